Context: an optimization exercise on an open-source flow, tuned for small area, a short achievable clock period and few clock cycles per item. The choices shown serve that exercise and are no tape-out recipe. The RTL was checked by simulation tests, not by an equivalence proof against the original design. Order is by start time. A run may have started before the one above it ended, and the first run may already hold edits. Some runs may be left out. An edit can pass the tests and still lose a function that they never use.

==> config.mk <==
export PLATFORM = sky130hd
export DESIGN_NAME = spiral
export DESIGN_NICKNAME = spiral
export VERILOG_FILES = /design/flow/design.v
export SDC_FILE = /design/flow/constraint.sdc
export NUM_CORES = 4
export LEC_CHECK = 0
export CAP_MARGIN = 20
export CORE_MARGIN = 2
export CORE_UTILIZATION = 50
export SETUP_SLACK_MARGIN = 0.8
export SLEW_MARGIN = 20
==> constraint.sdc <==
create_clock -name core_clock -period 7.0 [get_ports {clk}]
set_input_delay 1.4000 -clock core_clock [delete_from_list [all_inputs] [get_ports {clk}]]
set_output_delay 1.4000 -clock core_clock [all_outputs]
set_load 0.01 [all_outputs]
==> design.v <==
module spiral #(
  parameter DATA_WIDTH = 8,
  parameter R_WIDTH  = 3,
  parameter C_WIDTH  = 3
)
(
  input  logic                  clk,
  input  logic                  rstn,
  input  logic [R_WIDTH-1:0]    row,  
  input  logic [C_WIDTH-1:0]    col,  
  input  logic [DATA_WIDTH-1:0] data_in,
  input  logic                  data_in_valid,
  output logic                  data_in_rdy,
  output logic [DATA_WIDTH-1:0] data_out,
  output logic                  data_out_valid,
  input  logic                  data_out_rdy
);
  parameter MAX_R   = (1 << R_WIDTH);
  parameter MAX_C   = (1 << C_WIDTH);
  logic [R_WIDTH + C_WIDTH-1 :0] total_count, total_count_nxt;
  typedef enum {IDLE, WR_ROW, WR_COL, L2R, U2D, R2L, D2U} st_type;
  st_type state, next_state;
  logic [DATA_WIDTH-1:0] matrix_data[0:MAX_R-1][0:MAX_C-1];
  logic [DATA_WIDTH-1:0] matrix_data_nxt[0:MAX_R-1][0:MAX_C-1];
  logic [R_WIDTH-1:0] wr_addr_r, rd_addr_r, wr_addr_r_nxt, rd_addr_r_nxt;
  logic [C_WIDTH-1:0] wr_addr_c, rd_addr_c, wr_addr_c_nxt, rd_addr_c_nxt; 
  logic [R_WIDTH-1:0] row_reg, row_reg_nxt;
  logic [C_WIDTH-1:0] col_reg, col_reg_nxt;
  logic [R_WIDTH-1:0] row_reg_st, row_reg_st_nxt;
  logic [C_WIDTH-1:0] col_reg_st, col_reg_st_nxt;
  logic data_out_valid_nxt;
  always_ff @(posedge clk or negedge rstn)
  begin
    if (!rstn) begin
      data_in_rdy       <= '0;
      data_out_valid    <= '0;
      total_count       <= '0;
      for (int i =0; i < MAX_R; i++) begin
        for(int j =0; j < MAX_C; j++) begin
          matrix_data[i][j] <= '0;
        end
      end
      state             <= IDLE;
      wr_addr_r         <= '0;
      wr_addr_c         <= '0;
      rd_addr_r         <= '0;
      rd_addr_c         <= '0;
      row_reg           <= '0;
      col_reg           <= '0;
      row_reg_st        <= '0;
      col_reg_st        <= '0;
    end
    else  begin
      data_in_rdy       <= (next_state == IDLE || next_state == WR_ROW || next_state == WR_COL);
      data_out_valid    <= data_out_valid_nxt;
      total_count       <= total_count_nxt;
      for (int i =0; i < MAX_R; i++) begin
        for(int j =0; j < MAX_C; j++) begin
          matrix_data[i][j] <= matrix_data_nxt[i][j];
        end
      end
      state             <= next_state;
      wr_addr_r         <= wr_addr_r_nxt;
      wr_addr_c         <= wr_addr_c_nxt;
      rd_addr_r         <= rd_addr_r_nxt;
      rd_addr_c         <= rd_addr_c_nxt;
      row_reg           <= row_reg_nxt;
      col_reg           <= col_reg_nxt;
      row_reg_st        <= row_reg_st_nxt;
      col_reg_st        <= col_reg_st_nxt;
    end
  end
  assign data_out = matrix_data[rd_addr_r][rd_addr_c];
  always_comb begin
    for (int i =0; i < MAX_R; i++) begin
      for(int j =0; j < MAX_C; j++) begin
        matrix_data_nxt[i][j] = matrix_data[i][j];
      end
    end
    if (data_in_valid && data_in_rdy) begin
      matrix_data_nxt[wr_addr_r][wr_addr_c] = data_in;
    end
    next_state          =  state;
    wr_addr_r_nxt       =  wr_addr_r;
    wr_addr_c_nxt       =  wr_addr_c;
    rd_addr_r_nxt       =  rd_addr_r;
    rd_addr_c_nxt       =  rd_addr_c;
    total_count_nxt     =  total_count;
    row_reg_nxt         =  row_reg;
    col_reg_nxt         =  col_reg;
    row_reg_st_nxt      =  row_reg_st;
    col_reg_st_nxt      =  col_reg_st;
    data_out_valid_nxt  =  data_out_valid;
    case (state)
      IDLE: begin 
        if (data_in_valid && data_in_rdy) begin
          next_state                            =  WR_COL;
          wr_addr_c_nxt                         = wr_addr_c + 1'b1; 
          total_count_nxt                       = total_count + 1'b1;
          row_reg_nxt                           = row;
          col_reg_nxt                           = col;
        end
        if (data_in_valid && data_in_rdy && (wr_addr_c + 1'b1) == col) begin
          next_state                            = WR_ROW;
          wr_addr_c_nxt                         = '0;
          wr_addr_r_nxt                         = wr_addr_r + 1'b1;
        end
        if (data_in_valid && data_in_rdy && ((wr_addr_r + 1'b1) == row) && ((wr_addr_c + 1'b1) == col)) begin
          next_state                            = L2R;
          total_count_nxt                       = total_count;
          row_reg_st_nxt                        = row_reg_st + 1'b1;
          data_out_valid_nxt                    = '1;
          wr_addr_c_nxt                         = '0;
          wr_addr_r_nxt                         = '0;
        end
      end
      WR_COL: begin
        if(data_in_valid && data_in_rdy && ((wr_addr_c + 1'b1) == col) && ((wr_addr_r+ 1'b1) == row)) begin
          next_state                            = L2R;
          row_reg_st_nxt                        = row_reg_st + 1'b1;
          data_out_valid_nxt                    = '1;
          wr_addr_c_nxt                         = '0;
          wr_addr_r_nxt                         = '0;
        end
        else if(data_in_valid && data_in_rdy && ((wr_addr_c + 1'b1) == col)) begin
          next_state                            = WR_ROW;
          wr_addr_c_nxt                         = '0;
          wr_addr_r_nxt                         = wr_addr_r + 1'b1;
          total_count_nxt                       = total_count + 1'b1;
        end
        else if (data_in_valid && data_in_rdy) begin
          next_state                            = WR_COL;
          wr_addr_c_nxt                         = wr_addr_c + 1'b1;
          total_count_nxt                       = total_count + 1'b1;
        end
      end
      WR_ROW: begin
        if(data_in_valid && data_in_rdy && ((wr_addr_r + 1'b1) == row) && (wr_addr_c + 1'b1) == col) begin
          next_state                            = L2R;
          data_out_valid_nxt                    = '1;
          row_reg_st_nxt                        = row_reg_st + 1'b1;
          wr_addr_c_nxt                         = '0;
          wr_addr_r_nxt                         = '0;
        end
        else if (data_in_valid && data_in_rdy && (wr_addr_c + 1'b1) == col) begin
          next_state                            = WR_ROW;
          wr_addr_c_nxt                         = '0;
          wr_addr_r_nxt                         = wr_addr_r + 1'b1;
          total_count_nxt                       = total_count + 1'b1;
        end
        else if (data_in_valid && data_in_rdy) begin
          next_state                            = WR_COL;
          wr_addr_c_nxt                         = wr_addr_c + 1'b1;
          total_count_nxt                       = total_count + 1'b1;
        end
      end    
      L2R: begin
        if (data_out_valid && data_out_rdy && ((rd_addr_c + 1'b1) == col_reg)) begin
          next_state                            = U2D;
          col_reg_nxt                           = col_reg - 1'b1;
          rd_addr_r_nxt                         = rd_addr_r + 1'b1;
          total_count_nxt                       = total_count - 1'b1;
        end
        else if (data_out_valid && data_out_rdy) begin
          rd_addr_c_nxt                         = rd_addr_c + 1'b1;
          total_count_nxt                       = total_count - 1'b1;
        end
        if ( total_count == '0 && data_out_rdy) begin
          next_state                            = IDLE;
          rd_addr_r_nxt                         = '0;
          rd_addr_c_nxt                         = '0;
          data_out_valid_nxt                    = '0;
          col_reg_st_nxt                        = '0;
          row_reg_st_nxt                        = '0;
          total_count_nxt                       = '0;
        end
      end
      U2D: begin
        if (data_out_valid && data_out_rdy && ((rd_addr_r + 1'b1) == row_reg)) begin
          next_state                            = R2L;
          row_reg_nxt                           = row_reg - 1'b1;
          rd_addr_c_nxt                         = rd_addr_c - 1'b1;
          total_count_nxt                       = total_count - 1'b1;
        end
        else if (data_out_valid && data_out_rdy) begin
          rd_addr_r_nxt                         = rd_addr_r + 1'b1;
          total_count_nxt                       = total_count - 1'b1;
        end
        if ( total_count == '0 && data_out_rdy) begin
          next_state      = IDLE;
          rd_addr_r_nxt                         = '0;
          rd_addr_c_nxt                         = '0;
          data_out_valid_nxt                    = '0;
          col_reg_st_nxt                        = '0;
          row_reg_st_nxt                        = '0;
          total_count_nxt                       = '0;
        end
      end
      R2L: begin
        if (data_out_valid && data_out_rdy && ((rd_addr_c) == col_reg_st)) begin
          next_state                            = D2U;
          col_reg_st_nxt                        = col_reg_st + 1'b1;
          rd_addr_r_nxt                         = rd_addr_r - 1'b1;
          total_count_nxt                       = total_count - 1'b1;
        end
        else if (data_out_valid && data_out_rdy) begin
          rd_addr_c_nxt                         = rd_addr_c - 1'b1;
          total_count_nxt                       = total_count - 1'b1;
        end
        if ( total_count == '0 && data_out_rdy) begin
          next_state      = IDLE;
          rd_addr_r_nxt                         = '0;
          rd_addr_c_nxt                         = '0;
          data_out_valid_nxt                    = '0;
          col_reg_st_nxt                        = '0;
          row_reg_st_nxt                        = '0;
          total_count_nxt                       = '0;
        end
      end
      D2U: begin
        if (data_out_valid && data_out_rdy && ((rd_addr_r) == row_reg_st)) begin
          next_state                            = L2R;
          row_reg_st_nxt                        = row_reg_st + 1'b1;
          rd_addr_c_nxt                         = rd_addr_c + 1'b1;
          total_count_nxt                       = total_count - 1'b1;
        end
        else if (data_out_valid && data_out_rdy) begin
          rd_addr_r_nxt                         = rd_addr_r - 1'b1;
          total_count_nxt                       = total_count - 1'b1;
        end
        if ( total_count == '0 && data_out_rdy) begin
          next_state      = IDLE;
          rd_addr_r_nxt                         = '0;
          rd_addr_c_nxt                         = '0;
          data_out_valid_nxt                    = '0;
          col_reg_st_nxt                        = '0;
          row_reg_st_nxt                        = '0;
          total_count_nxt                       = '0;
        end
      end
    endcase
  end
endmodule
==> run.sh <==
#!/bin/bash
# synth_recipe.tcl (not shown) runs the flow's synth.tcl, then flattens the netlist and writes it again
# the make line also repeats each setting of config.mk as NAME=value (left out here)
make -C /OpenROAD-flow-scripts/flow DESIGN_CONFIG=/design/flow/config.mk WORK_HOME=/design/flow/orfs CLKGATE_MAP_FILE= SYNTH_SCRIPT=/design/flow/synth_recipe.tcl finish
==> out/metrics.cfg, run 1 <==
[outcome]
status = timing/DRC/antenna clean

[placed_design]
placed_area_mm2 = 0.0289
hpwl_um = 75900
place_congestion = 1.01
port_buffers = 27

[global_route]
grt_pass1_wl_um = 156000
grt_use_total_pct = 38.6
grt-ovfl-total = 0
met2_usage_pct = 55.8
grt_use_met3_pct = 9.85
grt_pass1_vias = 20700
gr-max-usage-layer = met2
grt_max_degree = 163
gr-usage-met1_pct = 55.3
antenna_found_initial = 4

[synthesis]
synthFlopType = dfrtp_1
synth_nets = 2384
ys_async_sr_fraction_pct = 100
synthCells = 2347
avgSynthCellArea_um2 = 11.8
synth-edff-count = 0
ys_seq_area_share_pct = 51.9
ys_top_cells_by_area = dfrtp_1, mux2_2, a22oi_1
yosys_warnings = 3
yosysUniqueCellTypes = 84
synth.largest_area_cell = dfrtp_1
synth_top_area_share_pct = 51.9
syn-cell-area_mm2 = 0.0278
synth-seq-cells = 576

[cts]
cts_tree = built
postCtsHoldBufs = 0
numCtsBuffers = 60
clockBufferDepth = 3
cts_sinks = 576
clock_insertion_delay_worst_skew_ns = 0.65
ctsHtreeMaxLevel = 2
path_clk_slew_ns = 0.06
cts_root_buffer = clkbuf_16

[sta]
relSlewSlack_pct = 16.8
skew_ns = 0.0358
tightest_slew_ns = 1.24
tns_ns = 0
min_period_over_period_pct = 87.7
whs_ns = 0.376
grt_setup_unrepaired = yes
min_period_ns = 6.14
final-setup-viol-count = 0
hold_violations = 0
clock.fmax_mhz = 163
drv_slew = 0

[die]
die_y_um = 240
start_util_pct = 50.5
die_area_mm2 = 0.0574
core-area_mm2 = 0.0550
fp-row-count = 86
io_pins = 28
dieWidth_um = 240

[critical_path]
required_ns = 5.60
crit_type = flop to primary output
cp-start-kind = flop
critPathMaxFanout = 16
crit_arrival_ns = 4.74
end_kind = primary output

[routing]
wirelength_um = 109000
wl_per_cell_um = 34.9
via_per_inst = 6.78
num_vias = 21200
ant_nets = 0
first_iter_violations = 2839
drc_errors = 0
firstDrtPassIters = 5

[cells_and_area]
final_common_cell = dfrtp_1
regMostFlops = matrix_data
final_area_mm2 = 0.0310
largest_register_ffs = 512
syn_to_final_growth_pct = 11.8
final_cell_mix = dfrtp_1, mux2_2, a22oi_1, nor2_1, nand2_1
layout.nets = 2372
antenna_cells = 0
drive_above_1_share_pct = 32.0
reg.largest.list = matrix_data x512, state x32, total_count x5
finish.utilization_pct = 56.4

[hold_path]
hold_class = flop to flop

[run]
maxCapViolations = 0

## layer usage
metal / routed length [um] / vias up / share of wire [%]
met2: 46400 / 1135 / 42
li1: - / 8701 / -
met5: 46 / - / 0.042
met4: 5040 / 6 / 4.6
met3: 11500 / 254 / 11
met1: 46200 / 11100 / 42
## worst max-delay path, cell delays in order, from the launching register on
cell             delay (ns)
dfrtp_1                0.71
nand2b_1               0.43
buf_4                  0.26
nor2_1                 0.21
a2111oi_0              0.84
nand3_1                0.34
nor4_1                 0.35
nand4_1                0.17
mux2_2                 0.29
clkdlybuf4s50_1        0.48
## Yosys cell counts, types with 5 or more instances
library cell and number:
a211oi_1 7, a21o_1 7, a21oi_1 52, a221oi_1 5
a22o_1 5, a22oi_1 229, a31oi_1 7, and2_1 8
and3_1 25, buf_1 22, buf_2 13, clkbuf_1 141
dfrtp_1 576, ha_1 19, inv_1 34, mux2_2 521
mux2i_1 13, nand2_1 110, nand2b_1 15, nand3_1 43
nand3b_1 9, nand4_1 52, nor2_1 129, nor2_2 8
nor2b_1 10, nor3_1 35, nor4_1 23, o211ai_1 13
o21a_1 8, o21ai_0 57, o21ai_1 7, o22ai_1 12
o31ai_1 7, or2_2 7, or3_1 6, or4_1 6
xor2_1 14
## metrics by stage
stage                     std cells  setup WS [ns]
final                          3133          0.863
after global placement         3018           1.44
after global routing           3133          0.764
after detailed placement       3018           1.37
after CTS                      3130          0.861
after floorplan                2347           2.78
## kinds of logic (layout without fill, tap and decap cells)
kind of cell,after synthesis,count (layout),synth area share [%]
flip-flops,576,576,51.9
AO/OA/AOI/OAI,472,472,12.1
adder cells (fa/ha/maj),19,19,0.857
XOR/XNOR,22,22,0.902
multiplexers,535,535,21.7
AND/OR/NAND/NOR,513,513,9.58
buffers and inverters,210,248,2.90
## final cells by class
cell class,count,area (um2)
Sequential cell,576,14400
Clock buffer,87,1720
Inverter,34,128
Tap cell,748,936
Timing Repair Buffer,102,827
Clock inverter,25,343
Fill cell,4658,24000
Multi-Input combinational cell,1561,12700
## final timing paths
path                              start                  to  slack (ns)  cells past startpoint
max                        rd_addr_r[2]         data_out[1]        0.86                      9
max in group asynchronous          rstn  matrix_data[17][3]        4.81                      2
min reg2reg                    state[3]            state[3]        0.38                      0
max reg2reg                wr_addr_c[0]  matrix_data[21][3]        1.81                      9
min                            state[3]            state[3]        0.38                      0
min in group asynchronous          rstn  matrix_data[16][6]        0.80                      1
## timing repair
| item | in CTS | in global routing |
|---|---|---|
| endpoints found under the setup margin | 1 | 2 |
| setup buffers | 0 | 2 |
| pin swaps | 0 | 1 |
| gates resized for setup | 2 | 2 |
Testbench counts, summed over its fixed seeds: cycles 16,276, items 8,134.
Power of run 1 is not shown: the default activity estimate is doubtful for this run.
==> run 2: changes to the inputs <==
==> design.v (replaced) <==
module spiral #(
  parameter DATA_WIDTH = 8,
  parameter R_WIDTH  = 3,
  parameter C_WIDTH  = 3
)
(
  input  logic                  clk,
  input  logic                  rstn,
  input  logic [R_WIDTH-1:0]    row,  
  input  logic [C_WIDTH-1:0]    col,  
  input  logic [DATA_WIDTH-1:0] data_in,
  input  logic                  data_in_valid,
  output logic                  data_in_rdy,
  output logic [DATA_WIDTH-1:0] data_out,
  output logic                  data_out_valid,
  input  logic                  data_out_rdy
);
  localparam int N = 7;
  logic [DATA_WIDTH-1:0] mem [0:N-1][0:N-1];
  logic [N-1:0]          full [0:N-1];
  logic [2:0] wi, wj;
  logic       wo;
  logic [2:0] wpi, wpj;           
  logic       wfire;
  logic       w_eor, w_eom;       
  logic [2:0] wi_n, wj_n;         
  logic       wo_n;
  logic [2:0] npi, npj;           
  logic       first_w;
  assign wpi   = wo ? 3'(6 - wi) : wi;
  assign wpj   = wo ? 3'(6 - wj) : wj;
  assign wfire = data_in_valid && data_in_rdy;
  assign w_eor = (wj == 3'(col - 3'd1));
  assign w_eom = w_eor && (wi == 3'(row - 3'd1));
  assign first_w = (wi == 3'd0) && (wj == 3'd0);
  always_comb begin
    wi_n = wi; wj_n = wj + 3'd1; wo_n = wo;
    if (w_eor) begin
      wj_n = 3'd0;
      wi_n = wi + 3'd1;
      if (w_eom) begin
        wi_n = 3'd0;
        wo_n = ~wo;
      end
    end
  end
  assign npi = wo_n ? 3'(6 - wi_n) : wi_n;
  assign npj = wo_n ? 3'(6 - wj_n) : wj_n;
  logic [1:0] qn;
  logic [5:0] q0, q1;
  localparam logic [1:0] D_R = 2'd0, D_D = 2'd1, D_L = 2'd2, D_U = 2'd3;
  logic       ract, ro;
  logic [2:0] ri, rj, rt, rb, rl, rr;
  logic [1:0] rdir;
  logic [2:0] rpi, rpj;
  logic       rfire, rdone, can_rd;
  assign can_rd = ract && full[rpi][rpj];
  assign rfire  = can_rd && (!data_out_valid || data_out_rdy);
  logic [2:0] ri_n, rj_n, rt_n, rb_n, rl_n, rr_n;
  logic [1:0] rdir_n;
  always_comb begin
    ri_n = ri; rj_n = rj; rt_n = rt; rb_n = rb; rl_n = rl; rr_n = rr;
    rdir_n = rdir; rdone = 1'b0;
    case (rdir)
      D_R: if (rj != rr) rj_n = rj + 3'd1;
           else begin
             rt_n = rt + 3'd1; rdone = (rt == rb); rdir_n = D_D; ri_n = ri + 3'd1;
           end
      D_D: if (ri != rb) ri_n = ri + 3'd1;
           else begin
             rr_n = rr - 3'd1; rdone = (rl == rr); rdir_n = D_L; rj_n = rj - 3'd1;
           end
      D_L: if (rj != rl) rj_n = rj - 3'd1;
           else begin
             rb_n = rb - 3'd1; rdone = (rb == rt); rdir_n = D_U; ri_n = ri - 3'd1;
           end
      default: if (ri != rt) ri_n = ri - 3'd1;
           else begin
             rl_n = rl + 3'd1; rdone = (rl == rr); rdir_n = D_R; rj_n = rj + 3'd1;
           end
    endcase
  end
  logic       rstart;
  logic [5:0] rshape;
  logic       qpop;
  always_comb begin
    rstart = 1'b0; rshape = q0; qpop = 1'b0;
    if (!ract || (rfire && rdone)) begin
      if (qn != 2'd0) begin
        rstart = 1'b1; qpop = 1'b1;
      end else if (wfire && first_w) begin
        rstart = 1'b1; rshape = {row, col};
      end
    end
  end
  always_ff @(posedge clk or negedge rstn) begin
    if (!rstn) begin
      wi <= '0; wj <= '0; wo <= 1'b0;
      data_in_rdy <= 1'b1;
      qn <= '0; q0 <= '0; q1 <= '0;
      ract <= 1'b0; ro <= 1'b0;
      ri <= '0; rj <= '0; rt <= '0; rb <= '0; rl <= '0; rr <= '0; rdir <= D_R;
      rpi <= '0; rpj <= '0;
      data_out_valid <= 1'b0;
      for (int i = 0; i < N; i++) full[i] <= '0;
    end else begin
      if (wfire) begin
        wi <= wi_n; wj <= wj_n; wo <= wo_n;
        data_in_rdy <= !full[npi][npj] && !((npi == wpi) && (npj == wpj));
      end else begin
        data_in_rdy <= !full[wpi][wpj];
      end
      begin
        logic push;
        push = wfire && first_w && !(rstart && qn == 2'd0);
        case ({push, qpop})
          2'b10: begin
            if (qn == 2'd0) q0 <= {row, col}; else q1 <= {row, col};
            qn <= qn + 2'd1;
          end
          2'b01: begin q0 <= q1; qn <= qn - 2'd1; end
          2'b11: begin
            if (qn == 2'd1) q0 <= {row, col};
            else begin q0 <= q1; q1 <= {row, col}; end
          end
          default: ;
        endcase
      end
      if (rstart) begin
        ract <= 1'b1;
        ro   <= ract ? ~ro : ro;
        ri <= '0; rj <= '0; rt <= '0; rl <= '0; rdir <= D_R;
        rb <= rshape[5:3] - 3'd1;
        rr <= rshape[2:0] - 3'd1;
        rpi <= (ract ? ~ro : ro) ? 3'd6 : 3'd0;
        rpj <= (ract ? ~ro : ro) ? 3'd6 : 3'd0;
      end else if (rfire) begin
        if (rdone) begin
          ract <= 1'b0;
          ro   <= ~ro;
        end
        ri <= ri_n; rj <= rj_n; rt <= rt_n; rb <= rb_n; rl <= rl_n; rr <= rr_n;
        rdir <= rdir_n;
        rpi <= ro ? 3'(6 - ri_n) : ri_n;
        rpj <= ro ? 3'(6 - rj_n) : rj_n;
      end
      if (rfire) data_out_valid <= 1'b1;
      else if (data_out_rdy) data_out_valid <= 1'b0;
      for (int i = 0; i < N; i++)
        for (int j = 0; j < N; j++) begin
          if (wfire && wpi == 3'(i) && wpj == 3'(j)) full[i][j] <= 1'b1;
          else if (rfire && rpi == 3'(i) && rpj == 3'(j)) full[i][j] <= 1'b0;
        end
    end
  end
  always_ff @(posedge clk) begin
    for (int i = 0; i < N; i++)
      for (int j = 0; j < N; j++)
        if (wfire && wpi == 3'(i) && wpj == 3'(j)) mem[i][j] <= data_in;
    if (rfire) data_out <= mem[rpi][rpj];
  end
endmodule
==> run 2 against run 1 <==
  * Still clean on timing, DRC and antenna
  * Flip-flop and latch count is 78 lower
  * Synthesized cell count decreased by 29%
  * Worst setup slack gained 0.61 ns
  * Cell count shrank 25%
  * Clock skew is 0.012 ns lower
  * Largest cell class unchanged
==> out/metrics.cfg, run 2 <==
[critical_path]
crit_arrival_ns = 5.86
cp_top_family = simple AND/OR/NAND/NOR gates
critPathBufInv = 2
max_stage_delay_ns = 0.60
path_cells = inv_1 -> ha_1 -> ha_1 -> ha_1 -> fa_1 -> a21o_1 -> a21oi_1 -> xnor2_1 -> nand2_1 -> nor2_1 -> buf_4 -> a221oi_1 -> nand4_1 -> or4_1
cp_common_cell = ha_1
cp-start-kind = flop
slowest_stage = dfrtp_1
required_ns = 7.33
crit_type = flop to flop
end_kind = flop
critPathMaxFanout = 16

[cells_and_area]
regMostFlops = mem
syn_to_final_growth_pct = 11.8
reg.largest.list = mem x392, full x49, data_out x8
final_common_cell = edfxtp_1
antenna_cells = 0
fillers = 3598
layout.nets = 1809
final_cell_mix = edfxtp_1, nor2_1, a22oi_1, o21ai_0, nand2_1
largest_register_ffs = 392
drive_above_1_share_pct = 9.83

[die]
die_area_mm2 = 0.0458
fp-row-count = 76
io_pins = 28
core-area_mm2 = 0.0433
dieWidth_um = 214
start_util_pct = 51.0
die_y_um = 214

[sta]
hold_violations = 0
clock.fmax_mhz = 181
skew_ns = 0.0234
relSlewSlack_pct = 17.7
tns_ns = 0
drv_slew = 0
min_period_ns = 5.53
final-setup-viol-count = 0
tightest_slew_ns = 1.23
grt_setup_unrepaired = no
min_period_over_period_pct = 79.0

[outcome]
status = timing/DRC/antenna clean

[synthesis]
synth_top_area_share_pct = 54.5
synth-seq-cells = 498
synth_nets = 1741
syn-cell-area_mm2 = 0.0220
yosysMostFrequentCell = edfxtp_1
synth-edff-count = 400
ys_seq_area_share_pct = 65.6
yosys-top-cells-count = edfxtp_1, nor2_1, a22oi_1
ys_top_cells_by_area = edfxtp_1, dfrtp_1, a22oi_1
ys_async_sr_fraction_pct = 19.7
avgSynthCellArea_um2 = 13.2
yosys_warnings = 3
synthCells = 1674
yosysUniqueCellTypes = 86
synth.largest_area_cell = edfxtp_1
synthFlopType = edfxtp_1

[global_route]
grt-ovfl-total = 0
grt_pass1_vias = 15000
grt_use_total_pct = 32.8
antenna_found_initial = 1
grt_max_degree = 68
grt_pass1_wl_um = 108000

[routing]
first_iter_violations = 2674
wirelength_um = 75200
firstDrtPassIters = 6
num_vias = 16000
drc_errors = 0
wl_per_cell_um = 31.8
ant_nets = 0
via_per_inst = 6.75

[cts]
cts_sinks = 498
cts_root_buffer = clkbuf_16
postCtsHoldBufs = 0
cts_tree = built
ctsHtreeMaxLevel = 2
cts-resized-gates = 0
numCtsBuffers = 50
clock_insertion_delay_worst_skew_ns = 0.60
clockBufferDepth = 3
path_clk_slew_ns = 0.06
cts_setup_buffers = 0

[placed_design]
place_congestion = 0.991
hpwl_um = 50900
port_buffers = 27

[run]
maxCapViolations = 0

[hold_path]
hold_class = flop to flop

## run 2: worst paths after layout
| kind | startpoint | endpoint | slack [ns] | cells after the start |
|---|---|---|---|---|
| worst max-delay path | rpi[0] | data_out[2] | 1.47 | 14 |
| worst min-delay path | q1[3] | q1[3] | 0.48 | 2 |
| worst max register to register | rpi[0] | data_out[2] | 1.47 | 14 |
| worst min register to register | q1[3] | q1[3] | 0.48 | 2 |
| max in group asynchronous | rstn | rt[0] | 4.95 | 2 |
| min in group asynchronous | rstn | full[2][6] | 0.75 | 1 |
## run 2: cells by family after synthesis
family                   synth area share, %
flip-flops                              65.6
XOR/XNOR                                2.23
buffers and inverters                   1.76
adder cells (fa/ha/maj)                 2.92
multiplexers                            2.54
AND/OR/NAND/NOR                         8.99
AO/OA/AOI/OAI                           16.0
## run 2: worst min-delay path, stage by stage (launching register included)
cell	delay, ns
dfrtp_1	0.34
nand2_1	0.05
o21ai_0	0.06
## run 2: final cells by class
| class | count | area [um2] | share of cell area [%] |
|---|---|---|---|
| Timing Repair Buffer | 72 | 566 | 2.29 |
| Clock buffer | 66 | 1380 | 5.58 |
| Multi-Input combinational cell | 1079 | 7230 | 29.3 |
| Inverter | 41 | 154 | 0.624 |
| Tap cell | 585 | 732 | 2.97 |
| Clock inverter | 24 | 124 | 0.503 |
| Sequential cell | 498 | 14500 | 58.7 |
## run 2: metal layers
metal  vias to the layer above  global-route usage [%]  wire (um)
met5                         -                       0         15
met4                         2                    9.42       1980
met3                       130                    9.36      10000
met2                      1035                    45.5      31300
met1                      8090                    50.0      31900
li1                       6715                       -          -
## run 2: stage by stage
stage / area, um2 / worst slack, ns / std cells / hold WS, ns / util (%)
after floorplan: 22000 / 2.35 / 1674 / 0.450 / -
after detailed placement: 23100 / 1.31 / 2273 / 0.471 / 53.4
after CTS: 24600 / 1.60 / 2363 / 0.486 / 56.9
final: 24600 / 1.47 / 2365 / 0.482 / 57.0
after global placement: 23100 / 1.41 / 2271 / 0.470 / 53.4
after global routing: 24600 / 1.33 / 2365 / 0.534 / 57.0
Testbench counts for the RTL of run 2, summed over its fixed seeds: cycles 9,614, items 8,134.
Power of run 2 is not shown: the default activity estimate is doubtful for this run.
==> run 3: changes to the inputs <==
==> design.v (replaced) <==
module spiral #(
  parameter DATA_WIDTH = 8,
  parameter R_WIDTH  = 3,
  parameter C_WIDTH  = 3
)
(
  input  logic                  clk,
  input  logic                  rstn,
  input  logic [R_WIDTH-1:0]    row,  
  input  logic [C_WIDTH-1:0]    col,  
  input  logic [DATA_WIDTH-1:0] data_in,
  input  logic                  data_in_valid,
  output logic                  data_in_rdy,
  output logic [DATA_WIDTH-1:0] data_out,
  output logic                  data_out_valid,
  input  logic                  data_out_rdy
);
  localparam int N = 7;
  function automatic logic [N-1:0] dec(input logic [2:0] x);
    dec = '0;
    for (int k = 0; k < N; k++) if (x == 3'(k)) dec[k] = 1'b1;
  endfunction
  function automatic logic [N-1:0] rev(input logic [N-1:0] x);
    for (int k = 0; k < N; k++) rev[k] = x[N-1-k];
  endfunction
  function automatic logic [N-1:0] phys(input logic [2:0] x, input logic o);
    phys = o ? rev(dec(x)) : dec(x);
  endfunction
  logic [DATA_WIDTH-1:0] mem  [0:N-1][0:N-1];
  logic [N*N-1:0]        full;             
  logic [N-1:0] col0, col6;
  always_comb
    for (int i = 0; i < N; i++) begin
      col0[i] = full[i*N];
      col6[i] = full[i*N + N-1];
    end
  function automatic logic full_at(input logic [N-1:0] r, input logic [N-1:0] c,
                                   input logic [N*N-1:0] f);
    logic [N-1:0] hit;
    for (int i = 0; i < N; i++) hit[i] = r[i] && |(f[i*N +: N] & c);
    full_at = |hit;
  endfunction
  function automatic logic same(input logic [N-1:0] r0, input logic [N-1:0] c0,
                                input logic [N-1:0] r1, input logic [N-1:0] c1);
    same = |(r0 & r1) && |(c0 & c1);
  endfunction
  logic [2:0]   wi, wj;         
  logic         wo;             
  logic [N-1:0] wrow, wcol;     
  logic         wfire, w_eor, w_eom, first_w;
  assign wfire   = data_in_valid && data_in_rdy;
  assign w_eor   = (wj == 3'(col - 3'd1));
  assign w_eom   = w_eor && (wi == 3'(row - 3'd1));
  assign first_w = (wi == 3'd0) && (wj == 3'd0);
  logic [N-1:0] a_col, b_row, b_col, c_rc;
  assign a_col = wo ? (wcol >> 1) : (wcol << 1);
  assign b_row = wo ? (wrow >> 1) : (wrow << 1);
  assign b_col = wo ? 7'b1000000 : 7'b0000001;
  assign c_rc  = wo ? 7'b0000001 : 7'b1000000;
  localparam logic [1:0] D_R = 2'd0, D_D = 2'd1, D_L = 2'd2, D_U = 2'd3;
  logic         ract, ro, rok;
  logic [2:0]   ri, rj, rt, rb, rl, rr;
  logic [1:0]   rdir;
  logic [N-1:0] rrow, rcol;
  logic         rfire, rdone;
  assign rfire = rok && (!data_out_valid || data_out_rdy);
  logic [2:0] ri_n, rj_n, rt_n, rb_n, rl_n, rr_n;
  logic [1:0] rdir_n;
  always_comb begin
    ri_n = ri; rj_n = rj; rt_n = rt; rb_n = rb; rl_n = rl; rr_n = rr;
    rdir_n = rdir; rdone = 1'b0;
    case (rdir)
      D_R: if (rj != rr) rj_n = rj + 3'd1;
           else begin
             rt_n = rt + 3'd1; rdone = (rt == rb); rdir_n = D_D; ri_n = ri + 3'd1;
           end
      D_D: if (ri != rb) ri_n = ri + 3'd1;
           else begin
             rr_n = rr - 3'd1; rdone = (rl == rr); rdir_n = D_L; rj_n = rj - 3'd1;
           end
      D_L: if (rj != rl) rj_n = rj - 3'd1;
           else begin
             rb_n = rb - 3'd1; rdone = (rb == rt); rdir_n = D_U; ri_n = ri - 3'd1;
           end
      default: if (ri != rt) ri_n = ri - 3'd1;
           else begin
             rl_n = rl + 3'd1; rdone = (rl == rr); rdir_n = D_R; rj_n = rj + 3'd1;
           end
    endcase
  end
  logic [N-1:0] adv_row, adv_col;
  assign adv_row = phys(ri_n, ro);
  assign adv_col = phys(rj_n, ro);
  logic [1:0] qn;
  logic [5:0] q0, q1;
  logic       rfree, start_ok, qpop, bypass;
  logic [5:0] rshape;
  logic [2:0] st_rb, st_rr;
  logic       ro_s;           
  logic [N-1:0] s_rc;         
  assign rfree    = !ract || (rfire && rdone);
  assign start_ok = (qn != 2'd0) || (wfire && first_w);
  assign qpop     = rfree && (qn != 2'd0);
  assign bypass   = rfree && (qn == 2'd0) && wfire && first_w;
  assign rshape   = (qn != 2'd0) ? q0 : {row, col};
  assign st_rb    = rshape[5:3] - 3'd1;
  assign st_rr    = rshape[2:0] - 3'd1;
  assign ro_s     = ract ? ~ro : ro;
  assign s_rc     = ro_s ? 7'b1000000 : 7'b0000001;
  function automatic logic rclr(input logic [N-1:0] r, input logic [N-1:0] c);
    rclr = rfire && same(rrow, rcol, r, c);
  endfunction
  logic w_f_cur, w_f_a, w_f_b, w_f_c, w_busy_n;
  assign w_f_cur = !data_in_rdy && !rclr(wrow, wcol);
  assign w_f_a   = full_at(wrow, a_col, full) && !rclr(wrow, a_col);
  assign w_f_b   = |(b_row & (wo ? col6 : col0)) && !rclr(b_row, b_col);
  assign w_f_c   = (full_at(c_rc, c_rc, full) && !rclr(c_rc, c_rc)) ||
                   same(wrow, wcol, c_rc, c_rc);
  always_comb begin
    if (!wfire)      w_busy_n = w_f_cur;
    else if (!w_eor) w_busy_n = w_f_a;
    else if (!w_eom) w_busy_n = w_f_b;
    else             w_busy_n = w_f_c;
  end
  logic r_f_cur, r_f_adv, r_f_s;
  logic r_wcur, r_wadv, r_ws;
  assign r_wcur  = same(wrow, wcol, rrow, rcol);
  assign r_wadv  = same(wrow, wcol, adv_row, adv_col);
  assign r_ws    = same(wrow, wcol, s_rc, s_rc);
  assign r_f_adv = full_at(adv_row, adv_col, full);
  assign r_f_s   = full_at(s_rc, s_rc, full);
  always_ff @(posedge clk or negedge rstn) begin
    if (!rstn) begin
      wi <= '0; wj <= '0; wo <= 1'b0;
      wrow <= 7'b0000001; wcol <= 7'b0000001;
      data_in_rdy <= 1'b1;
      qn <= '0; q0 <= '0; q1 <= '0;
      ract <= 1'b0; ro <= 1'b0; rok <= 1'b0;
      ri <= '0; rj <= '0; rt <= '0; rb <= '0; rl <= '0; rr <= '0; rdir <= D_R;
      rrow <= '0; rcol <= '0;
      data_out_valid <= 1'b0;
      full <= '0;
    end else begin
      data_in_rdy <= !w_busy_n;
      if (wfire) begin
        if (!w_eor) begin
          wj <= wj + 3'd1; wcol <= a_col;
        end else if (!w_eom) begin
          wi <= wi + 3'd1; wj <= 3'd0; wrow <= b_row; wcol <= b_col;
        end else begin
          wi <= 3'd0; wj <= 3'd0; wo <= ~wo; wrow <= c_rc; wcol <= c_rc;
        end
      end
      begin
        logic push;
        push = wfire && first_w && !bypass;
        case ({push, qpop})
          2'b10: begin
            if (qn == 2'd0) q0 <= {row, col}; else q1 <= {row, col};
            qn <= qn + 2'd1;
          end
          2'b01: begin q0 <= q1; qn <= qn - 2'd1; end
          2'b11: begin
            if (qn == 2'd1) q0 <= {row, col};
            else begin q0 <= q1; q1 <= {row, col}; end
          end
          default: ;
        endcase
      end
      if (!ract) begin
        if (start_ok) begin
          ract <= 1'b1;
          ri <= '0; rj <= '0; rt <= '0; rl <= '0; rdir <= D_R;
          rb <= st_rb; rr <= st_rr;
          rrow <= s_rc; rcol <= s_rc;
          rok <= r_f_s || (wfire && r_ws);
        end
      end else if (rfire) begin
        if (rdone) begin
          ro <= ~ro;
          ract <= start_ok;
          ri <= '0; rj <= '0; rt <= '0; rl <= '0; rdir <= D_R;
          rb <= st_rb; rr <= st_rr;
          rrow <= s_rc; rcol <= s_rc;
          rok <= start_ok && (r_f_s || (wfire && r_ws));
        end else begin
          ri <= ri_n; rj <= rj_n; rt <= rt_n; rb <= rb_n; rl <= rl_n; rr <= rr_n;
          rdir <= rdir_n;
          rrow <= adv_row; rcol <= adv_col;
          rok <= r_f_adv || (wfire && r_wadv);
        end
      end else begin
        rok <= rok || (wfire && r_wcur);
      end
      if (rfire) data_out_valid <= 1'b1;
      else if (data_out_rdy) data_out_valid <= 1'b0;
      for (int i = 0; i < N; i++)
        for (int j = 0; j < N; j++) begin
          if (wfire && wrow[i] && wcol[j]) full[i*N+j] <= 1'b1;
          else if (rfire && rrow[i] && rcol[j]) full[i*N+j] <= 1'b0;
        end
    end
  end
  logic [DATA_WIDTH-1:0] rdata;
  always_comb begin
    rdata = '0;
    for (int i = 0; i < N; i++)
      for (int j = 0; j < N; j++)
        if (rrow[i] && rcol[j]) rdata = rdata | mem[i][j];
  end
  always_ff @(posedge clk) begin
    for (int i = 0; i < N; i++)
      for (int j = 0; j < N; j++)
        if (wfire && wrow[i] && wcol[j]) mem[i][j] <= data_in;
    if (rfire) data_out <= rdata;
  end
endmodule
--- a/config.mk
+++ b/config.mk
@@ -5,8 +5,9 @@
 export SDC_FILE = /design/flow/constraint.sdc
 export NUM_CORES = 4
 export LEC_CHECK = 0
+export ABC_CLOCK_PERIOD_IN_PS = 3000
 export CAP_MARGIN = 20
 export CORE_MARGIN = 2
-export CORE_UTILIZATION = 50
-export SETUP_SLACK_MARGIN = 0.8
+export CORE_UTILIZATION = 55
+export SETUP_SLACK_MARGIN = 4.0
 export SLEW_MARGIN = 20
==> run 3 against run 2 <==
  * Register-to-register slack better by 1.8 ns
  * Count of clock-buffer cells in the layout up 1
  * Global-route usage up 5.4 points
  * Fmax up 49%
  * Synthesized cell count up 9.7%
  * First-iteration DRC count up 12%
  * Still clean on timing, DRC and antenna
  * Core utilization up 5.9 points
  * Worst hold slack worse by 0.0033 ns
==> out/metrics.cfg, run 3 <==
[sta]
relSlewSlack_pct = 24.1
grt_setup_unrepaired = yes
tightest_slew_ns = 1.14
tns_ns = 0
hold_violations = 0
min_period_ns = 3.70
final-setup-viol-count = 0
drv_slew = 0
skew_ns = 0.0330
min_period_over_period_pct = 52.9
clock.fmax_mhz = 270

[synthesis]
ys_async_sr_fraction_pct = 23.5
yosysMostFrequentCell = edfxtp_1
ys_top_cells_by_area = edfxtp_1, dfrtp_1, a22oi_1
synthCells = 1836
synthFlopType = edfxtp_1
yosys_warnings = 2
yosys-top-cells-count = edfxtp_1, nand3_1, nand2_1
synth_nets = 1879
ys_seq_area_share_pct = 65.1
avgSynthCellArea_um2 = 12.6
synth-seq-cells = 523
synth.largest_area_cell = edfxtp_1
syn-cell-area_mm2 = 0.0232
synth-edff-count = 400
synth_top_area_share_pct = 51.8
yosysUniqueCellTypes = 81

[cts]
path_clk_slew_ns = 0.07
clockBufferDepth = 3
cts_root_buffer = clkbuf_16
cts_sinks = 523
cts_tree = built
numCtsBuffers = 53
clock_insertion_delay_worst_skew_ns = 0.63
ctsHtreeMaxLevel = 2

[routing]
ant_nets = 0
firstDrtPassIters = 10
via_per_inst = 7.28
wl_per_cell_um = 34.3
wirelength_um = 83500
first_iter_violations = 2985
num_vias = 17700
drc_errors = 0

[cells_and_area]
layout.nets = 1895
fillers = 3222
syn_to_final_growth_pct = 13.3
final_cell_mix = edfxtp_1, nand3_1, nand2_1, a22oi_1, dfrtp_1
multi_input_area_mm2 = 0.00778
drive_above_1_share_pct = 14.0
largest_register_ffs = 392
register_area_mm2 = 0.0151
regMostFlops = mem
reg.largest.list = mem x392, full x49, data_out x8
final_common_cell = edfxtp_1

[critical_path]
crit_type = flop to flop
slowest_stage = or4b_4
critPathMaxFanout = 6
required_ns = 7.49
r2r-start = rj[0]
end_kind = flop
cp-start-kind = flop
rr_endpoint = rok
max_stage_delay_ns = 0.63
r2r_slack_ns = 3.30
reg2reg_depth = 12
path_cells = xor2_2 -> or4b_4 -> a41oi_4 -> o41a_1 -> buf_12 -> xnor2_4 -> mux2_4 -> a221o_1 -> o21ba_2 -> o31a_1 -> o31ai_2 -> a41oi_2
crit_arrival_ns = 4.20

[die]
io_pins = 28
dieWidth_um = 209
fp-row-count = 75
core-area_mm2 = 0.0418
die_y_um = 209
die_area_mm2 = 0.0438
start_util_pct = 55.5

[run]
maxCapViolations = 0

[global_route]
grt_use_total_pct = 38.1
grt_pass1_vias = 16500
grt_pass1_wl_um = 119000
antenna_found_initial = 2
grt_max_degree = 65
grt-ovfl-total = 0

[hold_path]
hold_start = qn[1]
min_path_cells = 2
hold_class = flop to flop
holdPathEnd = qn[1]

[outcome]
status = timing/DRC/antenna clean

[placed_design]
port_buffers = 27
place_congestion = 0.948
hpwl_um = 49600

[run 3: kinds of logic (layout without fill, tap and decap cells)]
group / Yosys count / after routing / share of synthesized area [%]
AO/OA/AOI/OAI: 518 / 518 / 16.3
buffers and inverters: 187 / 243 / 3.14
XOR/XNOR: 41 / 41 / 1.63
other: 0 / 2 / 0
AND/OR/NAND/NOR: 504 / 506 / 10.7
flip-flops: 523 / 523 / 65.1
adder cells (fa/ha/maj): 25 / 25 / 1.35
multiplexers: 38 / 38 / 1.79
[run 3: worst max path at each step]
| stage | from | end | slack, ns | depth (start not counted) |
|---|---|---|---|---|
| after floorplan | rj[2] | rok | 3.56 | 13 |
| after global placement | data_in_valid | rdir[1] | 2.64 | 9 |
| after detailed placement | data_in_valid | rdir[1] | 2.53 | 9 |
| after CTS | rj[2] | rok | 3.30 | 12 |
| after global routing | rj[1] | rok | 3.16 | 16 |
| final | rj[0] | rok | 3.30 | 12 |
[run 3: area by class of cell]
cell class	instances	area share, %
clock buffer	67	5.25
tap	539	2.57
sequential	523	57.6
inverter	46	0.767
clock inverter	30	0.958
multi-input combinational	1128	29.6
antenna	2	0.0191
timing repair buffer	100	3.22
[run 3: per-stage QoR]
| step | setup slack [ns] | hold slack [ns] | instances | utilization (%) | instance area, um2 |
|---|---|---|---|---|---|
| 6_report | 3.30 | 0.479 | 2435 | 62.9 | 26300 |
| 5_1_grt | 3.16 | 0.533 | 2433 | 62.9 | 26300 |
| 4_1_cts | 3.30 | 0.483 | 2411 | 61.9 | 25900 |
| 3_5_place_dp | 2.53 | 0.470 | 2291 | 57.1 | 23800 |
| 3_3_place_gp | 2.64 | 0.472 | 2290 | 57.1 | 23800 |
| 2_1_floorplan | 3.56 | 0.450 | 1836 | - | 23200 |
[run 3: what timing repair did]
| item | CTS | global route |
|---|---|---|
| setup endpoints to repair | 489 | 53 |
| gates cloned | 3 | 0 |
| resized for setup | 50 | 46 |
| setup buffers | 20 | 22 |
| pin swaps | 12 | 17 |
| hold buffers | 0 | 0 |
[run 3: routing by layer]
layer	share of wire (%)	global-route usage, %	vias to the layer above
li1	-	-	7275
met1	39	54.9	8871
met2	43	55.9	1370
met3	14	12.4	213
met4	3.1	10.9	2
met5	0.011	0.111	-
[run 3: critical path: cells and delay by family (launching register included)]
family	cells	cell delay, ns
flops	1	0.45
compound gates	7	1.61
xor+xnor	2	0.38
buf+inv	1	0.15
simple gates	1	0.63
mux	1	0.34
Testbench counts for the RTL of run 3, summed over its fixed seeds: cycles 9,507, items 8,134.
Power of run 3 is not shown: the default activity estimate is doubtful for this run.
==> run 4: changes to the inputs <==
==> design.v (replaced) <==
module spiral #(
  parameter DATA_WIDTH = 8,
  parameter R_WIDTH  = 3,
  parameter C_WIDTH  = 3
)
(
  input  logic                  clk,
  input  logic                  rstn,
  input  logic [R_WIDTH-1:0]    row,  
  input  logic [C_WIDTH-1:0]    col,  
  input  logic [DATA_WIDTH-1:0] data_in,
  input  logic                  data_in_valid,
  output logic                  data_in_rdy,
  output logic [DATA_WIDTH-1:0] data_out,
  output logic                  data_out_valid,
  input  logic                  data_out_rdy
);
  localparam int N = 7;
  localparam logic [N-1:0] LO = 7'b0000001;    
  localparam logic [N-1:0] HI = 7'b1000000;    
  function automatic logic [N-1:0] rev(input logic [N-1:0] x);
    for (int k = 0; k < N; k++) rev[k] = x[N-1-k];
  endfunction
  function automatic logic [N-1:0] dec1(input logic [2:0] x);
    dec1 = '0;
    for (int k = 0; k < N; k++) if (x == 3'(k + 1)) dec1[k] = 1'b1;
  endfunction
  logic [DATA_WIDTH-1:0] mem [0:N-1][0:N-1];
  logic [N*N-1:0]        full;
  function automatic logic full_at(input logic [N-1:0] r, input logic [N-1:0] c,
                                   input logic [N*N-1:0] f);
    logic [N-1:0] hit;
    for (int i = 0; i < N; i++) hit[i] = r[i] && |(f[i*N +: N] & c);
    full_at = |hit;
  endfunction
  function automatic logic same(input logic [N-1:0] r0, input logic [N-1:0] c0,
                                input logic [N-1:0] r1, input logic [N-1:0] c1);
    same = |(r0 & r1) && |(c0 & c1);
  endfunction
  logic [N-1:0] wrow, wcol;
  logic         wo;
  logic         wfire, w_eor, w_eom, first_w;
  assign wfire   = data_in_valid && data_in_rdy;
  logic eor_q, lr_q;
  assign first_w = wo ? (wrow[N-1] && wcol[N-1]) : (wrow[0] && wcol[0]);
  assign w_eor   = first_w ? (col == 3'd1) : eor_q;
  assign w_eom   = w_eor && (first_w ? (row == 3'd1) : lr_q);
  logic [N-1:0] a_col, b_row, b_col, c_rc;
  assign a_col = wo ? (wcol >> 1) : (wcol << 1);
  assign b_row = wo ? (wrow >> 1) : (wrow << 1);
  logic a_eor, b_lr;        
  assign a_eor = |((wo ? rev(a_col) : a_col) & dec1(col));
  assign b_lr  = |((wo ? rev(b_row) : b_row) & dec1(row));
  assign b_col = wo ? HI : LO;
  assign c_rc  = wo ? LO : HI;
  localparam logic [1:0] D_R = 2'd0, D_D = 2'd1, D_L = 2'd2, D_U = 2'd3;
  logic         ract, ro, rok;
  logic [N-1:0] rrow, rcol;
  logic [1:0]   rdir;
  logic [2:0]   cnt, hn, vn;    
  logic         rfire, seg_end, rdone;
  assign rfire   = rok && (!data_out_valid || data_out_rdy);
  assign seg_end = (cnt == 3'd1);
  assign rdone   = seg_end && (rdir[0] ? (hn == 3'd0) : (vn == 3'd0));
  logic [1:0]   ndir;
  logic [N-1:0] adv_row, adv_col;
  always_comb begin
    ndir = seg_end ? rdir + 2'd1 : rdir;
    adv_row = rrow; adv_col = rcol;
    case (ndir)
      D_R: adv_col = ro ? (rcol >> 1) : (rcol << 1);
      D_D: adv_row = ro ? (rrow >> 1) : (rrow << 1);
      D_L: adv_col = ro ? (rcol << 1) : (rcol >> 1);
      default: adv_row = ro ? (rrow << 1) : (rrow >> 1);
    endcase
  end
  logic [5:0] qs [0:1];
  logic         ro_s;
  logic [N-1:0] s_rc;
  logic         start_ok;
  logic [5:0]   rshape;
  assign ro_s     = ract ? ~ro : ro;
  assign s_rc     = ro_s ? HI : LO;
  logic rc_cur, rc_a, rc_b, rc_c;      
  assign rc_cur = rfire && same(rrow, rcol, wrow, wcol);
  assign rc_a   = rfire && same(rrow, rcol, wrow, a_col);
  assign rc_b   = rfire && same(rrow, rcol, b_row, b_col);
  assign rc_c   = rfire && same(rrow, rcol, c_rc, c_rc);
  logic fcol_lo, fcol_hi;
  logic w_f_a, w_f_b, w_f_c, w_busy_n;
  assign w_f_a = full_at(wrow, a_col, full) && !rc_a;
  assign w_f_b = full_at(b_row, b_col, full) && !rc_b;
  assign w_f_c = (full_at(c_rc, c_rc, full) && !rc_c) || same(wrow, wcol, c_rc, c_rc);
  always_comb begin
    if (!wfire)      w_busy_n = !data_in_rdy && !rc_cur;
    else if (!w_eor) w_busy_n = w_f_a;
    else if (!w_eom) w_busy_n = w_f_b;
    else             w_busy_n = w_f_c;
  end
  logic r_f_adv, r_f_s;
  assign r_f_adv = full_at(adv_row, adv_col, full) || (wfire && same(wrow, wcol, adv_row, adv_col));
  logic r_full_s;
  assign r_full_s = full_at(s_rc, s_rc, full);
  assign r_f_s    = r_full_s || (wfire && same(wrow, wcol, s_rc, s_rc));
  assign start_ok = r_f_s;
  assign rshape   = r_full_s ? qs[ro_s] : {row, col};
  always_ff @(posedge clk or negedge rstn) begin
    if (!rstn) begin
      wrow <= LO; wcol <= LO; wo <= 1'b0;
      eor_q <= 1'b0; lr_q <= 1'b0;
      data_in_rdy <= 1'b1;
      qs[0] <= '0; qs[1] <= '0;
      ract <= 1'b0; ro <= 1'b0; rok <= 1'b0;
      rrow <= '0; rcol <= '0; rdir <= D_R;
      cnt <= '0; hn <= '0; vn <= '0;
      data_out_valid <= 1'b0;
      full <= '0;
    end else begin
      data_in_rdy <= !w_busy_n;
      if (wfire) begin
        if (!w_eor) begin
          wcol <= a_col;
          eor_q <= a_eor;
          if (first_w) lr_q <= (row == 3'd1);
        end else if (!w_eom) begin
          wrow <= b_row; wcol <= b_col;
          eor_q <= (col == 3'd1);
          lr_q <= b_lr;
        end else begin
          wrow <= c_rc; wcol <= c_rc; wo <= ~wo;
        end
      end
      if (wfire && first_w) qs[wo] <= {row, col};
      if (!ract || (rfire && rdone)) begin
        if (ract) ro <= ~ro;
        ract <= start_ok;
        rdir <= D_R;
        cnt  <= rshape[2:0];
        hn   <= rshape[2:0] - 3'd1;
        vn   <= rshape[5:3] - 3'd1;
        rrow <= s_rc; rcol <= s_rc;
        rok  <= start_ok;
      end else if (rfire) begin
        rdir <= ndir;
        if (seg_end) begin
          if (rdir[0]) begin cnt <= hn; hn <= hn - 3'd1; end
          else         begin cnt <= vn; vn <= vn - 3'd1; end
        end else cnt <= cnt - 3'd1;
        rrow <= adv_row; rcol <= adv_col;
        rok  <= r_f_adv;
      end else begin
        rok <= rok || (wfire && same(wrow, wcol, rrow, rcol));
      end
      if (rfire) data_out_valid <= 1'b1;
      else if (data_out_rdy) data_out_valid <= 1'b0;
      for (int i = 0; i < N; i++)
        for (int j = 0; j < N; j++) begin
          if (wfire && wrow[i] && wcol[j]) full[i*N+j] <= 1'b1;
          else if (rfire && rrow[i] && rcol[j]) full[i*N+j] <= 1'b0;
        end
    end
  end
  logic [DATA_WIDTH-1:0] colv [0:N-1];
  logic [DATA_WIDTH-1:0] rdata;
  always_comb begin
    for (int j = 0; j < N; j++) begin
      colv[j] = '0;
      for (int i = 0; i < N; i++) colv[j] = colv[j] | (mem[i][j] & {DATA_WIDTH{rrow[i]}});
    end
    rdata = '0;
    for (int j = 0; j < N; j++) rdata = rdata | (colv[j] & {DATA_WIDTH{rcol[j]}});
  end
  always_ff @(posedge clk) begin
    for (int i = 0; i < N; i++)
      for (int j = 0; j < N; j++)
        if (wfire && wrow[i] && wcol[j]) mem[i][j] <= data_in;
    if (rfire) data_out <= rdata;
  end
endmodule
--- a/config.mk
+++ b/config.mk
@@ -5,9 +5,8 @@
 export SDC_FILE = /design/flow/constraint.sdc
 export NUM_CORES = 4
 export LEC_CHECK = 0
-export ABC_CLOCK_PERIOD_IN_PS = 3000
 export CAP_MARGIN = 20
 export CORE_MARGIN = 2
-export CORE_UTILIZATION = 55
+export CORE_UTILIZATION = 50
 export SETUP_SLACK_MARGIN = 4.0
 export SLEW_MARGIN = 20
==> run 4 against run 3 <==
  * First-iteration DRC count fell by 29%
  * Sequential share of layout area rose by 4.0 points
  * Worst setup slack improved by 0.70 ns
  * Register-to-register slack improved by 0.73 ns
  * Critical endpoint is now qs[1][3]
  * Largest cell class unchanged
  * Highest routed layer is now met4
==> out/metrics.cfg, run 4 <==
[outcome]
status = timing/DRC/antenna clean

[routing]
first_iter_violations = 2123
num_vias = 14600
drc_errors = 0
via_per_inst = 6.97
wl_per_cell_um = 30.2
firstDrtPassIters = 9
wirelength_um = 63000
ant_nets = 0

[cells_and_area]
drive_above_1_share_pct = 14.8
antenna_cells = 0
layout.nets = 1534
syn_to_final_growth_pct = 12.9
largest_register_ffs = 392
reg.largest.list = mem x392, full x49, qs x12
final_common_cell = edfxtp_1
final_cell_mix = edfxtp_1, a22oi_1, nand3_1, dfrtp_1, a222oi_1
regMostFlops = mem

[critical_path]
end_kind = flop
path_cells = clkdlybuf4s50_1 -> nand2_1 -> nor3_2 -> mux2_2
cp_top_family = simple AND/OR/NAND/NOR gates
crit_arrival_ns = 3.46
crit_type = primary input to flop
required_ns = 7.46
cp-start-kind = primary input
slowest_stage = nor3_2
critPathBufInv = 1
max_stage_delay_ns = 0.64
critPathMaxFanout = 21

[synthesis]
ys_seq_area_share_pct = 69.4
synth-seq-cells = 508
avgSynthCellArea_um2 = 14.1
synth_top_area_share_pct = 56.6
synthFlopType = edfxtp_1
yosys_warnings = 4
ys_top_cells_by_area = edfxtp_1, dfrtp_1, a22oi_1
ys_async_sr_fraction_pct = 21.3
yosys-top-cells-count = edfxtp_1, a22oi_1, nand3_1
synth.largest_area_cell = edfxtp_1
yosysUniqueCellTypes = 58
synthCells = 1503
syn-cell-area_mm2 = 0.0212
synth_nets = 1525
yosysMostFrequentCell = edfxtp_1
synth-edff-count = 400

[cts]
ctsHtreeMaxLevel = 2
path_clk_slew_ns = 0.06
numCtsBuffers = 51
clock_insertion_delay_worst_skew_ns = 0.59
postCtsHoldBufs = 0
clockBufferDepth = 3
cts_tree = built
cts_root_buffer = clkbuf_16
cts_sinks = 508

[sta]
min_period_over_period_pct = 42.9
tns_ns = 0
drv_slew = 0
min_period_ns = 3.00
final-setup-viol-count = 0
hold_violations = 0
tightest_slew_ns = 0.974
grt_setup_unrepaired = yes
relSlewSlack_pct = 35.1
skew_ns = 0.0255
clock.fmax_mhz = 333

[run]
maxCapViolations = 0

[hold_path]
hold_class = flop to flop

[die]
dieWidth_um = 210
start_util_pct = 50.6
io_pins = 28
die_y_um = 210
core-area_mm2 = 0.0419
die_area_mm2 = 0.0441
fp-row-count = 75

[global_route]
grt_pass1_wl_um = 92900
grt_max_degree = 61
grt-ovfl-total = 0
antenna_found_initial = 1
grt_pass1_vias = 13900
grt_use_total_pct = 28.7

[placed_design]
port_buffers = 27
place_congestion = 0.970
hpwl_um = 37300

run 4: cell count changes in the layout (fill, tap and decap cells not counted), sizes merged, moves of 21 or more:
cell    previous run  this run
nor2              55        29
xnor2             29         6
ha                25         4
a22oi            123       154
o21ai             70        45
nand3            174       132
buf               81        52
o22ai             49         9
nand4             34         2
a222oi            46        88
nand2            132        69
run 4: cells by family (layout without fill, tap and decap cells):
group | Yosys count | after routing | synth area share, %
multiplexers | 63 | 63 | 3.30
buffers and inverters | 139 | 185 | 2.53
adder cells (fa/ha/maj) | 4 | 4 | 0.236
AO/OA/AOI/OAI | 465 | 466 | 16.8
AND/OR/NAND/NOR | 316 | 316 | 7.33
XOR/XNOR | 8 | 8 | 0.366
flip-flops | 508 | 508 | 69.4
run 4: final cells by class:
class	instances	area (um2)
repair inverters	2	17.5
flip-flops and latches	508	14700
inverters	15	68.8
multi-input cells	857	6170
well taps	539	674
repair buffers	77	668
clock buffers	70	1410
fillers	3339	18000
clock inverters	21	198
run 4: per-stage QoR:
stage / utilization [%] / hold WS (ns) / std cells / cell area (um2) / setup slack (ns)
floorplan: - / 0.466 / 1503 / 21200 / 3.96
global placement: 52.4 / 0.485 / 1984 / 22000 / 2.76
detailed placement: 52.4 / 0.495 / 1984 / 22000 / 2.71
CTS: 56.7 / 0.509 / 2082 / 23800 / 3.85
global route: 57.1 / 0.515 / 2089 / 23900 / 3.87
finish: 57.1 / 0.507 / 2089 / 23900 / 4.00
run 4: layer usage:
| metal | vias to the layer above | global-route usage (%) | share of wire, % |
|---|---|---|---|
| li1 | 6150 | - | - |
| met1 | 7391 | 40.8 | 41 |
| met2 | 861 | 44.9 | 46 |
| met3 | 148 | 5.86 | 9.6 |
| met4 | 0 | 9.46 | 3.4 |
| met5 | - | 0 | 0 |
run 4: repair_timing:
item / 4_1_cts / 5_1_grt
gates resized for setup: 31 / 39
pin swaps: 2 / 2
cloned: 2 / 1
setup endpoints to repair: 69 / 220
buffers inserted: 5 / 6
run 4: path summary, 6_finish.rpt:
kind	end	depth (start not counted)	slack, ns	from
max in group asynchronous	full[17]	2	4.92	rstn
max	qs[1][3]	4	4.00	data_in_valid
min in group asynchronous	ro	1	0.86	rstn
max reg2reg	rok	10	4.03	cnt[1]
min	qs[1][5]	1	0.51	qs[1][5]
min reg2reg	qs[1][5]	1	0.51	qs[1][5]
run 4: worst register-to-register path, cell delays in order (launching register included):
cell and delay [ns]:
dfrtp_1 0.36, inv_1 0.09, ha_1 0.27, nor2b_4 0.24, nand2_2 0.20, o22ai_1 0.73
a222oi_1 0.26, and3_1 0.20, a211oi_1 0.28, a2111oi_2 0.11, a31oi_1 0.16
Testbench counts for the RTL of run 4, summed over its fixed seeds: cycles 9,507, items 8,134.
Power of run 4 is not shown: the default activity estimate is doubtful for this run.
==> run 5: changes to the inputs <==
--- a/design.v
+++ b/design.v
@@ -61,7 +61,7 @@
   logic         rfire, seg_end, rdone;
   assign rfire   = rok && (!data_out_valid || data_out_rdy);
   assign seg_end = (cnt == 3'd1);
-  assign rdone   = seg_end && (rdir[0] ? (hn == 3'd0) : (vn == 3'd0));
+  assign rdone   = seg_end && (rdir[0] ? (hn == 3'd1) : (vn == 3'd1));
   logic [1:0]   ndir;
   logic [N-1:0] adv_row, adv_col;
   always_comb begin
@@ -109,10 +109,7 @@
       wrow <= LO; wcol <= LO; wo <= 1'b0;
       eor_q <= 1'b0; lr_q <= 1'b0;
       data_in_rdy <= 1'b1;
-      qs[0] <= '0; qs[1] <= '0;
       ract <= 1'b0; ro <= 1'b0; rok <= 1'b0;
-      rrow <= '0; rcol <= '0; rdir <= D_R;
-      cnt <= '0; hn <= '0; vn <= '0;
       data_out_valid <= 1'b0;
       full <= '0;
     end else begin
@@ -130,23 +127,11 @@
           wrow <= c_rc; wcol <= c_rc; wo <= ~wo;
         end
       end
-      if (wfire && first_w) qs[wo] <= {row, col};
       if (!ract || (rfire && rdone)) begin
         if (ract) ro <= ~ro;
         ract <= start_ok;
-        rdir <= D_R;
-        cnt  <= rshape[2:0];
-        hn   <= rshape[2:0] - 3'd1;
-        vn   <= rshape[5:3] - 3'd1;
-        rrow <= s_rc; rcol <= s_rc;
         rok  <= start_ok;
       end else if (rfire) begin
-        rdir <= ndir;
-        if (seg_end) begin
-          if (rdir[0]) begin cnt <= hn; hn <= hn - 3'd1; end
-          else         begin cnt <= vn; vn <= vn - 3'd1; end
-        end else cnt <= cnt - 3'd1;
-        rrow <= adv_row; rcol <= adv_col;
         rok  <= r_f_adv;
       end else begin
         rok <= rok || (wfire && same(wrow, wcol, rrow, rcol));
@@ -158,6 +143,23 @@
           if (wfire && wrow[i] && wcol[j]) full[i*N+j] <= 1'b1;
           else if (rfire && rrow[i] && rcol[j]) full[i*N+j] <= 1'b0;
         end
+    end
+  end
+  always_ff @(posedge clk) begin
+    if (wfire && first_w) qs[wo] <= {row, col};
+    if (!ract || (rfire && rdone)) begin
+      rdir <= D_R;
+      cnt  <= rshape[2:0];
+      hn   <= rshape[2:0];
+      vn   <= rshape[5:3];
+      rrow <= s_rc; rcol <= s_rc;
+    end else if (rfire) begin
+      rdir <= ndir;
+      if (seg_end) begin
+        if (rdir[0]) begin cnt <= hn - 3'd1; hn <= hn - 3'd1; end
+        else         begin cnt <= vn - 3'd1; vn <= vn - 3'd1; end
+      end else cnt <= cnt - 3'd1;
+      rrow <= adv_row; rcol <= adv_col;
     end
   end
   logic [DATA_WIDTH-1:0] colv [0:N-1];
--- a/config.mk
+++ b/config.mk
@@ -8,5 +8,5 @@
 export CAP_MARGIN = 20
 export CORE_MARGIN = 2
 export CORE_UTILIZATION = 50
-export SETUP_SLACK_MARGIN = 4.0
+export SETUP_SLACK_MARGIN = 4.5
 export SLEW_MARGIN = 20
==> run 5 against run 4 <==
  * Clock skew fell by 0.0033 ns
  * Cell count fell by 0.14%
  * Worst setup slack improved by 0.30 ns
  * Critical path depth rose by 4
  * Non-clock buffer count rose by 63
  * Global-route usage fell by 0.28 points
  * Flip-flop and latch count did not move
  * Count of clock-buffer cells in the layout fell by 10
  * Register-to-register slack improved by 0.27 ns
  * Cell area rose by 3.9%
  * Routed wire length rose by 1.6%
  * Via count fell by 2.3%
==> out/metrics.cfg, run 5 <==
[outcome]
status = timing/DRC/antenna clean

[cells_and_area]
syn_to_final_growth_pct = 19.2
antenna_cells = 0
layout.nets = 1536
drive_above_1_share_pct = 21.9
regMostFlops = mem
stdcell_count = 2086
multi_input_area_mm2 = 0.00588
final_common_cell = edfxtp_1
largest_register_ffs = 392
fillers = 3138
final_cell_mix = edfxtp_1, a22oi_1, nand3_1, a222oi_1, buf_4
register_area_mm2 = 0.0149
reg.largest.list = mem x392, full x49, qs x12

[synthesis]
synth_nets = 1453
syn-cell-area_mm2 = 0.0209
yosysUniqueCellTypes = 63
synth-edff-count = 435
synthCells = 1429
avgSynthCellArea_um2 = 14.6
yosys_warnings = 3
ys_async_sr_fraction_pct = 14.0
ys_seq_area_share_pct = 71.4
synthFlopType = edfxtp_1
ys_top_cells_by_area = edfxtp_1, dfrtp_1, a22oi_1
yosysMostFrequentCell = edfxtp_1
yosys-top-cells-count = edfxtp_1, a22oi_1, nand3_1
synth.largest_area_cell = edfxtp_1
synth_top_area_share_pct = 62.6
synth-seq-cells = 508

[critical_path]
critical_path.startpoint = ro
crit_arrival_ns = 3.19
cp_top_family = compound AO/OA/AOI/OAI gates
required_ns = 7.49
r2r-start = ro
r2r_slack_ns = 4.30
reg2reg_depth = 8
crit_type = flop to flop
worstSetupPathDepth = 8
cp_common_cell = a31oi_1
end_kind = flop
max_stage_delay_ns = 0.50
critPathMaxFanout = 5
rr_endpoint = rok
critPathBufInv = 1
cp-start-kind = flop
endpoint = rok
slowest_stage = dfrtp_2
path_cells = xor2_4 -> buf_4 -> mux2i_2 -> a221oi_4 -> a222oi_1 -> a31oi_1 -> nor4_2 -> a31oi_1

[die]
fp-row-count = 74
start_util_pct = 50.8
dieWidth_um = 208
io_pins = 28
die_area_mm2 = 0.0434
core-area_mm2 = 0.0410
die_y_um = 208

[sta]
skew_ns = 0.0222
grt_setup_unrepaired = yes
tns_ns = 0
drv_slew = 0
tightest_slew_ns = 0.991
min_period_over_period_pct = 38.6
min_period_ns = 2.70
hold_violations = 0
clock.fmax_mhz = 371
final-setup-viol-count = 0
relSlewSlack_pct = 33.9

[routing]
firstDrtPassIters = 7
wirelength_um = 64000
wl_per_cell_um = 30.7
via_per_inst = 6.82
ant_nets = 0
first_iter_violations = 2121
drc_errors = 0
num_vias = 14200

[placed_design]
hpwl_um = 35200
place_congestion = 0.916
port_buffers = 27
dp_cells = 1896

[cts]
cts_sinks = 508
numCtsBuffers = 54
path_clk_slew_ns = 0.07
cts_tree = built
postCtsHoldBufs = 0
ctsHtreeMaxLevel = 2
clock_insertion_delay_worst_skew_ns = 0.61
clockBufferDepth = 3
cts_root_buffer = clkbuf_16

[global_route]
grt_pass1_vias = 13300
grt_pass1_wl_um = 90500
grt_max_degree = 72
grt-ovfl-total = 0
antenna_found_initial = 1
grt_use_total_pct = 28.5

[hold_path]
hold_class = flop to flop

[run]
maxCapViolations = 0

run 5: changes by cell type after synthesis, sizes merged, moves of 19 or more:
cell and change:
dfrtp -37, mux2i -22, edfxtp +35, mux2 -19, a221oi -19, a31oi +20
run 5: worst min path at each step:
stage          startpoint        to  slack, ns  cells after the start
2_1_floorplan       eor_q     eor_q       0.47                      1
3_3_place_gp        eor_q     eor_q       0.49                      1
3_5_place_dp        eor_q     eor_q       0.50                      1
4_1_cts             eor_q     eor_q       0.51                      1
5_1_grt          full[18]  full[18]       0.53                      1
6_report            eor_q     eor_q       0.51                      1
run 5: final cells by class:
type | count | share of cell area (%)
Clock buffer | 60 | 5.57
Clock inverter | 38 | 1.96
Inverter | 21 | 0.443
Timing Repair inverter | 1 | 0.0352
Sequential cell | 508 | 59.9
Tap cell | 532 | 2.68
Multi-Input combinational cell | 786 | 23.7
Timing Repair Buffer | 140 | 5.73
run 5: logic make-up (layout without fill, tap and decap cells):
group	after synthesis	after routing	share of synthesized area, %
flip-flops	508	508	71.4
AO/OA/AOI/OAI	433	436	16.0
AND/OR/NAND/NOR	308	308	7.37
buffers and inverters	139	260	2.82
multiplexers	22	22	1.27
XOR/XNOR	13	14	0.762
adder cells (fa/ha/maj)	6	6	0.360
run 5: what timing repair did:
action / CTS / global route
setup buffers: 26 / 51
endpoints found under the setup margin: 509 / 91
pin swaps: 16 / 47
cloned: 6 / 9
hold endpoints to repair: 0 / 0
resized for setup: 152 / 67
run 5: layer usage:
layer	vias to the layer above	GRT usage, %	share of wire (%)
li1	6037	-	-
met1	7196	40.2	41
met2	849	44.1	46
met3	135	6.13	10
met4	2	9.68	3.3
met5	-	0	0.020
run 5: worst register-to-register path, cell delays in order (launching register included):
cell	delay, ns
dfrtp_2	0.50
xor2_4	0.28
buf_4	0.18
mux2i_2	0.40
a221oi_4	0.20
a222oi_1	0.37
a31oi_1	0.20
nor4_2	0.33
a31oi_1	0.12
run 5: metrics by stage:
step | hold WS (ns) | instance area, um2 | setup WS (ns) | util (%)
floorplan | 0.470 | 20900 | 4.43 | -
global placement | 0.485 | 21500 | 3.00 | 52.5
detailed placement | 0.496 | 21500 | 2.97 | 52.5
CTS | 0.510 | 24100 | 4.30 | 58.7
global route | 0.532 | 24900 | 4.21 | 60.6
finish | 0.507 | 24900 | 4.30 | 60.6
Testbench counts for the RTL of run 5, summed over its fixed seeds: cycles 9,507, items 8,134.
Power of run 5 is not shown: the default activity estimate is doubtful for this run.
==> run 6: changes to the inputs <==
--- a/design.v
+++ b/design.v
@@ -40,6 +40,7 @@
   logic [N-1:0] wrow, wcol;
   logic         wo;
   logic         wfire, w_eor, w_eom, first_w;
+  logic         up;             
   assign wfire   = data_in_valid && data_in_rdy;
   logic eor_q, lr_q;
   assign first_w = wo ? (wrow[N-1] && wcol[N-1]) : (wrow[0] && wcol[0]);
@@ -92,13 +93,23 @@
   assign w_f_b = full_at(b_row, b_col, full) && !rc_b;
   assign w_f_c = (full_at(c_rc, c_rc, full) && !rc_c) || same(wrow, wcol, c_rc, c_rc);
   always_comb begin
-    if (!wfire)      w_busy_n = !data_in_rdy && !rc_cur;
+    if (!wfire)      w_busy_n = !data_in_rdy && up && !rc_cur;
     else if (!w_eor) w_busy_n = w_f_a;
     else if (!w_eom) w_busy_n = w_f_b;
     else             w_busy_n = w_f_c;
   end
+  logic [N-1:0] frow, fcol;
+  always_comb
+    for (int k = 0; k < N; k++) begin
+      frow[k] = 1'b0; fcol[k] = 1'b0;
+      for (int i = 0; i < N; i++) begin
+        frow[k] = frow[k] | (rrow[i] && full[i*N + k]);
+        fcol[k] = fcol[k] | (rcol[i] && full[k*N + i]);
+      end
+    end
   logic r_f_adv, r_f_s;
-  assign r_f_adv = full_at(adv_row, adv_col, full) || (wfire && same(wrow, wcol, adv_row, adv_col));
+  assign r_f_adv = (ndir[0] ? |(fcol & adv_row) : |(frow & adv_col)) ||
+                   (wfire && same(wrow, wcol, adv_row, adv_col));
   logic r_full_s;
   assign r_full_s = full_at(s_rc, s_rc, full);
   assign r_f_s    = r_full_s || (wfire && same(wrow, wcol, s_rc, s_rc));
@@ -108,12 +119,14 @@
     if (!rstn) begin
       wrow <= LO; wcol <= LO; wo <= 1'b0;
       eor_q <= 1'b0; lr_q <= 1'b0;
-      data_in_rdy <= 1'b1;
+      data_in_rdy <= 1'b0;
+      up <= 1'b0;
       ract <= 1'b0; ro <= 1'b0; rok <= 1'b0;
       data_out_valid <= 1'b0;
       full <= '0;
     end else begin
       data_in_rdy <= !w_busy_n;
+      up <= 1'b1;
       if (wfire) begin
         if (!w_eor) begin
           wcol <= a_col;
==> run 6 against run 5 <==
  * Worst hold slack gained 0.025 ns
  * Synthesized area increased by 1.3%
  * Non-clock buffer count down 31
  * Core utilization fell by 1.8 points
==> out/metrics.cfg, run 6 <==
[outcome]
status = timing/DRC/antenna clean

[cts]
cts_sinks = 509
cts_tree = built
ctsHtreeMaxLevel = 2
clock_insertion_delay_worst_skew_ns = 0.61
path_clk_slew_ns = 0.06
clockBufferDepth = 3
cts_root_buffer = clkbuf_16
numCtsBuffers = 51

[die]
fp-row-count = 75
io_pins = 28
start_util_pct = 50.5
core-area_mm2 = 0.0419
die_area_mm2 = 0.0439
dieWidth_um = 210
die_y_um = 210

[synthesis]
ys_top_cells_by_area = edfxtp_1, dfrtp_1, a22oi_1
ys_seq_area_share_pct = 70.5
synth-edff-count = 435
synthFlopType = edfxtp_1
synth.largest_area_cell = edfxtp_1
synth_nets = 1504
yosys-top-cells-count = edfxtp_1, a22oi_1, nand3_1
avgSynthCellArea_um2 = 14.3
yosys_warnings = 3
synthCells = 1480
syn-cell-area_mm2 = 0.0211
synth-seq-cells = 509
ys_async_sr_fraction_pct = 14.1
yosysUniqueCellTypes = 60
synth_top_area_share_pct = 61.8
yosysMostFrequentCell = edfxtp_1

[placed_design]
placed_area_mm2 = 0.0220
pre_cts_ws_ns = 3.04
hpwl_um = 37200
place_congestion = 0.939
port_buffers = 27

[cells_and_area]
largest_register_ffs = 392
fillers = 3268
regMostFlops = mem
syn_to_final_growth_pct = 16.4
final_common_cell = edfxtp_1
antenna_cells = 0
multi_input_area_mm2 = 0.00602
final_cell_mix = edfxtp_1, a22oi_1, nand3_1, a222oi_1, dfrtp_1
drive_above_1_share_pct = 16.9
finish.utilization_pct = 58.8
final_area_mm2 = 0.0246
reg.largest.list = mem x392, full x49, qs x12
register_area_mm2 = 0.0149
layout.nets = 1539

[hold_path]
hold_class = flop to flop

[routing]
wirelength_um = 65400
wl_per_cell_um = 31.2
drc_errors = 0
num_vias = 14400
ant_nets = 0
first_iter_violations = 2264
firstDrtPassIters = 11
via_per_inst = 6.88

[global_route]
grt_max_degree = 67
grt_use_total_pct = 29.9
grt_pass1_wl_um = 95900
antenna_found_initial = 0
grt-ovfl-total = 0
grt_pass1_vias = 13900

[sta]
min_period_over_period_pct = 38.1
final-setup-viol-count = 0
min_period_ns = 2.67
tns_ns = 0
skew_ns = 0.0150
drv_slew = 0
grt_setup_unrepaired = yes
fin_ws_ns = 4.33
tightest_slew_ns = 1.00
relSlewSlack_pct = 33.2
clock.fmax_mhz = 375
hold_violations = 0

[critical_path]
required_ns = 7.31
cp-start-kind = flop
crit_type = flop to flop
end_kind = flop
critPathMaxFanout = 47
crit_arrival_ns = 2.97

[run]
maxCapViolations = 0

run 6: final cells by class:
| type | instances | area share [%] |
|---|---|---|
| Sequential cell | 509 | 60.6 |
| Multi-Input combinational cell | 824 | 24.5 |
| Clock buffer | 73 | 5.82 |
| Timing Repair Buffer | 109 | 4.95 |
| Tap cell | 539 | 2.74 |
| Clock inverter | 23 | 1.03 |
| Inverter | 20 | 0.351 |
run 6: repair_timing:
action                                  CTS  global route
gates cloned                              7             2
buffers inserted                         33             7
pin swaps                                22            10
endpoints found under the setup margin  502            57
hold buffers                              0             0
gates resized for setup                 116            24
run 6: worst paths after layout:
check / startpoint / to / slack, ns / cells past startpoint
max: rrow[2] / data_out[4] / 4.33 / 6
min: eor_q / eor_q / 0.53 / 1
max reg2reg: rrow[2] / data_out[4] / 4.33 / 6
min reg2reg: eor_q / eor_q / 0.53 / 1
max in group asynchronous: rstn / wrow[6] / 5.18 / 2
min in group asynchronous: rstn / full[42] / 0.62 / 1
run 6: per-layer routing:
layer,global-route usage (%),wire length (um),vias to the layer above
li1,-,-,6137
met1,44.2,26900,7269
met2,45.1,29700,867
met3,5.52,6560,162
met4,10.4,2220,0
met5,0,0,-
run 6: stage by stage:
step	hold WS (ns)	instances
3_5_place_dp	0.523	1952
5_1_grt	0.546	2097
6_report	0.532	2097
2_1_floorplan	0.484	1480
3_3_place_gp	0.501	1952
4_1_cts	0.536	2088
run 6: worst max-delay path: stages (launching register included):
cell and delay, ns:
edfxtp_1 0.38, buf_6 0.25, buf_6 0.29, a22oi_1 0.21, nand3_1 0.17, a222oi_1 0.84
nand3_1 0.14
run 6: logic make-up after synthesis:
group / Yosys count / share of synthesized area [%]
flops: 509 / 70.5
compound gates: 446 / 16.4
simple gates: 329 / 7.74
buf+inv: 147 / 2.69
mux: 28 / 1.62
xor+xnor: 14 / 0.669
fa+ha+maj: 6 / 0.355
other cells: 1 / 0.0177
Testbench counts for the RTL of run 6, summed over its fixed seeds: cycles 9,515, items 8,134.
Power of run 6 is not shown: the default activity estimate is doubtful for this run.
==> run 7: changes to the inputs <==
--- a/design.v
+++ b/design.v
@@ -37,6 +37,9 @@
                                 input logic [N-1:0] r1, input logic [N-1:0] c1);
     same = |(r0 & r1) && |(c0 & c1);
   endfunction
+  logic                  in_v;
+  logic [DATA_WIDTH-1:0] in_d;
+  logic [N-1:0]          in_row, in_col;
   logic [N-1:0] wrow, wcol;
   logic         wo;
   logic         wfire, w_eor, w_eom, first_w;
@@ -60,7 +63,8 @@
   logic [1:0]   rdir;
   logic [2:0]   cnt, hn, vn;    
   logic         rfire, seg_end, rdone;
-  assign rfire   = rok && (!data_out_valid || data_out_rdy);
+  logic         sk_v;           
+  assign rfire   = rok && !sk_v;
   assign seg_end = (cnt == 3'd1);
   assign rdone   = seg_end && (rdir[0] ? (hn == 3'd1) : (vn == 3'd1));
   logic [1:0]   ndir;
@@ -78,22 +82,21 @@
   logic [5:0] qs [0:1];
   logic         ro_s;
   logic [N-1:0] s_rc;
-  logic         start_ok;
-  logic [5:0]   rshape;
-  assign ro_s     = ract ? ~ro : ro;
-  assign s_rc     = ro_s ? HI : LO;
-  logic rc_cur, rc_a, rc_b, rc_c;      
-  assign rc_cur = rfire && same(rrow, rcol, wrow, wcol);
-  assign rc_a   = rfire && same(rrow, rcol, wrow, a_col);
-  assign rc_b   = rfire && same(rrow, rcol, b_row, b_col);
-  assign rc_c   = rfire && same(rrow, rcol, c_rc, c_rc);
-  logic fcol_lo, fcol_hi;
+  assign ro_s = ract ? ~ro : ro;
+  assign s_rc = ro_s ? HI : LO;
+  function automatic logic busy(input logic [N-1:0] r, input logic [N-1:0] c,
+                                input logic [N*N-1:0] f,
+                                input logic clr, input logic [N-1:0] cr, input logic [N-1:0] cc,
+                                input logic wv, input logic [N-1:0] wr, input logic [N-1:0] wc);
+    busy = (full_at(r, c, f) && !(clr && same(cr, cc, r, c))) || (wv && same(wr, wc, r, c));
+  endfunction
   logic w_f_a, w_f_b, w_f_c, w_busy_n;
-  assign w_f_a = full_at(wrow, a_col, full) && !rc_a;
-  assign w_f_b = full_at(b_row, b_col, full) && !rc_b;
-  assign w_f_c = (full_at(c_rc, c_rc, full) && !rc_c) || same(wrow, wcol, c_rc, c_rc);
+  assign w_f_a = busy(wrow, a_col, full, rfire, rrow, rcol, in_v, in_row, in_col);
+  assign w_f_b = busy(b_row, b_col, full, rfire, rrow, rcol, in_v, in_row, in_col);
+  assign w_f_c = busy(c_rc, c_rc, full, rfire, rrow, rcol, in_v, in_row, in_col) ||
+                 same(wrow, wcol, c_rc, c_rc);
   always_comb begin
-    if (!wfire)      w_busy_n = !data_in_rdy && up && !rc_cur;
+    if (!wfire)      w_busy_n = !data_in_rdy && up && !(rfire && same(rrow, rcol, wrow, wcol));
     else if (!w_eor) w_busy_n = w_f_a;
     else if (!w_eom) w_busy_n = w_f_b;
     else             w_busy_n = w_f_c;
@@ -109,24 +112,22 @@
     end
   logic r_f_adv, r_f_s;
   assign r_f_adv = (ndir[0] ? |(fcol & adv_row) : |(frow & adv_col)) ||
-                   (wfire && same(wrow, wcol, adv_row, adv_col));
-  logic r_full_s;
-  assign r_full_s = full_at(s_rc, s_rc, full);
-  assign r_f_s    = r_full_s || (wfire && same(wrow, wcol, s_rc, s_rc));
-  assign start_ok = r_f_s;
-  assign rshape   = r_full_s ? qs[ro_s] : {row, col};
+                   (in_v && same(in_row, in_col, adv_row, adv_col));
+  assign r_f_s   = full_at(s_rc, s_rc, full) || (in_v && same(in_row, in_col, s_rc, s_rc));
   always_ff @(posedge clk or negedge rstn) begin
     if (!rstn) begin
       wrow <= LO; wcol <= LO; wo <= 1'b0;
       eor_q <= 1'b0; lr_q <= 1'b0;
       data_in_rdy <= 1'b0;
       up <= 1'b0;
+      in_v <= 1'b0;
       ract <= 1'b0; ro <= 1'b0; rok <= 1'b0;
-      data_out_valid <= 1'b0;
+      data_out_valid <= 1'b0; sk_v <= 1'b0;
       full <= '0;
     end else begin
       data_in_rdy <= !w_busy_n;
       up <= 1'b1;
+      in_v <= wfire;
       if (wfire) begin
         if (!w_eor) begin
           wcol <= a_col;
@@ -142,29 +143,38 @@
       end
       if (!ract || (rfire && rdone)) begin
         if (ract) ro <= ~ro;
-        ract <= start_ok;
-        rok  <= start_ok;
+        ract <= r_f_s;
+        rok  <= r_f_s;
       end else if (rfire) begin
         rok  <= r_f_adv;
       end else begin
-        rok <= rok || (wfire && same(wrow, wcol, rrow, rcol));
+        rok <= rok || (in_v && same(in_row, in_col, rrow, rcol));
       end
-      if (rfire) data_out_valid <= 1'b1;
-      else if (data_out_rdy) data_out_valid <= 1'b0;
+      if (sk_v) begin
+        if (data_out_rdy) sk_v <= 1'b0;
+      end else if (rfire) begin
+        data_out_valid <= 1'b1;
+        if (data_out_valid && !data_out_rdy) sk_v <= 1'b1;
+      end else if (data_out_rdy) data_out_valid <= 1'b0;
       for (int i = 0; i < N; i++)
         for (int j = 0; j < N; j++) begin
-          if (wfire && wrow[i] && wcol[j]) full[i*N+j] <= 1'b1;
+          if (in_v && in_row[i] && in_col[j]) full[i*N+j] <= 1'b1;
           else if (rfire && rrow[i] && rcol[j]) full[i*N+j] <= 1'b0;
         end
     end
   end
   always_ff @(posedge clk) begin
+    if (wfire) begin
+      in_d   <= data_in;
+      in_row <= wrow;
+      in_col <= wcol;
+    end
     if (wfire && first_w) qs[wo] <= {row, col};
     if (!ract || (rfire && rdone)) begin
       rdir <= D_R;
-      cnt  <= rshape[2:0];
-      hn   <= rshape[2:0];
-      vn   <= rshape[5:3];
+      cnt  <= qs[ro_s][2:0];
+      hn   <= qs[ro_s][2:0];
+      vn   <= qs[ro_s][5:3];
       rrow <= s_rc; rcol <= s_rc;
     end else if (rfire) begin
       rdir <= ndir;
@@ -185,10 +195,16 @@
     rdata = '0;
     for (int j = 0; j < N; j++) rdata = rdata | (colv[j] & {DATA_WIDTH{rcol[j]}});
   end
+  logic [DATA_WIDTH-1:0] sk_d;
   always_ff @(posedge clk) begin
     for (int i = 0; i < N; i++)
       for (int j = 0; j < N; j++)
-        if (wfire && wrow[i] && wcol[j]) mem[i][j] <= data_in;
-    if (rfire) data_out <= rdata;
+        if (in_v && in_row[i] && in_col[j]) mem[i][j] <= in_d;
+    if (sk_v) begin
+      if (data_out_rdy) data_out <= sk_d;
+    end else if (rfire) begin
+      if (!data_out_valid || data_out_rdy) data_out <= rdata;
+      else sk_d <= rdata;
+    end
   end
 endmodule
--- a/config.mk
+++ b/config.mk
@@ -8,5 +8,5 @@
 export CAP_MARGIN = 20
 export CORE_MARGIN = 2
 export CORE_UTILIZATION = 50
-export SETUP_SLACK_MARGIN = 4.5
+export SETUP_SLACK_MARGIN = 4.6
 export SLEW_MARGIN = 20
==> run 7 against run 6 <==
  * Die area grew 6.5%
  * Sequential share of layout area fell by 0.80 points
  * Cell count grew 7.7%
  * Largest cell class unchanged
  * Critical path depth grew 1
  * Critical endpoint is now data_out[1]
  * Still clean
==> out/metrics.cfg, run 7 <==
[synthesis]
synthCells = 1562
synth_nets = 1586
yosys-top-cells-count = edfxtp_1, a22oi_1, nand2_1
synth-edff-count = 465
ys_seq_area_share_pct = 70.4
yosysMostFrequentCell = edfxtp_1
synth-seq-cells = 541
syn-cell-area_mm2 = 0.0225
ys_async_sr_fraction_pct = 13.7
avgSynthCellArea_um2 = 14.4
ys_top_cells_by_area = edfxtp_1, dfrtp_1, a22oi_1
synth_top_area_share_pct = 62.0
synth.largest_area_cell = edfxtp_1
yosysUniqueCellTypes = 63
yosys_warnings = 3
synthFlopType = edfxtp_1

[cells_and_area]
regMostFlops = mem
drive_above_1_share_pct = 18.3
fillers = 3357
stdcell_count = 2258
layout.nets = 1643
reg.largest.list = mem x392, full x49, qs x12
syn_to_final_growth_pct = 17.7
antenna_cells = 0
largest_register_ffs = 392
final_cell_mix = edfxtp_1, a22oi_1, nand2_1, a222oi_1, nand3_1
final_common_cell = edfxtp_1

[placed_design]
place_congestion = 0.936
hpwl_um = 39400
dp_cells = 2087
port_buffers = 27

[hold_path]
hold_class = flop to flop
holdPathEnd = eor_q
min_path_cells = 1
hold_start = eor_q

[sta]
tightest_slew_ns = 1.00
tns_ns = 0
hold_violations = 0
final-setup-viol-count = 0
relSlewSlack_pct = 33.1
drv_slew = 0
min_period_ns = 2.66
clock.fmax_mhz = 376
min_period_over_period_pct = 38.0
grt_setup_unrepaired = yes
skew_ns = 0.0154

[routing]
via_per_inst = 6.95
num_vias = 15700
wirelength_um = 71900
firstDrtPassIters = 12
drc_errors = 0
first_iter_violations = 2867
wl_per_cell_um = 31.8
ant_nets = 0

[critical_path]
r2r_slack_ns = 4.34
reg2reg_depth = 7
r2r-start = rrow[1]
rr_endpoint = data_out[1]
critPathMaxFanout = 6
end_kind = flop
crit_arrival_ns = 3.04
required_ns = 7.38
crit_type = flop to flop
cp-start-kind = flop

[global_route]
grt_pass1_vias = 15000
grt_pass1_wl_um = 104000
grt-ovfl-total = 0
grt_max_degree = 71
antenna_found_initial = 1
grt_use_total_pct = 30.6

[cts]
path_clk_slew_ns = 0.06
numCtsBuffers = 56
postCtsHoldBufs = 0
cts_tree = built
cts_sinks = 541
ctsHtreeMaxLevel = 2
clock_insertion_delay_worst_skew_ns = 0.63
cts_root_buffer = clkbuf_16
clockBufferDepth = 3

[die]
die_area_mm2 = 0.0468
fp-row-count = 77
die_y_um = 216
dieWidth_um = 216
core-area_mm2 = 0.0443
start_util_pct = 50.8
io_pins = 28

[outcome]
status = timing/DRC/antenna clean

[run]
maxCapViolations = 0

[run 7: cell types whose count changed after synthesis, sizes merged, moves of 13 or more]
| cell | before | now |
|---|---|---|
| a22oi | 183 | 200 |
| mux2 | 9 | 32 |
| nand2 | 65 | 106 |
| nand3 | 138 | 99 |
| buf | 27 | 40 |
| edfxtp | 435 | 465 |
| and3 | 39 | 52 |
[run 7: through the flow]
step / util (%) / worst slack (ns) / instance area [um2] / hold slack [ns]
floorplan: - / 4.45 / 22600 / 0.423
global placement: 52.7 / 3.57 / 23300 / 0.485
detailed placement: 52.7 / 3.54 / 23300 / 0.494
CTS: 58.9 / 4.32 / 26100 / 0.507
global route: 59.9 / 4.27 / 26500 / 0.527
finish: 59.9 / 4.34 / 26500 / 0.503
[run 7: final cells by class]
class / count / area (um2) / area share [%]
multi-input combinational: 870 / 6470 / 24.4
inverter: 20 / 80.1 / 0.302
sequential: 541 / 15900 / 59.8
tap: 592 / 741 / 2.79
timing repair buffer: 129 / 1550 / 5.85
timing repair inverter: 1 / 7.51 / 0.0283
clock buffer: 81 / 1550 / 5.83
clock inverter: 24 / 251 / 0.948
[run 7: worst max-delay path: stages (launching register included)]
cell and delay [ns]:
edfxtp_1 0.47, buf_12 0.19, buf_12 0.13, a222oi_1 0.39
nand3_2 0.20, a222oi_1 0.53, nand3_2 0.18, mux2_4 0.30
[run 7: cell families (layout without fill, tap and decap cells)]
kind of cell,after synthesis,count (layout),share of synthesized area [%]
compound gates,464,464,16.1
xor+xnor,12,12,0.550
fa+ha+maj,6,6,0.333
buf+inv,151,255,2.75
flops,541,541,70.4
mux,50,50,2.63
other cells,1,1,0.0166
simple gates,337,337,7.25
[run 7: worst max path at each step]
stage                  from     endpoint  slack [ns]  cells after the start
floorplan            col[1]        eor_q        4.45                      7
global placement     col[1]        eor_q        3.57                      8
detailed placement   col[1]        eor_q        3.54                      8
CTS                 rrow[0]  data_out[4]        4.32                      7
global route        rrow[1]  data_out[1]        4.27                      7
finish              rrow[1]  data_out[1]        4.34                      7
[run 7: repair_timing]
| action | 4_1_cts | 5_1_grt |
|---|---|---|
| endpoints found under the setup margin | 82 | 55 |
| cloned | 12 | 3 |
| pin swaps | 41 | 56 |
| resized for setup | 141 | 63 |
| buffers inserted | 42 | 9 |
[run 7: per-layer routing]
metal | share of wire (%) | GRT usage [%] | vias up
li1 | - | - | 6496
met1 | 40 | 43.9 | 7952
met2 | 44 | 45.6 | 1075
met3 | 13 | 8.60 | 168
met4 | 3.2 | 9.45 | 2
met5 | 0.013 | 0 | -
Testbench counts for the RTL of run 7, summed over its fixed seeds: cycles 9,630, items 8,134.
Power of run 7 is not shown: the default activity estimate is doubtful for this run.
==> run 8: changes to the inputs <==
==> design.v: back to that of run 6 <==
--- a/config.mk
+++ b/config.mk
@@ -7,6 +7,6 @@
 export LEC_CHECK = 0
 export CAP_MARGIN = 20
 export CORE_MARGIN = 2
-export CORE_UTILIZATION = 50
-export SETUP_SLACK_MARGIN = 4.6
+export CORE_UTILIZATION = 65
+export SETUP_SLACK_MARGIN = 4.5
 export SLEW_MARGIN = 20
==> run 8 against run 7 <==
  * Routed wire length down 13%
  * Core utilization up 16 points
  * Worst hold slack better by 0.028 ns
  * Non-clock buffer count down 5
  * Fmax up 0.61%
  * Critical endpoint is now data_out[2]
==> out/metrics.cfg, run 8 <==
[routing]
ant_nets = 0
firstDrtPassIters = 8
wl_per_cell_um = 31.1
wirelength_um = 62600
met2_length_um = 27900
first_iter_violations = 2649
top_layer = met4
routedLengthMet1_um = 23400
drc_errors = 0
met3_length_um = 8480
num_vias = 14700
via_per_inst = 7.31

[outcome]
status = timing/DRC/antenna clean

[cells_and_area]
reg.largest.list = mem x392, full x49, qs x12
regMostFlops = mem
layout.nets = 1553
final_cell_mix = edfxtp_1, a22oi_1, nand3_1, a222oi_1, dfrtp_1
drive_above_1_share_pct = 17.9
largest_register_ffs = 392
syn_to_final_growth_pct = 16.5
final_common_cell = edfxtp_1

[synthesis]
synth_top_area_share_pct = 61.8
syn-cell-area_mm2 = 0.0211
avgSynthCellArea_um2 = 14.3
synth.largest_area_cell = edfxtp_1
synthCells = 1480
ys_top_cells_by_area = edfxtp_1, dfrtp_1, a22oi_1
ys_async_sr_fraction_pct = 14.1
yosysUniqueCellTypes = 60
synth-edff-count = 435
synth-seq-cells = 509
yosys-top-cells-count = edfxtp_1, a22oi_1, nand3_1
yosysMostFrequentCell = edfxtp_1
synthFlopType = edfxtp_1
synth_nets = 1504
ys_seq_area_share_pct = 70.5
yosys_warnings = 3

[global_route]
antenna_found_initial = 0
grt_pass1_wl_um = 92100
grt_pass1_vias = 13900
grt-ovfl-total = 0
grt_max_degree = 73
grt_use_total_pct = 37.5

[sta]
grt_setup_unrepaired = yes
tns_ns = 0
clock.fmax_mhz = 379
final-setup-viol-count = 0
relSlewSlack_pct = 31.1
min_period_over_period_pct = 37.7
hold_violations = 0
skew_ns = 0.0319
drv_slew = 0
min_period_ns = 2.64
tightest_slew_ns = 1.03

[cts]
cts_tree = built
numCtsBuffers = 50
path_clk_slew_ns = 0.06
ctsHtreeMaxLevel = 2
cts_sinks = 509
postCtsHoldBufs = 0
clock_insertion_delay_worst_skew_ns = 0.57
clockBufferDepth = 3
cts_root_buffer = clkbuf_16

[placed_design]
port_buffers = 27
place_congestion = 1.00
hpwl_um = 35100

[critical_path]
critPathMaxFanout = 47
required_ns = 7.26
end_kind = flop
max_stage_delay_ns = 0.77
crit_arrival_ns = 2.91
path_cells = buf_4 -> buf_8 -> a22oi_1 -> nand3_1 -> a222oi_1 -> nand3_1
crit_type = flop to flop
cp_common_cell = nand3_1
cp-start-kind = flop
slowest_stage = a222oi_1

[die]
io_pins = 28
dieWidth_um = 184
start_util_pct = 65.5
core-area_mm2 = 0.0323
die_y_um = 184
fp-row-count = 66
die_area_mm2 = 0.0340

[hold_path]
hold_class = flop to flop

[run]
maxCapViolations = 0

## run 8: changes by cell type after synthesis, sizes merged, moves of 9 or more
cell,change
a21oi,-11
buf,-13
nand3,+39
edfxtp,-30
nand2,-41
clkbuf,+9
and3,-13
mux2,-23
o21ai,+9
a22oi,-17
## run 8: cells by family after synthesis
logic type	after synthesis	synth area share (%)
mux	28	1.62
buf+inv	147	2.69
simple gates	329	7.74
other cells	1	0.0177
flops	509	70.5
fa+ha+maj	6	0.355
xor+xnor	14	0.669
compound gates	446	16.4
## run 8: metrics by stage
stage	util, %	setup WS [ns]	cells	area, um2	hold WS [ns]
2_1_floorplan	-	4.11	1480	21400	0.484
3_3_place_gp	67.8	3.10	1855	21900	0.505
3_5_place_dp	67.8	3.11	1855	21900	0.517
4_1_cts	75.8	4.42	2006	24500	0.529
5_1_grt	76.3	4.34	2012	24600	0.565
6_report	76.3	4.36	2013	24600	0.531
## run 8: per-layer routing
metal | global-route usage [%] | vias to the layer above
met1 | 54.0 | 7230
met5 | 0 | -
met2 | 55.7 | 1106
met4 | 14.7 | 0
li1 | - | 6176
met3 | 9.25 | 196
## run 8: cell type report
type / count / area [um2]
diodes: 1 / 2.50
clock buffers: 62 / 1340
clock inverters: 31 / 325
fillers: 1938 / 7660
inverters: 20 / 97.6
multi-input cells: 824 / 6030
flip-flops and latches: 509 / 14900
well taps: 442 / 553
repair buffers: 124 / 1370
## run 8: worst paths after layout
| check | start | end | slack, ns | cells past startpoint |
|---|---|---|---|---|
| max in group asynchronous | rstn | wrow[6] | 5.25 | 1 |
| setup / recovery | rrow[3] | data_out[2] | 4.36 | 6 |
| hold / removal | eor_q | eor_q | 0.53 | 1 |
| hold reg to reg | eor_q | eor_q | 0.53 | 1 |
| setup reg to reg | rrow[3] | data_out[2] | 4.36 | 6 |
| min in group asynchronous | rstn | rok | 1.02 | 1 |
## run 8: worst max-delay path: cells and delay by family (launching register included)
| kind | cells | cell delay, ns |
|---|---|---|
| flip-flops | 1 | 0.36 |
| AND/OR/NAND/NOR | 2 | 0.39 |
| buffers and inverters | 2 | 0.54 |
| AO/OA/AOI/OAI | 2 | 0.99 |
## run 8: repair_timing
item	CTS	global route
pin swaps	23	10
gates resized for setup	121	30
cloned	9	0
endpoints found under the setup margin	500	58
buffers inserted	49	6
Testbench counts for the RTL of run 8, summed over its fixed seeds: cycles 9,515, items 8,134.
Power of run 8 is not shown: the default activity estimate is doubtful for this run.
==> run 9: changes to the inputs <==
--- a/config.mk
+++ b/config.mk
@@ -7,6 +7,7 @@
 export LEC_CHECK = 0
 export CAP_MARGIN = 20
 export CORE_MARGIN = 2
-export CORE_UTILIZATION = 65
+export CORE_UTILIZATION = 50
+export CTS_BUF_LIST = sky130_fd_sc_hd__clkbuf_4 sky130_fd_sc_hd__clkbuf_8
 export SETUP_SLACK_MARGIN = 4.5
 export SLEW_MARGIN = 20
==> run 9 against run 8 <==
  * Still clean
  * Via count down 1.1%
  * Synthesized cell count unchanged
  * Register-to-register slack better by 0.11 ns
  * Non-clock buffer count down 13
  * Core utilization down 18 points
  * Cell area down 0.68%
  * Synthesized area unchanged
  * Cell count up 6.3%
  * Worst setup slack worse by 0.0075 ns
  * Critical path type is now flop to primary output
  * Critical endpoint is now data_out[7]
==> out/metrics.cfg, run 9 <==
[cells_and_area]
layout.nets = 1573
largest_register_ffs = 392
multi_input_area_mm2 = 0.00603
antenna_cells = 0
reg.largest.list = mem x392, full x49, qs x12
syn_to_final_growth_pct = 15.7
final_cell_mix = edfxtp_1, a22oi_1, nand3_1, a222oi_1, clkbuf_8
regMostFlops = mem
register_area_mm2 = 0.0149
final_common_cell = edfxtp_1
drive_above_1_share_pct = 20.1
fillers = 3329

[global_route]
grt-ovfl-total = 0
antenna_found_initial = 0
grt_use_total_pct = 30.1
grt_max_degree = 67
grt_pass1_wl_um = 96800
grt_pass1_vias = 14300

[cts]
cts_root_buffer = clkbuf_8
cts_tree = built
clock_insertion_delay_worst_skew_ns = 0.65
cts_sinks = 509
ctsHtreeMaxLevel = 3
clockBufferDepth = 3
postCtsHoldBufs = 0
path_clk_slew_ns = 0.06
numCtsBuffers = 83

[sta]
tightest_slew_ns = 1.02
hold_violations = 0
skew_ns = 0.0257
grt_setup_unrepaired = yes
min_period_ns = 2.65
tns_ns = 0
min_period_over_period_pct = 37.8
relSlewSlack_pct = 31.8
drv_slew = 0
final-setup-viol-count = 0
clock.fmax_mhz = 377

[critical_path]
crit_type = flop to primary output
cp_top_family = flip-flops
slowest_stage = edfxtp_1
critPathMaxFanout = 1
rr_endpoint = data_out[4]
crit_arrival_ns = 1.25
end_kind = primary output
critPathBufInv = 1
reg2reg_depth = 6
r2r_slack_ns = 4.47
r2r-start = rrow[2]
cp-start-kind = flop
max_stage_delay_ns = 0.43
required_ns = 5.60
path_cells = buf_2

[synthesis]
synthCells = 1480
synth_top_area_share_pct = 61.8
yosysMostFrequentCell = edfxtp_1
ys_seq_area_share_pct = 70.5
yosysUniqueCellTypes = 60
syn-cell-area_mm2 = 0.0211
synth-edff-count = 435
synth.largest_area_cell = edfxtp_1
yosys_warnings = 3
ys_async_sr_fraction_pct = 14.1
synthFlopType = edfxtp_1
avgSynthCellArea_um2 = 14.3
synth_nets = 1504
ys_top_cells_by_area = edfxtp_1, dfrtp_1, a22oi_1
yosys-top-cells-count = edfxtp_1, a22oi_1, nand3_1
synth-seq-cells = 509

[routing]
via_per_inst = 6.80
wl_per_cell_um = 30.7
wirelength_um = 65700
num_vias = 14600
firstDrtPassIters = 10
first_iter_violations = 2059
drc_errors = 0
ant_nets = 0

[outcome]
status = timing/DRC/antenna clean

[placed_design]
hpwl_um = 37200
place_congestion = 0.939
port_buffers = 27

[die]
fp-row-count = 75
start_util_pct = 50.5
core-area_mm2 = 0.0419
die_area_mm2 = 0.0439
die_y_um = 210
io_pins = 28
dieWidth_um = 210

[hold_path]
holdPathEnd = lr_q
hold_start = lr_q
hold_class = flop to flop
min_path_cells = 1

[run]
maxCapViolations = 0

## run 9: cell counts after synthesis
Identical to the previous run, type by type.
## run 9: final cells by class
| type | count | area share, % |
|---|---|---|
| clock inverters | 26 | 0.547 |
| well taps | 539 | 2.76 |
| multi-input cells | 824 | 24.6 |
| repair buffers | 111 | 5.05 |
| clock buffers | 111 | 5.66 |
| flip-flops and latches | 509 | 61.0 |
| inverters | 20 | 0.368 |
## run 9: cells by family (layout without fill, tap and decap cells)
family,count (synthesis),after routing,share of synthesized area (%)
AO/OA/AOI/OAI,446,446,16.4
AND/OR/NAND/NOR,329,329,7.74
flip-flops,509,509,70.5
XOR/XNOR,14,14,0.669
adder cells (fa/ha/maj),6,6,0.355
other,1,1,0.0177
multiplexers,28,28,1.62
buffers and inverters,147,268,2.69
## run 9: worst max-delay path by stage
| stage | startpoint | endpoint | slack [ns] | cells past startpoint |
|---|---|---|---|---|
| after CTS | data_out[7] | data_out[7] | 4.31 | 1 |
| after global placement | data_in_valid | mem[46][1] | 3.08 | 5 |
| after global routing | data_out[1] | data_out[1] | 4.33 | 1 |
| after detailed placement | data_in_valid | mem[46][6] | 3.04 | 5 |
| final | data_out[7] | data_out[7] | 4.35 | 1 |
| after floorplan | data_in_valid | rok | 4.11 | 8 |
## run 9: repair_timing
action	in CTS	in global routing
buffers inserted	35	8
resized for setup	114	22
endpoints found under the hold margin	0	0
setup endpoints to repair	452	26
cloned	7	1
pin swaps	23	15
## run 9: per-layer routing
layer | vias to the layer above | GRT usage [%] | wire length (um)
li1 | 6202 | - | -
met1 | 7351 | 43.5 | 27300
met2 | 830 | 45.1 | 29600
met4 | 0 | 12.2 | 2340
met5 | - | 0 | 0
met3 | 168 | 6.27 | 6470
## run 9: per-stage QoR
step	instance area [um2]	instances	setup WS [ns]	util, %	hold WS [ns]
floorplan	21400	1480	4.11	-	0.484
global placement	22000	1952	3.08	52.6	0.501
detailed placement	22000	1952	3.04	52.6	0.523
CTS	24300	2131	4.31	58.1	0.535
global route	24500	2140	4.33	58.4	0.544
finish	24500	2140	4.35	58.4	0.531
Power of run 9 is not shown: the default activity estimate is doubtful for this run.
==> run 10: changes to the inputs <==
--- a/design.v
+++ b/design.v
@@ -60,7 +60,11 @@
   logic [1:0]   rdir;
   logic [2:0]   cnt, hn, vn;    
   logic         rfire, seg_end, rdone;
-  assign rfire   = rok && (!data_out_valid || data_out_rdy);
+  logic r_wcur, byp, rav;
+  assign r_wcur  = ract && same(wrow, wcol, rrow, rcol);
+  assign byp     = !rok && wfire && r_wcur;
+  assign rav     = rok || byp;
+  assign rfire   = rav && (!data_out_valid || data_out_rdy);
   assign seg_end = (cnt == 3'd1);
   assign rdone   = seg_end && (rdir[0] ? (hn == 3'd1) : (vn == 3'd1));
   logic [1:0]   ndir;
@@ -91,7 +95,8 @@
   logic w_f_a, w_f_b, w_f_c, w_busy_n;
   assign w_f_a = full_at(wrow, a_col, full) && !rc_a;
   assign w_f_b = full_at(b_row, b_col, full) && !rc_b;
-  assign w_f_c = (full_at(c_rc, c_rc, full) && !rc_c) || same(wrow, wcol, c_rc, c_rc);
+  assign w_f_c = (full_at(c_rc, c_rc, full) && !rc_c) ||
+                 (same(wrow, wcol, c_rc, c_rc) && !(byp && rfire));
   always_comb begin
     if (!wfire)      w_busy_n = !data_in_rdy && up && !rc_cur;
     else if (!w_eor) w_busy_n = w_f_a;
@@ -147,14 +152,14 @@
       end else if (rfire) begin
         rok  <= r_f_adv;
       end else begin
-        rok <= rok || (wfire && same(wrow, wcol, rrow, rcol));
+        rok <= rav;
       end
       if (rfire) data_out_valid <= 1'b1;
       else if (data_out_rdy) data_out_valid <= 1'b0;
       for (int i = 0; i < N; i++)
         for (int j = 0; j < N; j++) begin
-          if (wfire && wrow[i] && wcol[j]) full[i*N+j] <= 1'b1;
-          else if (rfire && rrow[i] && rcol[j]) full[i*N+j] <= 1'b0;
+          if (rfire && rrow[i] && rcol[j]) full[i*N+j] <= 1'b0;
+          else if (wfire && wrow[i] && wcol[j]) full[i*N+j] <= 1'b1;
         end
     end
   end
@@ -189,6 +194,6 @@
     for (int i = 0; i < N; i++)
       for (int j = 0; j < N; j++)
         if (wfire && wrow[i] && wcol[j]) mem[i][j] <= data_in;
-    if (rfire) data_out <= rdata;
+    if (rfire) data_out <= rok ? rdata : data_in;
   end
 endmodule
--- a/config.mk
+++ b/config.mk
@@ -8,6 +8,5 @@
 export CAP_MARGIN = 20
 export CORE_MARGIN = 2
 export CORE_UTILIZATION = 50
-export CTS_BUF_LIST = sky130_fd_sc_hd__clkbuf_4 sky130_fd_sc_hd__clkbuf_8
 export SETUP_SLACK_MARGIN = 4.5
 export SLEW_MARGIN = 20
==> run 10 against run 9 <==
  * Register-to-register slack worse by 0.03 ns
  * Via count grew 1.6%
  * Global-route usage up 0.33 points
  * Worst hold slack better by 0.020 ns
  * Synthesized area increased by 0.57%
  * First-iteration DRC count up 26%
  * Routed wire length rose by 4.6%
  * Core utilization is 0.21 points higher
  * Flip-flop and latch count unchanged
  * Highest routed layer is now met5
==> out/metrics.cfg, run 10 <==
[sta]
grt_setup_unrepaired = yes
final-setup-viol-count = 0
tightest_slew_ns = 1.01
relSlewSlack_pct = 32.5
skew_ns = 0.0226
hold_violations = 0
min_period_ns = 2.61
drv_slew = 0
min_period_over_period_pct = 37.3
clock.fmax_mhz = 383
tns_ns = 0

[cells_and_area]
layout.nets = 1542
largest_register_ffs = 392
final_cell_mix = edfxtp_1, a22oi_1, a222oi_1, nand3_1, nor2_1
drive_above_1_share_pct = 19.6
reg.largest.list = mem x392, full x49, qs x12
stdcell_count = 2099
syn_to_final_growth_pct = 15.8
regMostFlops = mem
antenna_cells = 0
final_common_cell = edfxtp_1
finish.utilization_pct = 58.7

[synthesis]
synthCells = 1492
synth_nets = 1516
yosys-top-cells-count = edfxtp_1, a22oi_1, a222oi_1
synth-seq-cells = 509
syn-cell-area_mm2 = 0.0213
synth-edff-count = 435
yosysUniqueCellTypes = 67
yosys.area_share.simple_pct = 7.67
synthFlopType = edfxtp_1
avgSynthCellArea_um2 = 14.2
ys_seq_area_share_pct = 70.1
synthAdderAreaFrac_pct = 0.353
synth-compound-area-share_pct = 16.2
synth_top_family_by_area = compound AO/OA/AOI/OAI gates
yosys_warnings = 3
ys_async_sr_fraction_pct = 14.1
yosysMostFrequentCell = edfxtp_1
synth_xor_xnor_area_share_pct = 0.648
synth_mux_area_share_pct = 2.02
ys_top_cells_by_area = edfxtp_1, dfrtp_1, a22oi_1
synth_top_area_share_pct = 61.5
synth.largest_area_cell = edfxtp_1

[routing]
via_per_inst = 7.05
drc_errors = 0
wirelength_um = 68700
met2_length_um = 30800
first_iter_violations = 2602
top_layer = met5
met3_length_um = 7390
wl_per_cell_um = 32.7
num_vias = 14800
ant_nets = 0
firstDrtPassIters = 8
routedLengthMet1_um = 28100

[placed_design]
place_congestion = 0.950
hpwl_um = 38100
dp_cells = 1956
port_buffers = 27

[die]
start_util_pct = 50.7
die_area_mm2 = 0.0442
core-area_mm2 = 0.0419
fp-row-count = 75
dieWidth_um = 210
die_y_um = 210
io_pins = 28

[global_route]
antenna_found_initial = 1
grt_pass1_wl_um = 97500
grt_max_degree = 73
grt_use_total_pct = 30.5
grt-ovfl-total = 0
grt_pass1_vias = 13800

[cts]
cts_root_buffer = clkbuf_16
ctsHtreeMaxLevel = 2
clockBufferDepth = 3
postCtsHoldBufs = 0
clock_insertion_delay_worst_skew_ns = 0.61
numCtsBuffers = 51
path_clk_slew_ns = 0.07
cts_sinks = 509
cts_tree = built

[critical_path]
critPathMaxFanout = 1
crit_type = flop to primary output
slowest_stage = edfxtp_1
max_stage_delay_ns = 0.44
critPathBufInv = 1
cp-start-kind = flop
cp_top_family = flip-flops
crit_arrival_ns = 1.21
required_ns = 5.60
path_cells = buf_2
end_kind = primary output

[hold_path]
hold_class = flop to flop

[outcome]
status = timing/DRC/antenna clean

[run]
maxCapViolations = 0

## run 10: cell families (layout without fill, tap and decap cells)
| group | count (synthesis) | after routing |
|---|---|---|
| mux | 36 | 36 |
| compound gates | 451 | 451 |
| fa+ha+maj | 6 | 6 |
| flops | 509 | 509 |
| other cells | 1 | 1 |
| xor+xnor | 14 | 14 |
| buf+inv | 145 | 211 |
| simple gates | 330 | 332 |
## run 10: worst paths after layout
check / slack [ns] / from / cells after the start / endpoint
setup / recovery: 4.39 / data_out[5] / 1 / data_out[5]
hold / removal: 0.55 / lr_q / 2 / lr_q
setup reg to reg: 4.44 / rrow[2] / 5 / data_out[3]
hold reg to reg: 0.55 / lr_q / 2 / lr_q
max in group asynchronous: 5.37 / rstn / 1 / wo
min in group asynchronous: 0.92 / rstn / 1 / eor_q
## run 10: cell type report
class	instances	area [um2]
timing repair inverter	2	17.5
multi-input combinational	840	6150
clock buffer	70	1440
tap	539	674
sequential	509	14900
clock inverter	25	229
inverter	13	75.1
fill	3284	17300
timing repair buffer	101	1090
## run 10: metrics by stage
step / area [um2] / hold WS (ns) / setup slack [ns]
6_report: 24600 / 0.551 / 4.39
5_1_grt: 24600 / 0.581 / 4.35
4_1_cts: 24100 / 0.549 / 4.36
3_5_place_dp: 22000 / 0.530 / 2.96
3_3_place_gp: 22000 / 0.521 / 3.04
2_1_floorplan: 21500 / 0.481 / 4.24
## run 10: routing by layer
layer  GRT usage [%]  vias to the layer above
met2            45.7                      966
met1            44.9                     7492
met5               0                        -
met4            10.4                        2
met3            5.90                      155
li1                -                     6173
## run 10: what timing repair did
action / in CTS / in global routing
resized for setup: 106 / 46
setup endpoints to repair: 535 / 123
gates cloned: 5 / 7
pin swaps: 10 / 22
setup buffers: 14 / 22
Testbench counts for the RTL of run 10, summed over its fixed seeds: cycles 9,408, items 8,134.
Power of run 10 is not shown: the default activity estimate is doubtful for this run.
==> run 11: changes to the inputs <==
--- a/config.mk
+++ b/config.mk
@@ -8,5 +8,6 @@
 export CAP_MARGIN = 20
 export CORE_MARGIN = 2
 export CORE_UTILIZATION = 50
+export CTS_BUF_LIST = sky130_fd_sc_hd__clkbuf_4 sky130_fd_sc_hd__clkbuf_8
 export SETUP_SLACK_MARGIN = 4.5
 export SLEW_MARGIN = 20
==> run 11 against run 10 <==
  * Still clean
  * Cell count increased by 3.4%
  * Via count increased by 1.5%
  * Routed wire length increased by 1.6%
  * Non-clock buffer count increased by 18
  * First-iteration DRC count decreased by 5.6%
  * Largest cell class unchanged
  * Highest routed layer is now met4
==> out/metrics.cfg, run 11 <==
[synthesis]
synthCells = 1492
yosys-top-cells-count = edfxtp_1, a22oi_1, a222oi_1
yosys_warnings = 3
synthFlopType = edfxtp_1
synth.largest_area_cell = edfxtp_1
synth_nets = 1516
synth-edff-count = 435
ys_top_cells_by_area = edfxtp_1, dfrtp_1, a22oi_1
synth-seq-cells = 509
ys_async_sr_fraction_pct = 14.1
avgSynthCellArea_um2 = 14.2
synth_top_area_share_pct = 61.5
yosysUniqueCellTypes = 67
yosysMostFrequentCell = edfxtp_1
ys_seq_area_share_pct = 70.1
syn-cell-area_mm2 = 0.0213

[placed_design]
port_buffers = 27
place_congestion = 0.950
hpwl_um = 38100

[routing]
firstDrtPassIters = 10
num_vias = 15000
wirelength_um = 69800
first_iter_violations = 2455
ant_nets = 0
drc_errors = 0
wl_per_cell_um = 32.2
via_per_inst = 6.92

[critical_path]
required_ns = 5.60
end_kind = primary output
critPathBufInv = 1
critPathMaxFanout = 1
cp-start-kind = flop
path_cells = buf_2
crit_type = flop to primary output
crit_arrival_ns = 1.27
slowest_stage = edfxtp_1
critical_path.startpoint = data_out[0]
max_stage_delay_ns = 0.43
r2r-start = rrow[5]
cp_top_family = flip-flops

[cts]
clock_insertion_delay_worst_skew_ns = 0.67
path_clk_slew_ns = 0.06
cts_tree = built
cts_sinks = 509
postCtsHoldBufs = 0
cts_root_buffer = clkbuf_8
ctsHtreeMaxLevel = 3
numCtsBuffers = 83
clockBufferDepth = 3

[global_route]
antenna_found_initial = 0
grt_max_degree = 73
grt-ovfl-total = 0
grt_pass1_wl_um = 98800
grt_pass1_vias = 14200
grt_use_total_pct = 31.0

[die]
core-area_mm2 = 0.0419
dieWidth_um = 210
die_y_um = 210
fp-row-count = 75
die_area_mm2 = 0.0442
io_pins = 28
start_util_pct = 50.7

[sta]
drv_slew = 0
relSlewSlack_pct = 33.5
whs_ns = 0.551
min_period_ns = 2.67
clock.fmax_mhz = 375
min_period_over_period_pct = 38.1
hold_violations = 0
final-setup-viol-count = 0
skew_ns = 0.0539
tns_ns = 0
tightest_slew_ns = 0.997
grt_setup_unrepaired = yes

[outcome]
status = timing/DRC/antenna clean

[cells_and_area]
reg.largest.list = mem x392, full x49, qs x12
final_cell_mix = edfxtp_1, a22oi_1, a222oi_1, clkbuf_8, nand3_1
syn_to_final_growth_pct = 16.5
largest_register_ffs = 392
layout.nets = 1591
antenna_cells = 0
finish.utilization_pct = 59.0
drive_above_1_share_pct = 23.5
regMostFlops = mem
final_common_cell = edfxtp_1

[run]
maxCapViolations = 0

[hold_path]
hold_start = lr_q
hold_class = flop to flop

[run 11: per-stage QoR]
stage	worst slack, ns	cells	area, um2
3_5_place_dp	2.96	1956	22000
3_3_place_gp	3.04	1956	22000
2_1_floorplan	4.24	1492	21500
6_report	4.33	2170	24800
4_1_cts	4.29	2135	24200
5_1_grt	4.31	2170	24800
[run 11: final timing paths]
check | end | slack [ns] | cells past startpoint
max | data_out[0] | 4.33 | 1
min | lr_q | 0.55 | 2
max reg2reg | data_out[3] | 4.41 | 6
min reg2reg | lr_q | 0.55 | 2
max in group asynchronous | wo | 5.38 | 1
min in group asynchronous | eor_q | 0.89 | 1
[run 11: cell families after synthesis]
| kind of cell | after synthesis | share of synthesized area, % |
|---|---|---|
| flops | 509 | 70.1 |
| compound gates | 451 | 16.2 |
| simple gates | 330 | 7.67 |
| buf+inv | 145 | 2.92 |
| mux | 36 | 2.02 |
| xor+xnor | 14 | 0.648 |
| fa+ha+maj | 6 | 0.353 |
| other cells | 1 | 0.0176 |
[run 11: layer usage]
metal	global-route usage, %	up-vias	share of wire (%)
met4	11.4	0	3.2
met2	46.5	1027	45
li1	-	6260	-
met1	44.1	7551	40
met5	0	-	0
met3	8.02	176	12
[run 11: what timing repair did]
action | 4_1_cts | 5_1_grt
setup endpoints to repair | 516 | 80
gates resized for setup | 113 | 63
buffers inserted | 23 | 30
gates cloned | 7 | 5
endpoints found under the hold margin | 0 | 0
pin swaps | 15 | 25
[run 11: area by class of cell]
cell class,instances,area (um2)
repair buffers,119,1290
multi-input cells,840,6180
well taps,539,674
clock inverters,34,191
flip-flops and latches,509,14900
repair inverters,1,8.76
inverters,13,78.8
fillers,3270,17200
clock buffers,115,1400
[run 11: worst min-delay path, stage by stage (launching register included)]
cell	delay, ns
dfrtp_1	0.38
a21oi_1	0.05
nor2_1	0.08
Power of run 11 is not shown: the default activity estimate is doubtful for this run.
==> run 12: changes to the inputs <==
--- a/config.mk
+++ b/config.mk
@@ -9,5 +9,5 @@
 export CORE_MARGIN = 2
 export CORE_UTILIZATION = 50
 export CTS_BUF_LIST = sky130_fd_sc_hd__clkbuf_4 sky130_fd_sc_hd__clkbuf_8
-export SETUP_SLACK_MARGIN = 4.5
+export SETUP_SLACK_MARGIN = 4.8
 export SLEW_MARGIN = 20
==> run 12 against run 11 <==
  * Still clean on timing, DRC and antenna
  * Global-route usage is 3.6 points higher
  * Count of clock-buffer cells in the layout is 8 higher
  * Routed wire length is 9.2% higher
  * Critical path type unchanged
  * Largest cell class unchanged
  * Highest routed layer is now met5
==> out/metrics.cfg, run 12 <==
[cts]
clock_insertion_delay_worst_skew_ns = 0.69
clockBufferDepth = 3
cts_sinks = 509
ctsHtreeMaxLevel = 3
path_clk_slew_ns = 0.08
cts_tree = built
cts_root_buffer = clkbuf_8
numCtsBuffers = 83

[sta]
hold_violations = 0
tns_ns = 0
final-setup-viol-count = 0
fin_ws_ns = 4.32
clock.fmax_mhz = 373
drv_slew = 0
tightest_slew_ns = 1.05
whs_ns = 0.536
min_period_ns = 2.68
skew_ns = 0.0633
relSlewSlack_pct = 30.1
grt_setup_unrepaired = yes
min_period_over_period_pct = 38.3

[routing]
via_per_inst = 7.08
num_vias = 15800
firstDrtPassIters = 9
wl_per_cell_um = 34.2
wirelength_um = 76200
drc_errors = 0
ant_nets = 0
first_iter_violations = 2630

[critical_path]
critPathBufInv = 1
crit_arrival_ns = 1.28
max_stage_delay_ns = 0.45
r2r_slack_ns = 4.41
path_cells = buf_6
slowest_stage = dfrtp_2
required_ns = 5.60
rr_endpoint = full[23]
cp-start-kind = flop
cp_top_family = flip-flops
critPathMaxFanout = 2
reg2reg_depth = 13
end_kind = primary output
r2r-start = rrow[2]
crit_type = flop to primary output

[die]
die_y_um = 210
start_util_pct = 50.7
fp-row-count = 75
core-area_mm2 = 0.0419
io_pins = 28
die_area_mm2 = 0.0442
dieWidth_um = 210

[placed_design]
hpwl_um = 38500
place_congestion = 0.953
port_buffers = 27
pre_cts_ws_ns = 2.83

[outcome]
status = timing/DRC/antenna clean

[cells_and_area]
regMostFlops = mem
final_cell_mix = edfxtp_1, a22oi_1, a222oi_1, clkbuf_8, nand3_1
multi_input_area_mm2 = 0.00684
final_common_cell = edfxtp_1
fillers = 3090
layout.nets = 1645
drive_above_1_share_pct = 31.4
largest_register_ffs = 392
register_area_mm2 = 0.0149
syn_to_final_growth_pct = 24.0
reg.largest.list = mem x392, full x49, qs x12

[synthesis]
synthCells = 1492
yosysUniqueCellTypes = 67
ys_top_cells_by_area = edfxtp_1, dfrtp_1, a22oi_1
synth_top_area_share_pct = 61.5
synthFlopType = edfxtp_1
synth-edff-count = 435
yosys_warnings = 3
ys_async_sr_fraction_pct = 14.1
synth_nets = 1516
yosysMostFrequentCell = edfxtp_1
synth-seq-cells = 509
synth.largest_area_cell = edfxtp_1
yosys-top-cells-count = edfxtp_1, a22oi_1, a222oi_1
ys_seq_area_share_pct = 70.1
syn-cell-area_mm2 = 0.0213
avgSynthCellArea_um2 = 14.2

[global_route]
grt_max_degree = 73
antenna_found_initial = 1
grt_use_total_pct = 34.7
grt_pass1_wl_um = 109000
grt_pass1_vias = 15100
grt-ovfl-total = 0

[hold_path]
holdPathEnd = data_in_rdy
min_path_cells = 2
hold_class = flop to flop
hold_start = up

[run]
maxCapViolations = 0

[run 12: cell counts after synthesis]
Identical to the previous run, type by type.
[run 12: area by class of cell]
type | instances | share of cell area (%)
Antenna cell | 2 | 0.0190
Inverter | 13 | 0.261
Multi-Input combinational cell | 841 | 26.0
Clock inverter | 28 | 0.607
Tap cell | 539 | 2.56
Timing Repair Buffer | 171 | 8.22
Sequential cell | 509 | 56.6
Clock buffer | 123 | 5.61
Timing Repair inverter | 2 | 0.123
[run 12: kinds of logic after synthesis]
kind of cell | count (synthesis) | share of synthesized area (%)
compound gates | 451 | 16.2
xor+xnor | 14 | 0.648
fa+ha+maj | 6 | 0.353
buf+inv | 145 | 2.92
flops | 509 | 70.1
mux | 36 | 2.02
other cells | 1 | 0.0176
simple gates | 330 | 7.67
[run 12: metal layers]
layer  track usage (%)  up-vias  share of wire, %
met3              9.36      238                12
met5                 0        -             0.038
met2              51.2     1177                45
met4              14.4        2               4.4
met1              48.9     7979                39
li1                  -     6383                 -
[run 12: metrics by stage]
stage | instance area, um2 | std cells | util, %
after floorplan | 21700 | 1492 | -
after global placement | 22200 | 1955 | 53.0
after detailed placement | 22200 | 1956 | 53.0
after CTS | 25800 | 2213 | 61.6
after global routing | 26400 | 2227 | 62.8
final | 26400 | 2228 | 62.9
[run 12: worst max-delay path by stage]
| stage | start | to | slack [ns] | depth (start not counted) |
|---|---|---|---|---|
| 6_report | data_in_rdy | data_in_rdy | 4.32 | 1 |
| 3_5_place_dp | data_in_valid | full[35] | 2.83 | 8 |
| 2_1_floorplan | data_in_valid | data_in_rdy | 4.24 | 10 |
| 5_1_grt | data_in_rdy | data_in_rdy | 4.29 | 1 |
| 3_3_place_gp | data_in_valid | full[23] | 2.96 | 8 |
| 4_1_cts | data_in_rdy | data_in_rdy | 4.30 | 1 |
[run 12: timing repair]
| item | in CTS | in global routing |
|---|---|---|
| resized for setup | 243 | 83 |
| endpoints found under the setup margin | 548 | 136 |
| setup buffers | 84 | 12 |
| pin swaps | 85 | 35 |
| hold buffers | 0 | 0 |
| gates cloned | 22 | 1 |
Power of run 12 is not shown: the default activity estimate is doubtful for this run.
==> run 13: changes to the inputs <==
--- a/config.mk
+++ b/config.mk
@@ -8,6 +8,7 @@
 export CAP_MARGIN = 20
 export CORE_MARGIN = 2
 export CORE_UTILIZATION = 50
-export CTS_BUF_LIST = sky130_fd_sc_hd__clkbuf_4 sky130_fd_sc_hd__clkbuf_8
-export SETUP_SLACK_MARGIN = 4.8
+export CTS_CLUSTER_DIAMETER = 80
+export CTS_CLUSTER_SIZE = 20
+export SETUP_SLACK_MARGIN = 4.5
 export SLEW_MARGIN = 20
==> run 13 against run 12 <==
  * Count of clock-buffer cells in the layout decreased by 70
  * Sequential share of layout area grew 6.2 points
  * Flip-flop and latch count did not move
  * Core utilization is 6.2 points lower
  * Routed wire length fell by 12%
  * Still clean on timing, DRC and antenna
  * Critical path depth increased by 5
  * Worst setup slack worse by 0.014 ns
  * Die area unchanged
  * Via count decreased by 8.2%
==> out/metrics.cfg, run 13 <==
[synthesis]
syn-cell-area_mm2 = 0.0213
synthCells = 1492
avgSynthCellArea_um2 = 14.2
ys_async_sr_fraction_pct = 14.1
synth.largest_area_cell = edfxtp_1
yosysUniqueCellTypes = 67
synth_nets = 1516
synth_top_area_share_pct = 61.5
yosys_warnings = 3
ys_seq_area_share_pct = 70.1
synth-seq-cells = 509
yosys-top-cells-count = edfxtp_1, a22oi_1, a222oi_1
yosysMostFrequentCell = edfxtp_1
synth-edff-count = 435
synthFlopType = edfxtp_1
ys_top_cells_by_area = edfxtp_1, dfrtp_1, a22oi_1

[routing]
first_iter_violations = 2328
num_vias = 14500
drc_errors = 0
met2_length_um = 30400
top_layer = met4
ant_nets = 0
via_per_inst = 7.04
wl_per_cell_um = 32.6
firstDrtPassIters = 7
wirelength_um = 67100
routedLengthMet1_um = 27700
met3_length_um = 7110

[sta]
drv_slew = 0
grt_setup_unrepaired = yes
tightest_slew_ns = 0.994
tns_ns = 0
clock.fmax_mhz = 371
min_period_ns = 2.69
skew_ns = 0.0311
hold_violations = 0
whs_ns = 0.549
relSlewSlack_pct = 33.7
min_period_over_period_pct = 38.5
final-setup-viol-count = 0

[die]
die_y_um = 210
start_util_pct = 50.7
dieWidth_um = 210
die_area_mm2 = 0.0442
io_pins = 28
core-area_mm2 = 0.0419
fp-row-count = 75

[critical_path]
critPathMaxFanout = 47
end_kind = flop
path_cells = buf_4 -> buf_12 -> a22oi_1 -> nand3_1 -> a222oi_1 -> a41oi_1
cp-start-kind = flop
slowest_stage = a222oi_1
required_ns = 7.31
crit_type = flop to flop
max_stage_delay_ns = 0.88
crit_arrival_ns = 3.00

[cells_and_area]
layout.nets = 1518
antenna_cells = 0
drive_above_1_share_pct = 17.1
final_common_cell = edfxtp_1
stdcell_count = 2057
reg.largest.list = mem x392, full x49, qs x12
syn_to_final_growth_pct = 11.7
final_cell_mix = edfxtp_1, a22oi_1, a222oi_1, nand3_1, nor2_1
largest_register_ffs = 392
final_area_mm2 = 0.0237
regMostFlops = mem

[placed_design]
place_congestion = 0.950
dp_cells = 1956
hpwl_um = 38100
port_buffers = 27
placed_area_mm2 = 0.0220

[cts]
path_clk_slew_ns = 0.09
numCtsBuffers = 31
cts_tree = built
postCtsHoldBufs = 0
ctsHtreeMaxLevel = 1
cts_root_buffer = clkbuf_16
cts_sinks = 509
clock_insertion_delay_worst_skew_ns = 0.61
clockBufferDepth = 3

[global_route]
grt_use_total_pct = 29.9
grt_max_degree = 73
grt-ovfl-total = 0
grt_pass1_vias = 13400
grt_pass1_wl_um = 95800
antenna_found_initial = 0

[hold_path]
hold_class = flop to flop

[run]
maxCapViolations = 0

[outcome]
status = timing/DRC/antenna clean

## run 13: kinds of logic after synthesis
group,share of synthesized area (%)
flip-flops,70.1
AO/OA/AOI/OAI,16.2
AND/OR/NAND/NOR,7.67
buffers and inverters,2.92
multiplexers,2.02
XOR/XNOR,0.648
adder cells (fa/ha/maj),0.353
other,0.0176
## run 13: area by class of cell
cell class                 instances  area, um2
clock buffer                      53        880
sequential                       509      14900
timing repair buffer              99        998
multi-input combinational        840       6140
inverter                          13       75.1
fill                            3340      18200
tap                              539        674
clock inverter                     4       56.3
## run 13: metal layers
| layer | vias up | GRT usage (%) |
|---|---|---|
| met2 | 873 | 45.7 |
| met4 | 0 | 7.80 |
| met5 | - | 0 |
| met3 | 120 | 7.29 |
| met1 | 7413 | 43.1 |
| li1 | 6079 | - |
## run 13: per-stage QoR
stage,util (%),setup WS [ns]
after global placement,52.6,3.04
after floorplan,-,4.24
after CTS,55.8,4.35
after detailed placement,52.6,2.96
after global routing,56.6,4.31
final,56.6,4.31
## run 13: worst paths after layout
kind                       depth (start not counted)     from  slack, ns           to
min                                                2     lr_q       0.55         lr_q
min reg2reg                                        2     lr_q       0.55         lr_q
max                                                6  rrow[5]       4.31  data_out[3]
max reg2reg                                        6  rrow[5]       4.31  data_out[3]
max in group asynchronous                          1     rstn       5.37           wo
min in group asynchronous                          1     rstn       0.92        eor_q
## run 13: worst max-delay path, delay by kind of cell (launching register included)
kind | cells | cell delay (ns)
buffers and inverters | 2 | 0.53
flip-flops | 1 | 0.37
AO/OA/AOI/OAI | 3 | 1.29
AND/OR/NAND/NOR | 1 | 0.15
## run 13: what timing repair did
item                                    4_1_cts  5_1_grt
cloned                                        5        2
endpoints found under the setup margin      535      120
endpoints found under the hold margin         0        0
pin swaps                                    10       21
buffers inserted                             14       23
resized for setup                           105       35
Power of run 13 is not shown: the default activity estimate is doubtful for this run.
==> run 14: changes to the inputs <==
--- a/config.mk
+++ b/config.mk
@@ -8,7 +8,5 @@
 export CAP_MARGIN = 20
 export CORE_MARGIN = 2
 export CORE_UTILIZATION = 50
-export CTS_CLUSTER_DIAMETER = 80
-export CTS_CLUSTER_SIZE = 20
-export SETUP_SLACK_MARGIN = 4.5
+export SETUP_SLACK_MARGIN = 4.3
 export SLEW_MARGIN = 20
==> run 14 against run 13 <==
  * Critical endpoint is now data_out_valid
  * Still clean on timing, DRC and antenna
  * Fmax grew 1.2%
  * Register-to-register slack gained 0.05 ns
  * Critical path depth shrank 5
==> out/metrics.cfg, run 14 <==
[sta]
grt_setup_unrepaired = yes
skew_ns = 0.0402
tightest_slew_ns = 0.987
min_period_over_period_pct = 38.0
min_period_ns = 2.66
fin_ws_ns = 4.34
clock.fmax_mhz = 376
hold_violations = 0
tns_ns = 0
drv_slew = 0
final-setup-viol-count = 0
relSlewSlack_pct = 34.2
whs_ns = 0.540

[routing]
via_per_inst = 6.99
drc_errors = 0
firstDrtPassIters = 9
wirelength_um = 66000
wl_per_cell_um = 32.0
num_vias = 14400
ant_nets = 0
first_iter_violations = 2381

[synthesis]
synthCells = 1492
synth_top_area_share_pct = 61.5
ys_async_sr_fraction_pct = 14.1
synth_nets = 1516
yosys_warnings = 3
synth-seq-cells = 509
syn-cell-area_mm2 = 0.0213
synth_mux_area_share_pct = 2.02
synthFlopType = edfxtp_1
synth-edff-count = 435
yosysUniqueCellTypes = 67
yosys-top-cells-count = edfxtp_1, a22oi_1, a222oi_1
synth.largest_area_cell = edfxtp_1
yosysMostFrequentCell = edfxtp_1
synth_xor_xnor_area_share_pct = 0.648
ys_seq_area_share_pct = 70.1
synth_top_family_by_area = compound AO/OA/AOI/OAI gates
avgSynthCellArea_um2 = 14.2
synth-compound-area-share_pct = 16.2
ys_top_cells_by_area = edfxtp_1, dfrtp_1, a22oi_1
yosys.area_share.simple_pct = 7.67
synthAdderAreaFrac_pct = 0.353

[die]
core-area_mm2 = 0.0419
io_pins = 28
die_area_mm2 = 0.0442
dieWidth_um = 210
die_y_um = 210
fp-row-count = 75
start_util_pct = 50.7

[cells_and_area]
multi_input_area_mm2 = 0.00596
antenna_cells = 0
largest_register_ffs = 392
syn_to_final_growth_pct = 12.9
reg.largest.list = mem x392, full x49, qs x12
final_cell_mix = edfxtp_1, a22oi_1, a222oi_1, nand3_1, nor2_1
fillers = 3293
regMostFlops = mem
stdcell_count = 2064
layout.nets = 1506
drive_above_1_share_pct = 14.4
register_area_mm2 = 0.0149
final_common_cell = edfxtp_1

[outcome]
status = timing/DRC/antenna clean

[cts]
cts_root_buffer = clkbuf_16
numCtsBuffers = 52
cts_tree = built
postCtsHoldBufs = 0
ctsHtreeMaxLevel = 2
path_clk_slew_ns = 0.06
cts_sinks = 509
clockBufferDepth = 3
clock_insertion_delay_worst_skew_ns = 0.62

[critical_path]
required_ns = 5.60
slowest_stage = dfrtp_1
critPathMaxFanout = 2
end_kind = primary output
cp_top_family = flip-flops
cp-start-kind = flop
crit_type = flop to primary output
max_stage_delay_ns = 0.38
path_cells = dlygate4sd2_1
critPathBufInv = 1
crit_arrival_ns = 1.26

[placed_design]
place_congestion = 0.946
hpwl_um = 38700
port_buffers = 27
pre_cts_ws_ns = 3.03
dp_cells = 1956

[global_route]
grt-ovfl-total = 0
grt_max_degree = 73
grt_pass1_wl_um = 97500
grt_pass1_vias = 13900
antenna_found_initial = 1
grt_use_total_pct = 30.3

[run]
maxCapViolations = 0

[hold_path]
hold_class = flop to flop

==> run 14: per-stage QoR <==
step	area, um2	util [%]
after global routing	24000	57.2
after floorplan	21400	-
after CTS	23900	56.9
after detailed placement	21900	52.2
after global placement	21900	52.2
final	24000	57.2
==> run 14: cells by family (layout without fill, tap and decap cells) <==
| family | after synthesis | count (layout) |
|---|---|---|
| flops | 509 | 509 |
| compound gates | 451 | 451 |
| simple gates | 330 | 332 |
| buf+inv | 145 | 176 |
| mux | 36 | 36 |
| xor+xnor | 14 | 14 |
| fa+ha+maj | 6 | 6 |
| other cells | 1 | 1 |
==> run 14: worst paths after layout <==
path	from	to	slack [ns]	depth (start not counted)
max	data_out_valid	data_out_valid	4.34	1
min	lr_q	lr_q	0.54	2
max reg2reg	rrow[0]	data_out[3]	4.36	5
min reg2reg	lr_q	lr_q	0.54	2
max in group asynchronous	rstn	wo	5.38	1
min in group asynchronous	rstn	wcol[5]	0.94	1
==> run 14: layout make-up <==
cell class | count | share of cell area [%]
tap | 539 | 2.81
timing repair buffer | 66 | 2.30
multi-input combinational | 840 | 24.8
sequential | 509 | 62.2
inverter | 13 | 0.313
clock buffer | 63 | 5.77
clock inverter | 34 | 1.80
==> run 14: routing by layer <==
metal / wire, um / vias up / track usage (%)
met3: 6830 / 172 / 5.69
met5: 0 / - / 0
li1: - / 6079 / -
met2: 30000 / 854 / 46.3
met1: 26700 / 7317 / 44.2
met4: 2390 / 0 / 10.1
==> run 14: timing repair <==
item / 4_1_cts / 5_1_grt
gates cloned: 2 / 0
pin swaps: 4 / 8
gates resized for setup: 77 / 33
buffers inserted: 5 / 4
setup endpoints to repair: 496 / 127
Power of run 14 is not shown: the default activity estimate is doubtful for this run.
==> run 15: changes to the inputs <==
--- a/config.mk
+++ b/config.mk
@@ -8,5 +8,7 @@
 export CAP_MARGIN = 20
 export CORE_MARGIN = 2
 export CORE_UTILIZATION = 50
-export SETUP_SLACK_MARGIN = 4.3
+export CTS_CLUSTER_DIAMETER = 80
+export CTS_CLUSTER_SIZE = 20
+export SETUP_SLACK_MARGIN = 4.65
 export SLEW_MARGIN = 20
==> run 15 against run 14 <==
  * Still clean on timing, DRC and antenna
  * Die area did not move
  * Routed wire length up 14%
  * Cell area up 6.7%
  * Non-clock buffer count up 125
==> out/metrics.cfg, run 15 <==
[critical_path]
cp_top_family = flip-flops
critPathMaxFanout = 1
max_stage_delay_ns = 0.46
required_ns = 5.60
end_kind = primary output
crit_arrival_ns = 1.26
cp-start-kind = flop
slowest_stage = edfxtp_1
path_cells = buf_2
critPathBufInv = 1
crit_type = flop to primary output

[sta]
relSlewSlack_pct = 28.8
grt_setup_unrepaired = yes
drv_slew = 0
skew_ns = 0.0156
hold_violations = 0
tightest_slew_ns = 1.07
fin_ws_ns = 4.34
min_period_ns = 2.66
tns_ns = 0
whs_ns = 0.555
min_period_over_period_pct = 38.0
final-setup-viol-count = 0
clock.fmax_mhz = 376

[synthesis]
synth_xor_xnor_area_share_pct = 0.648
synthCells = 1492
ys_async_sr_fraction_pct = 14.1
synthFlopType = edfxtp_1
ys_seq_area_share_pct = 70.1
synth-edff-count = 435
yosysMostFrequentCell = edfxtp_1
yosysUniqueCellTypes = 67
synth_mux_area_share_pct = 2.02
synth_nets = 1516
yosys_warnings = 3
yosys.area_share.simple_pct = 7.67
synth.largest_area_cell = edfxtp_1
syn-cell-area_mm2 = 0.0213
yosys-top-cells-count = edfxtp_1, a22oi_1, a222oi_1
avgSynthCellArea_um2 = 14.2
ys_top_cells_by_area = edfxtp_1, dfrtp_1, a22oi_1
synthAdderAreaFrac_pct = 0.353
synth-compound-area-share_pct = 16.2
synth-seq-cells = 509
synth_top_family_by_area = compound AO/OA/AOI/OAI gates
synth_top_area_share_pct = 61.5

[routing]
first_iter_violations = 2727
ant_nets = 0
firstDrtPassIters = 10
wl_per_cell_um = 35.0
via_per_inst = 7.20
drc_errors = 0
num_vias = 15500
wirelength_um = 75300

[cells_and_area]
reg.largest.list = mem x392, full x49, qs x12
layout.nets = 1614
largest_register_ffs = 392
finish.utilization_pct = 61.0
antenna_cells = 0
regMostFlops = mem
drive_above_1_share_pct = 26.8
final_cell_mix = edfxtp_1, a22oi_1, buf_4, a222oi_1, nand3_1
syn_to_final_growth_pct = 20.4
final_common_cell = edfxtp_1

[cts]
clockBufferDepth = 3
clock_insertion_delay_worst_skew_ns = 0.62
ctsHtreeMaxLevel = 1
numCtsBuffers = 30
cts_root_buffer = clkbuf_16
cts_tree = built
cts_sinks = 509
postCtsHoldBufs = 0
path_clk_slew_ns = 0.09

[die]
start_util_pct = 50.7
core-area_mm2 = 0.0419
die_y_um = 210
fp-row-count = 75
die_area_mm2 = 0.0442
io_pins = 28
dieWidth_um = 210

[global_route]
grt-ovfl-total = 0
grt_max_degree = 73
grt_use_met3_pct = 7.46
gr-usage-met1_pct = 45.9
met2_usage_pct = 48.7
antenna_found_initial = 2
grt_pass1_wl_um = 102000
gr-max-usage-layer = met2
grt_use_total_pct = 32.0
grt_pass1_vias = 14000

[placed_design]
port_buffers = 27
pre_cts_ws_ns = 2.89
hpwl_um = 38400
place_congestion = 0.960

[hold_path]
hold_class = flop to flop

[run]
maxCapViolations = 0

[outcome]
status = timing/DRC/antenna clean

-- run 15: path summary, 6_finish.rpt --
check	cells past startpoint	endpoint	slack [ns]	from
min in group asynchronous	1	ro	0.90	rstn
max in group asynchronous	1	wrow[2]	5.36	rstn
worst max register to register	6	data_out[4]	4.45	rrow[2]
worst min register to register	2	lr_q	0.55	lr_q
worst max-delay path	1	data_out[5]	4.34	data_out[5]
worst min-delay path	2	lr_q	0.55	lr_q
-- run 15: per-layer routing --
metal	vias to the layer above	part of all wire (%)
li1	6291	-
met1	7894	39
met2	1090	45
met3	222	12
met4	4	4.1
met5	-	0.037
-- run 15: kinds of logic after synthesis --
group,count (synthesis)
flops,509
compound gates,451
simple gates,330
buf+inv,145
mux,36
xor+xnor,14
fa+ha+maj,6
other cells,1
-- run 15: timing repair --
item / in CTS / in global routing
setup buffers: 61 / 51
pin swaps: 41 / 89
gates cloned: 16 / 11
setup endpoints to repair: 544 / 178
hold endpoints to repair: 0 / 0
gates resized for setup: 178 / 143
-- run 15: area by class of cell --
class | instances | area (um2)
multi-input cells | 844 | 6700
clock inverters | 4 | 51.3
inverters | 13 | 78.8
repair inverters | 1 | 20.0
clock buffers | 52 | 843
flip-flops and latches | 509 | 14900
fillers | 3143 | 16300
well taps | 539 | 674
repair buffers | 191 | 2290
-- run 15: stage by stage --
stage | cells | cell area, um2
3_5_place_dp | 1958 | 22200
5_1_grt | 2153 | 25600
6_report | 2153 | 25600
4_1_cts | 2091 | 24400
3_3_place_gp | 1958 | 22200
2_1_floorplan | 1492 | 21700
Power of run 15 is not shown: the default activity estimate is doubtful for this run.
==> run 16: changes to the inputs <==
--- a/config.mk
+++ b/config.mk
@@ -8,7 +8,7 @@
 export CAP_MARGIN = 20
 export CORE_MARGIN = 2
 export CORE_UTILIZATION = 50
-export CTS_CLUSTER_DIAMETER = 80
-export CTS_CLUSTER_SIZE = 20
-export SETUP_SLACK_MARGIN = 4.65
+export CTS_CLUSTER_DIAMETER = 90
+export CTS_CLUSTER_SIZE = 30
+export SETUP_SLACK_MARGIN = 4.5
 export SLEW_MARGIN = 20
==> run 16 against run 15 <==
  * Via count decreased by 5.5%
  * Cell area decreased by 7.2%
  * Largest cell class unchanged
  * Worst setup slack improved by 0.051 ns
  * Flip-flop and latch count unchanged
  * Critical endpoint is now data_out[0]
  * Fmax increased by 2.0%
  * Synthesized area did not move
  * Clock skew grew 0.0079 ns
  * Non-clock buffer count decreased by 75
  * Still clean
  * Cell count decreased by 4.4%
==> out/metrics.cfg, run 16 <==
[outcome]
status = timing/DRC/antenna clean

[cells_and_area]
largest_register_ffs = 392
reg.largest.list = mem x392, full x49, qs x12
drive_above_1_share_pct = 18.3
antenna_cells = 0
final_common_cell = edfxtp_1
layout.nets = 1528
final_cell_mix = edfxtp_1, a22oi_1, a222oi_1, nand3_1, nor2_1
syn_to_final_growth_pct = 11.8
regMostFlops = mem

[sta]
tns_ns = 0
min_period_over_period_pct = 37.3
min_period_ns = 2.61
skew_ns = 0.0235
drv_slew = 0
grt_setup_unrepaired = yes
clock.fmax_mhz = 383
final-setup-viol-count = 0
hold_violations = 0
tightest_slew_ns = 1.02
relSlewSlack_pct = 32.1

[global_route]
antenna_found_initial = 0
grt_pass1_vias = 13500
grt_pass1_wl_um = 96700
grt_max_degree = 73
grt_use_total_pct = 30.1
grt-ovfl-total = 0

[placed_design]
place_congestion = 0.950
port_buffers = 27
hpwl_um = 38100

[synthesis]
synth.largest_area_cell = edfxtp_1
yosys_warnings = 3
synthFlopType = edfxtp_1
yosysUniqueCellTypes = 67
synth-edff-count = 435
synth_top_family_by_area = compound AO/OA/AOI/OAI gates
yosys.area_share.simple_pct = 7.67
ys_seq_area_share_pct = 70.1
yosys-top-cells-count = edfxtp_1, a22oi_1, a222oi_1
ys_top_cells_by_area = edfxtp_1, dfrtp_1, a22oi_1
synth-seq-cells = 509
synth_mux_area_share_pct = 2.02
syn-cell-area_mm2 = 0.0213
ys_async_sr_fraction_pct = 14.1
synthCells = 1492
synth_top_area_share_pct = 61.5
synth_nets = 1516
synth-compound-area-share_pct = 16.2
yosysMostFrequentCell = edfxtp_1
synthAdderAreaFrac_pct = 0.353
avgSynthCellArea_um2 = 14.2
synth_xor_xnor_area_share_pct = 0.648

[die]
fp-row-count = 75
io_pins = 28
die_y_um = 210
core-area_mm2 = 0.0419
die_area_mm2 = 0.0442
dieWidth_um = 210
start_util_pct = 50.7

[critical_path]
rr_endpoint = data_in_rdy
required_ns = 5.60
critical_path.startpoint = data_out[0]
critPathMaxFanout = 1
critPathBufInv = 1
endpoint = data_out[0]
reg2reg_depth = 9
path_cells = buf_2
crit_type = flop to primary output
r2r-start = rrow[2]
end_kind = primary output
slowest_stage = edfxtp_1
r2r_slack_ns = 4.41
cp_top_family = flip-flops
max_stage_delay_ns = 0.46
crit_arrival_ns = 1.21
worstSetupPathDepth = 1
cp-start-kind = flop

[routing]
firstDrtPassIters = 9
via_per_inst = 7.11
drc_errors = 0
ant_nets = 0
wirelength_um = 68400
wl_per_cell_um = 33.2
num_vias = 14600
first_iter_violations = 2338

[cts]
postCtsHoldBufs = 0
cts_tree = built
numCtsBuffers = 22
cts_sinks = 509
cts_root_buffer = clkbuf_16
clockBufferDepth = 3
clock_insertion_delay_worst_skew_ns = 0.59
ctsHtreeMaxLevel = 1
path_clk_slew_ns = 0.11

[run]
maxCapViolations = 0

[hold_path]
hold_class = flop to flop

[run 16: logic make-up (layout without fill, tap and decap cells)]
kind of cell               Yosys count  after routing
buffers and inverters              145            171
other                                1              1
DFF                                509            509
and+or+nand+nor                    330            332
adders and majority gates            6              6
AOI/OAI and AO/OA                  451            451
muxes                               36             36
xor gates and xnor gates            14             14
[run 16: worst min path at each step]
stage | startpoint | to | slack, ns | depth (start not counted)
2_1_floorplan | lr_q | lr_q | 0.48 | 2
6_report | lr_q | lr_q | 0.55 | 2
4_1_cts | lr_q | lr_q | 0.55 | 2
3_5_place_dp | lr_q | lr_q | 0.53 | 2
3_3_place_gp | lr_q | lr_q | 0.52 | 2
5_1_grt | lr_q | lr_q | 0.59 | 2
[run 16: area by class of cell]
class | instances | area, um2
Fill cell | 3332 | 18200
Tap cell | 539 | 674
Timing Repair Buffer | 116 | 1210
Inverter | 13 | 78.8
Sequential cell | 509 | 14900
Clock inverter | 6 | 75.1
Clock buffer | 34 | 617
Timing Repair inverter | 2 | 17.5
Multi-Input combinational cell | 840 | 6160
[run 16: per-stage QoR]
| step | cells | hold slack, ns | util, % | worst slack, ns | cell area, um2 |
|---|---|---|---|---|---|
| detailed placement | 1956 | 0.530 | 52.6 | 2.96 | 22000 |
| global route | 2059 | 0.585 | 56.7 | 4.29 | 23800 |
| CTS | 2019 | 0.554 | 55.4 | 4.37 | 23200 |
| finish | 2059 | 0.552 | 56.7 | 4.39 | 23800 |
| global placement | 1956 | 0.521 | 52.6 | 3.04 | 22000 |
| floorplan | 1492 | 0.481 | - | 4.24 | 21500 |
[run 16: what timing repair did]
item	CTS	global route
buffers inserted	15	36
gates cloned	8	4
pin swaps	13	25
gates resized for setup	116	44
endpoints found under the setup margin	535	93
[run 16: routing by layer]
metal / routed length [um] / GRT usage, %
met1: 27500 / 43.9
met2: 30700 / 46.5
met3: 7930 / 6.23
met4: 2280 / 8.14
met5: 0 / 0
Power of run 16 is not shown: the default activity estimate is doubtful for this run.
==> run 17: changes to the inputs <==
--- a/config.mk
+++ b/config.mk
@@ -8,7 +8,7 @@
 export CAP_MARGIN = 20
 export CORE_MARGIN = 2
 export CORE_UTILIZATION = 50
-export CTS_CLUSTER_DIAMETER = 90
-export CTS_CLUSTER_SIZE = 30
+export CTS_CLUSTER_DIAMETER = 80
+export CTS_CLUSTER_SIZE = 25
 export SETUP_SLACK_MARGIN = 4.5
 export SLEW_MARGIN = 20
==> run 17 against run 16 <==
  * Flip-flop and latch count unchanged
  * First-iteration DRC count fell by 5.6%
  * Via count shrank 1.2%
  * Sequential share of layout area fell by 0.18 points
  * Count of clock-buffer cells in the layout rose by 6
  * Critical path type is now flop to flop
==> out/metrics.cfg, run 17 <==
[outcome]
status = timing/DRC/antenna clean

[placed_design]
hpwl_um = 38100
port_buffers = 27
place_congestion = 0.950

[routing]
num_vias = 14500
ant_nets = 0
drc_errors = 0
wirelength_um = 67000
via_per_inst = 7.04
firstDrtPassIters = 9
wl_per_cell_um = 32.6
first_iter_violations = 2207

[cts]
numCtsBuffers = 28
clock_insertion_delay_worst_skew_ns = 0.60
cts_sinks = 509
clockBufferDepth = 3
ctsHtreeMaxLevel = 1
cts_root_buffer = clkbuf_16
path_clk_slew_ns = 0.09
cts_tree = built
postCtsHoldBufs = 0

[cells_and_area]
regMostFlops = mem
syn_to_final_growth_pct = 12.1
reg.largest.list = mem x392, full x49, qs x12
final_cell_mix = edfxtp_1, a22oi_1, a222oi_1, nand3_1, nor2_1
final_common_cell = edfxtp_1
drive_above_1_share_pct = 18.2
layout.nets = 1517
largest_register_ffs = 392

[global_route]
grt_pass1_wl_um = 95800
grt_max_degree = 73
grt-ovfl-total = 0
grt_use_total_pct = 29.9
grt_pass1_vias = 13500
antenna_found_initial = 0

[critical_path]
reg2reg_depth = 7
path_cells = inv_1 -> o21ai_2 -> a22oi_1 -> nand3_1 -> a222oi_1 -> a31o_1 -> o311a_1
rr_endpoint = data_in_rdy
worstSetupPathDepth = 7
critPathBufInv = 1
crit_arrival_ns = 3.19
cp_top_family = compound AO/OA/AOI/OAI gates
end_kind = flop
crit_type = flop to flop
r2r_slack_ns = 4.33
endpoint = data_in_rdy
critPathMaxFanout = 11
slowest_stage = dfrtp_1
cp-start-kind = flop
r2r-start = wcol[4]
critical_path.startpoint = wcol[4]
required_ns = 7.52
max_stage_delay_ns = 0.59

[die]
dieWidth_um = 210
io_pins = 28
die_area_mm2 = 0.0442
die_y_um = 210
start_util_pct = 50.7
core-area_mm2 = 0.0419
fp-row-count = 75

[sta]
skew_ns = 0.0319
clock.fmax_mhz = 375
final-setup-viol-count = 0
tns_ns = 0
hold_violations = 0
grt_setup_unrepaired = yes
min_period_ns = 2.67
min_period_over_period_pct = 38.1
drv_slew = 0
relSlewSlack_pct = 32.8
tightest_slew_ns = 1.01

[synthesis]
syn-cell-area_mm2 = 0.0213
yosysUniqueCellTypes = 67
ys_async_sr_fraction_pct = 14.1
synth-seq-cells = 509
synth_top_area_share_pct = 61.5
synth-edff-count = 435
ys_seq_area_share_pct = 70.1
yosys-top-cells-count = edfxtp_1, a22oi_1, a222oi_1
avgSynthCellArea_um2 = 14.2
synthCells = 1492
ys_top_cells_by_area = edfxtp_1, dfrtp_1, a22oi_1
yosysMostFrequentCell = edfxtp_1
synth.largest_area_cell = edfxtp_1
synthFlopType = edfxtp_1
synth_nets = 1516
yosys_warnings = 3

[hold_path]
hold_class = flop to flop

[run]
maxCapViolations = 0

==> run 17: cell families after synthesis <==
group                    synth area share, %
multiplexers                            2.02
buffers and inverters                   2.92
other                                 0.0176
AO/OA/AOI/OAI                           16.2
adder cells (fa/ha/maj)                0.353
AND/OR/NAND/NOR                         7.67
XOR/XNOR                               0.648
flip-flops                              70.1
==> run 17: layer usage <==
layer | wire length, um | vias to the layer above | track usage (%)
li1 | - | 6074 | -
met1 | 27300 | 7354 | 43.4
met2 | 29900 | 906 | 45.7
met3 | 7500 | 138 | 6.56
met4 | 2360 | 0 | 8.63
met5 | 0 | - | 0
==> run 17: metrics by stage <==
| step | setup WS (ns) | std cells | cell area, um2 | utilization [%] | hold slack (ns) |
|---|---|---|---|---|---|
| detailed placement | 2.96 | 1956 | 22000 | 52.6 | 0.530 |
| finish | 4.33 | 2055 | 23800 | 56.8 | 0.554 |
| global placement | 3.04 | 1956 | 22000 | 52.6 | 0.521 |
| CTS | 4.35 | 2027 | 23400 | 55.9 | 0.554 |
| floorplan | 4.24 | 1492 | 21500 | - | 0.481 |
| global route | 4.32 | 2054 | 23800 | 56.8 | 0.586 |
==> run 17: timing repair <==
item / 4_1_cts / 5_1_grt
gates resized for setup: 106 / 42
gates cloned: 5 / 3
buffers inserted: 14 / 24
endpoints found under the hold margin: 0 / 0
pin swaps: 10 / 22
setup endpoints to repair: 535 / 119
==> run 17: worst min path at each step <==
stage,slack [ns],endpoint,cells past startpoint,from
after floorplan,0.48,lr_q,2,lr_q
after global placement,0.52,lr_q,2,lr_q
after detailed placement,0.53,lr_q,2,lr_q
after CTS,0.55,lr_q,2,lr_q
after global routing,0.59,lr_q,2,lr_q
final,0.55,lr_q,2,lr_q
==> run 17: worst reg2reg max path, stage by stage, from the launching register on <==
cell,delay [ns]
dfrtp_1,0.59
inv_1,0.41
o21ai_2,0.27
a22oi_1,0.25
nand3_1,0.13
a222oi_1,0.56
a31o_1,0.23
o311a_1,0.15
==> run 17: cell type report <==
type                    instances  area, um2
fillers                      3342      18100
flip-flops and latches        509      14900
multi-input cells             841       6170
repair buffers                100       1010
clock buffers                  40        777
well taps                     539        674
clock inverters                12        188
inverters                      13       75.1
diodes                          1       2.50
Power of run 17 is not shown: the default activity estimate is doubtful for this run.
==> run 18: changes to the inputs <==
==> flow/run.sh (new file) <==
#!/bin/bash
# The standard layout (standard synthesis and ORFS steps), except that
# clock tree synthesis is told not to add dummy load cells for balancing.
set -euo pipefail
export CTS_ARGS="-sink_clustering_enable -repair_clock_nets -dont_use_dummy_load -sink_clustering_size 20 -sink_clustering_max_diameter 80"
bash standard.sh > standard.log 2>&1
==> standard.sh (new file) <==
#!/bin/bash
# synth_recipe.tcl (not shown) runs the flow's synth.tcl, then flattens the netlist and writes it again
# the make line also repeats each setting of config.mk as NAME=value (left out here)
make -C /OpenROAD-flow-scripts/flow DESIGN_CONFIG=/design/flow/config.mk WORK_HOME=/design/flow/orfs CLKGATE_MAP_FILE= SYNTH_SCRIPT=/design/flow/synth_recipe.tcl "${@:-finish}"
--- a/config.mk
+++ b/config.mk
@@ -9,6 +9,6 @@
 export CORE_MARGIN = 2
 export CORE_UTILIZATION = 50
 export CTS_CLUSTER_DIAMETER = 80
-export CTS_CLUSTER_SIZE = 25
+export CTS_CLUSTER_SIZE = 20
 export SETUP_SLACK_MARGIN = 4.5
 export SLEW_MARGIN = 20
removed: run.sh
==> run 18 against run 17 <==
  * Count of clock-buffer cells in the layout fell by 9
  * Routed wire length is 2.1% higher
  * Core utilization is 0.060 points higher
  * Synthesized cell count did not move
  * Fmax is 1.1% higher
  * Cell area up 0.10%
  * Register-to-register slack better by 0.03 ns
  * Via count is 1.1% higher
  * Critical path depth stayed put
  * Critical path type unchanged
  * Flip-flop and latch count did not move
  * Sequential share of layout area fell by 0.061 points
  * Synthesized area is the same
==> out/metrics.cfg, run 18 <==
[critical_path]
critical_path.startpoint = rrow[6]
required_ns = 7.31
crit_arrival_ns = 2.95
cp-start-kind = flop
critPathMaxFanout = 6
r2r-start = rrow[6]
crit_type = flop to flop
end_kind = flop

[sta]
min_period_over_period_pct = 37.7
min_period_ns = 2.64
final-setup-viol-count = 0
hold_violations = 0
grt_setup_unrepaired = yes
drv_slew = 0
clock.fmax_mhz = 379
relSlewSlack_pct = 33.9
tightest_slew_ns = 0.992
tns_ns = 0
skew_ns = 0.0484

[synthesis]
yosysUniqueCellTypes = 67
syn-cell-area_mm2 = 0.0213
yosysMostFrequentCell = edfxtp_1
synth-edff-count = 435
ys_seq_area_share_pct = 70.1
synthCells = 1492
synth_top_area_share_pct = 61.5
avgSynthCellArea_um2 = 14.2
ys_top_cells_by_area = edfxtp_1, dfrtp_1, a22oi_1
synth.largest_area_cell = edfxtp_1
yosys_warnings = 3
ys_async_sr_fraction_pct = 14.1
synth_nets = 1516
synth-seq-cells = 509
synthFlopType = edfxtp_1
yosys-top-cells-count = edfxtp_1, a22oi_1, a222oi_1

[cts]
postCtsHoldBufs = 0
ctsHtreeMaxLevel = 1
clock_insertion_delay_worst_skew_ns = 0.61
cts_tree = built
numCtsBuffers = 31
path_clk_slew_ns = 0.08
clockBufferDepth = 3
cts_root_buffer = clkbuf_16
cts_sinks = 509

[cells_and_area]
layout.nets = 1533
drive_above_1_share_pct = 18.4
syn_to_final_growth_pct = 12.2
fillers = 3297
largest_register_ffs = 392
final_common_cell = edfxtp_1
final_cell_mix = edfxtp_1, a22oi_1, a222oi_1, nand3_1, nor2_1
regMostFlops = mem
reg.largest.list = mem x392, full x49, qs x12

[global_route]
grt_pass1_vias = 13600
grt_use_total_pct = 30.2
grt_max_degree = 73
grt_pass1_wl_um = 96800
grt-ovfl-total = 0
antenna_found_initial = 1

[routing]
via_per_inst = 7.14
first_iter_violations = 2593
met2_length_um = 30800
routedLengthMet1_um = 27600
top_layer = met4
wl_per_cell_um = 33.4
firstDrtPassIters = 7
drc_errors = 0
wirelength_um = 68400
ant_nets = 0
met3_length_um = 7890
num_vias = 14600

[die]
core-area_mm2 = 0.0419
start_util_pct = 50.7
fp-row-count = 75
die_y_um = 210
dieWidth_um = 210
io_pins = 28
die_area_mm2 = 0.0442

[outcome]
status = timing/DRC/antenna clean

[placed_design]
hpwl_um = 38100
port_buffers = 27
place_congestion = 0.950

[run]
maxCapViolations = 0

[hold_path]
hold_start = lr_q
hold_class = flop to flop

run 18: cell counts after synthesis:
No cell type changed its count.
run 18: path summary, 6_finish.rpt:
kind	end	slack, ns	cells after the start
worst min-delay path	lr_q	0.54	2
worst max-delay path	data_out[3]	4.36	7
max in group asynchronous	wo	5.36	1
worst max register to register	data_out[3]	4.36	7
min in group asynchronous	ro	0.93	1
worst min register to register	lr_q	0.54	2
run 18: area by class of cell:
| cell class | count | area (um2) | share of cell area (%) |
|---|---|---|---|
| repair inverters | 1 | 8.76 | 0.0367 |
| multi-input cells | 840 | 6170 | 25.9 |
| repair buffers | 113 | 1210 | 5.08 |
| well taps | 539 | 674 | 2.83 |
| inverters | 13 | 75.1 | 0.315 |
| flip-flops and latches | 509 | 14900 | 62.6 |
| clock buffers | 31 | 776 | 3.25 |
| diodes | 2 | 5.00 | 0.0210 |
run 18: routing by layer:
metal	global-route usage, %	vias up
met1	43.8	7447
met3	7.18	138
met5	0	-
met4	9.10	0
met2	45.8	959
li1	-	6085
run 18: cells by family (layout without fill, tap and decap cells):
kind of cell | Yosys count | after routing | share of synthesized area, %
adder cells (fa/ha/maj) | 6 | 6 | 0.353
XOR/XNOR | 14 | 14 | 0.648
buffers and inverters | 145 | 158 | 2.92
other | 1 | 3 | 0.0176
flip-flops | 509 | 509 | 70.1
AND/OR/NAND/NOR | 330 | 332 | 7.67
AO/OA/AOI/OAI | 451 | 451 | 16.2
multiplexers | 36 | 36 | 2.02
run 18: critical path: stages, from the launching register on:
cell      delay [ns]
edfxtp_1        0.45
buf_12          0.18
buf_8           0.13
buf_16          0.14
a222oi_1        0.22
nand3_1         0.18
a222oi_1        0.83
a41oi_1         0.22
run 18: per-stage QoR:
step	std cells	util [%]	setup WS, ns	hold WS, ns	area, um2
after floorplan	1492	-	4.24	0.481	21500
after global placement	1956	52.6	3.04	0.521	22000
after detailed placement	1956	52.6	2.96	0.530	22000
after CTS	2018	55.8	4.35	0.548	23400
after global routing	2046	56.9	4.33	0.580	23800
final	2048	56.9	4.36	0.543	23900
run 18: repair_timing:
| item | 4_1_cts | 5_1_grt |
|---|---|---|
| setup buffers | 24 | 24 |
| cloned | 7 | 4 |
| resized for setup | 120 | 45 |
| setup endpoints to repair | 535 | 98 |
| pin swaps | 17 | 23 |
Power of run 18 is not shown: the default activity estimate is doubtful for this run.
==> run 19: changes to the inputs <==
==> run.sh (new file) <==
#!/bin/bash
# synth_recipe.tcl (not shown) runs the flow's synth.tcl, then flattens the netlist and writes it again
# the make line also repeats each setting of config.mk as NAME=value (left out here)
make -C /OpenROAD-flow-scripts/flow DESIGN_CONFIG=/design/flow/config.mk WORK_HOME=/design/flow/orfs CLKGATE_MAP_FILE= SYNTH_SCRIPT=/design/flow/synth_recipe.tcl finish
--- a/config.mk
+++ b/config.mk
@@ -7,8 +7,8 @@
 export LEC_CHECK = 0
 export CAP_MARGIN = 20
 export CORE_MARGIN = 2
-export CORE_UTILIZATION = 50
-export CTS_CLUSTER_DIAMETER = 80
-export CTS_CLUSTER_SIZE = 20
+export CORE_UTILIZATION = 60
+export CTS_CLUSTER_DIAMETER = 90
+export CTS_CLUSTER_SIZE = 30
 export SETUP_SLACK_MARGIN = 4.5
 export SLEW_MARGIN = 20
removed: flow/run.sh
removed: standard.sh
==> run 19 against run 18 <==
  * Largest cell class unchanged
  * Global-route usage is 5.0 points higher
  * Worst setup slack is essentially flat
  * Highest routed layer unchanged
  * Critical path type is now flop to primary output
  * Critical path depth down 6
  * Still clean
  * Fmax about the same
  * Critical endpoint is now data_out[5]
  * Via count grew 0.29%
==> out/metrics.cfg, run 19 <==
[synthesis]
yosys_warnings = 3
ys_seq_area_share_pct = 70.1
syn-cell-area_mm2 = 0.0213
synth_top_area_share_pct = 61.5
synth-edff-count = 435
yosysUniqueCellTypes = 67
synth.largest_area_cell = edfxtp_1
yosys-top-cells-count = edfxtp_1, a22oi_1, a222oi_1
synthFlopType = edfxtp_1
avgSynthCellArea_um2 = 14.2
synth_nets = 1516
synthCells = 1492
yosysMostFrequentCell = edfxtp_1
ys_async_sr_fraction_pct = 14.1
synth-seq-cells = 509
ys_top_cells_by_area = edfxtp_1, dfrtp_1, a22oi_1

[global_route]
met2_usage_pct = 52.6
grt_use_total_pct = 35.2
grt-ovfl-total = 0
grt_pass1_wl_um = 93900
grt_max_degree = 73
grt_pass1_vias = 13700
antenna_found_initial = 0
gr-usage-met1_pct = 52.2
grt_use_met3_pct = 7.13
gr-max-usage-layer = met2

[sta]
min_period_ns = 2.64
grt_setup_unrepaired = yes
fin_ws_ns = 4.36
tightest_slew_ns = 0.990
hold_violations = 0
clock.fmax_mhz = 379
min_period_over_period_pct = 37.7
tns_ns = 0
final-setup-viol-count = 0
skew_ns = 0.0180
drv_slew = 0
relSlewSlack_pct = 34.0

[cts]
clockBufferDepth = 3
clock_insertion_delay_worst_skew_ns = 0.57
ctsHtreeMaxLevel = 1
cts_root_buffer = clkbuf_16
path_clk_slew_ns = 0.11
cts_tree = built
postCtsHoldBufs = 0
cts_sinks = 509
numCtsBuffers = 21

[die]
fp-row-count = 68
start_util_pct = 61.2
die_y_um = 192
dieWidth_um = 192
core-area_mm2 = 0.0347
io_pins = 28
die_area_mm2 = 0.0369

[cells_and_area]
final_common_cell = edfxtp_1
syn_to_final_growth_pct = 10.8
layout.nets = 1521
final_cell_mix = edfxtp_1, a22oi_1, a222oi_1, nand3_1, nor2_1
largest_register_ffs = 392
drive_above_1_share_pct = 18.3
reg.largest.list = mem x392, full x49, qs x12
antenna_cells = 0
regMostFlops = mem

[critical_path]
required_ns = 5.60
critPathBufInv = 1
max_stage_delay_ns = 0.49
end_kind = primary output
crit_type = flop to primary output
critPathMaxFanout = 1
slowest_stage = edfxtp_1
cp-start-kind = flop
cp_top_family = flip-flops
path_cells = buf_2
crit_arrival_ns = 1.24

[routing]
first_iter_violations = 2615
via_per_inst = 7.46
wirelength_um = 66000
wl_per_cell_um = 33.6
ant_nets = 0
drc_errors = 0
num_vias = 14700
firstDrtPassIters = 9

[hold_path]
hold_class = flop to flop

[placed_design]
place_congestion = 0.956
pre_cts_ws_ns = 2.99
port_buffers = 27
hpwl_um = 37300

[outcome]
status = timing/DRC/antenna clean

[run]
maxCapViolations = 0

## run 19: cell counts after synthesis
Identical to the previous run, type by type.
## run 19: area by class of cell
class,count,area (um2)
Inverter,13,78.8
Sequential cell,509,14900
Fill cell,2453,11200
Timing Repair inverter,2,17.5
Timing Repair Buffer,110,1140
Tap cell,455,569
Clock buffer,35,599
Multi-Input combinational cell,840,6160
Clock inverter,3,40.0
## run 19: logic make-up after synthesis
family / count (synthesis) / synth area share, %
xor+xnor: 14 / 0.648
simple gates: 330 / 7.67
flops: 509 / 70.1
mux: 36 / 2.02
buf+inv: 145 / 2.92
compound gates: 451 / 16.2
other cells: 1 / 0.0176
fa+ha+maj: 6 / 0.353
## run 19: what timing repair did
action / CTS / global route
setup endpoints to repair: 541 / 148
resized for setup: 115 / 66
cloned: 3 / 9
pin swaps: 14 / 26
buffers inserted: 14 / 33
## run 19: metal layers
metal	vias to the layer above	part of all wire, %
li1	6066	-
met1	7351	38
met2	1079	45
met3	175	13
met4	0	4.0
met5	-	0
## run 19: path summary, 6_finish.rpt
path	startpoint	endpoint	slack [ns]	depth (start not counted)
setup / recovery	data_out[5]	data_out[5]	4.36	1
hold / removal	lr_q	lr_q	0.55	2
setup reg to reg	rrow[0]	data_out[3]	4.48	8
hold reg to reg	lr_q	lr_q	0.55	2
max in group asynchronous	rstn	wrow[3]	5.33	1
min in group asynchronous	rstn	data_out_valid	0.94	1
## run 19: through the flow
step / utilization, % / hold WS [ns] / instance area, um2 / cells
2_1_floorplan: - / 0.481 / 21500 / 1492
3_3_place_gp: 63.1 / 0.526 / 21900 / 1870
3_5_place_dp: 63.1 / 0.523 / 21900 / 1870
4_1_cts: 66.1 / 0.551 / 22900 / 1925
5_1_grt: 67.8 / 0.581 / 23500 / 1967
6_report: 67.8 / 0.547 / 23500 / 1967
Power of run 19 is not shown: the default activity estimate is doubtful for this run.
==> run 20: changes to the inputs <==
--- a/config.mk
+++ b/config.mk
@@ -7,8 +7,9 @@
 export LEC_CHECK = 0
 export CAP_MARGIN = 20
 export CORE_MARGIN = 2
-export CORE_UTILIZATION = 60
-export CTS_CLUSTER_DIAMETER = 90
-export CTS_CLUSTER_SIZE = 30
+export CORE_UTILIZATION = 50
+export CTS_CLUSTER_DIAMETER = 100
+export CTS_CLUSTER_SIZE = 24
+export PLACE_DENSITY = 0.7
 export SETUP_SLACK_MARGIN = 4.5
 export SLEW_MARGIN = 20
==> run 20 against run 19 <==
  * Via count rose by 1.1%
  * Cell count rose by 4.2%
  * Die area rose by 20%
  * Non-clock buffer count is 9 lower
  * Flip-flop and latch count unchanged
  * Critical path depth stayed put
  * Worst hold slack improved by 0.0026 ns
  * Largest cell class unchanged
==> out/metrics.cfg, run 20 <==
[synthesis]
yosys.area_share.simple_pct = 7.67
ys_top_cells_by_area = edfxtp_1, dfrtp_1, a22oi_1
synth_xor_xnor_area_share_pct = 0.648
yosysMostFrequentCell = edfxtp_1
synth_mux_area_share_pct = 2.02
yosysUniqueCellTypes = 67
synth-seq-cells = 509
synth_top_area_share_pct = 61.5
synth-edff-count = 435
syn-cell-area_mm2 = 0.0213
yosys_warnings = 3
yosys-top-cells-count = edfxtp_1, a22oi_1, a222oi_1
synth.largest_area_cell = edfxtp_1
synth-compound-area-share_pct = 16.2
synth_top_family_by_area = compound AO/OA/AOI/OAI gates
ys_seq_area_share_pct = 70.1
avgSynthCellArea_um2 = 14.2
ys_async_sr_fraction_pct = 14.1
synthAdderAreaFrac_pct = 0.353
synthCells = 1492
synth_nets = 1516
synthFlopType = edfxtp_1

[cts]
cts_root_buffer = clkbuf_16
clockBufferDepth = 3
numCtsBuffers = 25
ctsHtreeMaxLevel = 1
cts_sinks = 509
clock_insertion_delay_worst_skew_ns = 0.57
path_clk_slew_ns = 0.10
cts_tree = built
postCtsHoldBufs = 0

[cells_and_area]
final_cell_mix = edfxtp_1, a22oi_1, a222oi_1, nand3_1, nor2_1
final_common_cell = edfxtp_1
regMostFlops = mem
layout.nets = 1515
syn_to_final_growth_pct = 11.5
drive_above_1_share_pct = 17.1
largest_register_ffs = 392
stdcell_count = 2049
reg.largest.list = mem x392, full x49, qs x12

[critical_path]
critPathBufInv = 1
slowest_stage = edfxtp_1
end_kind = primary output
max_stage_delay_ns = 0.45
critPathMaxFanout = 1
cp_top_family = flip-flops
required_ns = 5.60
cp-start-kind = flop
crit_arrival_ns = 1.19
crit_type = flop to primary output
path_cells = buf_2

[die]
die_area_mm2 = 0.0442
core-area_mm2 = 0.0419
die_y_um = 210
start_util_pct = 50.7
dieWidth_um = 210
fp-row-count = 75
io_pins = 28

[sta]
final-setup-viol-count = 0
skew_ns = 0.0185
hold_violations = 0
min_period_ns = 2.59
relSlewSlack_pct = 31.2
drv_slew = 0
tns_ns = 0
fin_ws_ns = 4.41
tightest_slew_ns = 1.03
clock.fmax_mhz = 386
min_period_over_period_pct = 37.0
grt_setup_unrepaired = yes

[global_route]
grt_use_total_pct = 29.0
grt_max_degree = 73
grt_pass1_wl_um = 94900
antenna_found_initial = 1
grt-ovfl-total = 0
grt_pass1_vias = 14100

[routing]
first_iter_violations = 2582
wirelength_um = 65100
drc_errors = 0
ant_nets = 0
firstDrtPassIters = 9
num_vias = 14800
wl_per_cell_um = 31.8
via_per_inst = 7.24

[placed_design]
place_congestion = 0.966
port_buffers = 27
pre_cts_ws_ns = 2.97
hpwl_um = 36500
dp_cells = 1953

[outcome]
status = timing/DRC/antenna clean

[run]
maxCapViolations = 0

[hold_path]
hold_class = flop to flop

[run 20: final timing paths]
kind | start | to | slack (ns) | depth (start not counted)
max | data_out[6] | data_out[6] | 4.41 | 1
min | lr_q | lr_q | 0.55 | 2
max reg2reg | wo | data_in_rdy | 4.41 | 7
min reg2reg | lr_q | lr_q | 0.55 | 2
max in group asynchronous | rstn | wrow[2] | 5.31 | 1
min in group asynchronous | rstn | ro | 0.97 | 1
[run 20: kinds of logic after synthesis]
kind of cell / after synthesis
fa+ha+maj: 6
mux: 36
flops: 509
xor+xnor: 14
compound gates: 451
buf+inv: 145
simple gates: 330
other cells: 1
[run 20: repair_timing]
item	in CTS	in global routing
resized for setup	124	53
buffers inserted	25	14
setup endpoints to repair	543	148
cloned	8	3
pin swaps	13	20
[run 20: per-stage QoR]
| stage | hold slack [ns] | area [um2] | util, % |
|---|---|---|---|
| 2_1_floorplan | 0.481 | 21500 | - |
| 3_3_place_gp | 0.519 | 22000 | 52.5 |
| 3_5_place_dp | 0.515 | 22000 | 52.5 |
| 4_1_cts | 0.543 | 23400 | 55.8 |
| 5_1_grt | 0.590 | 23700 | 56.5 |
| 6_report | 0.550 | 23700 | 56.5 |
[run 20: cell type report]
type / count / area, um2
timing repair buffer: 101 / 1110
inverter: 13 / 65.1
sequential: 509 / 14900
multi-input combinational: 840 / 6180
timing repair inverter: 1 / 20.0
fill: 3208 / 18200
antenna: 1 / 2.50
tap: 539 / 674
clock buffer: 44 / 707
clock inverter: 1 / 20.0
[run 20: layer usage]
metal | up-vias | global-route usage (%) | share of wire [%]
li1 | 6065 | - | -
met1 | 7410 | 39.9 | 37
met2 | 1116 | 45.3 | 45
met3 | 238 | 6.72 | 12
met4 | 0 | 11.3 | 5.0
met5 | - | 0 | 0
Power of run 20 is not shown: the default activity estimate is doubtful for this run.
==> run 21: changes to the inputs <==
--- a/config.mk
+++ b/config.mk
@@ -10,6 +10,6 @@
 export CORE_UTILIZATION = 50
 export CTS_CLUSTER_DIAMETER = 100
 export CTS_CLUSTER_SIZE = 24
-export PLACE_DENSITY = 0.7
+export PLACE_DENSITY = 0.8
 export SETUP_SLACK_MARGIN = 4.5
 export SLEW_MARGIN = 20
==> run 21 against run 20 <==
  * Still clean on timing, DRC and antenna
  * Sequential share of layout area decreased by 0.37 points
  * Synthesized cell count unchanged
  * Fmax decreased by 2.0%
  * Routed wire length decreased by 0.49%
  * Register-to-register slack improved by 0.03 ns
  * Cell count increased by 1.0%
  * Global-route usage decreased by 0.47 points
  * Cell area increased by 0.68%
  * Worst setup slack got worse by 0.052 ns
  * Non-clock buffer count increased by 21
  * Clock skew increased by 0.024 ns
  * Critical path type unchanged
==> out/metrics.cfg, run 21 <==
[outcome]
status = timing/DRC/antenna clean

[synthesis]
ys_top_cells_by_area = edfxtp_1, dfrtp_1, a22oi_1
yosysUniqueCellTypes = 67
yosys_warnings = 3
ys_seq_area_share_pct = 70.1
synth_nets = 1516
synthCells = 1492
yosysMostFrequentCell = edfxtp_1
synthFlopType = edfxtp_1
synth-seq-cells = 509
synth.largest_area_cell = edfxtp_1
syn-cell-area_mm2 = 0.0213
synth_top_area_share_pct = 61.5
synth-edff-count = 435
ys_async_sr_fraction_pct = 14.1
yosys-top-cells-count = edfxtp_1, a22oi_1, a222oi_1
avgSynthCellArea_um2 = 14.2

[cts]
numCtsBuffers = 25
cts_root_buffer = clkbuf_16
postCtsHoldBufs = 0
clock_insertion_delay_worst_skew_ns = 0.61
clockBufferDepth = 3
cts_sinks = 509
cts_tree = built
ctsHtreeMaxLevel = 1
path_clk_slew_ns = 0.09

[routing]
via_per_inst = 7.29
first_iter_violations = 2873
top_layer = met5
met2_length_um = 29800
drc_errors = 0
ant_nets = 0
firstDrtPassIters = 11
met3_length_um = 8940
wl_per_cell_um = 31.3
num_vias = 15100
wirelength_um = 64800
routedLengthMet1_um = 22600

[sta]
hold_violations = 0
grt_setup_unrepaired = yes
tns_ns = 0
final-setup-viol-count = 0
skew_ns = 0.0426
min_period_ns = 2.64
relSlewSlack_pct = 33.8
drv_slew = 0
clock.fmax_mhz = 378
tightest_slew_ns = 0.993
min_period_over_period_pct = 37.8

[cells_and_area]
final_area_mm2 = 0.0239
reg.largest.list = mem x392, full x49, qs x12
final_common_cell = edfxtp_1
regMostFlops = mem
final_cell_mix = edfxtp_1, a22oi_1, a222oi_1, nand3_1, nor2_1
layout.nets = 1536
syn_to_final_growth_pct = 12.3
largest_register_ffs = 392
drive_above_1_share_pct = 18.4
antenna_cells = 0

[critical_path]
crit_arrival_ns = 1.24
max_stage_delay_ns = 0.46
slowest_stage = edfxtp_1
crit_type = flop to primary output
path_cells = buf_2
cp-start-kind = flop
critPathMaxFanout = 1
r2r-start = rrow[3]
rr_endpoint = data_out[3]
r2r_slack_ns = 4.44
end_kind = primary output
reg2reg_depth = 6
required_ns = 5.60
cp_top_family = flip-flops
critPathBufInv = 1

[placed_design]
placed_area_mm2 = 0.0221
port_buffers = 27
place_congestion = 0.989
hpwl_um = 36400

[die]
die_area_mm2 = 0.0442
dieWidth_um = 210
fp-row-count = 75
io_pins = 28
die_y_um = 210
start_util_pct = 50.7
core-area_mm2 = 0.0419

[hold_path]
min_path_cells = 2
hold_start = lr_q
holdPathEnd = lr_q
hold_class = flop to flop

[global_route]
grt_pass1_vias = 14300
grt-ovfl-total = 0
antenna_found_initial = 1
grt_pass1_wl_um = 94000
grt_use_total_pct = 28.6
grt_max_degree = 73

[run]
maxCapViolations = 0

==> run 21: final cells by class <==
class / count / area, um2
Fill cell: 3081 / 18100
Tap cell: 539 / 674
Clock buffer: 44 / 707
Sequential cell: 509 / 14900
Timing Repair Buffer: 122 / 1290
Inverter: 13 / 56.3
Timing Repair inverter: 1 / 6.26
Multi-Input combinational cell: 840 / 6150
Clock inverter: 2 / 40.0
==> run 21: repair_timing <==
item,in CTS,in global routing
endpoints found under the hold margin,0,0
pin swaps,14,24
endpoints found under the setup margin,529,112
resized for setup,111,60
setup buffers,27,26
cloned,8,4
==> run 21: how the worst max path moves through the flow <==
stage                        from     endpoint  slack (ns)  depth (start not counted)
finish                data_out[6]  data_out[6]        4.36                          1
CTS                   data_out[6]  data_out[6]        4.36                          1
global route              rrow[3]  data_out[3]        4.35                          6
detailed placement  data_in_valid     full[36]        2.99                          8
global placement    data_in_valid        vn[1]        3.12                          8
floorplan           data_in_valid  data_in_rdy        4.24                         10
==> run 21: routing by layer <==
metal | GRT usage [%] | vias to the layer above
met5 | 0 | -
li1 | - | 6105
met1 | 37.7 | 7421
met2 | 45.1 | 1291
met4 | 13.6 | 2
met3 | 6.60 | 263
==> run 21: cell families after synthesis <==
family	after synthesis	synth area share, %
and+or+nand+nor	330	7.67
DFF	509	70.1
buffers and inverters	145	2.92
xor gates and xnor gates	14	0.648
AOI/OAI and AO/OA	451	16.2
muxes	36	2.02
other	1	0.0176
adders and majority gates	6	0.353
==> run 21: through the flow <==
step | worst slack (ns) | instances | hold slack [ns] | utilization (%)
after global routing | 4.35 | 2070 | 0.580 | 56.9
final | 4.36 | 2070 | 0.555 | 56.9
after CTS | 4.36 | 2040 | 0.556 | 55.7
after floorplan | 4.24 | 1492 | 0.481 | -
after global placement | 3.12 | 1959 | 0.519 | 52.6
after detailed placement | 2.99 | 1959 | 0.528 | 52.6
Power of run 21 is not shown: the default activity estimate is doubtful for this run.
==> run 22: changes to the inputs <==
--- a/config.mk
+++ b/config.mk
@@ -10,6 +10,6 @@
 export CORE_UTILIZATION = 50
 export CTS_CLUSTER_DIAMETER = 100
 export CTS_CLUSTER_SIZE = 24
-export PLACE_DENSITY = 0.8
-export SETUP_SLACK_MARGIN = 4.5
+export PLACE_DENSITY = 0.7
+export SETUP_SLACK_MARGIN = 4.55
 export SLEW_MARGIN = 20
==> run 22 against run 21 <==
  * Largest cell class unchanged
  * Routed wire length grew 3.9%
  * Core utilization increased by 0.34 points
  * Non-clock buffer count fell by 4
==> out/metrics.cfg, run 22 <==
[outcome]
status = timing/DRC/antenna clean

[run]
maxCapViolations = 0

[sta]
skew_ns = 0.0203
min_period_over_period_pct = 37.3
relSlewSlack_pct = 34.0
hold_violations = 0
grt_setup_unrepaired = yes
drv_slew = 0
clock.fmax_mhz = 383
tightest_slew_ns = 0.990
final-setup-viol-count = 0
min_period_ns = 2.61
tns_ns = 0

[cts]
ctsHtreeMaxLevel = 1
cts_tree = built
clock_insertion_delay_worst_skew_ns = 0.60
path_clk_slew_ns = 0.09
cts_sinks = 509
cts_root_buffer = clkbuf_16
numCtsBuffers = 25
clockBufferDepth = 3

[placed_design]
port_buffers = 27
dp_cells = 1956
place_congestion = 0.976
hpwl_um = 37200

[global_route]
grt-ovfl-total = 0
grt_use_total_pct = 29.6
antenna_found_initial = 0
grt_pass1_vias = 14000
grt_max_degree = 73
grt_pass1_wl_um = 96500

[routing]
num_vias = 14900
ant_nets = 0
via_per_inst = 7.20
wl_per_cell_um = 32.6
first_iter_violations = 2582
firstDrtPassIters = 9
wirelength_um = 67300
drc_errors = 0

[cells_and_area]
fillers = 3194
regMostFlops = mem
reg.largest.list = mem x392, full x49, qs x12
largest_register_ffs = 392
drive_above_1_share_pct = 19.0
final_cell_mix = edfxtp_1, a22oi_1, a222oi_1, nand3_1, nor2_1
final_common_cell = edfxtp_1
layout.nets = 1533
multi_input_area_mm2 = 0.00628
antenna_cells = 0
stdcell_count = 2067
register_area_mm2 = 0.0149
syn_to_final_growth_pct = 12.9

[critical_path]
required_ns = 5.60
crit_arrival_ns = 1.21
end_kind = primary output
max_stage_delay_ns = 0.45
critPathBufInv = 1
slowest_stage = edfxtp_1
r2r_slack_ns = 4.50
critPathMaxFanout = 1
cp_top_family = flip-flops
cp-start-kind = flop
crit_type = flop to primary output
path_cells = buf_2

[die]
start_util_pct = 50.7
dieWidth_um = 210
fp-row-count = 75
die_y_um = 210
core-area_mm2 = 0.0419
die_area_mm2 = 0.0442
io_pins = 28

[synthesis]
synth-seq-cells = 509
ys_seq_area_share_pct = 70.1
synthCells = 1492
synth.largest_area_cell = edfxtp_1
synthFlopType = edfxtp_1
synth-edff-count = 435
ys_async_sr_fraction_pct = 14.1
yosys_warnings = 3
syn-cell-area_mm2 = 0.0213
yosys-top-cells-count = edfxtp_1, a22oi_1, a222oi_1
avgSynthCellArea_um2 = 14.2
yosysMostFrequentCell = edfxtp_1
yosysUniqueCellTypes = 67
ys_top_cells_by_area = edfxtp_1, dfrtp_1, a22oi_1
synth_top_area_share_pct = 61.5
synth_nets = 1516

[hold_path]
hold_class = flop to flop

## run 22: final timing paths
kind,from,end,cells past startpoint
max,data_out[6],data_out[6],1
min,up,data_in_rdy,2
max reg2reg,wcol[4],data_in_rdy,7
min reg2reg,up,data_in_rdy,2
max in group asynchronous,rstn,wrow[3],1
min in group asynchronous,rstn,wcol[4],1
## run 22: tightest hold or removal path, cell delays in order (launching register included)
cell	delay, ns
dfrtp_1	0.34
nand3b_1	0.07
o311a_1	0.12
## run 22: layout make-up
cell class              instances  share of cell area [%]
clock inverters                 5                   0.193
repair inverters                2                  0.0730
flip-flops and latches        509                    62.2
multi-input cells             840                    26.2
clock buffers                  41                    2.86
well taps                     539                    2.81
repair buffers                118                    5.45
inverters                      13                   0.235
## run 22: layer usage
metal,vias to the layer above,track usage (%),wire (um)
met5,-,0,0
met4,0,9.51,3110
met3,242,7.00,8640
met2,1091,45.4,30200
met1,7438,42.1,25400
li1,6107,-,-
## run 22: stage by stage
stage | utilization [%] | area, um2 | setup slack [ns] | hold slack (ns)
2_1_floorplan | - | 21600 | 4.24 | 0.496
3_3_place_gp | 52.7 | 22100 | 3.07 | 0.533
3_5_place_dp | 52.7 | 22100 | 2.96 | 0.543
4_1_cts | 55.9 | 23500 | 4.37 | 0.558
5_1_grt | 57.2 | 24000 | 4.38 | 0.582
6_report | 57.2 | 24000 | 4.39 | 0.559
## run 22: timing repair
action                                  4_1_cts  5_1_grt
gates resized for setup                     129       67
endpoints found under the setup margin      542      131
setup buffers                                26       26
hold buffers                                  0        0
pin swaps                                    17       36
gates cloned                                  7        6
hold endpoints to repair                      0        0
## run 22: kinds of logic after synthesis
family | after synthesis | synth area share [%]
adders and majority gates | 6 | 0.353
other | 1 | 0.0176
DFF | 509 | 70.1
AOI/OAI and AO/OA | 451 | 16.2
muxes | 36 | 2.02
and+or+nand+nor | 330 | 7.67
xor gates and xnor gates | 14 | 0.648
buffers and inverters | 145 | 2.92
Power of run 22 is not shown: the default activity estimate is doubtful for this run.

==> separate check: timing with driven ports <==
No port has a modelled driver above. Below, the same layouts with a new extraction and two added sets of constraints. Step 1 (the two cells are an assumption about what drives the block):
set clk [get_ports {clk}]
set_driving_cell -lib_cell sky130_fd_sc_hd__clkbuf_16 $clk
set_driving_cell -lib_cell sky130_fd_sc_hd__buf_2 [delete_from_list [all_inputs] $clk]
Step 2 also shifts input and output timing later by t, the mid clock arrival at the registers, as if the neighbouring blocks saw the same clock. Slacks: no drivers / after step 1 / after step 2; pairs: no drivers / after step 1.
| run | t (ns) | setup WS [ns] | worst setup path at the end | slew at the worst register clock pin (ns) | pins driven straight from the clock port |
|---|---|---|---|---|---|
| run 1 | 0.693 | 0.863 / 0.800 / 1.493 | register to output | 0.07 / 0.07 | 1 |
| run 2 | 0.643 | 1.472 / 1.472 / 1.258 | input to register | 0.06 / 0.06 | 1 |
| run 3 | 0.669 | 3.296 / 3.296 / 3.265 | input to register | 0.07 / 0.07 | 1 |
| run 4 | 0.636 | 3.998 / 4.017 / 3.391 | input to register | 0.07 / 0.07 | 1 |
| run 5 | 0.657 | 4.301 / 4.267 / 3.820 | input to register | 0.07 / 0.07 | 1 |
| run 6 | 0.656 | 4.333 / 4.333 / 3.850 | input to register | 0.07 / 0.07 | 1 |
| run 7 | 0.679 | 4.342 / 4.342 / 4.013 | input to register | 0.06 / 0.06 | 1 |
| run 8 | 0.613 | 4.358 / 4.358 / 3.915 | input to register | 0.07 / 0.07 | 1 |
| run 9 | 0.689 | 4.351 / 4.300 / 3.876 | input to register | 0.07 / 0.07 | 1 |
| run 10 | 0.651 | 4.389 / 4.334 / 3.840 | input to register | 0.07 / 0.07 | 1 |
| run 11 | 0.694 | 4.332 / 4.282 / 3.847 | input to register | 0.07 / 0.07 | 1 |
| run 12 | 0.715 | 4.322 / 4.264 / 3.849 | input to register | 0.08 / 0.08 | 1 |
| run 13 | 0.653 | 4.308 / 4.308 / 3.785 | input to register | 0.09 / 0.09 | 1 |
| run 14 | 0.659 | 4.339 / 4.282 / 3.785 | input to register | 0.06 / 0.06 | 1 |
| run 15 | 0.673 | 4.339 / 4.280 / 3.911 | input to register | 0.09 / 0.09 | 1 |
| run 16 | 0.629 | 4.390 / 4.334 / 3.909 | input to register | 0.12 / 0.12 | 1 |
| run 17 | 0.645 | 4.330 / 4.327 / 3.764 | input to register | 0.10 / 0.10 | 1 |
| run 18 | 0.637 | 4.359 / 4.326 / 3.861 | input to register | 0.09 / 0.09 | 1 |
| run 19 | 0.619 | 4.359 / 4.305 / 3.981 | input to register | 0.12 / 0.12 | 1 |
| run 20 | 0.615 | 4.407 / 4.357 / 3.942 | input to register | 0.10 / 0.10 | 1 |
| run 21 | 0.644 | 4.356 / 4.303 / 3.906 | input to register | 0.11 / 0.11 | 1 |
| run 22 | 0.637 | 4.388 / 4.335 / 3.943 | input to register | 0.11 / 0.11 | 1 |
After both steps setup and hold are still met in every run listed. For run 4, which loses most, drivers alone change the setup slack by +0.019 ns; drivers and shift together by -0.607 ns.
